From an optimization exercise on the open Yosys and OpenROAD flow, aimed at small area; shortcuts taken in it are not production practice.
In this exercise RTL edits were held to simulation tests only and were not proved equivalent to the original.
Order is by start time. A run may have started before the one above it ended, and the first run may already hold edits.
The series may have gaps, and a smaller design here may also do less where the tests do not look.
Power is estimated from default activity; no workload was simulated.

<file path="design/flow/run.sh">
#!/bin/bash
# synth_recipe.tcl (not shown) runs the flow's synth.tcl, then flattens the netlist and writes it again
# the make line also repeats each setting of config.mk as NAME=value (left out here)
make -C /OpenROAD-flow-scripts/flow DESIGN_CONFIG=/design/flow/config.mk WORK_HOME=/design/flow/orfs CLKGATE_MAP_FILE= SYNTH_SCRIPT=/design/flow/synth_recipe.tcl finish
</file>
<file path="design/flow/config.mk">
export PLATFORM = sky130hd
export DESIGN_NAME = SD_TOP
export DESIGN_NICKNAME = SD_TOP
export VERILOG_FILES = /design/flow/design.v
export SDC_FILE = /design/flow/constraint.sdc
export NUM_CORES = 4
export LEC_CHECK = 0
export CAP_MARGIN = 20
export CORE_MARGIN = 2
export CORE_UTILIZATION = 40
export PLACE_DENSITY = 0.6
export SLEW_MARGIN = 20
</file>
<file path="design/flow/constraint.sdc">
create_clock -name core_clock -period 10.0 [get_ports {clk}]
set_input_delay 2.0000 -clock core_clock [delete_from_list [all_inputs] [get_ports {clk}]]
set_output_delay 2.0000 -clock core_clock [all_outputs]
set_load 0.01 [all_outputs]
</file>
<file path="design/flow/design.v">
module SD_TOP(
    input      rst_n,
    input      clk,
    input      SD_MISO,
    output     SD_CK,
    output     SD_MOSI,
    output     SD_CSn
);
reg  SD_CLK;
always@(posedge clk or negedge rst_n)begin
    if(!rst_n)begin
        SD_CLK <= 1'b0;
    end
    else begin
        SD_CLK <= ~SD_CLK;
    end
end
wire SD_CLK_rise  = ~SD_CLK;
reg  SD_CLK1;
always@(posedge clk or negedge rst_n)begin
    if(!rst_n)begin
        SD_CLK1 <= 1'b0;
    end
    else if(SD_CLK_rise)begin
        SD_CLK1 <= ~SD_CLK1;
    end
end
wire SD_CLK1_rise = SD_CLK_rise & ~SD_CLK1;
reg  SD_CLK2;
always@(posedge clk or negedge rst_n)begin
    if(!rst_n)begin
        SD_CLK2 <= 1'b0;
    end
    else if(SD_CLK1_rise)begin
        SD_CLK2 <= ~SD_CLK2;
    end
end
wire SD_CLK2_rise = SD_CLK1_rise & ~SD_CLK2;
reg  SD_CLK3;
always@(posedge clk or negedge rst_n)begin
    if(!rst_n)begin
        SD_CLK3 <= 1'b0;
    end
    else if(SD_CLK2_rise)begin
        SD_CLK3 <= ~SD_CLK3;
    end
end
wire ck_rise = SD_CLK2_rise & ~SD_CLK3;
wire ck_fall = SD_CLK2_rise &  SD_CLK3;
wire SD_MOSI_init,SD_MOSI_read,SD_MOSI_write;
wire SD_CSn_init,SD_CSn_read,SD_CSn_write;
wire init_o,read_ok,write_ok;
sd_initial sd_initial(
     .rst_n     (rst_n        )
    ,.clk       (clk          )
    ,.ck_rise   (ck_rise      )
    ,.ck_fall   (ck_fall      )
    ,.SD_MISO   (SD_MISO      )
    ,.SD_CSn    (SD_CSn_init  )
    ,.SD_MOSI   (SD_MOSI_init )
    ,.init_ok   (init_o       )
);
sd_read sd_read(
     .rst_n      (rst_n         )
    ,.SD_MISO    (SD_MISO       )
    ,.clk        (clk           )
    ,.ck_rise    (ck_rise       )
    ,.ck_fall    (ck_fall       )
    ,.SD_MOSI    (SD_MOSI_read  )
    ,.SD_CSn     (SD_CSn_read   )
    ,.init_o     (init_o        )
    ,.read_seq   (1'b1          ) 
    ,.ok         (read_ok     )
);
sd_write sd_write(
     .rst_n      (rst_n         )
    ,.SD_MISO    (SD_MISO       )
    ,.clk        (clk           )
    ,.ck_rise    (ck_rise       )
    ,.ck_fall    (ck_fall       )
    ,.SD_MOSI    (SD_MOSI_write )
    ,.SD_CSn     (SD_CSn_write  )
    ,.init_o     (init_o        )
    ,.write_seq  (read_ok       ) 
    ,.ok         (write_ok      )
);
assign SD_MOSI = SD_MOSI_init&SD_MOSI_read&SD_MOSI_write;
assign SD_CSn  = SD_CSn_init &SD_CSn_read &SD_CSn_write;
assign SD_CK   = SD_CLK3;
endmodule
module sd_initial(
    input           rst_n,
    input           clk,
    input           ck_rise, 
    input           ck_fall, 
    input           SD_MISO,
    output          SD_MOSI,
    output          SD_CSn,
    output          init_ok
);
parameter idle        =4'b0000;  
parameter send_cmd0   =4'b0001;  
parameter wait_01     =4'b0010;  
parameter waitb       =4'b0011;  
parameter send_cmd8   =4'b0100;  
parameter waita       =4'b0101;  
parameter send_cmd55  =4'b0110;  
parameter send_acmd41 =4'b0111;  
parameter init_done   =4'b1000;  
parameter init_fail   =4'b1001;  
parameter dummy       =4'b1010;  
reg      en; 
reg[5:0] rx_cnt; 
reg      rx_valid;
reg[47:0]rx;
reg[5:0] state,next_state;
reg      init_o,next_init_o;
reg      SD_DATAIN,next_SD_DATAIN;
reg      SD_CS,next_SD_CS;
reg[5:0] tx_cnt,next_tx_cnt;
reg[47:0]data,next_data;
reg[9:0] cnt,next_cnt;
wire     SD_DATAOUT;
always@(posedge clk or negedge rst_n)begin
    if(!rst_n)begin
        en       <= 1'b0;
        rx_valid <= 1'b0;
        rx_cnt   <= 0;
        rx       <= 48'hff_ff_ff_ff_ff_ff;
    end
    else if(ck_rise)begin
        if(!SD_DATAIN)begin
            rx <= 48'hff_ff_ff_ff_ff_ff;
            en <= 1'b0;
        end
        else if(!SD_DATAOUT&!en)begin
            rx[47:0] <= {rx[46:0],SD_DATAOUT};
            rx_valid <= 1'b0;
            en       <= 1'b1;
            rx_cnt   <= 47;
        end
        else if(en)begin
            rx_cnt   <= rx_cnt - |rx_cnt;
            if(|rx_cnt)begin
                rx[47:0] <= {rx[46:0],SD_DATAOUT};
            end
            else begin
                rx_valid <= 1'b1;
                en       <= 1'b0;
            end
        end
        else begin
            rx_valid <= 1'b0;
        end
    end
end
always@(posedge clk or negedge rst_n)begin
    if(!rst_n)begin
        state     <= idle;
        init_o    <= 1'b0;
        SD_DATAIN <= 1'b1;
        SD_CS     <= 1'b1;
        tx_cnt    <= 0;
        data      <= 0;
        cnt       <= 0;
    end
    else if(ck_fall)begin
        state     <= next_state;
        init_o    <= next_init_o;
        SD_DATAIN <= next_SD_DATAIN;
        SD_CS     <= next_SD_CS;
        tx_cnt    <= next_tx_cnt;
        data      <= next_data;
        cnt       <= next_cnt;
    end
end
always@(*)begin
    next_state     = state;
    next_tx_cnt    = tx_cnt - |tx_cnt;
    next_init_o    = init_o;
    next_SD_DATAIN = SD_DATAIN;
    next_SD_CS     = SD_CS;
    next_data      = data;
    next_cnt       = cnt  - |cnt;
    case(state)
        idle:begin
            next_cnt       = 1023;
            next_SD_CS     = 1'b1;
            next_SD_DATAIN = 1'b1;
            next_init_o    = 1'b0;
            next_state     = dummy;
        end
        dummy:begin
            if(|cnt)begin
                next_state = dummy;
            end
            else begin
                next_SD_CS  = 1'b1;
                next_state  = send_cmd0;
                next_data   = {8'h40,8'h00,8'h00,8'h00,8'h00,8'h95};
                next_tx_cnt = 48;
                next_cnt    = 0;
            end
        end
        send_cmd0:begin 
            if(|tx_cnt)begin
                next_SD_CS     = 1'b0;
                next_SD_DATAIN = data[tx_cnt-1];
            end
            else begin
                next_SD_CS     = 1'b0;
                next_SD_DATAIN = 1'b1;
                next_state     = wait_01;
            end
        end
        wait_01:begin 
            if(rx_valid)begin
                next_SD_CS     = 1'b1;
                next_SD_DATAIN = 1'b1;
                if(rx[47:40]==8'h01)begin
                    next_state = waitb;
                    next_cnt   = 1023;
                end
                else begin
                    next_state = idle;
                end
            end
            else begin
                next_SD_CS     = 1'b0;
                next_SD_DATAIN = 1'b1;
            end
        end
        waitb:begin 
            next_SD_CS     = 1'b1;
            next_SD_DATAIN = 1'b1;
            if(|cnt)begin
                next_state = waitb;
            end
            else begin
                next_state  = send_cmd8;
                next_data   = {8'h48,8'h00,8'h00,8'h01,8'haa,8'h87};
                next_tx_cnt = 48;
            end
        end
        send_cmd8:begin 
            next_SD_CS     = 1'b0;
            if(|tx_cnt)begin
                next_SD_DATAIN = data[tx_cnt-1];
                next_state     = send_cmd8;
            end
            else begin
                next_state     = waita;
                next_SD_DATAIN = 1'b1;
            end
        end
        waita:begin 
            if(rx_valid)begin
                if(rx[19:16]==4'b0001)begin
                    next_state  = send_cmd55;
                    next_data   = {8'h77,8'h00,8'h00,8'h00,8'h00,8'hff};
                    next_tx_cnt = 48;
                end
                else begin
                    next_state = init_fail;
                end
                next_SD_CS = 1'b1;
            end
            else begin
                next_SD_CS     = 1'b0;
                next_SD_DATAIN = 1'b1;
                next_state     = waita;
            end
        end
        send_cmd55:begin
            if(|tx_cnt)begin
                next_SD_CS = 1'b0;
                next_SD_DATAIN = data[tx_cnt-1];
                next_state     = send_cmd55;
                next_cnt       = tx_cnt==1 ? 127 : cnt;
            end
            else if(|cnt)begin
               next_SD_DATAIN  = 1'b1;
               if(rx_valid&rx[47:40]==8'h01)begin 
                   next_state  = send_acmd41;
                   next_data   = {8'h69,8'h40,8'h00,8'h00,8'h00,8'hff};
                   next_tx_cnt = 48;
                   next_cnt    = 0;
                   next_SD_CS = 1'b1;
               end
               else begin
                   next_state = send_cmd55;
                   next_SD_CS = 1'b0;
               end
            end
            else begin
                next_SD_CS = 1'b1;
                next_state = init_fail;
            end
        end
        send_acmd41:begin
            if(|tx_cnt)begin
                next_SD_CS = 1'b0;
                next_SD_DATAIN = data[tx_cnt-1];
                next_state     = send_acmd41;
                next_cnt       = tx_cnt==1 ? 127 : cnt;
            end
            else if(|cnt)begin
                next_SD_CS = 1'b0;
                next_SD_DATAIN = 1'b1;
                if(rx_valid&rx[47:40]==8'h00)begin
                    next_state = init_done;
                end
                else begin
                    next_state = send_acmd41;
                end
            end
            else begin
                next_SD_CS = 1'b1;
                next_state = init_fail;
            end
        end
        init_done:begin
            next_init_o    = 1'b1;
            next_SD_CS     = 1'b1;
            next_SD_DATAIN = 1'b1;
        end
        init_fail:begin
            next_init_o    = 1'b0;
            next_SD_CS     = 1'b1;
            next_SD_DATAIN = 1'b1;
            next_state     = waitb; 
        end
        default:begin
            next_state     = idle; 
            next_init_o    = 1'b0;
            next_SD_CS     = 1'b1;
            next_SD_DATAIN = 1'b1;
        end
    endcase
end
assign SD_DATAOUT = SD_MISO;
assign SD_MOSI    = SD_DATAIN;
assign SD_CSn     = SD_CS;
assign init_ok    = init_o;
endmodule
module sd_read(
    input      rst_n,
    input           clk,
    input           ck_rise, 
    input           ck_fall, 
    input      SD_MISO,
    output     SD_MOSI,
    output     SD_CSn,
    input      init_o,
    input      read_seq,
    output     ok
);
reg[7:0] rx;
reg[3:0] rx_cnt;
reg      rx_valid;
reg      en;
reg SD_DATAIN,next_SD_DATAIN;
assign SD_MOSI    = SD_DATAIN;
wire   SD_DATAOUT = SD_MISO;
always@(posedge clk or negedge rst_n)begin
    if(!rst_n)begin
        rx <= 0;
    end
    else if(ck_rise)begin
        rx <= {rx[6:0],SD_DATAOUT};
    end
end
always@(posedge clk or negedge rst_n)begin
    if(!rst_n)begin
        en       <= 1'b1;
        rx_cnt   <= 0;
        rx_valid <= 1'b0;
    end
    else if(ck_rise)begin
    if(!SD_DATAIN)begin
        rx_valid <= 1'b0;
    end
    else if(!SD_DATAOUT&!en)begin
        en <= 1'b1;
    end
    else if(en)begin
        rx_cnt <= rx_cnt - |rx_cnt;
        if(~|rx_cnt)begin
            rx_valid <= 1'b1;
        end
    end
    else begin
        en       <= 1'b0;
        rx_valid <= 1'b0;
    end
    end
end
reg[47:0] data,next_data;
reg[5:0]  state,next_state;
reg[12:0]  cnt,next_cnt;
parameter idle          = 6'h00;
parameter read_cmd      = 6'h01;
parameter read_cmd_resp = 6'h02;
parameter dummy         = 6'h03;
parameter read_start    = 6'h04;
parameter read          = 6'h05;
parameter read_done     = 6'h06;
reg[5:0] tx_cnt,next_tx_cnt;
reg      SD_CS,next_SD_CS;
reg      read_ok,next_read_ok;
reg[11:0] s_cnt,next_s_cnt;
always@(posedge clk or negedge rst_n)begin
    if(!rst_n)begin
        state     <= idle;
        data      <= 0;
        tx_cnt    <= 0;
        cnt       <= 0;
        SD_CS     <= 0;
        SD_DATAIN <= 1'b0;
        read_ok   <= 1'b0;
        s_cnt     <= 0;
    end
    else if(ck_fall)begin
        state      <= next_state;
        tx_cnt     <= next_tx_cnt;
        data       <= next_data;
        cnt        <= next_cnt;
        SD_CS      <= next_SD_CS;
        SD_DATAIN  <= next_SD_DATAIN;
        read_ok    <= next_read_ok;
        s_cnt      <= next_s_cnt;
    end
end
always@(*)begin
    next_state     = state;
    next_data      = data;
    next_tx_cnt    = tx_cnt - |tx_cnt;
    next_cnt       = cnt - |cnt;
    next_SD_CS     = SD_CS;
    next_SD_DATAIN = SD_DATAIN;
    next_read_ok   = read_ok;
    next_s_cnt     = s_cnt -((|s_cnt)&(tx_cnt==1));
    case(state)
        idle:begin
            next_SD_CS     = 1'b1;
            next_SD_DATAIN = 1'b1;
            if(!init_o)begin
                next_state = state;
            end
            else if(read_seq)begin
                next_state  = read_cmd;
                next_data   = {8'h51,8'h0,8'h0,8'h0,8'h0,8'hff};
                next_cnt    = 48;
            end
        end
        read_cmd:begin
            if(|cnt)begin
                next_tx_cnt = 48;
            end
            else begin
                next_SD_CS     = 1'b0;
                if(|tx_cnt)begin
                    next_state     = read_cmd;
                    next_SD_DATAIN = data[tx_cnt-1];
                end
                else begin
                    next_SD_DATAIN = 1'b1;
                    next_state     = read_cmd_resp;
                    next_cnt       = 128;
                end
            end
        end
        read_cmd_resp:begin
            if(|cnt)begin
                if(rx==8'h0)begin
                    next_state = dummy;
                    next_cnt   = 2048;
                    next_SD_CS = 1'b0;
                end
                else begin
                    next_state = read_cmd_resp;
                    next_SD_CS = 1'b0;
                end
            end
            else begin 
                next_state = idle;
                next_SD_CS = 1'b1;
            end
        end
        dummy:begin
            if(|cnt)begin
                if(rx==8'hfe)begin
                    next_state  = read;
                    next_s_cnt  = 512+1;
                    next_tx_cnt = 8;
                    next_cnt    = 0;
                end
                else begin
                    next_state = dummy;
                end
            end
            else begin
                next_state = idle;
            end
        end
        read:begin 
            if(|tx_cnt|(|s_cnt))begin
                if(tx_cnt==1)begin
                    next_tx_cnt = s_cnt==1 ? 0 :8;
                end
                next_SD_CS = 1'b0;
                next_state = read;
            end
            else begin
                next_SD_CS     = 1'b0;
                next_state     = read_done;
            end
        end
        read_done:begin
            next_SD_CS = 1'b1;
            next_read_ok = 1'b1;
        end
     endcase
end
assign ok         = read_ok;
assign SD_CSn     = SD_CS;
endmodule
module sd_write(
    input      rst_n,
    input           clk,
    input           ck_rise, 
    input           ck_fall, 
    input      SD_MISO,
    output     SD_MOSI,
    output     SD_CSn,
    input      init_o,
    input      write_seq,
    output     ok
);
parameter idle        = 0;
parameter write_cmd   = 1;
parameter wait_8clk   = 2;
parameter write_data  = 3;
parameter write_dummy = 4;
parameter write_done  = 5;
reg[5:0]          state,next_state;
reg[48:0]         data,next_data;
reg[12:0]         tx_cnt,next_tx_cnt;
reg[10:0]         cnt,next_cnt;
reg[9:0]          s_cnt,next_s_cnt;
reg               SD_CS,next_SD_CS;
reg[47:0]         rx;
reg[7:0]          rx_cnt;
reg               rx_valid;
reg               en;
reg SD_DATAIN,next_SD_DATAIN;
assign SD_MOSI    = SD_DATAIN;
wire   SD_DATAOUT = SD_MISO;
reg write_ok,next_write_ok;
always@(posedge clk or negedge rst_n)begin
    if(!rst_n)begin
        state     <= 0;
        SD_CS     <= 1'b0;
        SD_DATAIN <= 1'b1;
        tx_cnt    <= 0;
        cnt       <= 0;
        s_cnt     <= 0;
        data      <= 0;
        write_ok  <= 0;
    end
    else if(ck_fall)begin
        state     <= next_state;
        SD_CS     <= next_SD_CS;
        SD_DATAIN <= next_SD_DATAIN;
        tx_cnt    <= next_tx_cnt;
        cnt       <= next_cnt;
        data      <= next_data;
        write_ok  <= next_write_ok;
        s_cnt     <= next_s_cnt;
    end
end
reg KKK;
always@(*)begin
    next_state     = state;
    next_SD_CS     = SD_CS;
    next_SD_DATAIN = SD_DATAIN;
    next_tx_cnt    = tx_cnt-|tx_cnt;
    next_cnt       = cnt-|cnt;
    next_data      = data;
    next_write_ok  = write_ok;
    next_s_cnt     = s_cnt - ((|s_cnt)&(tx_cnt==1));
    case(state)
        idle:begin
            next_SD_CS     = 1'b1;
            next_SD_DATAIN = 1'b1;
            if(!init_o)begin
                next_state = idle;
            end
            else if(write_seq)begin
                next_data   = {8'h58,8'h0,8'h0,8'h0,8'h0,8'hff};
                next_tx_cnt = 48;
                next_state  = write_cmd;
            end
        end
        write_cmd:begin
            if(|tx_cnt)begin
                next_SD_CS     = 1'b0;
                next_SD_DATAIN = data[tx_cnt-1];
                next_state     = write_cmd;
                next_cnt       = 2047;
            end
            else if(|cnt)begin
                if(rx[47:40]==8'h0)begin
                    next_state     = write_data;
                    next_tx_cnt    = 8;
                    next_s_cnt     = 1+512+2; 
                    next_data      = 8'hfe;
                    next_SD_DATAIN = 1'b1;
                    next_SD_CS     = 1'b1;
                end
            end
            else begin
                next_state = idle;
            end
        end
        write_data:begin
            if((|tx_cnt)|(|s_cnt))begin
                if(tx_cnt==1)begin
                    next_data   = s_cnt==3|s_cnt==2 ? 8'hff : s_cnt;
                    next_tx_cnt = s_cnt==1 ? 0 : 8;
                end
                next_SD_CS     = 1'b0;
                next_SD_DATAIN = data[tx_cnt-1];
            end
            else begin
                next_state     = write_dummy;
                next_cnt       = 8;
                next_SD_CS     = 1'b0;
                next_SD_DATAIN = 1'b1;
            end
        end
        write_dummy:begin
            if(rx[47:40]==8'he5)begin 
                next_state = write_done;
                next_SD_CS = 1'b0;
            end
        end
        write_done:begin
            if(rx[47:40]==8'hff)begin
                next_write_ok = 1'b1;
                next_SD_CS    = 1'b1;
            end
        end
    endcase
end
assign ok = write_ok;
always@(posedge clk or negedge rst_n)begin
    if(!rst_n)begin
        rx <= 0;
    end
    else if(ck_rise)begin
    if(!SD_DATAIN)begin
        rx <= 48'hff_ff_ff_ff_ff_ff;
    end
    else begin
        rx <= {rx[46:0],SD_DATAOUT};
    end
    end
end
always@(posedge clk or negedge rst_n)begin
    if(!rst_n)begin
        en       <= 1'b1;
        rx_cnt   <= 0;
        rx_valid <= 1'b0;
    end
    else if(ck_rise)begin
    if(!SD_DATAIN)begin
        rx_valid <= 1'b0;
        rx_cnt   <= 48;
    end
    else if(!SD_DATAOUT&!en)begin
        en <= 1'b1;
    end
    else if(en)begin
        rx_cnt <= rx_cnt - |rx_cnt;
        if(~|rx_cnt)begin
            rx_valid <= 1'b1;
        end
    end
    else begin
        en       <= 1'b0;
        rx_valid <= 1'b0;
    end
    end
end
assign SD_CSn = SD_CS;
endmodule
</file>
==> run notes, run 1 <==
main flop type after synthesis dfrtp_1; GRT Util Overall about 17%; number of global-route vias before repair between 9000 and 10000; I/O pin total 6; Initial Util 40.3%; commonest non-fill, non-tap cell in the layout dfrtp_1; WS Path Type reg -> out; max-slew violation count 0; Congestion Overflow GR 0; Post-Syn Area roughly 0.013 mm²; relative slew slack about a third; synth unique cells 89; final antenna-violating net count 0; Final GP Congestion between 0.8 and 0.9; Clock Skew 17.9 ps; detailed-placement wirelength estimate about 18000 µm; RSZ-0062 raised after global routing no; most frequent cells in the layout dfrtp_1 (184), nor2_1 (179), nand2_1 (168), o21ai_0 (151), a21oi_1 (72); Synth Warn # 4; FILL cells between 3000 and 4000; clk buf depth 3; worst hold path type reg -> reg; DRT iter0 DRCs between 600 and 700; cts hold-fix bufs 0; Post-Syn Nets between 1500 and 2000; sequential power share between 40% and 50%; Clk pwr share 49.2%; Layout Utilization about 44%; Post-synth EDFFs 0; Critical Path AT around 2400 ps; worst hold slack 475 ps; largest net degree at the start of global routing approximately 130; Critical Path Source sd_write.SD_DATAIN; Max Cap Viol 0; fin cells 1900; nets roughly 1500; Leak Pwr 6.02 nW; Antenna Cells 0; core area 0.0323 mm²; post-synthesis register bit count 235; die area 0.0340 mm²; placed cells 1849; WP data required about 8000 ps; share of cells above drive strength 1 between 10% and 20%; outcome complete, no violations; CTS clock-pin slew for the worst setup and hold paths 60 ps; TritonCTS clock tree yes; crit share post-route roughly 44%; row cnt 66; setup TNS 0 ps; Vias/cell ~5.5; sequential fraction of the synthesis area 45.7%; Net Sw Power ~0.00045 W; drt drc 0; Setup WS post-layout around 5600 ps; Chip Width 184 µm; sw frac 21.3%; post-CTS resize count 0; worst hold path startpoint sd_initial.rx[31]; Area Growth Syn to Fin 9.91%; Die Height about 180 µm; Crit Path Max Fanout 50; worst vdd ir 0.150 mV; Worst-Margin Slew 979 ps; Gate power share roughly 2.6%; Critical Path Source Type flop; Post-Synthesis Cells around 1500; H-tree depth 1; FMAX around 230 MHz; Post-CTS Setup Inserts 0; Placement Setup Slack approximately 5700 ps; first-pass GRT wire length between 40000 and 50000 µm; Tmin final ~4400 ps; Hold Fails Final Rpt 0; first-pass detailed-route iteration total 5; Int Pwr between 0.0015 and 0.002 W; Root Driver clkbuf_16; antenna violations before repair 0; Avg Inst Size Synth roughly 9 µm²; IO Port Bufs 5; vias approximately 10000; Async S/R FF share, synth 100%; clock tree sinks roughly 240; reg2reg start sd_read.cnt[7]; clock latency on the worst-skew pair around 540 ps; Post-Route WL roughly 28000 µm; Critical Path Sink Type output port; Avg WL per Cell ~15 µm; power density cells about 150 mW/mm²; endpoints failing setup 0; CTS Buf Count 28
## critical path, stage by stage, from the launching register on
cell and delay, ps:
dfstp_2 1020, and3_1 300, clkdlybuf4s50_1 540
## layer usage
layer  global-route usage [%]  share of wire, %  vias to the layer above  wire length (µm)
li1                         -                 -                     5171                 -
met1                     23.2                48                     5012             13300
met2                     27.5                46                      179             12800
met3                     2.39               3.9                       41              1080
met4                     3.81               1.7                        0               466
met5                        0                 0                        -                 0
## registers in the layout (all words and copies together), names as in the netlist, 3 cells and up
| name | cells |
|---|---|
| sd_initial.cnt | 10 |
| sd_initial.data | 8 |
| sd_initial.rx | 48 |
| sd_initial.rx_cnt | 6 |
| sd_initial.state | 4 |
| sd_initial.tx_cnt | 6 |
| sd_read.cnt | 13 |
| sd_read.rx | 8 |
| sd_read.s_cnt | 12 |
| sd_read.state | 3 |
| sd_read.tx_cnt | 6 |
| sd_write.cnt | 11 |
| sd_write.data | 11 |
| sd_write.rx | 48 |
| sd_write.s_cnt | 10 |
| sd_write.state | 3 |
| sd_write.tx_cnt | 13 |
## logic make-up (layout without fill, tap and decap cells)
family          after synthesis  in the layout  share of synthesized area (%)
simple gates                613            613                           23.4
xor+xnor                     45             45                           3.03
fa+ha+maj                    25             25                           2.41
compound gates              385            385                           18.3
buf+inv                     161            132                           4.89
mux                          23             23                           2.24
flops                       235            235                           45.7
## metrics by stage
step / area, µm² / total power (W)
floorplan: 13000 / 0.00105
global placement: 13300 / 0.00108
detailed placement: 13300 / 0.00108
CTS: 14300 / 0.00214
global route: 14300 / 0.00218
finish: 14300 / 0.00210
## final cells by class
cell class / instances / area, µm² / share of cell area (%)
clock buffers: 45 / 900 / 6.29
clock inverters: 6 / 58.8 / 0.411
inverters: 65 / 249 / 1.74
multi-input cells: 1091 / 6450 / 45.1
flip-flops and latches: 235 / 5940 / 41.6
well taps: 442 / 553 / 3.87
repair buffers: 16 / 138 / 0.963
## worst paths after layout
check | end | slack [ps] | depth (start not counted)
max in group asynchronous | sd_read.s_cnt[3] | 6460 | 3
hold reg to reg | sd_initial.rx[31] | 480 | 2
min in group asynchronous | sd_initial.data[43] | 1590 | 1
setup reg to reg | sd_read.cnt[10] | 6770 | 11
hold / removal | sd_initial.rx[31] | 480 | 2
setup / recovery | SD_MOSI | 5590 | 2
## cells in the mapped netlist, types with 16 or more instances
| library cell | number | area share [%] |
|---|---|---|
| dfrtp_1 | 184 | 35 |
| nor2_1 | 180 | 5.2 |
| nand2_1 | 168 | 4.8 |
| o21ai_0 | 152 | 5.8 |
| clkbuf_1 | 75 | 2.2 |
| a21oi_1 | 72 | 2.8 |
| inv_1 | 62 | 1.8 |
| nor3_1 | 57 | 2.2 |
| dfstp_2 | 51 | 10 |
| a31oi_1 | 43 | 2.1 |
| nand3_1 | 30 | 1.2 |
| nor3b_1 | 28 | 1.6 |
| xnor2_1 | 28 | 1.9 |
| ha_1 | 25 | 2.4 |
| nor2b_1 | 23 | 1.1 |
| nor4_1 | 20 | 0.96 |
| xor2_1 | 17 | 1.1 |
| o31ai_1 | 16 | 0.92 |
## power groups by stage
stage / Clock (W) / Combinational [W] / Sequential, W
after global routing: 0.00110 / 0.0000664 / 0.00102
after detailed placement: 0 / 0.0000569 / 0.00103
final: 0.00103 / 0.0000538 / 0.00101
after CTS: 0.00107 / 0.0000566 / 0.00101
after floorplan: 0 / 0.0000299 / 0.00102
after global placement: 0 / 0.0000545 / 0.00103
==> run 2, diff against run 1 <==
==> design/flow/design.v (replaced) <==
module SD_TOP(
    input      rst_n,
    input      clk,
    input      SD_MISO,
    output     SD_CK,
    output     SD_MOSI,
    output     SD_CSn
);
reg [3:0] dv;
always@(posedge clk or negedge rst_n)begin
    if(!rst_n) dv <= 4'd0;
    else       dv <= dv - 1'b1;
end
wire rise = (dv == 4'd0);
wire fall = (dv == 4'd8);
assign SD_CK = dv[3];
localparam C0    = 5'd0,   
           W01   = 5'd1,   
           C8    = 5'd2,   
           WA    = 5'd3,   
           C55   = 5'd4,   
           C55W  = 5'd5,   
           A41   = 5'd6,   
           A41W  = 5'd7,   
           C17   = 5'd8,   
           RRESP = 5'd9,   
           RDUM  = 5'd10,  
           RREAD = 5'd11,  
           C24   = 5'd16,  
           WCW   = 5'd17,  
           WCP   = 5'd18,  
           WDATA = 5'd24,  
           WDATF = 5'd25,  
           WDUM  = 5'd26,  
           WFIRE = 5'd27;  
localparam [47:0] CMD0   = {8'h40,8'h00,8'h00,8'h00,8'h00,8'h95};
localparam [47:0] CMD8   = {8'h48,8'h00,8'h00,8'h01,8'haa,8'h87};
localparam [47:0] CMD55  = {8'h77,8'h00,8'h00,8'h00,8'h00,8'hff};
localparam [47:0] ACMD41 = {8'h69,8'h40,8'h00,8'h00,8'h00,8'hff};
localparam [47:0] CMD17  = {8'h51,8'h00,8'h00,8'h00,8'h00,8'hff};
localparam [47:0] CMD24  = {8'h58,8'h00,8'h00,8'h00,8'h00,8'hff};
reg [4:0]  st;
reg [12:0] mc;    
reg [5:0]  rc;    
reg        en,rv;
reg [3:0]  t;     
reg        mosi,cs;
reg [48:0] cv;
always@(*)begin
    case(st)
        C0     : cv = {CMD0  ,1'b1};
        C8     : cv = {CMD8  ,1'b1};
        C55    : cv = {CMD55 ,1'b1};
        A41    : cv = {ACMD41,1'b1};
        C17    : cv = {CMD17 ,1'b1};
        default: cv = {CMD24 ,1'b1};
    endcase
end
wire pre    = (mc > 13'd48);
wire cbit   = pre ? 1'b1 : cv[mc[5:0]];
wire mz     = (mc == 13'd0);
wire m1     = (mc == 13'd1);
wire [12:0] mcd = mc - 1'b1;
wire [7:0] wbyte = (mc[12] & mc[5])   ? 8'hfe :
                   (mc[12:4] == 9'd1) ? 8'hff : mc[10:3];
wire wbit = wbyte[mc[2:0]];
wire p00 = (t == 4'b0111);
wire pfe = (t == 4'b1111);
wire b = SD_MISO;
always@(posedge clk or negedge rst_n)begin
    if(!rst_n)begin
        st   <= C0;
        mc   <= 13'd1073;
        rc   <= 6'd0;
        en   <= 1'b0;
        rv   <= 1'b0;
        t    <= 4'd0;
        mosi <= 1'b0;
        cs   <= 1'b0;
    end
    else if(fall)begin
        case(st)
            C0,C8,C55,A41,C17,C24:begin
                cs   <= pre;
                mosi <= cbit;
                mc   <= mcd;
                if(!pre)begin
                    if(mz)begin
                        mc <= (st == C17) ? 13'd128 : 13'd0;
                        st <= (st == C0) ? W01 : (st == C8) ? WA : RRESP;
                    end
                    else if(m1 & (st == C55 | st == A41))begin
                        mc <= 13'd127;
                        st <= (st == C55) ? C55W : A41W;
                    end
                    else if(m1 & (st == C24))begin
                        mc <= 13'd2047;
                        st <= WCW;
                    end
                end
            end
            W01:begin
                mosi <= 1'b1;
                cs   <= rv;
                if(rv)begin
                    st <= t[1] ? C8 : C0;
                    mc <= t[1] ? 13'd1072 : 13'd1073;
                end
            end
            WA:begin
                if(rv)begin
                    cs <= 1'b1;
                    st <= t[2] ? C55 : C8;
                    mc <= t[2] ? 13'd48 : 13'd50;
                end
                else begin
                    cs   <= 1'b0;
                    mosi <= 1'b1;
                end
            end
            C55W:begin
                if(!mz)begin
                    mosi <= 1'b1;
                    mc   <= mcd;
                    cs   <= rv & t[1];
                    if(rv & t[1])begin
                        st <= A41;
                        mc <= 13'd48;
                    end
                end
                else begin
                    cs <= 1'b1;
                    st <= C8;
                    mc <= 13'd50;
                end
            end
            A41W:begin
                if(!mz)begin
                    cs   <= 1'b0;
                    mosi <= 1'b1;
                    mc   <= mcd;
                    if(rv & t[0])begin
                        st <= C17;
                        mc <= 13'd98;
                    end
                end
                else begin
                    cs <= 1'b1;
                    st <= C8;
                    mc <= 13'd50;
                end
            end
            RRESP:begin
                if(!mz)begin
                    cs <= 1'b0;
                    mc <= mcd;
                    if(p00)begin
                        st <= RDUM;
                        mc <= 13'd2048;
                    end
                end
                else begin
                    cs <= 1'b1;
                    st <= C17;
                    mc <= 13'd97;
                end
            end
            RDUM:begin
                if(!mz)begin
                    mc <= mcd;
                    if(pfe)begin
                        st <= RREAD;
                        mc <= 13'd4104;
                    end
                end
                else begin
                    st <= C17;
                    mc <= 13'd97;
                end
            end
            RREAD:begin
                if(!mz) mc <= mcd;
                else begin
                    st <= C24;
                    mc <= 13'd50;
                end
            end
            WCW:begin
                if(!mz) mc <= mcd;
                else begin
                    st <= C24;
                    mc <= 13'd49;
                end
            end
            WCP:begin
                if(!mz) mc <= mcd;
                else begin
                    st   <= WDATA;
                    mc   <= 13'd4135;
                    cs   <= 1'b1;
                    mosi <= 1'b1;
                end
            end
            WDATA,WDATF:begin
                cs <= 1'b0;
                if(mc[12:4] == 9'd0)begin
                    mosi <= 1'b1;
                    st   <= (st == WDATA) ? WDUM : WFIRE;
                end
                else begin
                    mosi <= wbit;
                    mc   <= mcd;
                end
                if(st == WDATF) rc <= rc - (|rc);
            end
            WFIRE:begin
                rc <= rc - (|rc);
                if(rc == 6'd0) cs <= 1'b1;
            end
            default:;
        endcase
    end
    else if(rise)begin
        case(st[4:3])
            2'b00:begin 
                if(!mosi)begin
                    en <= 1'b0;
                    t  <= 4'd0;
                end
                else if(!b & !en)begin
                    rv   <= 1'b0;
                    en   <= 1'b1;
                    rc   <= 6'd47;
                    t[0] <= 1'b1;
                end
                else if(en)begin
                    if(rc != 6'd0)begin
                        rc <= rc - 1'b1;
                        if(rc >= 6'd42)      t[0] <= t[0] & ~b;
                        else if(rc == 6'd41) begin
                            t[1] <= t[0] &  b;
                            t[0] <= t[0] & ~b;
                        end
                        else if(rc == 6'd20) t[2] <= ~b;
                        else if(rc == 6'd19 | rc == 6'd18) t[2] <= t[2] & ~b;
                        else if(rc == 6'd17) t[2] <= t[2] & b;
                    end
                    else begin
                        rv <= 1'b1;
                        en <= 1'b0;
                    end
                end
                else rv <= 1'b0;
            end
            2'b01:begin 
                if(t[3])begin
                    if(t[2:0] == 3'd7) t <= b ? 4'b1000 : 4'b0001;
                    else if(b)         t <= {1'b1, (t[2:0] == 3'd6) ? 3'd6 : t[2:0] + 1'b1};
                    else               t <= (t[2:0] == 3'd6) ? 4'b1111 : 4'b0000;
                end
                else begin
                    if(b) t <= 4'b1000;
                    else  t <= {1'b0, (t[2:0] == 3'd7) ? 3'd7 : t[2:0] + 1'b1};
                end
            end
            2'b10:begin 
                if(!mosi | b) t <= 4'd0;
                else          t <= {1'b0, (t[2:0] == 3'd7) ? 3'd7 : t[2:0] + 1'b1};
                if(st == WCW & mosi & !b & (t[2:0] == 3'd7) & (mc >= 13'd41))begin
                    st <= WCP;
                    mc <= 13'd40;
                end
            end
            default:begin 
                if(st == WDATA | st == WDUM)begin
                    if(!mosi) t <= 4'd3;
                    else if(t[3])begin
                        if(!b) t <= 4'd8;
                        else if(t[2:0] == 3'd7)begin
                            st <= (st == WDATA) ? WDATF : WFIRE;
                            rc <= 6'd40;
                        end
                        else t <= t + 1'b1;
                    end
                    else begin
                        case(t[2:0])
                            3'd0: t <= b ? 4'd1 : 4'd0;
                            3'd1: t <= b ? 4'd2 : 4'd0;
                            3'd2: t <= b ? 4'd3 : 4'd0;
                            3'd3: t <= b ? 4'd3 : 4'd4;
                            3'd4: t <= b ? 4'd1 : 4'd5;
                            3'd5: t <= b ? 4'd6 : 4'd0;
                            3'd6: t <= b ? 4'd2 : 4'd7;
                            3'd7: t <= b ? 4'd9 : 4'd0;
                        endcase
                    end
                end
            end
        endcase
    end
end
assign SD_MOSI = mosi;
assign SD_CSn  = cs;
endmodule
==> run 2 against run 1 <==
Still clean. Sequential power fell by 85%. Clock skew fell by 9.6 ps. Final cell count fell by 61%. Count of clock-buffer cells in the layout fell by 40. Via count fell by 52%. Worst setup slack got worse by 140 ps. Final area fell by 66%. Die area fell by 62%. Global-route usage rose by 7.9 points. Critical path depth rose by 4. Combinational power fell by 54%. Largest power group unchanged.
==> run notes, run 2 <==
synth unique cells 93 (+4.5%); Largest regs mc x13, rc x6, st x5; antenna violations before repair 0 (unchanged); Root Driver clkbuf_16; FMAX 220 MHz (-3.1%); first-pass GRT wire length 25500 µm (-47%); register with the most flip-flops mc; Hold Path Stages 1 (-1); largest net degree at the start of global routing 47 (-63%); Chip Width 114 µm (-38%); crit share post-route 45.5% (+1.4 points); Async S/R FF share, synth 100% (unchanged); CTS Buf Count 5 (-82%); worst vdd ir 0.0519 mV (-66%); setup TNS 0 ps (unchanged); Gate power share 6.7% (+4.1 points); Critical Path AT 4730 ps (+2320 ps); max-slew violation count 0 (unchanged); Post-Syn Nets 656 (-57%); post-CTS resize count 0 (unchanged); cts hold-fix bufs 0 (unchanged); detailed-placement wirelength estimate 11100 µm (-37%); Post-Syn Area 0.00480 mm² (-63%); first-pass detailed-route iteration total 5 (unchanged); Area Growth Syn to Fin 2.32%; WS Path Type in -> reg; Avg WL per Cell 21.2 µm (+46%); row cnt 40 (-39%); Hold EP dv[0]; drt drc 0 (unchanged); Crit Path Max Fanout 25 (-50%); core area 0.0119 mm² (-63%); main flop type after synthesis dfrtp_1; area of the multi-input gates 0.00347 mm² (-46%); Int Pwr 0.000273 W (-83%); post-synthesis register bit count 36 (-85%); WP data required 10180 ps (+2180 ps); Die Height 114 µm (-38%); sequential fraction of the synthesis area 18.9% (-27 points); Post-synth EDFFs 0 (unchanged); number of flip-flops in the largest register 13; Post-Synthesis Cells 631 (-58%); fin cells 742 (-61%); Placement Setup Slack 5190 ps (-499 ps); vias 5003 (-52%); Post-Route WL 15700 µm (-43%); most instantiated library cell after synthesis nand2_1; IO Port Bufs 5 (unchanged); Critical Path Sink Type flop; Synth top area share 16.7% (-19 points); overall power 0.000365 W (-83%); Final GP Congestion 0.961 (+17%); Max Cap Viol 0 (unchanged); GRT Util Overall 24.6% (+7.9 points); Tmin final 4550 ps (+141 ps); relative slew slack 30.3% (-4.4 points); Net Sw Power 0.0000913 W (-80%); Initial Util 40.5% (+0.17 points); clock latency on the worst-skew pair 290 ps (-250 ps); die area 0.0129 mm² (-62%); reg2reg end mc[6]; outcome complete, no violations; worst hold path startpoint dv[0]; share of cells above drive strength 1 8.07% (-2.4 points); Hold Fails Final Rpt 0 (unchanged); top post-synthesis cells by area dfrtp_1 (17%), ha_1 (5.7%), a21oi_1 (5.4%), o21ai_0 (5.0%), nand2_1 (4.7%); commonest non-fill, non-tap cell in the layout nand2_1; reg2reg start mc[0]; leading area contributor after synthesis dfrtp_1; Setup WS post-layout 5450 ps (-141 ps); Synth Warn # 1 (-3); clk buf depth 2 (-1); power density cells 74.3 mW/mm² (-49%); endpoints failing setup 0 (unchanged); Critical Path Source Type primary input; H-tree depth 2 (+1); Worst-Margin Slew 1040 ps (+63.0 ps); Reg2Reg Depth 8 (-3); sw frac 25.1% (+3.8 points); register-to-register setup slack 6450 ps (-320 ps); Post-CTS Setup Inserts 0 (unchanged); Leak Pwr 1.93 nW (-68%); placed cells 734 (-60%); TritonCTS clock tree yes; Clock Skew 8.27 ps (-9.64 ps); final antenna-violating net count 0 (unchanged); Antenna Cells 0 (unchanged); Congestion Overflow GR 0 (unchanged); Sequential Area 906 µm² (-85%); sequential power share 41.7% (-6.6 points); most frequent cells in the layout nand2_1 (60), a21oi_1 (52), o21ai_0 (48), nor2_1 (39), dfrtp_1 (32); RSZ-0062 raised after global routing no; CTS clock-pin slew for the worst setup and hold paths 60 ps (about the same); DRT iter0 DRCs 528 (-24%); clock tree sinks 36 (-85%); worst hold path type reg -> reg; Post-synth top cells nand2_1 (60), a21oi_1 (52), o21ai_0 (48); Vias/cell 6.74 (+23%); FILL cells 1193 (-61%); I/O pin total 6 (unchanged); nets 619 (-58%); number of global-route vias before repair 4767 (-52%); Avg Inst Size Synth 7.60 µm² (-13%); Clk pwr share 51.5% (+2.3 points); worst hold slack 438 ps (-37.3 ps)
-- run 2: cell types whose count changed after synthesis, sizes merged, moves of 19 or more --
cell    change
inv        -42
nand2     -108
dfstp      -47
xnor2      -23
nor3b      -20
nor3       -29
a31oi      -36
nor2      -142
o21ai      -98
nand3      -22
clkbuf     -36
a21oi      -19
dfrtp     -152
-- run 2: final cells by class --
type,instances,area share [%]
clock buffers,5,2.55
clock inverters,3,0.866
inverters,22,1.68
multi-input cells,517,70.7
flip-flops and latches,36,18.5
well taps,147,3.75
repair buffers,12,1.99
-- run 2: worst max path at each step --
| stage | from | endpoint | slack, ps | cells after the start |
|---|---|---|---|---|
| detailed placement | SD_MISO | rc[3] | 5190 | 6 |
| finish | SD_MISO | rc[3] | 5450 | 6 |
| CTS | SD_MISO | rc[3] | 5490 | 6 |
| global route | SD_MISO | rc[3] | 5240 | 6 |
| floorplan | SD_MISO | rc[3] | 6600 | 5 |
| global placement | SD_MISO | rc[3] | 5290 | 6 |
-- run 2: power by group through the flow --
stage / sequential (W) / combinational (W) / clock (W)
5_1_grt: 0.000152 / 0.0000282 / 0.000197
4_1_cts: 0.000152 / 0.0000247 / 0.000190
2_1_floorplan: 0.000151 / 0.0000184 / 0
3_5_place_dp: 0.000155 / 0.0000244 / 0
6_report: 0.000152 / 0.0000246 / 0.000188
3_3_place_gp: 0.000155 / 0.0000238 / 0
-- run 2: critical path, cell delays in order --
cell and delay (ps):
clkdlybuf4s50_1 810, o21ai_0 670, o221a_1 270, o21ai_1 210, or4_1 570, a21o_1 200
-- run 2: cell families after synthesis --
| logic type | Yosys count | synth area share, % |
|---|---|---|
| xor+xnor | 13 | 2.37 |
| fa+ha+maj | 22 | 5.74 |
| simple gates | 234 | 26.4 |
| compound gates | 237 | 34.6 |
| mux | 11 | 3.29 |
| buf+inv | 78 | 8.76 |
| flops | 36 | 18.9 |
-- run 2: layer usage --
metal | vias to the layer above | part of all wire [%] | global-route usage (%)
met5 | - | 0 | 0
met4 | 0 | 3.3 | 9.51
met3 | 42 | 6.6 | 3.45
met2 | 243 | 46 | 39.8
met1 | 2411 | 44 | 33.2
li1 | 2307 | - | -
-- run 2: through the flow --
stage / area, µm² / utilization (%)
after floorplan: 4800 / -
after global placement: 4740 / 40.0
after detailed placement: 4740 / 40.0
after CTS: 4910 / 41.4
after global routing: 4910 / 41.4
final: 4910 / 41.4
==> run 3, diff against run 2 <==
--- a/design/flow/design.v
+++ b/design/flow/design.v
@@ -8,2 +8,37 @@
 );
+function [12:0] dec13(input [12:0] x);
+    integer i; reg bw;
+    begin
+        bw = 1'b1;
+        for(i = 0; i < 13; i = i + 1)begin
+            dec13[i] = x[i] ^ bw;
+            bw       = bw & ~x[i];
+        end
+    end
+endfunction
+function [5:0] dec6(input [5:0] x);
+    integer i; reg bw;
+    begin
+        bw = 1'b1;
+        for(i = 0; i < 6; i = i + 1)begin
+            dec6[i] = x[i] ^ bw;
+            bw      = bw & ~x[i];
+        end
+    end
+endfunction
+function [3:0] dec4(input [3:0] x);
+    integer i; reg bw;
+    begin
+        bw = 1'b1;
+        for(i = 0; i < 4; i = i + 1)begin
+            dec4[i] = x[i] ^ bw;
+            bw      = bw & ~x[i];
+        end
+    end
+endfunction
+function [2:0] inc3(input [2:0] x);
+    begin
+        inc3 = {x[2] ^ (x[1] & x[0]), x[1] ^ x[0], ~x[0]};
+    end
+endfunction
 reg [3:0] dv;
@@ -11,3 +46,3 @@
     if(!rst_n) dv <= 4'd0;
-    else       dv <= dv - 1'b1;
+    else       dv <= dec4(dv);
 end
@@ -58,7 +93,8 @@
 end
-wire pre    = (mc > 13'd48);
+wire hi    = |mc[12:6];
+wire pre    = hi | (mc[5] & mc[4] & (|mc[3:0]));
 wire cbit   = pre ? 1'b1 : cv[mc[5:0]];
-wire mz     = (mc == 13'd0);
+wire mz     = ~hi & (mc[5:0] == 6'd0);
 wire m1     = (mc == 13'd1);
-wire [12:0] mcd = mc - 1'b1;
+wire [12:0] mcd = dec13(mc);
 wire [7:0] wbyte = (mc[12] & mc[5])   ? 8'hfe :
@@ -213,6 +249,6 @@
                 end
-                if(st == WDATF) rc <= rc - (|rc);
+                if(st == WDATF) rc <= (|rc) ? dec6(rc) : rc;
             end
             WFIRE:begin
-                rc <= rc - (|rc);
+                rc <= (|rc) ? dec6(rc) : rc;
                 if(rc == 6'd0) cs <= 1'b1;
@@ -237,3 +273,3 @@
                     if(rc != 6'd0)begin
-                        rc <= rc - 1'b1;
+                        rc <= dec6(rc);
                         if(rc >= 6'd42)      t[0] <= t[0] & ~b;
@@ -257,3 +293,3 @@
                     if(t[2:0] == 3'd7) t <= b ? 4'b1000 : 4'b0001;
-                    else if(b)         t <= {1'b1, (t[2:0] == 3'd6) ? 3'd6 : t[2:0] + 1'b1};
+                    else if(b)         t <= {1'b1, (t[2:0] == 3'd6) ? 3'd6 : inc3(t[2:0])};
                     else               t <= (t[2:0] == 3'd6) ? 4'b1111 : 4'b0000;
@@ -262,3 +298,3 @@
                     if(b) t <= 4'b1000;
-                    else  t <= {1'b0, (t[2:0] == 3'd7) ? 3'd7 : t[2:0] + 1'b1};
+                    else  t <= {1'b0, (t[2:0] == 3'd7) ? 3'd7 : inc3(t[2:0])};
                 end
@@ -267,4 +303,4 @@
                 if(!mosi | b) t <= 4'd0;
-                else          t <= {1'b0, (t[2:0] == 3'd7) ? 3'd7 : t[2:0] + 1'b1};
-                if(st == WCW & mosi & !b & (t[2:0] == 3'd7) & (mc >= 13'd41))begin
+                else          t <= {1'b0, (t[2:0] == 3'd7) ? 3'd7 : inc3(t[2:0])};
+                if(st == WCW & mosi & !b & (t[2:0] == 3'd7) & (hi | (mc[5] & (mc[4] | (mc[3] & (|mc[2:0]))))))begin
                     st <= WCP;
@@ -274,2 +310,6 @@
             default:begin 
+                if(st == WDATF & !mosi)begin
+                    st <= WDATA;
+                    t  <= 4'd3;
+                end
                 if(st == WDATA | st == WDUM)begin
@@ -282,3 +322,3 @@
                         end
-                        else t <= t + 1'b1;
+                        else t <= {t[3], inc3(t[2:0])};
                     end
==> design/flow/flow/run.sh (new file) <==
#!/bin/bash
# Standard ORFS layout, except that synthesis maps the logic with an
# area-oriented ABC script (flow/abc_area.script) and leaves adders to ABC
# instead of mapping them to half/full-adder cells first. The synthesis
# script itself (synth_recipe.tcl) and every register are unchanged.
set -euo pipefail
W=$PWD
rm -rf "$W/scripts_area"
cp -r "$FLOW_HOME/scripts" "$W/scripts_area"
cp "$W/flow/abc_area.script" "$W/scripts_area/abc_area.script"
bash standard.sh synth SCRIPTS_DIR="$W/scripts_area" ADDER_MAP_FILE= > "$W/synth.log" 2>&1
bash standard.sh > "$W/layout.log" 2>&1
==> design/flow/flow/abc_area.script (new file) <==
strash
&get -n
&fraig -x
&put
scorr
dc2
strash; &get -n; &dch -f; &nf -R 1000; &put
strash; &get -n; &dch -f; &nf -R 1000; &put
strash; &get -n; &dch -f; &nf -R 1000; &put
strash; &get -n; &dch -f; &nf -R 1000; &put
topo
dnsize
==> design/flow/standard.sh (new file) <==
#!/bin/bash
# synth_recipe.tcl (not shown) runs the flow's synth.tcl, then flattens the netlist and writes it again
# the make line also repeats each setting of config.mk as NAME=value (left out here)
make -C /OpenROAD-flow-scripts/flow DESIGN_CONFIG=/design/flow/config.mk WORK_HOME=/design/flow/orfs CLKGATE_MAP_FILE= SYNTH_SCRIPT=/design/flow/synth_recipe.tcl "${@:-finish}"
--- a/design/flow/config.mk
+++ b/design/flow/config.mk
@@ -7,2 +7,3 @@
 export LEC_CHECK = 0
+export ABC_AREA = 1
 export CAP_MARGIN = 20
removed: design/flow/run.sh
==> run 3 against run 2 <==
Sequential power rose by 9.9%. Sequential share of layout area grew 8.6 points. Utilization is 2.6 points higher. Sequential cell count stayed put. Synthesized area decreased by 36%. Count of clock-buffer cells in the layout rose by 2. Critical path depth up 4. Fmax increased by 7.3%. Synthesized cell count shrank 30%. Combinational power grew 25%. Register-to-register slack worse by 160 ps.
==> run notes, run 3 <==
Area Growth Syn to Fin 8.65%; Post-Syn Area 0.00308 mm² (-36%); Clock Skew 14.6 ps (+6.32 ps); most frequent cells in the layout nor2_1 (73), nand2_1 (62), o21ai_0 (47), a21oi_1 (44), dfrtp_1 (32); Avg Inst Size Synth 6.96 µm² (-8.5%); relative slew slack 32.9% (+2.6 points); register-to-register setup slack 6290 ps (-160 ps); Post-Route WL 10800 µm (-32%); outcome complete, no violations; first-pass detailed-route iteration total 5 (unchanged); IO Port Bufs 5 (unchanged); Critical Path Source Type primary input; Async S/R FF share, synth 100% (unchanged); Post-synth top cells nor2_1 (73), nand2_1 (62), o21ai_0 (47); cts hold-fix bufs 0 (unchanged); Hold Fails Final Rpt 0 (unchanged); H-tree depth 2 (unchanged); post-synthesis register bit count 36 (unchanged); endpoints failing setup 0 (unchanged); drt drc 0 (unchanged); Critical Path AT 4450 ps (-280 ps); CTS Buf Count 5 (unchanged); CP Capture Point st[1]; reg2reg start mc[1]; main flop type after synthesis dfrtp_1; most instantiated library cell after synthesis nor2_1; Worst-Margin Slew 1000 ps (-39.7 ps); reg2reg end st[2]; max-slew violation count 0 (unchanged); global-route track usage on met2 43.0% (+3.2 points); leading area contributor after synthesis dfrtp_1; crit share post-route 42.4% (-3.1 points); detailed-placement wirelength estimate 8010 µm (-28%); post-CTS resize count 0 (unchanged); vias 3681 (-26%); largest net degree at the start of global routing 37 (-21%); Initial Util 40.5% (+0.056 points); Root Driver clkbuf_8; Synth top area share 26.0% (+9.3 points); Post-synth EDFFs 0 (unchanged); Reg2Reg Depth 10 (+2); Vias/cell 6.60 (-2.2%); row cnt 32 (-20%); CTS clock-pin slew for the worst setup and hold paths 70 ps (about the same); Tmin final 4240 ps (-311 ps); Most Used Layer, Global Route met2; Post-Synthesis Cells 443 (-30%); commonest non-fill, non-tap cell in the layout nor2_1; TritonCTS clock tree yes; GRT Util Overall 26.3% (+1.7 points); number of global-route vias before repair 3429 (-28%); first-pass GRT wire length 17600 µm (-31%); WS Path Type in -> reg; Antenna Cells 0 (unchanged); top post-synthesis cells by area dfrtp_1 (26%), nor2_1 (8.9%), o21ai_0 (7.6%), nand2_1 (7.6%), a21oi_1 (7.1%); setup TNS 0 ps (unchanged); Crit Path Max Fanout 17 (-32%); Post-CTS Setup Inserts 0 (unchanged); DRT iter0 DRCs 358 (-32%); FMAX 236 MHz (+7.3%); worst hold path type reg -> reg; Avg WL per Cell 19.3 µm (-9.2%); die area 0.00842 mm² (-35%); worst hold slack 512 ps (+74.2 ps); clock tree sinks 36 (unchanged); Congestion Overflow GR 0 (unchanged); Max Cap Viol 0 (unchanged); M1 GR Usage 35.2% (+1.9 points); clk buf depth 2 (unchanged); Synth Warn # 1 (unchanged); worst vdd ir 0.0563 mV (+8.6%); FILL cells 821 (-31%); Chip Width 91.8 µm (-19%); sequential fraction of the synthesis area 29.4% (+11 points); power density cells 93.0 mW/mm² (+25%); I/O pin total 6 (unchanged); Critical Path Sink Type flop; Leak Pwr 1.25 nW (-35%); synth unique cells 47 (-49%); clock latency on the worst-skew pair 300 ps (about the same); core area 0.00761 mm² (-36%); Die Height 91.8 µm (-19%); Largest regs mc x13, rc x6, st x5; share of cells above drive strength 1 2.63% (-5.4 points); nets 458 (-26%); register with the most flip-flops mc; RSZ-0062 raised after global routing no; WP data required 10210 ps (+30 ps); antenna violations before repair 0 (unchanged); Final GP Congestion 0.924 (-3.9%); Post-Syn Nets 446 (-32%); final antenna-violating net count 0 (unchanged); number of flip-flops in the largest register 13 (unchanged); GRT met3 Usage 3.78% (+0.33 points); Critical Path Source SD_MISO
[run 3: changes by cell type in the layout (fill, tap and decap cells not counted), sizes merged, moves of 9 or more]
cell | before | now
nor2 | 39 | 73
ha | 22 | 0
inv | 22 | 0
nand3 | 8 | 25
nand2b | 15 | 4
nor2b | 17 | 6
o31ai | 13 | 2
a21oi | 53 | 44
a31oi | 7 | 16
o21ai | 56 | 47
[run 3: worst min path at each step]
stage           start  endpoint  depth (start not counted)
6_report       mc[10]    mc[10]                          2
2_1_floorplan   dv[0]     dv[0]                          1
4_1_cts         dv[0]     dv[0]                          1
3_3_place_gp    dv[0]     dv[0]                          1
3_5_place_dp    dv[0]     dv[0]                          1
5_1_grt         dv[0]     dv[0]                          1
[run 3: kinds of logic after synthesis]
group,Yosys count,share of synthesized area [%]
AND/OR/NAND/NOR,226,33.5
flip-flops,36,29.4
AO/OA/AOI/OAI,167,34.1
XOR/XNOR,8,2.27
buffers and inverters,6,0.731
[run 3: where the power goes]
group	switching [W]	internal [W]	total, W
Combinational	0.0000178	0.0000130	0.0000308
Sequential	0.0000153	0.000152	0.000167
Clock	0.0000571	0.0000561	0.000113
Total	0.0000903	0.000221	0.000311
[run 3: layout make-up]
cell class / instances / area (µm²) / area share [%]
multi-input combinational: 401 / 2150 / 64.3
sequential: 36 / 906 / 27.1
tap: 102 / 128 / 3.81
clock buffer: 7 / 86.3 / 2.58
timing repair buffer: 5 / 45.0 / 1.35
inverter: 6 / 22.5 / 0.673
clock inverter: 1 / 7.51 / 0.224
[run 3: layer usage]
metal / wire length, µm / vias to the layer above / share of wire, %
met3: 756 / 33 / 7.0
met4: 355 / 0 / 3.3
met1: 4570 / 1732 / 43
met2: 5070 / 198 / 47
met5: 0 / - / 0
li1: - / 1718 / -
[run 3: worst max-delay path, cell delays in order]
cell and delay [ps]:
clkdlybuf4s50_1 700, nand2b_1 320, a2111o_1 350, o21ai_0 250, o22ai_1 110, nor2_1 140, o21ai_0 170, a21oi_1 190
nor2_1 60, a31oi_1 160
[run 3: stage by stage]
| stage | worst slack [ps] | power (W) | area, µm² | util (%) | std cells |
|---|---|---|---|---|---|
| final | 5760 | 0.000311 | 3350 | 44.0 | 558 |
| after global routing | 5540 | 0.000326 | 3350 | 44.0 | 558 |
| after CTS | 5820 | 0.000313 | 3350 | 44.0 | 558 |
| after detailed placement | 5530 | 0.000201 | 3250 | 42.8 | 550 |
| after global placement | 5610 | 0.000199 | 3250 | 42.8 | 550 |
| after floorplan | 6610 | 0.000188 | 3080 | - | 443 |
==> run 4, diff against run 3 <==
==> design/flow/flow/abc_area.script (replaced) <==
strash
dc2
&get -n; &deepsyn -T 150; &put
strash; &get -n; &dch -f; &nf -R 1000; &put
strash; &get -n; &dch -f; &nf -R 1000; &put
topo
dnsize
==> run 4 against run 3 <==
Worst setup slack worse by 340 ps. Final area fell by 17%. Fmax fell by 7.5%. Count of clock-buffer cells in the layout is 2 lower. Power down 6.3%. Still clean. Utilization grew 2.2 points. Clock power is 16% higher. Register-to-register slack worse by 420 ps. Synthesized cell count fell by 24%. Sequential cell count is the same.
==> run notes, run 4 <==
XOR/XNOR Fraction of Synth Area 3.46% (+1.2 points); Post-Syn Nets 339 (-24%); Critical Path AT 4760 ps (+310 ps); Post-synth top cells nand2_1 (51), nor2_1 (39), o21ai_0 (36); mux share of post-synthesis cell area 0.395% (+0.40 points); share of cells above drive strength 1 3.72% (+1.1 points); H-tree depth 2 (unchanged); Avg WL per Cell 16.8 µm (-13%); clock tree sinks 36 (unchanged); Critical Path Sink Type flop; nets 351 (-23%); worst vdd ir 0.0767 mV (+36%); Sequential Area 906 µm² (unchanged); most instantiated library cell after synthesis nand2_1; area of the multi-input gates 0.00159 mm² (-26%); Clk pwr share 44.8% (+8.4 points); Post-Synthesis Cells 336 (-24%); register with the most flip-flops mc; Congestion Overflow GR 0 (unchanged); Layout Utilization 46.2% (+2.2 points); Synth Warn # 1 (unchanged); post-synthesis register bit count 36 (unchanged); post-synthesis compound-gate area fraction 28.6% (-5.5 points); max-slew violation count 0 (unchanged); IO Port Bufs 5 (unchanged); Async S/R FF share, synth 100% (unchanged); largest net degree at the start of global routing 37 (unchanged); main flop type after synthesis dfrtp_1; Leak Pwr 1.01 nW (-19%); outcome complete, no violations; RSZ-0062 raised after global routing no; Largest regs mc x13, rc x6, st x5; leading area contributor after synthesis dfrtp_1; Die Height 83.6 µm (-8.9%); commonest non-fill, non-tap cell in the layout nand2_1; I/O pin total 6 (unchanged); most frequent cells in the layout nand2_1 (51), nor2_1 (39), o21ai_0 (36), dfrtp_1 (32), a21oi_1 (28); TritonCTS clock tree yes; Synth Area in Simple Gates 30.1% (-3.4 points); sw frac 22.9% (-6.1 points); core area 0.00603 mm² (-21%); setup TNS 0 ps (unchanged); Net Sw Power 0.0000668 W (-26%); Tmin final 4580 ps (+342 ps); sequential fraction of the synthesis area 35.8% (+6.4 points); GRT Util Overall 21.1% (-5.1 points); Root Driver clkbuf_8; Max Cap Viol 0 (unchanged); top post-synthesis cells by area dfrtp_1 (32%), nand2_1 (7.6%), o21ai_0 (7.1%), nor2_1 (5.8%), a21oi_1 (5.5%); first-pass detailed-route iteration total 5 (unchanged); post-CTS resize count 0 (unchanged); relative slew slack 45.2% (+12 points); Final GP Congestion 0.915 (-0.99%); Avg Inst Size Synth 7.54 µm² (+8.4%); largest family of logic cells by synthesized area simple AND/OR/NAND/NOR gates; Initial Util 42.0% (+1.5 points); worst hold path type reg -> reg; Post-CTS Setup Inserts 0 (unchanged); clock latency on the worst-skew pair 300 ps (about the same); CTS clock-pin slew for the worst setup and hold paths 70 ps (about the same); detailed-placement wirelength estimate 5110 µm (-36%); die area 0.00699 mm² (-17%); cts hold-fix bufs 0 (unchanged); WP data required 10180 ps (-30 ps); Post-synth EDFFs 0 (unchanged); final antenna-violating net count 0 (unchanged); Post-Route WL 7140 µm (-34%); vias 2669 (-27%); number of global-route vias before repair 2386 (-30%); Int Pwr 0.000225 W (+1.7%); Chip Width 83.6 µm (-8.9%); Vias/cell 6.29 (-4.6%); endpoints failing setup 0 (unchanged); power density cells 105 mW/mm² (+13%); Worst-Margin Slew 822 ps (-180 ps); FILL cells 614 (-25%); number of flip-flops in the largest register 13 (unchanged); placed cells 416 (-24%); DRT iter0 DRCs 421 (+18%); overall power 0.000292 W (-6.3%); FMAX 218 MHz (-7.5%); WS Path Type in -> reg; fin cells 424 (-24%); Hold Fails Final Rpt 0 (unchanged); Post-Syn Area 0.00253 mm² (-18%); Crit Path Max Fanout 11 (-6); Post-Synth Adder-Cell Area 0% (unchanged); Clock Skew 8.76 ps (-5.82 ps); Antenna Cells 0 (unchanged); drt drc 0 (unchanged); crit share post-route 45.8% (+3.4 points); antenna violations before repair 0 (unchanged); Synth top area share 31.6% (+5.6 points); Critical Path Source Type primary input; synth unique cells 49 (+4.3%); Area Growth Syn to Fin 9.88%; CTS Buf Count 5 (unchanged); Gate power share 3.5% (-6.4 points); row cnt 28 (-13%); sequential power share 51.7% (-2.1 points); clk buf depth 2 (unchanged); first-pass GRT wire length 12100 µm (-31%)
==> run 4: cell types whose count changed after synthesis, sizes merged, moves of 6 or more <==
cell / change
a22o: -6
nand2: -11
nand3: -12
o21ai: -11
a21oi: -16
nand4: -6
a31oi: -7
nor2: -34
nand2b: +6
==> run 4: final timing paths <==
| path | startpoint | endpoint | slack [ps] | cells past startpoint |
|---|---|---|---|---|
| worst max-delay path | SD_MISO | st[0] | 5420 | 12 |
| worst min-delay path | dv[1] | dv[1] | 480 | 1 |
| worst max register to register | st[3] | mc[12] | 5870 | 18 |
| worst min register to register | dv[1] | dv[1] | 480 | 1 |
| max in group asynchronous | rst_n | st[0] | 7680 | 1 |
| min in group asynchronous | rst_n | mc[2] | 1790 | 1 |
==> run 4: stage by stage <==
step | hold slack (ps) | area (µm²) | setup slack, ps
final | 484 | 2780 | 5420
after global routing | 526 | 2780 | 5150
after CTS | 488 | 2780 | 5460
after detailed placement | 477 | 2670 | 5170
after global placement | 479 | 2670 | 5170
after floorplan | 456 | 2530 | 6150
==> run 4: cells by family (layout without fill, tap and decap cells) <==
family                    Yosys count  count (layout)
AOI/OAI and AO/OA                 116             116
muxes                               1               1
xor gates and xnor gates           10              10
buffers and inverters              11              24
and+or+nand+nor                   162             162
DFF                                36              36
==> run 4: area by class of cell <==
type	count	share of cell area [%]
clock buffer	5	2.47
tap	75	3.37
clock inverter	3	1.53
multi-input combinational	289	57.0
sequential	36	32.5
inverter	11	1.48
timing repair buffer	5	1.62
==> run 4: layer usage <==
layer / wire, µm / global-route usage (%) / part of all wire, % / vias to the layer above
li1: - / - / - / 1281
met1: 3350 / 30.9 / 47 / 1221
met2: 3020 / 31.1 / 42 / 147
met3: 609 / 5.04 / 8.5 / 20
met4: 160 / 5.87 / 2.2 / 0
met5: 0 / 0 / 0 / -
==> run 4: power groups by stage <==
stage | Sequential (W) | Clock [W] | Combinational [W]
floorplan | 0.000153 | 0 | 0.00000539
global placement | 0.000153 | 0 | 0.0000104
detailed placement | 0.000153 | 0 | 0.0000105
CTS | 0.000151 | 0.000135 | 0.0000105
global route | 0.000151 | 0.000142 | 0.0000121
finish | 0.000151 | 0.000131 | 0.0000102
==> run 4: worst max-delay path, stage by stage <==
cell and delay, ps:
clkdlybuf4s50_1 610, nand3b_1 310, nor4_1 260, o21ai_0 160
nand2b_1 360, a211o_1 300, a31oi_1 230, nor2_1 60
o21ai_0 80, nand2_1 90, o32ai_1 220, nand2b_1 80
==> run 5, diff against run 4 <==
==> design/flow/flow/run.sh (replaced) <==
#!/bin/bash
# Standard ORFS layout, except:
# - synthesis maps the logic with an area-oriented ABC script
#   (flow/abc_area.script) and leaves adders to ABC instead of mapping them
#   to half/full-adder cells first; the synthesis script itself
#   (synth_recipe.tcl) and every register are unchanged;
# - the port buffers are buf_1 cells;
# - clock tree synthesis uses clkbuf_4 cells and no dummy loads.
set -euo pipefail
W=$PWD
rm -rf "$W/scripts_area"
cp -r "$FLOW_HOME/scripts" "$W/scripts_area"
cp "$W/flow/abc_area.script" "$W/scripts_area/abc_area.script"
bash standard.sh synth SCRIPTS_DIR="$W/scripts_area" ADDER_MAP_FILE= > "$W/synth.log" 2>&1
bash standard.sh finish \
    "BUFFER_PORTS_ARGS=-buffer_cell sky130_fd_sc_hd__buf_1" \
    "CTS_ARGS=-sink_clustering_enable -repair_clock_nets -dont_use_dummy_load -buf_list sky130_fd_sc_hd__clkbuf_4 -root_buf sky130_fd_sc_hd__clkbuf_4" \
    > "$W/layout.log" 2>&1
==> run 5 against run 4 <==
Critical path depth stayed put. Synthesized area stayed put. Power is 19% lower. First-iteration DRC count is 14% lower. Hold slack better by 13 ps. Final cell count is 0.71% lower. Non-clock buffer count stayed put. Still clean. Combinational power hardly changed. Sequential cell count stayed put. Sequential share of layout area is 1.2 points higher. Synthesized cell count stayed put. Via count is 1.4% higher.
==> run notes, run 5 <==
I/O pin total 6 (unchanged); Max Cap Viol 0 (unchanged); cts hold-fix bufs 0 (unchanged); sw frac 26.2% (+3.3 points); RSZ-0062 raised after global routing no; die area 0.00699 mm² (unchanged); post-route cell area 0.00269 mm² (-3.6%); GRT Util Overall 22.1% (+1.0 points); CP max stage cell nand2b_1; FMAX 240 MHz (+9.7%); CP cell instances buf_1, nand3b_1, nor4_1, o21ai_0, nand2b_1, a211o_1, a31oi_1, nor2_1, o21ai_0, nand2_1, o32ai_1, nand2b_1; Async S/R FF share, synth 100% (unchanged); Sequential Area 906 µm² (unchanged); reg2reg start st[3]; drt drc 0 (unchanged); Critical Path Source Type primary input; Post-Route WL 7420 µm (+3.9%); Synth Area in Simple Gates 30.1% (unchanged); setup TNS 0 ps (unchanged); row cnt 28 (unchanged); TritonCTS clock tree yes; detailed-placement wirelength estimate 5300 µm (+3.6%); Post-Syn Nets 339 (unchanged); DRT iter0 DRCs 361 (-14%); Hold Fails Final Rpt 0 (unchanged); largest family of logic cells by synthesized area simple AND/OR/NAND/NOR gates; Critical Path Source SD_MISO; WS Path Type in -> reg; first-pass GRT wire length 12600 µm (+4.2%); XOR/XNOR Fraction of Synth Area 3.46% (unchanged); max-slew violation count 0 (unchanged); crit share post-route 41.7% (-4.1 points); Critical Path Sink Type flop; commonest non-fill, non-tap cell in the layout nand2_1; Clock Skew 10.6 ps (+1.87 ps); Clk pwr share 32.0% (-13 points); Area Growth Syn to Fin 5.98%; Post-Synth Adder-Cell Area 0% (unchanged); Avg Inst Size Synth 7.54 µm² (unchanged); WP data required 10230 ps (+50 ps); Chip Width 83.6 µm (unchanged); first-pass detailed-route iteration total 7 (+2); Initial Util 42.0% (unchanged); clock latency on the worst-skew pair 350 ps (+50 ps); CP max stage delay 360 ps (-250 ps); FILL cells 641 (+4.4%); leading area contributor after synthesis dfrtp_1; Largest regs mc x13, rc x6, st x5; IO Port Bufs 5 (unchanged); Tmin final 4170 ps (-406 ps); sequential fraction of the synthesis area 35.8% (unchanged); number of global-route vias before repair 2501 (+4.8%); Reg2Reg Depth 17 (-1); share of cells above drive strength 1 2.89% (-0.83 points); Worst-Margin Slew 914 ps (+91.8 ps); core area 0.00603 mm² (unchanged); Congestion Overflow GR 0 (unchanged); worst hold path type reg -> reg; CTS Buf Count 5 (unchanged); area of the multi-input gates 0.00159 mm² (unchanged); Net Sw Power 0.0000620 W (-7.2%); Levels on crit path 12 (unchanged); outcome complete, no violations; post-CTS resize count 0 (unchanged); most frequent cells in the layout nand2_1 (51), nor2_1 (39), o21ai_0 (36), dfrtp_1 (32), a21oi_1 (28); Post-synth top cells nand2_1 (51), nor2_1 (39), o21ai_0 (36); Post-CTS Setup Inserts 0 (unchanged); Critical Path AT 4410 ps (-350 ps); sequential power share 63.8% (+12 points); clk buf depth 2 (unchanged); Post-DP Area 0.00265 mm² (-0.94%); final antenna-violating net count 0 (unchanged); Gate power share 4.2% (+0.7 points); Synth Warn # 1 (unchanged); family with the most delay on the worst path simple AND/OR/NAND/NOR gates; worst vdd ir 0.0542 mV (-29%); antenna violations before repair 0 (unchanged); Int Pwr 0.000175 W (-22%); Post-synth EDFFs 0 (unchanged); post-synthesis register bit count 36 (unchanged); CP bufs+invs 1 (unchanged); most instantiated library cell after synthesis nand2_1; nets 351 (unchanged); Post-Syn Area 0.00253 mm² (unchanged); synth unique cells 49 (unchanged); H-tree depth 2 (unchanged); number of flip-flops in the largest register 13 (unchanged); Leak Pwr 0.963 nW (-4.3%); power density cells 88.1 mW/mm² (-16%); top post-synthesis cells by area dfrtp_1 (32%), nand2_1 (7.6%), o21ai_0 (7.1%), nor2_1 (5.8%), a21oi_1 (5.5%); relative slew slack 39.1% (-6.1 points); CP Capture Point st[0]; CTS clock-pin slew for the worst setup and hold paths 110 ps (+40 ps); vias 2707 (+1.4%); Final GP Congestion 0.925 (+1.1%); Antenna Cells 0 (unchanged); register with the most flip-flops mc; register-to-register setup slack 5850 ps (-20 ps); main flop type after synthesis dfrtp_1; Root Driver clkbuf_4; clock tree sinks 36 (unchanged); Crit Path Max Fanout 11 (unchanged); post-synthesis compound-gate area fraction 28.6% (unchanged); Die Height 83.6 µm (unchanged); endpoints failing setup 0 (unchanged); Vias/cell 6.43 (+2.1%); largest net degree at the start of global routing 37 (unchanged); Avg WL per Cell 17.6 µm (+4.7%); Synth top area share 31.6% (unchanged); reg2reg end mc[12]; mux share of post-synthesis cell area 0.395% (unchanged); Post-Synthesis Cells 336 (unchanged)
## run 5: final cells by class
type,count,area share [%]
well taps,75,3.49
repair buffers,5,0.746
flip-flops and latches,36,33.7
clock buffers,5,1.40
multi-input cells,289,59.1
inverters,11,1.54
## run 5: logic make-up (layout without fill, tap and decap cells)
group           count (synthesis)  after routing
simple gates                  162            162
xor+xnor                       10             10
flops                          36             36
buf+inv                        11             21
compound gates                116            116
mux                             1              1
## run 5: how the worst min path moves through the flow
stage	start	end	depth (start not counted)
after CTS	dv[1]	dv[1]	1
final	dv[1]	dv[1]	1
after global routing	dv[1]	dv[1]	1
after floorplan	dv[1]	dv[1]	1
after global placement	dv[1]	dv[1]	1
after detailed placement	dv[1]	dv[1]	1
## run 5: per-stage QoR
stage / cells / total power [W] / setup WS, ps / util (%) / hold slack [ps]
after floorplan: 336 / 0.000158 / 6150 / - / 456
after detailed placement: 416 / 0.000164 / 5510 / 43.9 / 483
after global routing: 421 / 0.000247 / 5480 / 44.6 / 535
after CTS: 421 / 0.000238 / 5880 / 44.6 / 500
after global placement: 416 / 0.000164 / 5590 / 43.9 / 480
final: 421 / 0.000237 / 5830 / 44.6 / 497
## run 5: routing by layer
metal | track usage (%) | share of wire (%)
met5 | 0 | 0
met1 | 33.6 | 49
met2 | 30.8 | 42
met3 | 4.06 | 6.9
met4 | 8.80 | 2.0
## run 5: power groups by stage
stage	clock, W	combinational [W]	sequential (W)
6_report	0.0000757	0.0000100	0.000151
3_3_place_gp	0	0.0000101	0.000153
4_1_cts	0.0000773	0.0000103	0.000151
3_5_place_dp	0	0.0000103	0.000154
5_1_grt	0.0000833	0.0000121	0.000151
2_1_floorplan	0	0.00000539	0.000153
==> run 6, diff against run 5 <==
--- a/design/flow/flow/run.sh
+++ b/design/flow/flow/run.sh
@@ -16,3 +16,3 @@
     "BUFFER_PORTS_ARGS=-buffer_cell sky130_fd_sc_hd__buf_1" \
-    "CTS_ARGS=-sink_clustering_enable -repair_clock_nets -dont_use_dummy_load -buf_list sky130_fd_sc_hd__clkbuf_4 -root_buf sky130_fd_sc_hd__clkbuf_4" \
+    "CTS_ARGS=-sink_clustering_enable -repair_clock_nets -dont_use_dummy_load -sink_clustering_size 10 -buf_list sky130_fd_sc_hd__clkbuf_4 -root_buf sky130_fd_sc_hd__clkbuf_4" \
     > "$W/layout.log" 2>&1
==> run 6 against run 5 <==
Combinational power barely moved. Sequential power about the same. Final area unchanged. First-iteration DRC count unchanged. Fmax did not move. Synthesized area unchanged. Clock skew unchanged. Critical path type unchanged.
==> run notes, run 6 <==
detailed-placement wirelength estimate 5300 µm (unchanged); Post-Syn Area 0.00253 mm² (unchanged); WL met1 3610 µm (unchanged); first-pass GRT wire length 12600 µm (unchanged); Post-Synth Adder-Cell Area 0% (unchanged); vias 2707 (unchanged); met3 WL 509 µm (unchanged); Post-synth top cells nand2_1 (51), nor2_1 (39), o21ai_0 (36); Post-CTS Setup Inserts 0 (unchanged); placed cells 416 (unchanged); Reg2Reg Depth 17 (unchanged); number of global-route vias before repair 2501 (unchanged); register-to-register setup slack 5850 ps (about the same); endpoints failing setup 0 (unchanged); worst hold path startpoint dv[1]; Avg WL per Cell 17.6 µm (unchanged); cts hold-fix bufs 0 (unchanged); DRT iter0 DRCs 361 (unchanged); synth unique cells 49 (unchanged); row cnt 28 (unchanged); power density cells 88.1 mW/mm² (unchanged); Initial Util 42.0% (unchanged); main flop type after synthesis dfrtp_1; clock tree sinks 36 (unchanged); register with the most flip-flops mc; worst hold path type reg -> reg; reg2reg start st[3]; Post-Synthesis Cells 336 (unchanged); number of flip-flops in the largest register 13 (unchanged); CTS Buf Count 5 (unchanged); Crit Path Max Fanout 11 (unchanged); reg2reg end mc[12]; Net Sw Power 0.0000620 W (unchanged); post-synthesis compound-gate area fraction 28.6% (unchanged); WP data required 10230 ps (about the same); setup TNS 0 ps (unchanged); sw frac 26.2% (unchanged); WS Path Type in -> reg; Critical Path AT 4410 ps (about the same); commonest non-fill, non-tap cell in the layout nand2_1; Int Pwr 0.000175 W (unchanged); Critical Path Source Type primary input; first-pass detailed-route iteration total 7 (unchanged); Synth Warn # 1 (unchanged); post-synthesis register bit count 36 (unchanged); Gate power share 4.2% (about the same); outcome complete, no violations; CTS clock-pin slew for the worst setup and hold paths 110 ps (about the same); I/O pin total 6 (unchanged); Hold Fails Final Rpt 0 (unchanged); mux share of post-synthesis cell area 0.395% (unchanged); Post-synth EDFFs 0 (unchanged); Leak Pwr 0.963 nW (unchanged); max-slew violation count 0 (unchanged); die area 0.00699 mm² (unchanged); CP max stage delay 360 ps (about the same); Max Cap Viol 0 (unchanged); top post-synthesis cells by area dfrtp_1 (32%), nand2_1 (7.6%), o21ai_0 (7.1%), nor2_1 (5.8%), a21oi_1 (5.5%); leading area contributor after synthesis dfrtp_1; FMAX 240 MHz (unchanged); Antenna Cells 0 (unchanged); Clock Skew 10.6 ps (unchanged); TritonCTS clock tree yes; worst vdd ir 0.0542 mV (unchanged); Clk pwr share 32.0% (about the same); Top Metal Used met4; Final GP Congestion 0.925 (unchanged); Vias/cell 6.43 (unchanged); Post-Route WL 7420 µm (unchanged); antenna violations before repair 0 (unchanged); Post-Syn Nets 339 (unchanged); post-CTS resize count 0 (unchanged); Async S/R FF share, synth 100% (unchanged); most instantiated library cell after synthesis nand2_1; XOR/XNOR Fraction of Synth Area 3.46% (unchanged); Area Growth Syn to Fin 5.98% (unchanged); Synth Area in Simple Gates 30.1% (unchanged); CP max stage cell nand2b_1; Die Height 83.6 µm (unchanged); Avg Inst Size Synth 7.54 µm² (unchanged); clk buf depth 2 (unchanged); FILL cells 641 (unchanged); RSZ-0062 raised after global routing no; H-tree depth 2 (unchanged); most frequent cells in the layout nand2_1 (51), nor2_1 (39), o21ai_0 (36), dfrtp_1 (32), a21oi_1 (28); sequential fraction of the synthesis area 35.8% (unchanged); sequential power share 63.8% (about the same); CP cell instances buf_1, nand3b_1, nor4_1, o21ai_0, nand2b_1, a211o_1, a31oi_1, nor2_1, o21ai_0, nand2_1, o32ai_1, nand2b_1; crit share post-route 41.7% (unchanged); core area 0.00603 mm² (unchanged); Critical Path Sink Type flop; Hold EP dv[1]; Synth top area share 31.6% (unchanged); post-route cell area 0.00269 mm² (unchanged); relative slew slack 39.1% (unchanged); Chip Width 83.6 µm (unchanged); largest net degree at the start of global routing 37 (unchanged); Largest regs mc x13, rc x6, st x5; Root Driver clkbuf_4; Post-DP Area 0.00265 mm² (unchanged); drt drc 0 (unchanged); clock latency on the worst-skew pair 350 ps (about the same); nets 351 (unchanged); final antenna-violating net count 0 (unchanged); Congestion Overflow GR 0 (unchanged); share of cells above drive strength 1 2.89% (unchanged); GRT Util Overall 22.1% (unchanged); Hold Path Stages 1 (unchanged); Worst-Margin Slew 914 ps (unchanged); worst hold slack 497 ps (unchanged); Setup WS post-layout 5830 ps (unchanged); Tmin final 4170 ps (unchanged); met2 wire length 3150 µm (unchanged); IO Port Bufs 5 (unchanged); largest family of logic cells by synthesized area simple AND/OR/NAND/NOR gates; fin cells 421 (unchanged); Placement Setup Slack 5510 ps (unchanged)
[run 6: cell counts after synthesis]
No cell type changed its count.
[run 6: cell type report]
type / count / area, µm² / share of cell area, %
clock buffer: 5 / 37.5 / 1.40
inverter: 11 / 41.3 / 1.54
multi-input combinational: 289 / 1590 / 59.1
sequential: 36 / 906 / 33.7
tap: 75 / 93.8 / 3.49
timing repair buffer: 5 / 20.0 / 0.746
[run 6: power groups by stage]
stage	Sequential [W]	Combinational [W]	Clock [W]
2_1_floorplan	0.000153	0.00000539	0
3_3_place_gp	0.000153	0.0000101	0
3_5_place_dp	0.000154	0.0000103	0
4_1_cts	0.000151	0.0000103	0.0000773
5_1_grt	0.000151	0.0000121	0.0000833
6_report	0.000151	0.0000100	0.0000757
[run 6: kinds of logic after synthesis]
family	Yosys count
AO/OA/AOI/OAI	116
XOR/XNOR	10
buffers and inverters	11
flip-flops	36
multiplexers	1
AND/OR/NAND/NOR	162
[run 6: worst max-delay path by stage]
stage	startpoint	end	slack [ps]	cells after the start
final	SD_MISO	st[0]	5830	12
after global routing	st[3]	mc[12]	5480	18
after CTS	SD_MISO	st[0]	5880	12
after detailed placement	SD_MISO	st[0]	5510	12
after global placement	SD_MISO	st[0]	5590	12
after floorplan	SD_MISO	st[0]	6150	11
[run 6: through the flow]
step / util [%] / total power, W
floorplan: - / 0.000158
global placement: 43.9 / 0.000164
detailed placement: 43.9 / 0.000164
CTS: 44.6 / 0.000238
global route: 44.6 / 0.000247
finish: 44.6 / 0.000237
[run 6: per-layer routing]
layer  up-vias  GRT usage (%)
met5         -              0
met4         0           8.80
met3        12           4.06
met2       135           30.8
met1      1293           33.6
li1       1267              -
[run 6: worst max-delay path: cells and delay by family]
family          cells  cell delay, ps
buf+inv             1             230
compound gates      5            1030
simple gates        6            1140
==> run 7, diff against run 6 <==
--- a/design/flow/flow/run.sh
+++ b/design/flow/flow/run.sh
@@ -16,3 +16,3 @@
     "BUFFER_PORTS_ARGS=-buffer_cell sky130_fd_sc_hd__buf_1" \
-    "CTS_ARGS=-sink_clustering_enable -repair_clock_nets -dont_use_dummy_load -sink_clustering_size 10 -buf_list sky130_fd_sc_hd__clkbuf_4 -root_buf sky130_fd_sc_hd__clkbuf_4" \
+    "CTS_ARGS=-sink_clustering_enable -repair_clock_nets -dont_use_dummy_load -buf_list {sky130_fd_sc_hd__clkbuf_4 sky130_fd_sc_hd__clkbuf_8} -root_buf sky130_fd_sc_hd__clkbuf_4" \
     > "$W/layout.log" 2>&1
==> run 7 against run 6 <==
Still clean on timing, DRC and antenna. Sequential power barely moved. Count of clock-buffer cells in the layout did not move. Synthesized area did not move. Global-route usage did not move. Critical endpoint unchanged.
==> run notes, run 7 <==
outcome complete, no violations; Post-Route WL 7420 µm (unchanged); setup TNS 0 ps (unchanged); number of global-route vias before repair 2501 (unchanged); sequential fraction of the synthesis area 35.8% (unchanged); clk buf depth 2 (unchanged); max-slew violation count 0 (unchanged); number of flip-flops in the largest register 13 (unchanged); nets 351 (unchanged); FILL cells 641 (unchanged); WP data required 10230 ps (about the same); RSZ-0062 raised after global routing no; most frequent cells in the layout nand2_1 (51), nor2_1 (39), o21ai_0 (36), dfrtp_1 (32), a21oi_1 (28); Max Cap Viol 0 (unchanged); CTS clock-pin slew for the worst setup and hold paths 110 ps (about the same); clock tree sinks 36 (unchanged); Clock Skew 10.6 ps (unchanged); die area 0.00699 mm² (unchanged); DRT iter0 DRCs 361 (unchanged); leading area contributor after synthesis dfrtp_1; Post-CTS Setup Inserts 0 (unchanged); Post-Syn Nets 339 (unchanged); Hold Path Stages 1 (unchanged); Vias/cell 6.43 (unchanged); top post-synthesis cells by area dfrtp_1 (32%), nand2_1 (7.6%), o21ai_0 (7.1%), nor2_1 (5.8%), a21oi_1 (5.5%); Leak Pwr 0.963 nW (unchanged); Die Height 83.6 µm (unchanged); share of cells above drive strength 1 2.89% (unchanged); Initial Util 42.0% (unchanged); Post-Syn Area 0.00253 mm² (unchanged); FMAX 240 MHz (unchanged); first-pass detailed-route iteration total 7 (unchanged); Post-synth EDFFs 0 (unchanged); Worst-Margin Slew 914 ps (unchanged); Setup WS post-layout 5830 ps (unchanged); overall power 0.000237 W (unchanged); Chip Width 83.6 µm (unchanged); register-to-register setup slack 5850 ps (about the same); Critical Path Sink Type flop; most instantiated library cell after synthesis nand2_1; Tmin final 4170 ps (unchanged); Avg WL per Cell 17.6 µm (unchanged); CP max stage delay 360 ps (about the same); commonest non-fill, non-tap cell in the layout nand2_1; antenna violations before repair 0 (unchanged); Sequential Area 906 µm² (unchanged); Avg Inst Size Synth 7.54 µm² (unchanged); post-CTS resize count 0 (unchanged); Congestion Overflow GR 0 (unchanged); worst hold path type reg -> reg; Post-synth top cells nand2_1 (51), nor2_1 (39), o21ai_0 (36); drt drc 0 (unchanged); WS Path Type in -> reg; post-synthesis register bit count 36 (unchanged); Synth top area share 31.6% (unchanged); synth unique cells 49 (unchanged); Largest regs mc x13, rc x6, st x5; TritonCTS clock tree yes; main flop type after synthesis dfrtp_1; core area 0.00603 mm² (unchanged); Area Growth Syn to Fin 5.98% (unchanged); Root Driver clkbuf_4; Crit Path Max Fanout 11 (unchanged); relative slew slack 39.1% (unchanged); reg2reg end mc[12]; Antenna Cells 0 (unchanged); IO Port Bufs 5 (unchanged); worst hold path startpoint dv[1]; final antenna-violating net count 0 (unchanged); worst vdd ir 0.0542 mV (unchanged); power density cells 88.1 mW/mm² (unchanged); family with the most delay on the worst path simple AND/OR/NAND/NOR gates; CP bufs+invs 1 (unchanged); crit share post-route 41.7% (unchanged); register with the most flip-flops mc; Final GP Congestion 0.925 (unchanged); CTS Buf Count 5 (unchanged); cts hold-fix bufs 0 (unchanged); Post-Synthesis Cells 336 (unchanged); GRT Util Overall 22.1% (unchanged); Async S/R FF share, synth 100% (unchanged); endpoints failing setup 0 (unchanged); reg2reg start st[3]; first-pass GRT wire length 12600 µm (unchanged); row cnt 28 (unchanged); Critical Path Source SD_MISO; Critical Path Source Type primary input; area of the multi-input gates 0.00159 mm² (unchanged); CP max stage cell nand2b_1; clock latency on the worst-skew pair 350 ps (about the same); Reg2Reg Depth 17 (unchanged); I/O pin total 6 (unchanged); largest net degree at the start of global routing 37 (unchanged); CP cell instances buf_1, nand3b_1, nor4_1, o21ai_0, nand2b_1, a211o_1, a31oi_1, nor2_1, o21ai_0, nand2_1, o32ai_1, nand2b_1; Synth Warn # 1 (unchanged); H-tree depth 2 (unchanged); Placement Setup Slack 5510 ps (unchanged); vias 2707 (unchanged); Hold EP dv[1]; Critical Path AT 4410 ps (about the same); detailed-placement wirelength estimate 5300 µm (unchanged); Hold Fails Final Rpt 0 (unchanged)
[run 7: cell counts after synthesis]
Identical to the previous run, type by type.
[run 7: cells by family after synthesis]
logic type	Yosys count	share of synthesized area [%]
simple gates	162	30.1
compound gates	116	28.6
flops	36	35.8
buf+inv	11	1.63
xor+xnor	10	3.46
mux	1	0.395
[run 7: report_power, final]
group / internal [W] / switching [W]
clock: 0.0000236 / 0.0000521
combinational: 0.00000335 / 0.00000665
sequential: 0.000148 / 0.00000318
[run 7: worst max path at each step]
| stage | endpoint | slack, ps | depth (start not counted) |
|---|---|---|---|
| 2_1_floorplan | st[0] | 6150 | 11 |
| 3_3_place_gp | st[0] | 5590 | 12 |
| 3_5_place_dp | st[0] | 5510 | 12 |
| 4_1_cts | st[0] | 5880 | 12 |
| 5_1_grt | mc[12] | 5480 | 18 |
| 6_report | st[0] | 5830 | 12 |
[run 7: through the flow]
stage          hold slack [ps]  utilization [%]  area (µm²)  cells
2_1_floorplan              456                -        2530    336
3_3_place_gp               480             43.9        2650    416
3_5_place_dp               483             43.9        2650    416
4_1_cts                    500             44.6        2690    421
5_1_grt                    535             44.6        2690    421
6_report                   497             44.6        2690    421
[run 7: cell type report]
class	instances	area share [%]
inverter	11	1.54
timing repair buffer	5	0.746
sequential	36	33.7
tap	75	3.49
clock buffer	5	1.40
multi-input combinational	289	59.1
[run 7: metal layers]
metal	global-route usage (%)	up-vias	wire length, µm
met4	8.80	0	148
met2	30.8	135	3150
met3	4.06	12	509
met1	33.6	1293	3610
li1	-	1267	-
met5	0	-	0
[run 7: worst register-to-register path, stage by stage, from the launching register on]
cell	delay, ps
dfrtp_1	670
or2_0	510
nor2_1	200
nand2_1	110
a21oi_1	80
nor2b_1	200
nand3_1	180
a21oi_1	360
nand2_1	220
nor2_1	520
nand2_1	130
nand2_1	160
a31oi_1	150
nor2_1	100
o21ai_0	90
nand2_1	100
mux2i_1	90
xnor2_1	150
==> run 8, diff against run 7 <==
--- a/design/flow/flow/run.sh
+++ b/design/flow/flow/run.sh
@@ -16,3 +16,3 @@
     "BUFFER_PORTS_ARGS=-buffer_cell sky130_fd_sc_hd__buf_1" \
-    "CTS_ARGS=-sink_clustering_enable -repair_clock_nets -dont_use_dummy_load -buf_list {sky130_fd_sc_hd__clkbuf_4 sky130_fd_sc_hd__clkbuf_8} -root_buf sky130_fd_sc_hd__clkbuf_4" \
+    "CTS_ARGS=-sink_clustering_enable -repair_clock_nets -dont_use_dummy_load -buf_list sky130_fd_sc_hd__clkbuf_8 -root_buf sky130_fd_sc_hd__clkbuf_4" \
     > "$W/layout.log" 2>&1
==> run 8 against run 7 <==
Utilization is the same. Synthesized area is the same. Die area is the same. Clock power is essentially flat. Power is the same. Final cell count is the same. Sequential power is essentially flat.
==> run notes, run 8 <==
clk buf depth 2 (unchanged); largest net degree at the start of global routing 37 (unchanged); top post-synthesis cells by area dfrtp_1 (32%), nand2_1 (7.6%), o21ai_0 (7.1%), nor2_1 (5.8%), a21oi_1 (5.5%); endpoints failing setup 0 (unchanged); main flop type after synthesis dfrtp_1; Async S/R FF share, synth 100% (unchanged); leading area contributor after synthesis dfrtp_1; Crit Path Max Fanout 11 (unchanged); Congestion Overflow GR 0 (unchanged); share of cells above drive strength 1 2.89% (unchanged); synth unique cells 49 (unchanged); fin cells 421 (unchanged); DRT iter0 DRCs 361 (unchanged); setup TNS 0 ps (unchanged); Post-synth top cells nand2_1 (51), nor2_1 (39), o21ai_0 (36); CP max stage cell nand2b_1; Critical Path Source Type primary input; placed cells 416 (unchanged); Largest regs mc x13, rc x6, st x5; Avg WL per Cell 17.6 µm (unchanged); RSZ-0062 raised after global routing no; Final GP Congestion 0.925 (unchanged); antenna violations before repair 0 (unchanged); vias 2707 (unchanged); Antenna Cells 0 (unchanged); number of flip-flops in the largest register 13 (unchanged); Post-Route WL 7420 µm (unchanged); worst vdd ir 0.0542 mV (unchanged); max-slew violation count 0 (unchanged); Synth top area share 31.6% (unchanged); Critical Path Source SD_MISO; Synth Warn # 1 (unchanged); first-pass detailed-route iteration total 7 (unchanged); Max Cap Viol 0 (unchanged); Worst-Margin Slew 914 ps (unchanged); Root Driver clkbuf_4; worst hold path type reg -> reg; relative slew slack 39.1% (unchanged); Critical Path AT 4410 ps (about the same); Top Metal Used met4; WP data required 10230 ps (about the same); commonest non-fill, non-tap cell in the layout nand2_1; worst hold path startpoint dv[1]; Chip Width 83.6 µm (unchanged); Layout Utilization 44.6% (unchanged); WL met1 3610 µm (unchanged); Critical Path Sink Type flop; drt drc 0 (unchanged); clock tree sinks 36 (unchanged); WS Path Type in -> reg; Post-Synthesis Cells 336 (unchanged); overall power 0.000237 W (unchanged); post-synthesis register bit count 36 (unchanged); Avg Inst Size Synth 7.54 µm² (unchanged); most frequent cells in the layout nand2_1 (51), nor2_1 (39), o21ai_0 (36), dfrtp_1 (32), a21oi_1 (28); CP max stage delay 360 ps (about the same); Area Growth Syn to Fin 5.98% (unchanged); core area 0.00603 mm² (unchanged); power density cells 88.1 mW/mm² (unchanged); I/O pin total 6 (unchanged); TritonCTS clock tree yes; crit share post-route 41.7% (unchanged); Hold Fails Final Rpt 0 (unchanged); Initial Util 42.0% (unchanged); row cnt 28 (unchanged); CTS Buf Count 5 (unchanged); family with the most delay on the worst path simple AND/OR/NAND/NOR gates; register with the most flip-flops mc; IO Port Bufs 5 (unchanged); Tmin final 4170 ps (unchanged); outcome complete, no violations; Post-CTS Setup Inserts 0 (unchanged); sequential fraction of the synthesis area 35.8% (unchanged); cts hold-fix bufs 0 (unchanged); CTS clock-pin slew for the worst setup and hold paths 110 ps (about the same); detailed-placement wirelength estimate 5300 µm (unchanged); CP bufs+invs 1 (unchanged); GRT Util Overall 22.1% (unchanged); most instantiated library cell after synthesis nand2_1; met2 wire length 3150 µm (unchanged); Leak Pwr 0.963 nW (unchanged); reg2reg start st[3]; number of global-route vias before repair 2501 (unchanged); post-CTS resize count 0 (unchanged); Clock Skew 10.6 ps (unchanged); CP cell instances buf_1, nand3b_1, nor4_1, o21ai_0, nand2b_1, a211o_1, a31oi_1, nor2_1, o21ai_0, nand2_1, o32ai_1, nand2b_1; Vias/cell 6.43 (unchanged); final antenna-violating net count 0 (unchanged); clock latency on the worst-skew pair 350 ps (about the same); FMAX 240 MHz (unchanged); Post-Syn Nets 339 (unchanged); Post-Syn Area 0.00253 mm² (unchanged); nets 351 (unchanged); met3 WL 509 µm (unchanged); first-pass GRT wire length 12600 µm (unchanged); H-tree depth 2 (unchanged); Die Height 83.6 µm (unchanged); Post-synth EDFFs 0 (unchanged); die area 0.00699 mm² (unchanged)
run 8: power breakdown:
| part | internal (W) | leakage [nW] | switching [W] |
|---|---|---|---|
| combinational | 0.00000335 | 0.543 | 0.00000665 |
| clock | 0.0000236 | 0.0230 | 0.0000521 |
| sequential | 0.000148 | 0.397 | 0.00000318 |
| total | 0.000175 | 0.963 | 0.0000620 |
run 8: logic make-up (layout without fill, tap and decap cells):
| logic type | Yosys count | in the layout | share of synthesized area [%] |
|---|---|---|---|
| buffers and inverters | 11 | 21 | 1.63 |
| AO/OA/AOI/OAI | 116 | 116 | 28.6 |
| flip-flops | 36 | 36 | 35.8 |
| XOR/XNOR | 10 | 10 | 3.46 |
| AND/OR/NAND/NOR | 162 | 162 | 30.1 |
| multiplexers | 1 | 1 | 0.395 |
run 8: worst paths after layout:
path	to	slack (ps)	cells after the start
setup / recovery	st[0]	5830	12
hold / removal	dv[1]	500	1
setup reg to reg	mc[12]	5850	17
hold reg to reg	dv[1]	500	1
max in group asynchronous	rc[0]	7660	1
min in group asynchronous	st[1]	1760	1
run 8: area by class of cell:
class,count,area (µm²)
multi-input combinational,289,1590
sequential,36,906
timing repair buffer,5,20.0
fill,641,3340
tap,75,93.8
clock buffer,5,37.5
inverter,11,41.3
run 8: per-stage QoR:
| step | hold WS (ps) | setup slack [ps] | cell area, µm² |
|---|---|---|---|
| 2_1_floorplan | 456 | 6150 | 2530 |
| 3_3_place_gp | 480 | 5590 | 2650 |
| 3_5_place_dp | 483 | 5510 | 2650 |
| 4_1_cts | 500 | 5880 | 2690 |
| 5_1_grt | 535 | 5480 | 2690 |
| 6_report | 497 | 5830 | 2690 |
run 8: metal layers:
metal / vias to the layer above / GRT usage [%]
li1: 1267 / -
met3: 12 / 4.06
met4: 0 / 8.80
met1: 1293 / 33.6
met2: 135 / 30.8
met5: - / 0
==> run 9, diff against run 8 <==
--- a/design/flow/flow/run.sh
+++ b/design/flow/flow/run.sh
@@ -16,3 +16,3 @@
     "BUFFER_PORTS_ARGS=-buffer_cell sky130_fd_sc_hd__buf_1" \
-    "CTS_ARGS=-sink_clustering_enable -repair_clock_nets -dont_use_dummy_load -buf_list sky130_fd_sc_hd__clkbuf_8 -root_buf sky130_fd_sc_hd__clkbuf_4" \
+    "CTS_ARGS=-sink_clustering_enable -repair_clock_nets -dont_use_dummy_load -buf_list sky130_fd_sc_hd__clkbuf_4 -root_buf sky130_fd_sc_hd__clkbuf_4" \
     > "$W/layout.log" 2>&1
--- a/design/flow/config.mk
+++ b/design/flow/config.mk
@@ -10,4 +10,4 @@
 export CORE_MARGIN = 2
-export CORE_UTILIZATION = 40
-export PLACE_DENSITY = 0.6
+export CORE_UTILIZATION = 65
+export PLACE_DENSITY = 0.75
 export SLEW_MARGIN = 20
==> run 9 against run 8 <==
Clock skew decreased by 5.0 ps. Via count decreased by 2.2%. Register-to-register slack improved by 70 ps. First-iteration DRC count increased by 21%.
==> run notes, run 9 <==
first-pass detailed-route iteration total 5 (-2); CTS Buf Count 5 (unchanged); final antenna-violating net count 0 (unchanged); TritonCTS clock tree yes; Hold Fails Final Rpt 0 (unchanged); Area Growth Syn to Fin 4.64%; FMAX 241 MHz (+0.47%); Critical Path AT 4380 ps (-30 ps); crit share post-route 41.5% (-0.20 points); Synth Warn # 1 (unchanged); Tmin final 4150 ps (-19.5 ps); power density cells 87.0 mW/mm² (-1.3%); register with the most flip-flops mc; most frequent cells in the layout nand2_1 (51), nor2_1 (39), o21ai_0 (36), dfrtp_1 (32), a21oi_1 (28); Initial Util 68.2% (+26 points); Vias/cell 6.72 (+4.5%); clock latency on the worst-skew pair 340 ps (about the same); reg2reg end mc[12]; Post-Route WL 6900 µm (-7.0%); Post-Syn Area 0.00253 mm² (unchanged); Leak Pwr 0.963 nW (unchanged); Critical Path Source Type primary input; number of global-route vias before repair 2395 (-4.2%); top post-synthesis cells by area dfrtp_1 (32%), nand2_1 (7.6%), o21ai_0 (7.1%), nor2_1 (5.8%), a21oi_1 (5.5%); Post-synth EDFFs 0 (unchanged); DRT iter0 DRCs 436 (+21%); nets 351 (unchanged); post-synthesis register bit count 36 (unchanged); outcome complete, no violations; core area 0.00372 mm² (-38%); die area 0.00441 mm² (-37%); cts hold-fix bufs 0 (unchanged); GRT Util Overall 35.2% (+13 points); most instantiated library cell after synthesis nand2_1; setup TNS 0 ps (unchanged); Worst-Margin Slew 885 ps (-29.5 ps); Avg WL per Cell 17.5 µm (-0.65%); post-CTS resize count 0 (unchanged); reg2reg start st[3]; detailed-placement wirelength estimate 5050 µm (-4.6%); endpoints failing setup 0 (unchanged); Max Cap Viol 0 (unchanged); CTS clock-pin slew for the worst setup and hold paths 100 ps (about the same); Post-Syn Nets 339 (unchanged); commonest non-fill, non-tap cell in the layout nand2_1; max-slew violation count 0 (unchanged); number of flip-flops in the largest register 13 (unchanged); I/O pin total 6 (unchanged); Post-CTS Setup Inserts 0 (unchanged); Congestion Overflow GR 0 (unchanged); IO Port Bufs 5 (unchanged); Layout Utilization 71.3% (+27 points); main flop type after synthesis dfrtp_1; Reg2Reg Depth 18 (+1); worst hold path type reg -> reg; H-tree depth 2 (unchanged); drt drc 0 (unchanged); Final GP Congestion 1.02 (+10%); Synth top area share 31.6% (unchanged); Hold Path Stages 1 (unchanged); Critical Path Sink Type flop; placed cells 389 (-6.5%); first-pass GRT wire length 11800 µm (-6.1%); Chip Width 66.4 µm (-21%); CP max stage cell nand2b_1; antenna violations before repair 0 (unchanged); Async S/R FF share, synth 100% (unchanged); CP max stage delay 340 ps (-20 ps); RSZ-0062 raised after global routing no; sequential fraction of the synthesis area 35.8% (unchanged); vias 2648 (-2.2%); worst hold path startpoint dv[1]; WS Path Type in -> reg; Largest regs mc x13, rc x6, st x5; synth unique cells 49 (unchanged); largest net degree at the start of global routing 37 (unchanged); Die Height 66.4 µm (-21%); Antenna Cells 0 (unchanged); Hold EP dv[1]; register-to-register setup slack 5920 ps (+70 ps); Post-Synthesis Cells 336 (unchanged); clock tree sinks 36 (unchanged); fin cells 394 (-6.4%); WP data required 10220 ps (about the same); row cnt 22 (-21%); relative slew slack 41.0% (+2.0 points); Crit Path Max Fanout 11 (unchanged); Clock Skew 5.67 ps (-4.96 ps); share of cells above drive strength 1 2.89% (unchanged); Root Driver clkbuf_4; clk buf depth 2 (unchanged); leading area contributor after synthesis dfrtp_1; Avg Inst Size Synth 7.54 µm² (unchanged); worst hold slack 498 ps (+0.110 ps); CP cell instances buf_1, nand3b_1, nor4_1, o21ai_0, nand2b_1, a211o_1, a31oi_1, nor2_1, o21ai_0, nand2_1, o32ai_1, nand2b_1; worst vdd ir 0.107 mV (+98%); Post-synth top cells nand2_1 (51), nor2_1 (39), o21ai_0 (36)
-- run 9: cell counts in the layout (fill, tap and decap cells not counted) --
Identical to the previous run, type by type.
-- run 9: routing by layer --
| layer | routed length, µm | track usage [%] |
|---|---|---|
| met1 | 3220 | 54.9 |
| met2 | 2850 | 50.0 |
| met5 | 0 | 0 |
| met3 | 716 | 7.16 |
| met4 | 110 | 7.40 |
-- run 9: cells by family (layout without fill, tap and decap cells) --
group / after synthesis / after routing / share of synthesized area [%]
buffers and inverters: 11 / 21 / 1.63
AOI/OAI and AO/OA: 116 / 116 / 28.6
DFF: 36 / 36 / 35.8
muxes: 1 / 1 / 0.395
and+or+nand+nor: 162 / 162 / 30.1
xor gates and xnor gates: 10 / 10 / 3.46
-- run 9: area by class of cell --
type,count,area [µm²]
inverters,11,41.3
multi-input cells,289,1590
repair buffers,5,20.0
well taps,48,60.1
flip-flops and latches,36,906
fillers,340,1060
clock buffers,5,37.5
-- run 9: worst max path at each step --
stage,from,end,slack [ps],cells after the start
final,SD_MISO,st[0],5850,12
after global routing,SD_MISO,st[0],5590,12
after CTS,SD_MISO,st[0],5890,12
after detailed placement,SD_MISO,st[0],5550,12
after global placement,SD_MISO,st[0],5670,12
after floorplan,SD_MISO,st[0],6150,11
-- run 9: metrics by stage --
step	cell area (µm²)	worst slack, ps	power, W
5_1_grt	2650	5590	0.000239
2_1_floorplan	2530	6150	0.000158
3_5_place_dp	2610	5550	0.000164
4_1_cts	2650	5890	0.000232
6_report	2650	5850	0.000231
3_3_place_gp	2610	5670	0.000163
-- run 9: power breakdown --
part	total [W]	internal, W	switching (W)
sequential	0.000151	0.000148	0.00000342
clock	0.0000698	0.0000235	0.0000463
combinational	0.00000976	0.00000335	0.00000641
total	0.000231	0.000174	0.0000561
-- run 9: worst max-delay path, delay by kind of cell --
| kind | cells | cell delay, ps |
|---|---|---|
| and+or+nand+nor | 6 | 1130 |
| buffers and inverters | 1 | 230 |
| AOI/OAI and AO/OA | 5 | 1010 |
==> run 10, diff against run 9 <==
--- a/design/flow/design.v
+++ b/design/flow/design.v
@@ -79,3 +79,3 @@
 reg [5:0]  rc;    
-reg        en,rv;
+reg        rv;
 reg [3:0]  t;     
@@ -110,3 +110,2 @@
         rc   <= 6'd0;
-        en   <= 1'b0;
         rv   <= 1'b0;
@@ -262,16 +261,15 @@
                 if(!mosi)begin
-                    en <= 1'b0;
+                    rc <= 6'd0;
                     t  <= 4'd0;
                 end
-                else if(!b & !en)begin
+                else if(!b & (rc == 6'd0))begin
                     rv   <= 1'b0;
-                    en   <= 1'b1;
-                    rc   <= 6'd47;
+                    rc   <= 6'd48;
                     t[0] <= 1'b1;
                 end
-                else if(en)begin
-                    if(rc != 6'd0)begin
+                else if(rc != 6'd0)begin
+                    if(rc != 6'd1)begin
                         rc <= dec6(rc);
-                        if(rc >= 6'd42)      t[0] <= t[0] & ~b;
-                        else if(rc == 6'd41) begin
+                        if(rc >= 6'd43)      t[0] <= t[0] & ~b;
+                        else if(rc == 6'd42) begin
                             t[1] <= t[0] &  b;
@@ -279,5 +277,5 @@
                         end
-                        else if(rc == 6'd20) t[2] <= ~b;
-                        else if(rc == 6'd19 | rc == 6'd18) t[2] <= t[2] & ~b;
-                        else if(rc == 6'd17) t[2] <= t[2] & b;
+                        else if(rc == 6'd21) t[2] <= ~b;
+                        else if(rc == 6'd20 | rc == 6'd19) t[2] <= t[2] & ~b;
+                        else if(rc == 6'd18) t[2] <= t[2] & b;
                     end
@@ -285,3 +283,3 @@
                         rv <= 1'b1;
-                        en <= 1'b0;
+                        rc <= 6'd0;
                     end
==> run 10 against run 9 <==
Worst setup slack better by 230 ps. Combinational power rose to 2.6 times the previous value. Clock skew up 8.2 ps. Non-clock buffer count up 1. Largest power group unchanged.
==> run notes, run 10 <==
worst hold path startpoint cs; sequential fraction of the synthesis area 34.8% (-0.92 points); Post-Synthesis Cells 337 (+0.30%); Critical Path Sink Type flop; cts hold-fix bufs 0 (unchanged); most instantiated library cell after synthesis nand2_1; Critical Path Source Type flop; Synth top area share 30.7% (-0.93 points); leading area contributor after synthesis dfrtp_1; Tmin final 3920 ps (-232 ps); register-to-register setup slack 6080 ps (+160 ps); relative slew slack 40.8% (-0.26 points); first-pass GRT wire length 12200 µm (+2.7%); Initial Util 68.6% (+0.37 points); Root Driver clkbuf_4; endpoints failing setup 0 (unchanged); Critical Path Source st[3]; Area Growth Syn to Fin 4.95%; drt drc 0 (unchanged); Async S/R FF share, synth 100% (unchanged); Critical Path AT 4140 ps (-240 ps); register with the most flip-flops mc; Antenna Cells 0 (unchanged); max-slew violation count 0 (unchanged); post-CTS resize count 0 (unchanged); Vias/cell 7.09 (+5.5%); sw frac 27.1% (+2.7 points); Hold Fails Final Rpt 0 (unchanged); clk buf depth 2 (unchanged); DRT iter0 DRCs 548 (+26%); Worst-Margin Slew 889 ps (+3.84 ps); synth unique cells 46 (-6.1%); Die Height 66.4 µm (about the same); I/O pin total 6 (unchanged); Most Used Layer, Global Route met1; most frequent cells in the layout nand2_1 (48), a21oi_1 (44), o21ai_0 (37), nor2_1 (34), dfrtp_1 (31); share of cells above drive strength 1 3.16% (+0.27 points); Crit Path Max Fanout 18 (+7); global-route track usage on met2 51.7% (+1.7 points); Congestion Overflow GR 0 (unchanged); die area 0.00440 mm² (-0.20%); core area 0.00369 mm² (-0.74%); main flop type after synthesis dfrtp_1; WP data required 10210 ps (about the same); GRT met3 Usage 8.18% (+1.0 points); Post-CTS Setup Inserts 0 (unchanged); first-pass detailed-route iteration total 5 (unchanged); reg2reg end mc[12]; CTS clock-pin slew for the worst setup and hold paths 100 ps (about the same); setup TNS 0 ps (unchanged); Largest regs mc x13, rc x6, st x5; post-synthesis register bit count 35 (-2.8%); GRT Util Overall 36.4% (+1.2 points); Post-synth EDFFs 0 (unchanged); sequential power share 63.4% (-2.1 points); RSZ-0062 raised after global routing no; top post-synthesis cells by area dfrtp_1 (31%), a21oi_1 (8.7%), o21ai_0 (7.5%), nand2_1 (7.1%), nor2_1 (5.0%); Reg2Reg Depth 13 (-5); commonest non-fill, non-tap cell in the layout nand2_1; number of global-route vias before repair 2468 (+3.0%); worst hold path type reg -> reg; FMAX 255 MHz (+5.9%); largest net degree at the start of global routing 36 (-2.7%); Post-Syn Area 0.00253 mm² (-0.20%); Post-Syn Nets 340 (+0.29%); detailed-placement wirelength estimate 5340 µm (+5.8%); clock latency on the worst-skew pair 330 ps (about the same); vias 2808 (+6.0%); reg2reg start st[3]; final antenna-violating net count 0 (unchanged); M1 GR Usage 54.6% (-0.30 points); worst vdd ir 0.0814 mV (-24%); Clock Skew 13.9 ps (+8.20 ps); Avg WL per Cell 18.6 µm (+6.0%); IO Port Bufs 5 (unchanged); antenna violations before repair 0 (unchanged); Gate power share 10.4% (+6.2 points); Leak Pwr 0.968 nW (+0.51%); Synth Warn # 1 (unchanged); Final GP Congestion 1.02 (about the same); crit share post-route 39.2% (-2.3 points); Max Cap Viol 0 (unchanged); number of flip-flops in the largest register 13 (unchanged); Chip Width 66.4 µm (about the same); Setup WS post-layout 6080 ps (+232 ps); clock tree sinks 35 (-2.8%); Int Pwr 0.000181 W (+3.5%); power density cells 93.3 mW/mm² (+7.2%); CTS Buf Count 5 (unchanged); Net Sw Power 0.0000670 W (+19%); WS Path Type reg -> reg; nets 353 (+0.57%); row cnt 22 (unchanged); H-tree depth 2 (unchanged); Post-Route WL 7350 µm (+6.5%); Avg Inst Size Synth 7.50 µm² (-0.49%); CP Capture Point mc[12]; Post-synth top cells nand2_1 (48), a21oi_1 (44), o21ai_0 (38); Clk pwr share 26.3% (-4.0 points); outcome complete, no violations; TritonCTS clock tree yes; Placement Setup Slack 6060 ps (+510 ps)
[run 10: cell types whose count changed in the layout (fill, tap and decap cells not counted), sizes merged, moves of 4 or more]
cell and delta:
a21o +4, a21oi +16, and2 +4, and3 +5, clkinv -4, nor2 -5
o211ai +4, o31ai +4, xnor2 -5
[run 10: worst min-delay path by stage]
stage | to | cells past startpoint
2_1_floorplan | dv[0] | 1
3_5_place_dp | cs | 1
4_1_cts | cs | 1
5_1_grt | cs | 1
6_report | cs | 1
3_3_place_gp | cs | 1
[run 10: logic make-up (layout without fill, tap and decap cells)]
group,after synthesis,in the layout,share of synthesized area (%)
compound gates,136,136,32.9
xor+xnor,4,4,1.39
buf+inv,7,18,1.04
flops,35,35,34.8
mux,4,4,1.68
simple gates,151,151,28.2
[run 10: final cells by class]
type,instances,area (µm²)
clock buffer,5,37.5
sequential,35,881
fill,303,1030
tap,48,60.1
inverter,7,26.3
multi-input combinational,295,1620
timing repair buffer,6,27.5
[run 10: power by group through the flow]
stage	clock network [W]	registers (W)	logic [W]
after floorplan	0	0.000156	0.0000179
after global placement	0	0.000159	0.0000250
after detailed placement	0	0.000159	0.0000253
after CTS	0.0000671	0.000156	0.0000255
after global routing	0.0000717	0.000158	0.0000295
final	0.0000650	0.000157	0.0000257
[run 10: per-stage QoR]
step                hold slack (ps)  utilization (%)  area [µm²]  power [W]  instances
global placement                478             70.9        2620   0.000184        391
global route                    533             71.9        2650   0.000259        396
CTS                             514             71.9        2650   0.000249        396
detailed placement              480             70.9        2620   0.000184        391
floorplan                       479                -        2530   0.000174        337
finish                          509             71.9        2650   0.000248        396
[run 10: worst max-delay path, stage by stage, from the launching register on]
cell and delay, ps:
dfrtp_1 700, or2_0 300, nor2_1 190, o21ai_0 230
o21ai_0 170, a41o_1 260, o21ai_0 240, nor2_1 140
nor2_1 220, nand2_1 170, o21ai_0 670, o211ai_1 260
a21oi_1 200, a31oi_1 60
[run 10: layer usage]
layer | vias to the layer above | part of all wire (%)
li1 | 1293 | -
met1 | 1270 | 43
met2 | 219 | 43
met3 | 26 | 13
met4 | 0 | 1.9
met5 | - | 0
==> run 11, diff against run 10 <==
--- a/design/flow/design.v
+++ b/design/flow/design.v
@@ -96,2 +96,3 @@
 wire cbit   = pre ? 1'b1 : cv[mc[5:0]];
+wire wide   = hi | (mc[5] & (mc[4] | (mc[3] & (|mc[2:0])))); 
 wire mz     = ~hi & (mc[5:0] == 6'd0);
@@ -223,3 +224,7 @@
             WCW:begin
-                if(!mz) mc <= mcd;
+                if(t[3] & wide)begin 
+                    st <= WCP;
+                    mc <= 13'd39;
+                end
+                else if(!mz) mc <= mcd;
                 else begin
@@ -234,2 +239,3 @@
                     mc   <= 13'd4135;
+                    rv   <= 1'b0;
                     cs   <= 1'b1;
@@ -242,3 +248,3 @@
                     mosi <= 1'b1;
-                    st   <= (st == WDATA) ? WDUM : WFIRE;
+                    st   <= (st == WDATF | rv) ? WFIRE : WDUM;
                 end
@@ -247,4 +253,12 @@
                     mc   <= mcd;
+                    st   <= ((st == WDATF | rv) & wbit) ? WDATF : WDATA;
                 end
                 if(st == WDATF) rc <= (|rc) ? dec6(rc) : rc;
+                else            rc <= 6'd39;
+            end
+            WDUM:begin
+                if(rv)begin
+                    st <= WFIRE;
+                    rc <= 6'd39;
+                end
             end
@@ -302,20 +316,13 @@
                 else          t <= {1'b0, (t[2:0] == 3'd7) ? 3'd7 : inc3(t[2:0])};
-                if(st == WCW & mosi & !b & (t[2:0] == 3'd7) & (hi | (mc[5] & (mc[4] | (mc[3] & (|mc[2:0]))))))begin
-                    st <= WCP;
-                    mc <= 13'd40;
-                end
+                if(st == WCW & mosi & !b & (t[2:0] == 3'd7)) t[3] <= 1'b1;
             end
             default:begin 
-                if(st == WDATF & !mosi)begin
-                    st <= WDATA;
-                    t  <= 4'd3;
-                end
                 if(st == WDATA | st == WDUM)begin
-                    if(!mosi) t <= 4'd3;
+                    if(!mosi)begin
+                        t  <= 4'd3;
+                        rv <= 1'b0;
+                    end
                     else if(t[3])begin
                         if(!b) t <= 4'd8;
-                        else if(t[2:0] == 3'd7)begin
-                            st <= (st == WDATA) ? WDATF : WFIRE;
-                            rc <= 6'd40;
-                        end
+                        else if(t[2:0] == 3'd7) rv <= 1'b1; 
                         else t <= {t[3], inc3(t[2:0])};
==> design/flow/flow/run.sh (replaced) <==
#!/bin/bash
# Standard ORFS layout, except:
# - synthesis maps the logic with an area-oriented ABC script
#   (flow/abc_area.script, built around ABC's &deepsyn) and leaves adders to
#   ABC instead of mapping them to half/full-adder cells first. The
#   synthesis script itself (synth_recipe.tcl) and every register are
#   unchanged. &deepsyn is a randomised search, so synthesis runs once per
#   seed, in parallel, and the layout continues from the smallest netlist;
# - the port buffers are buf_1 cells;
set -euo pipefail
W=$PWD
SEEDS="1 2 3 4"
for k in $SEEDS; do
    rm -rf "$W/scripts_$k" "$W/orfs_$k"
    cp -r "$FLOW_HOME/scripts" "$W/scripts_$k"
    sed "s/SEED/$k/" "$W/flow/abc_area.script" > "$W/scripts_$k/abc_area.script"
    ( bash standard.sh synth SCRIPTS_DIR="$W/scripts_$k" ADDER_MAP_FILE= \
          WORK_HOME="$W/orfs_$k" > "$W/synth_$k.log" 2>&1 || true ) &
done
wait
best=""
bestarea=""
for k in $SEEDS; do
    f="$W/orfs_$k/reports/$FLOW_PLATFORM/SD_TOP/base/synth_stat.txt"
    [[ -f "$W/orfs_$k/results/$FLOW_PLATFORM/SD_TOP/base/1_synth.odb" && -f "$f" ]] || continue
    a=$(grep "Chip area" "$f" | awk '{print $NF}')
    echo "seed $k: synthesised area $a" >> "$W/synth_choice.log"
    if [[ -z "$best" ]] || awk -v a="$a" -v b="$bestarea" 'BEGIN{exit !(a < b)}'; then
        best=$k
        bestarea=$a
    fi
done
echo "using seed $best" >> "$W/synth_choice.log"
rm -rf "$W/orfs"
cp -a "$W/orfs_$best" "$W/orfs"
bash standard.sh finish \
    "BUFFER_PORTS_ARGS=-buffer_cell sky130_fd_sc_hd__buf_1" \
    > "$W/layout.log" 2>&1
==> design/flow/flow/abc_area.script (replaced) <==
strash
dc2
&get -n; &deepsyn -T 300 -S SEED; &put
strash; &get -n; &dch -f; &nf -R 1000; &put
strash; &get -n; &dch -f; &nf -R 1000; &put
topo
dnsize
==> run 11 against run 10 <==
Clock skew fell by 9.4 ps. Sequential cell count did not move. Critical path depth fell by 3. Fmax rose by 5.2%. Critical endpoint is now mc[2].
==> run notes, run 11 <==
Post-CTS Setup Inserts 0 (unchanged); worst hold path type reg -> reg; clock latency on the worst-skew pair 290 ps (-40 ps); clk buf depth 2 (unchanged); Initial Util 67.8% (-0.78 points); cts hold-fix bufs 0 (unchanged); Root Driver clkbuf_8; Async S/R FF share, synth 100% (unchanged); Post-DP Area 0.00256 mm² (-2.1%); I/O pin total 6 (unchanged); Synth Warn # 1 (unchanged); final antenna-violating net count 0 (unchanged); Critical Path Source st[3]; Post-synth top cells nand2_1 (43), nor2_1 (38), dfrtp_1 (31); worst vdd ir 0.0774 mV (-4.8%); row cnt 22 (unchanged); Critical Path Source Type flop; Area Growth Syn to Fin 7.92%; DRT iter0 DRCs 329 (-40%); CP cell instances or2_0, a21oi_1, o21ai_0, a31oi_1, nor2b_1, nand2_1, a31o_1, o21ai_0, a21boi_0, o22ai_1; worst hold path startpoint cs; Post-Syn Nets 322 (-5.3%); detailed-placement wirelength estimate 4970 µm (-7.0%); vias 2697 (-4.0%); number of global-route vias before repair 2496 (+1.1%); top post-synthesis cells by area dfrtp_1 (31%), nand2_1 (6.5%), nor2_1 (5.7%), a21oi_1 (5.0%), o21ai_0 (4.8%); Post-Route WL 6960 µm (-5.3%); GRT Util Overall 34.7% (-1.7 points); Critical Path AT 3880 ps (-260 ps); nets 334 (-5.4%); Avg WL per Cell 18.3 µm (-1.3%); Crit Path Max Fanout 23 (+5); Levels on crit path 10 (-3); sequential fraction of the synthesis area 35.5% (+0.67 points); outcome complete, no violations; Post-Syn Area 0.00248 mm² (-1.9%); commonest non-fill, non-tap cell in the layout nand2_1; first-pass GRT wire length 11600 µm (-4.3%); Max Cap Viol 0 (unchanged); fin cells 380 (-4.0%); largest net degree at the start of global routing 36 (unchanged); post-synthesis register bit count 35 (unchanged); Largest regs mc x13, rc x6, st x5; most frequent cells in the layout nand2_1 (43), nor2_1 (38), dfrtp_1 (31), a21oi_1 (25), o21ai_0 (24); sequential power share 48.8% (-15 points); CP max stage cell nor2b_1; H-tree depth 2 (unchanged); register-to-register setup slack 6280 ps (+200 ps); CP max stage delay 700 ps (about the same); power density cells 120 mW/mm² (+29%); FILL cells 304 (+0.33%); Chip Width 65.8 µm (-0.89%); Layout Utilization 73.1% (+1.2 points); drt drc 0 (unchanged); share of cells above drive strength 1 3.92% (+0.75 points); Final GP Congestion 0.998 (-2.2%); WP data required 10160 ps (-50 ps); max-slew violation count 0 (unchanged); TritonCTS clock tree yes; Tmin final 3720 ps (-196 ps); register with the most flip-flops mc; most instantiated library cell after synthesis nand2_1; crit share post-route 37.2% (-2.0 points); Clock Skew 4.52 ps (-9.35 ps); WS Path Type reg -> reg; Clk pwr share 41.8% (+15 points); Avg Inst Size Synth 7.78 µm² (+3.7%); Post-Synthesis Cells 319 (-5.3%); CTS Buf Count 5 (unchanged); IO Port Bufs 5 (unchanged); synth unique cells 45 (-2.2%); antenna violations before repair 0 (unchanged); Worst-Margin Slew 875 ps (-13.2 ps); family with the most delay on the worst path compound AO/OA/AOI/OAI gates; Reg2Reg Depth 10 (-3); core area 0.00366 mm² (-0.75%); post-route cell area 0.00268 mm² (+0.90%); relative slew slack 41.6% (+0.88 points); main flop type after synthesis dfrtp_1; Antenna Cells 0 (unchanged); reg2reg start st[3]; cell repeated most along the worst path o21ai_0; Die Height 65.8 µm (-0.89%); CP bufs+invs 0 (unchanged); post-CTS resize count 0 (unchanged); first-pass detailed-route iteration total 5 (unchanged); clock tree sinks 35 (unchanged); Congestion Overflow GR 0 (unchanged); die area 0.00433 mm² (-1.8%); FMAX 268 MHz (+5.2%); leading area contributor after synthesis dfrtp_1; CTS clock-pin slew for the worst setup and hold paths 80 ps (-20 ps); Post-synth EDFFs 0 (unchanged); Synth top area share 31.3% (+0.59 points); Critical Path Sink Type flop; RSZ-0062 raised after global routing no; Hold Path Stages 2 (+1); sw frac 27.0% (-0.085 points); Leak Pwr 1.04 nW (+7.7%); Net Sw Power 0.0000868 W (+30%); Gate power share 9.4% (-1.0 points); Vias/cell 7.10 (about the same); Hold Fails Final Rpt 0 (unchanged); number of flip-flops in the largest register 13 (unchanged); endpoints failing setup 0 (unchanged); Int Pwr 0.000235 W (+30%); setup TNS 0 ps (unchanged); placed cells 372 (-4.9%)
==> run 11: worst reg2reg max path, cell delays in order (launching register included) <==
cell and delay, ps:
dfrtp_1 650, or2_0 460, a21oi_1 250, o21ai_0 150, a31oi_1 230, nor2b_1 700, nand2_1 230, a31o_1 310
o21ai_0 290, a21boi_0 240, o22ai_1 90
==> run 11: final timing paths <==
check | endpoint
worst max-delay path | mc[2]
worst min-delay path | cs
worst max register to register | mc[2]
worst min register to register | cs
max in group asynchronous | t[0]
min in group asynchronous | mc[3]
==> run 11: cell type report <==
cell class	count	area, µm²	share of cell area (%)
repair buffers	5	20.0	0.748
inverters	6	22.5	0.841
well taps	48	60.1	2.24
flip-flops and latches	35	881	32.9
clock buffers	5	68.8	2.57
multi-input cells	278	1580	58.9
clock inverters	3	47.5	1.78
==> run 11: kinds of logic (layout without fill, tap and decap cells) <==
family	Yosys count	count (layout)	synth area share [%]
AO/OA/AOI/OAI	121	121	31.9
multiplexers	2	2	0.807
AND/OR/NAND/NOR	144	144	27.0
XOR/XNOR	11	11	3.88
buffers and inverters	6	19	0.908
flip-flops	35	35	35.5
==> run 11: power groups by stage <==
stage	Clock (W)	Sequential [W]	Combinational (W)
5_1_grt	0.000139	0.000158	0.0000342
6_report	0.000135	0.000157	0.0000302
2_1_floorplan	0	0.000157	0.0000212
3_5_place_dp	0	0.000160	0.0000298
4_1_cts	0.000136	0.000157	0.0000300
3_3_place_gp	0	0.000159	0.0000289
==> run 11: metrics by stage <==
stage | total power (W) | hold WS (ps) | setup WS (ps)
6_report | 0.000322 | 497 | 6280
5_1_grt | 0.000331 | 525 | 5940
4_1_cts | 0.000323 | 499 | 6420
3_5_place_dp | 0.000189 | 481 | 6190
3_3_place_gp | 0.000188 | 469 | 6260
2_1_floorplan | 0.000178 | 479 | 6780
==> run 11: routing by layer <==
layer	vias to the layer above	GRT usage (%)	part of all wire (%)	routed length, µm
li1	1237	-	-	-
met1	1231	43.7	40	2760
met2	193	57.2	47	3260
met3	36	5.62	9.5	659
met4	0	18.0	4.1	288
met5	-	0	0	0
==> run 12, diff against run 11 <==
--- a/design/flow/flow/run.sh
+++ b/design/flow/flow/run.sh
@@ -9,2 +9,3 @@
 # - the port buffers are buf_1 cells;
+# - clock tree synthesis uses small clusters of clkbuf_4 cells and no dummy loads.
 set -euo pipefail
@@ -37,2 +38,3 @@
     "BUFFER_PORTS_ARGS=-buffer_cell sky130_fd_sc_hd__buf_1" \
+    "CTS_ARGS=-sink_clustering_enable -repair_clock_nets -dont_use_dummy_load -sink_clustering_size 5 -sink_clustering_max_diameter 40 -buf_list sky130_fd_sc_hd__clkbuf_4 -root_buf sky130_fd_sc_hd__clkbuf_4" \
     > "$W/layout.log" 2>&1
==> run 12 against run 11 <==
Still clean on timing, DRC and antenna. Synthesized cell count stayed put. Die area is the same. Power is 20% lower. Synthesized area is the same. Combinational power about the same. Critical path type unchanged. Critical endpoint is now rv. Largest power group unchanged. Highest routed layer unchanged.
==> run notes, run 12 <==
Post-CTS Setup Inserts 0 (unchanged); I/O pin total 6 (unchanged); Antenna Cells 0 (unchanged); worst hold slack 507 ps (+10.2 ps); TritonCTS clock tree yes; vias 2692 (-0.19%); sequential fraction of the synthesis area 35.5% (unchanged); Chip Width 65.8 µm (unchanged); power density cells 99.4 mW/mm² (-17%); Post-synth top cells nand2_1 (43), nor2_1 (38), dfrtp_1 (31); post-CTS resize count 0 (unchanged); Worst-Margin Slew 872 ps (-3.66 ps); clock latency on the worst-skew pair 360 ps (+70 ps); largest family of logic cells by synthesized area compound AO/OA/AOI/OAI gates; Avg Inst Size Synth 7.78 µm² (unchanged); most frequent cells in the layout nand2_1 (43), nor2_1 (38), dfrtp_1 (31), a21oi_1 (25), o21ai_0 (24); max-slew violation count 0 (unchanged); post-route cell area 0.00260 mm² (-2.9%); first-pass detailed-route iteration total 6 (+1); FILL cells 314 (+3.3%); cell repeated most along the worst path nand2_1; antenna violations before repair 0 (unchanged); number of flip-flops in the largest register 13 (unchanged); Avg WL per Cell 18.5 µm (+1.1%); endpoints failing setup 0 (unchanged); WS Path Type reg -> reg; Post-Route WL 6990 µm (+0.33%); Synth Warn # 1 (unchanged); post-synthesis register bit count 35 (unchanged); final antenna-violating net count 0 (unchanged); FMAX 271 MHz (+0.83%); XOR/XNOR Fraction of Synth Area 3.88% (unchanged); CP cell instances or3_1, or3_1, nor2_1, nand2_1, a22oi_1, o21ai_0, a21oi_1, nor2_1, nand2_1, and2_0, nand3_1, nand3b_1, nand2_1; Critical Path Source Type flop; relative slew slack 41.9% (+0.24 points); Synth top area share 31.3% (unchanged); Post-Syn Area 0.00248 mm² (unchanged); Post-synth EDFFs 0 (unchanged); GRT Util Overall 34.8% (+0.15 points); CP max stage delay 650 ps (-50 ps); Critical Path AT 3920 ps (+40 ps); DRT iter0 DRCs 395 (+20%); leading area contributor after synthesis dfrtp_1; H-tree depth 2 (unchanged); WP data required 10220 ps (+60 ps); Clock Skew 33.6 ps (+29.1 ps); Post-Syn Nets 322 (unchanged); Root Driver clkbuf_4; Congestion Overflow GR 0 (unchanged); worst vdd ir 0.0715 mV (-7.7%); Post-DP Area 0.00256 mm² (unchanged); top post-synthesis cells by area dfrtp_1 (31%), nand2_1 (6.5%), nor2_1 (5.7%), a21oi_1 (5.0%), o21ai_0 (4.8%); Initial Util 67.8% (unchanged); Tmin final 3690 ps (-30.8 ps); drt drc 0 (unchanged); share of cells above drive strength 1 3.04% (-0.88 points); Post-Synth Adder-Cell Area 0% (unchanged); most instantiated library cell after synthesis nand2_1; number of global-route vias before repair 2478 (-0.72%); Leak Pwr 1.01 nW (-3.4%); worst hold path type reg -> reg; register with the most flip-flops mc; clk buf depth 2 (unchanged); CTS clock-pin slew for the worst setup and hold paths 120 ps (+40 ps); mux share of post-synthesis cell area 0.807% (unchanged); Layout Utilization 71.0% (-2.2 points); detailed-placement wirelength estimate 4970 µm (unchanged); Final GP Congestion 0.998 (unchanged); outcome complete, no violations; core area 0.00366 mm² (unchanged); commonest non-fill, non-tap cell in the layout nand2_1; Critical Path Sink Type flop; Hold Fails Final Rpt 0 (unchanged); family with the most delay on the worst path simple AND/OR/NAND/NOR gates; synth unique cells 45 (unchanged); die area 0.00433 mm² (unchanged); nets 334 (unchanged); RSZ-0062 raised after global routing no; first-pass GRT wire length 11600 µm (about the same); CP max stage cell and2_0; largest net degree at the start of global routing 36 (unchanged); Setup WS post-layout 6310 ps (+30.8 ps); Vias/cell 7.14 (+0.61%); Synth Area in Simple Gates 27.0% (unchanged); IO Port Bufs 5 (unchanged); Largest regs mc x13, rc x6, st x5; CTS Buf Count 5 (unchanged); cts hold-fix bufs 0 (unchanged); Max Cap Viol 0 (unchanged); CP bufs+invs 0 (unchanged); Crit Path Max Fanout 13 (-43%); row cnt 22 (unchanged); Die Height 65.8 µm (unchanged); crit share post-route 36.9% (-0.31 points); Post-Synthesis Cells 319 (unchanged); clock tree sinks 35 (unchanged); main flop type after synthesis dfrtp_1; setup TNS 0 ps (unchanged); Placement Setup Slack 6190 ps (unchanged); Async S/R FF share, synth 100% (unchanged); Area Growth Syn to Fin 4.74%; post-synthesis compound-gate area fraction 31.9% (unchanged)
run 12: worst paths after layout:
kind,startpoint,end,slack (ps),cells after the start
hold reg to reg,cs,cs,510,2
hold / removal,cs,cs,510,2
max in group asynchronous,rst_n,t[0],7690,1
setup reg to reg,mc[1],rv,6310,13
min in group asynchronous,rst_n,dv[3],1730,1
setup / recovery,mc[1],rv,6310,13
run 12: area by class of cell:
cell class	instances	area (µm²)	area share, %
Tap cell	48	60.1	2.31
Timing Repair Buffer	5	20.0	0.770
Sequential cell	35	881	33.9
Inverter	6	22.5	0.867
Multi-Input combinational cell	278	1580	60.7
Clock buffer	5	37.5	1.44
run 12: power breakdown:
| part | internal (W) | switching [W] |
|---|---|---|
| combinational | 0.0000122 | 0.0000181 |
| sequential | 0.000147 | 0.00000978 |
| clock | 0.0000235 | 0.0000473 |
run 12: cell families (layout without fill, tap and decap cells):
| kind of cell | after synthesis | count (layout) |
|---|---|---|
| flops | 35 | 35 |
| compound gates | 121 | 121 |
| xor+xnor | 11 | 11 |
| mux | 2 | 2 |
| simple gates | 144 | 144 |
| buf+inv | 6 | 16 |
run 12: tightest hold or removal path, cell delays in order (launching register included):
cell	delay, ps
dfrtp_1	370
nand2_1	50
o21ai_0	70
run 12: metal layers:
metal  GRT usage [%]  part of all wire [%]
met5               0                     0
met4            18.5                   4.2
met3            7.33                   7.6
met2            56.6                    48
met1            43.4                    41
run 12: through the flow:
| stage | total power [W] | std cells |
|---|---|---|
| floorplan | 0.000178 | 319 |
| global placement | 0.000188 | 372 |
| detailed placement | 0.000189 | 372 |
| CTS | 0.000257 | 377 |
| global route | 0.000267 | 377 |
| finish | 0.000258 | 377 |
==> run 13, diff against run 12 <==
--- a/design/flow/design.v
+++ b/design/flow/design.v
@@ -77,3 +77,5 @@
 reg [4:0]  st;
-reg [12:0] mc;    
+localparam [12:0] MK = 13'd1073;
+reg [12:0] mcx;
+wire [12:0] mc = mcx ^ MK;
 reg [5:0]  rc;    
@@ -109,3 +111,3 @@
         st   <= C0;
-        mc   <= 13'd1073;
+        mcx  <= 13'd0;
         rc   <= 6'd0;
@@ -121,6 +123,6 @@
                 mosi <= cbit;
-                mc   <= mcd;
+                mcx   <= (mcd) ^ MK;
                 if(!pre)begin
                     if(mz)begin
-                        mc <= (st == C17) ? 13'd128 : 13'd0;
+                        mcx <= ((st == C17) ? 13'd128 : 13'd0) ^ MK;
                         st <= (st == C0) ? W01 : (st == C8) ? WA : RRESP;
@@ -128,3 +130,3 @@
                     else if(m1 & (st == C55 | st == A41))begin
-                        mc <= 13'd127;
+                        mcx <= (13'd127) ^ MK;
                         st <= (st == C55) ? C55W : A41W;
@@ -132,3 +134,3 @@
                     else if(m1 & (st == C24))begin
-                        mc <= 13'd2047;
+                        mcx <= (13'd2047) ^ MK;
                         st <= WCW;
@@ -142,3 +144,3 @@
                     st <= t[1] ? C8 : C0;
-                    mc <= t[1] ? 13'd1072 : 13'd1073;
+                    mcx <= (t[1] ? 13'd1072 : 13'd1073) ^ MK;
                 end
@@ -149,3 +151,3 @@
                     st <= t[2] ? C55 : C8;
-                    mc <= t[2] ? 13'd48 : 13'd50;
+                    mcx <= (t[2] ? 13'd48 : 13'd50) ^ MK;
                 end
@@ -159,3 +161,3 @@
                     mosi <= 1'b1;
-                    mc   <= mcd;
+                    mcx   <= (mcd) ^ MK;
                     cs   <= rv & t[1];
@@ -163,3 +165,3 @@
                         st <= A41;
-                        mc <= 13'd48;
+                        mcx <= (13'd48) ^ MK;
                     end
@@ -169,3 +171,3 @@
                     st <= C8;
-                    mc <= 13'd50;
+                    mcx <= (13'd50) ^ MK;
                 end
@@ -176,6 +178,6 @@
                     mosi <= 1'b1;
-                    mc   <= mcd;
+                    mcx   <= (mcd) ^ MK;
                     if(rv & t[0])begin
                         st <= C17;
-                        mc <= 13'd98;
+                        mcx <= (13'd98) ^ MK;
                     end
@@ -185,3 +187,3 @@
                     st <= C8;
-                    mc <= 13'd50;
+                    mcx <= (13'd50) ^ MK;
                 end
@@ -191,6 +193,6 @@
                     cs <= 1'b0;
-                    mc <= mcd;
+                    mcx <= (mcd) ^ MK;
                     if(p00)begin
                         st <= RDUM;
-                        mc <= 13'd2048;
+                        mcx <= (13'd2048) ^ MK;
                     end
@@ -200,3 +202,3 @@
                     st <= C17;
-                    mc <= 13'd97;
+                    mcx <= (13'd97) ^ MK;
                 end
@@ -205,6 +207,6 @@
                 if(!mz)begin
-                    mc <= mcd;
+                    mcx <= (mcd) ^ MK;
                     if(pfe)begin
                         st <= RREAD;
-                        mc <= 13'd4104;
+                        mcx <= (13'd4104) ^ MK;
                     end
@@ -213,3 +215,3 @@
                     st <= C17;
-                    mc <= 13'd97;
+                    mcx <= (13'd97) ^ MK;
                 end
@@ -217,6 +219,6 @@
             RREAD:begin
-                if(!mz) mc <= mcd;
+                if(!mz) mcx <= (mcd) ^ MK;
                 else begin
                     st <= C24;
-                    mc <= 13'd50;
+                    mcx <= (13'd50) ^ MK;
                 end
@@ -226,8 +228,8 @@
                     st <= WCP;
-                    mc <= 13'd39;
+                    mcx <= (13'd39) ^ MK;
                 end
-                else if(!mz) mc <= mcd;
+                else if(!mz) mcx <= (mcd) ^ MK;
                 else begin
                     st <= C24;
-                    mc <= 13'd49;
+                    mcx <= (13'd49) ^ MK;
                 end
@@ -235,6 +237,6 @@
             WCP:begin
-                if(!mz) mc <= mcd;
+                if(!mz) mcx <= (mcd) ^ MK;
                 else begin
                     st   <= WDATA;
-                    mc   <= 13'd4135;
+                    mcx   <= (13'd4135) ^ MK;
                     rv   <= 1'b0;
@@ -252,3 +254,3 @@
                     mosi <= wbit;
-                    mc   <= mcd;
+                    mcx   <= (mcd) ^ MK;
                     st   <= ((st == WDATF | rv) & wbit) ? WDATF : WDATA;
--- a/design/flow/flow/run.sh
+++ b/design/flow/flow/run.sh
@@ -9,3 +9,3 @@
 # - the port buffers are buf_1 cells;
-# - clock tree synthesis uses small clusters of clkbuf_4 cells and no dummy loads.
+# - clock tree synthesis uses a clkbuf_4 root, clkbuf_8 branches and no dummy loads.
 set -euo pipefail
@@ -38,3 +38,3 @@
     "BUFFER_PORTS_ARGS=-buffer_cell sky130_fd_sc_hd__buf_1" \
-    "CTS_ARGS=-sink_clustering_enable -repair_clock_nets -dont_use_dummy_load -sink_clustering_size 5 -sink_clustering_max_diameter 40 -buf_list sky130_fd_sc_hd__clkbuf_4 -root_buf sky130_fd_sc_hd__clkbuf_4" \
+    "CTS_ARGS=-sink_clustering_enable -repair_clock_nets -dont_use_dummy_load -root_buf sky130_fd_sc_hd__clkbuf_4 -tree_buf sky130_fd_sc_hd__clkbuf_8 -buf_list sky130_fd_sc_hd__clkbuf_8" \
     > "$W/layout.log" 2>&1
==> run 13 against run 12 <==
Combinational power fell by 42%. Synthesized area down 0.96%. Sequential cell count stayed put. Fmax shrank 0.83%. Power shrank 6.0%. Global-route usage up 0.41 points. Sequential power about the same. Via count decreased by 0.71%. Non-clock buffer count grew 1. Synthesized cell count is 1.9% higher. Largest power group unchanged. Critical path depth is 3 higher. Final cell count rose by 1.9%.
==> run notes, run 13 <==
Antenna Cells 0 (unchanged); RSZ-0062 raised after global routing no; H-tree depth 2 (unchanged); leading area contributor after synthesis dfrtp_1; Post-CTS Setup Inserts 0 (unchanged); Hold Path Stages 1 (-1); Root Driver clkbuf_4; Critical Path Source Type flop; CP max stage delay 740 ps (+90 ps); vias 2673 (-0.71%); FMAX 268 MHz (-0.83%); Hold Fails Final Rpt 0 (unchanged); Post-Route WL 6860 µm (-1.8%); Clock Skew 18.0 ps (-15.6 ps); WP data required 10200 ps (-20 ps); IO Port Bufs 5 (unchanged); DRT iter0 DRCs 563 (+43%); worst vdd ir 0.0900 mV (+26%); TritonCTS clock tree yes; post-synthesis register bit count 35 (unchanged); clk buf depth 2 (unchanged); relative slew slack 41.3% (-0.59 points); Initial Util 67.1% (-0.65 points); Crit Path Max Fanout 19 (+6); Congestion Overflow GR 0 (unchanged); most frequent cells in the layout o21ai_0 (43), nor2_1 (42), nand2_1 (39), dfrtp_1 (35), a21oi_1 (32); post-CTS resize count 0 (unchanged); CTS clock-pin slew for the worst setup and hold paths 110 ps (about the same); share of cells above drive strength 1 2.08% (-0.96 points); register-to-register setup slack 6280 ps (-30 ps); register with the most flip-flops mcx; most instantiated library cell after synthesis o21ai_0; post-route cell area 0.00258 mm² (-0.63%); Post-Synthesis Cells 325 (+1.9%); power density cells 94.1 mW/mm² (-5.4%); Final GP Congestion 1.03 (+3.0%); Chip Width 65.5 µm (-0.45%); Largest regs mcx x13, rc x6, st x5; number of flip-flops in the largest register 13 (unchanged); WS Path Type reg -> reg; Vias/cell 6.96 (-2.5%); Avg Inst Size Synth 7.56 µm² (-2.8%); Synth Warn # 1 (unchanged); sequential fraction of the synthesis area 35.6% (+0.14 points); Synth top area share 35.6% (+4.4 points); cts hold-fix bufs 0 (unchanged); Async S/R FF share, synth 100% (unchanged); CP bufs+invs 1 (+1); max-slew violation count 0 (unchanged); Post-Syn Area 0.00246 mm² (-0.96%); first-pass GRT wire length 11700 µm (+0.41%); Die Height 65.5 µm (-0.45%); Worst-Margin Slew 881 ps (+8.80 ps); Tmin final 3720 ps (+30.8 ps); overall power 0.000243 W (-6.0%); Max Cap Viol 0 (unchanged); crit share post-route 37.2% (+0.31 points); reg2reg end st[4]; main flop type after synthesis dfrtp_1; CP max stage cell dfrtp_1; Post-Syn Nets 328 (+1.9%); synth unique cells 45 (unchanged); setup TNS 0 ps (unchanged); core area 0.00366 mm² (unchanged); worst hold path type reg -> reg; Area Growth Syn to Fin 5.09%; detailed-placement wirelength estimate 4950 µm (-0.38%); number of global-route vias before repair 2360 (-4.8%); Reg2Reg Depth 16 (+3); reg2reg start st[2]; Post-synth EDFFs 0 (unchanged); Hold EP dv[1]; worst hold path startpoint dv[1]; Post-DP Area 0.00254 mm² (-0.64%); Avg WL per Cell 17.9 µm (-3.6%); family with the most delay on the worst path compound AO/OA/AOI/OAI gates; endpoints failing setup 0 (unchanged); final antenna-violating net count 0 (unchanged); clock tree sinks 35 (unchanged); Critical Path Sink Type flop; I/O pin total 6 (unchanged); largest net degree at the start of global routing 36 (unchanged); Leak Pwr 0.931 nW (-7.5%); die area 0.00429 mm² (-0.89%); nets 341 (+2.1%); GRT Util Overall 35.2% (+0.41 points); first-pass detailed-route iteration total 6 (unchanged); clock latency on the worst-skew pair 340 ps (-20 ps); drt drc 0 (unchanged); row cnt 22 (unchanged); top post-synthesis cells by area dfrtp_1 (36%), o21ai_0 (8.8%), a21oi_1 (6.5%), nor2_1 (6.4%), nand2_1 (6.0%); commonest non-fill, non-tap cell in the layout o21ai_0; outcome complete, no violations; CTS Buf Count 5 (unchanged); antenna violations before repair 0 (unchanged); Post-synth top cells o21ai_0 (43), nor2_1 (42), nand2_1 (39); Critical Path AT 3920 ps (about the same); CP cell instances nor2_1, nand2_1, a21oi_1, nor2_1, o21ai_0, o31a_1, a31oi_1, buf_4, nand2_1, a21oi_1, and2_0, o21ai_0, o21ai_0, nor2_1, a21oi_1, a31oi_1
run 13: layout make-up:
type                    instances  area [µm²]
inverters                      13        48.8
clock buffers                   5        37.5
well taps                      48        60.1
multi-input cells             277        1530
repair buffers                  6        27.5
flip-flops and latches         35         876
fillers                       299        1080
run 13: layer usage:
| layer | track usage, % | share of wire [%] |
|---|---|---|
| met5 | 0 | 0 |
| met4 | 9.11 | 1.9 |
| met3 | 9.42 | 12 |
| met2 | 47.2 | 41 |
| met1 | 55.8 | 45 |
run 13: through the flow:
stage	instances	setup WS [ps]	hold slack, ps	utilization, %
6_report	384	6280	539	70.5
5_1_grt	384	5940	557	70.5
4_1_cts	384	6430	540	70.5
3_5_place_dp	379	6160	513	69.5
3_3_place_gp	379	6250	507	69.5
2_1_floorplan	325	6650	479	-
run 13: worst max path at each step:
stage	from	to	slack [ps]	cells past startpoint
3_3_place_gp	SD_MISO	t[1]	6250	9
4_1_cts	st[2]	st[4]	6430	16
2_1_floorplan	SD_MISO	t[1]	6650	8
3_5_place_dp	SD_MISO	t[1]	6160	9
6_report	st[2]	st[4]	6280	16
5_1_grt	mcx[6]	st[4]	5940	14
run 13: logic make-up after synthesis:
logic type                Yosys count  synth area share (%)
AOI/OAI and AO/OA                 126                  31.4
xor gates and xnor gates           14                  4.99
buffers and inverters              13                  1.99
DFF                                35                  35.6
muxes                               2                 0.866
and+or+nand+nor                   135                  25.1
run 13: report_power, final:
part           leakage, nW  internal, W  total (W)  switching, W
combinational        0.493   0.00000738  0.0000175     0.0000101
sequential           0.414     0.000146   0.000156    0.00000984
clock               0.0230    0.0000235  0.0000697     0.0000462
total                0.931     0.000177   0.000243     0.0000661
==> run 14, diff against run 13 <==
--- a/design/flow/design.v
+++ b/design/flow/design.v
@@ -61,11 +61,11 @@
            RRESP = 5'd9,   
-           RDUM  = 5'd10,  
-           RREAD = 5'd11,  
+           RDUM  = 5'd11,  
+           RREAD = 5'd13,  
            C24   = 5'd16,  
            WCW   = 5'd17,  
-           WCP   = 5'd18,  
-           WDATA = 5'd24,  
-           WDATF = 5'd25,  
-           WDUM  = 5'd26,  
-           WFIRE = 5'd27;  
+           WCP   = 5'd19,  
+           WDATA = 5'd25,  
+           WDATF = 5'd27,  
+           WDUM  = 5'd29,  
+           WFIRE = 5'd31;  
 localparam [47:0] CMD0   = {8'h40,8'h00,8'h00,8'h00,8'h00,8'h95};
--- a/design/flow/flow/run.sh
+++ b/design/flow/flow/run.sh
@@ -9,14 +9,16 @@
 # - the port buffers are buf_1 cells;
-# - clock tree synthesis uses a clkbuf_4 root, clkbuf_8 branches and no dummy loads.
+# - clock tree synthesis uses clkbuf_4 buffers and no dummy loads.
 set -euo pipefail
 W=$PWD
-SEEDS="1 2 3 4"
-for k in $SEEDS; do
-    rm -rf "$W/scripts_$k" "$W/orfs_$k"
-    cp -r "$FLOW_HOME/scripts" "$W/scripts_$k"
-    sed "s/SEED/$k/" "$W/flow/abc_area.script" > "$W/scripts_$k/abc_area.script"
-    ( bash standard.sh synth SCRIPTS_DIR="$W/scripts_$k" ADDER_MAP_FILE= \
-          WORK_HOME="$W/orfs_$k" > "$W/synth_$k.log" 2>&1 || true ) &
+SEEDS="1 2 3 4 5 6 7 8"
+for wave in "1 2 3 4" "5 6 7 8"; do
+    for k in $wave; do
+        rm -rf "$W/scripts_$k" "$W/orfs_$k"
+        cp -r "$FLOW_HOME/scripts" "$W/scripts_$k"
+        sed "s/SEED/$k/" "$W/flow/abc_area.script" > "$W/scripts_$k/abc_area.script"
+        ( bash standard.sh synth SCRIPTS_DIR="$W/scripts_$k" ADDER_MAP_FILE= \
+              WORK_HOME="$W/orfs_$k" > "$W/synth_$k.log" 2>&1 || true ) &
+    done
+    wait
 done
-wait
 best=""
==> run 14 against run 13 <==
Critical path depth fell by 5. Synthesized area fell by 0.46%. Worst setup slack improved by 400 ps. Largest power group unchanged.
==> run notes, run 14 <==
final antenna-violating net count 0 (unchanged); register with the most flip-flops mcx; nets 341 (unchanged); CTS clock-pin slew for the worst setup and hold paths 120 ps (about the same); Post-synth EDFFs 0 (unchanged); clk buf depth 2 (unchanged); relative slew slack 42.2% (+0.88 points); post-synthesis register bit count 35 (unchanged); clock latency on the worst-skew pair 350 ps (about the same); Area Growth Syn to Fin 4.81%; main flop type after synthesis dfrtp_1; power density cells 85.4 mW/mm² (-9.2%); clock tree sinks 35 (unchanged); WS Path Type reg -> reg; share of cells above drive strength 1 1.79% (-0.30 points); GRT met3 Usage 7.71% (-1.7 points); Chip Width 65.3 µm (-0.21%); antenna violations before repair 0 (unchanged); Largest regs mcx x13, rc x6, st x5; Tmin final 3330 ps (-396 ps); synth unique cells 42 (-6.7%); die area 0.00427 mm² (-0.43%); Die Height 65.3 µm (-0.21%); vias 2666 (-0.26%); register-to-register setup slack 6670 ps (+400 ps); drt drc 0 (unchanged); Final GP Congestion 1.01 (-2.2%); Avg WL per Cell 18.4 µm (+2.9%); post-route cell area 0.00256 mm² (-0.73%); CTS Buf Count 5 (unchanged); Post-CTS Setup Inserts 0 (unchanged); Max Cap Viol 0 (unchanged); max-slew violation count 0 (unchanged); Root Driver clkbuf_4; Crit Path Max Fanout 17 (-2); Post-Syn Area 0.00245 mm² (-0.46%); Initial Util 67.3% (+0.20 points); row cnt 22 (unchanged); CP max stage cell dfrtp_1; number of flip-flops in the largest register 13 (unchanged); most instantiated library cell after synthesis nor2_1; FMAX 300 MHz (+12%); worst hold path startpoint dv[0]; number of global-route vias before repair 2587 (+9.6%); worst hold path type reg -> reg; Post-synth top cells nor2_1 (44), nand2_1 (41), a21oi_1 (36); Most Used Layer, Global Route met2; cell repeated most along the worst path a21oi_1; most frequent cells in the layout nor2_1 (44), nand2_1 (41), a21oi_1 (36), dfrtp_1 (35), o21ai_0 (30); crit share post-route 33.3% (-4.0 points); WP data required 10260 ps (+60 ps); H-tree depth 2 (unchanged); post-CTS resize count 0 (unchanged); largest net degree at the start of global routing 36 (unchanged); sequential fraction of the synthesis area 35.8% (+0.16 points); outcome complete, no violations; Critical Path AT 3590 ps (-330 ps); Antenna Cells 0 (unchanged); Synth Warn # 1 (unchanged); endpoints failing setup 0 (unchanged); TritonCTS clock tree yes; reg2reg end st[1]; I/O pin total 6 (unchanged); Leak Pwr 0.923 nW (-0.86%); Synth top area share 35.8% (+0.16 points); M1 GR Usage 50.1% (-5.7 points); Avg Inst Size Synth 7.50 µm² (-0.76%); CP cell instances nor2b_1, a21oi_1, nor3_1, o31ai_1, a21oi_1, o21a_1, nor2_1, a21oi_1, a21boi_0, nor2_1, a41oi_1; Vias/cell 6.94 (-0.26%); Post-Syn Nets 329 (+0.30%); first-pass detailed-route iteration total 6 (unchanged); Worst-Margin Slew 867 ps (-13.1 ps); Post-DP Area 0.00253 mm² (-0.74%); family with the most delay on the worst path compound AO/OA/AOI/OAI gates; CP max stage delay 650 ps (-90 ps); Hold Path Stages 1 (unchanged); setup TNS 0 ps (unchanged); RSZ-0062 raised after global routing no; commonest non-fill, non-tap cell in the layout nor2_1; GRT Util Overall 37.8% (+2.5 points); worst vdd ir 0.0827 mV (-8.2%); CP bufs+invs 0 (-1); Post-Synthesis Cells 326 (+0.31%); Hold Fails Final Rpt 0 (unchanged); Congestion Overflow GR 0 (unchanged); Hold EP dv[1]; FILL cells 334 (+12%); Critical Path Source Type flop; Critical Path Sink Type flop; detailed-placement wirelength estimate 5040 µm (+1.7%); reg2reg start st[0]; Clock Skew 29.0 ps (+11.0 ps); leading area contributor after synthesis dfrtp_1; core area 0.00363 mm² (-0.75%); Reg2Reg Depth 11 (-5); Post-Route WL 7060 µm (+2.9%); global-route track usage on met2 59.6% (+12 points); Async S/R FF share, synth 100% (unchanged); cts hold-fix bufs 0 (unchanged); first-pass GRT wire length 12400 µm (+6.3%); IO Port Bufs 5 (unchanged); top post-synthesis cells by area dfrtp_1 (36%), a21oi_1 (7.4%), nor2_1 (6.8%), nand2_1 (6.3%), o21ai_0 (6.1%); DRT iter0 DRCs 371 (-34%)
run 14: worst register-to-register path, stage by stage, from the launching register on:
cell and delay, ps:
dfrtp_1 650, nor2b_1 420, a21oi_1 80, nor3_1 410, o31ai_1 150, a21oi_1 280
o21a_1 540, nor2_1 90, a21oi_1 200, a21boi_0 200, nor2_1 60, a41oi_1 180
run 14: worst max path at each step:
stage / start / endpoint / slack [ps] / cells past startpoint
2_1_floorplan: SD_MISO / rv / 7180 / 6
3_3_place_gp: SD_MISO / t[0] / 6760 / 7
3_5_place_dp: SD_MISO / rv / 6610 / 7
4_1_cts: mcx[6] / st[1] / 6800 / 12
5_1_grt: st[4] / st[0] / 6410 / 9
6_report: st[0] / st[1] / 6670 / 11
run 14: layout make-up:
| class | count | area (µm²) | share of cell area (%) |
|---|---|---|---|
| Sequential cell | 35 | 876 | 34.2 |
| Multi-Input combinational cell | 280 | 1530 | 59.6 |
| Tap cell | 48 | 60.1 | 2.34 |
| Inverter | 11 | 41.3 | 1.61 |
| Timing Repair Buffer | 5 | 20.0 | 0.781 |
| Clock buffer | 5 | 37.5 | 1.46 |
run 14: power by group:
group          switching, W  internal [W]
logic            0.00000544    0.00000225
registers        0.00000142      0.000142
clock network     0.0000443     0.0000235
run 14: cell families (layout without fill, tap and decap cells):
family	after synthesis	after routing	share of synthesized area, %
AND/OR/NAND/NOR	150	150	28.6
AO/OA/AOI/OAI	120	120	30.3
flip-flops	35	35	35.8
buffers and inverters	11	21	1.69
XOR/XNOR	10	10	3.58
run 14: layer usage:
layer / up-vias / share of wire (%)
li1: 1236 / -
met5: - / 0
met2: 164 / 47
met1: 1236 / 41
met4: 0 / 3.8
met3: 30 / 7.8
run 14: stage by stage:
step / setup WS (ps) / hold WS (ps) / cells / power, W / utilization, %
2_1_floorplan: 7180 / 479 / 326 / 0.000149 / -
3_3_place_gp: 6760 / 493 / 379 / 0.000154 / 69.5
3_5_place_dp: 6610 / 509 / 379 / 0.000154 / 69.5
4_1_cts: 6800 / 508 / 384 / 0.000221 / 70.6
5_1_grt: 6410 / 551 / 384 / 0.000228 / 70.6
6_report: 6670 / 514 / 384 / 0.000219 / 70.6
==> run 15, diff against run 14 <==
--- a/design/flow/design.v
+++ b/design/flow/design.v
@@ -61,11 +61,11 @@
            RRESP = 5'd9,   
-           RDUM  = 5'd11,  
-           RREAD = 5'd13,  
+           RDUM  = 5'd10,  
+           RREAD = 5'd11,  
            C24   = 5'd16,  
            WCW   = 5'd17,  
-           WCP   = 5'd19,  
-           WDATA = 5'd25,  
-           WDATF = 5'd27,  
-           WDUM  = 5'd29,  
-           WFIRE = 5'd31;  
+           WCP   = 5'd18,  
+           WDATA = 5'd24,  
+           WDATF = 5'd25,  
+           WDUM  = 5'd26,  
+           WFIRE = 5'd27;  
 localparam [47:0] CMD0   = {8'h40,8'h00,8'h00,8'h00,8'h00,8'h95};
==> run 15 against run 14 <==
Count of clock-buffer cells in the layout unchanged. Clock power increased by 3%. Final cell count unchanged. Global-route usage decreased by 2.5 points. Fmax decreased by 11%. Sequential power increased by 9%. Hold slack improved by 25 ps. Die area increased by 0.43%. Register-to-register slack got worse by 400 ps. Critical path type unchanged. Largest cell class unchanged. Highest routed layer unchanged.
==> run notes, run 15 <==
Post-Syn Area 0.00246 mm² (+0.46%); endpoints failing setup 0 (unchanged); post-synthesis register bit count 35 (unchanged); Synth top area share 35.6% (-0.16 points); Max Cap Viol 0 (unchanged); outcome complete, no violations; worst hold slack 539 ps (+25.3 ps); detailed-placement wirelength estimate 4950 µm (-1.7%); Avg Inst Size Synth 7.56 µm² (+0.77%); antenna violations before repair 0 (unchanged); Vias/cell 6.96 (+0.26%); WP data required 10200 ps (-60 ps); worst vdd ir 0.0900 mV (+8.9%); Die Height 65.5 µm (+0.21%); nets 341 (unchanged); CP max stage cell dfrtp_1; synth unique cells 45 (+7.1%); crit share post-route 37.2% (+4.0 points); clock tree sinks 35 (unchanged); Initial Util 67.1% (-0.20 points); Synth Warn # 1 (unchanged); WS Path Type reg -> reg; first-pass detailed-route iteration total 6 (unchanged); DRT iter0 DRCs 563 (+52%); worst hold path type reg -> reg; clock latency on the worst-skew pair 340 ps (about the same); Chip Width 65.5 µm (+0.21%); leading area contributor after synthesis dfrtp_1; max-slew violation count 0 (unchanged); Post-Route WL 6860 µm (-2.8%); cts hold-fix bufs 0 (unchanged); drt drc 0 (unchanged); TritonCTS clock tree yes; FMAX 268 MHz (-11%); Post-synth EDFFs 0 (unchanged); row cnt 22 (unchanged); Avg WL per Cell 17.9 µm (-2.8%); clk buf depth 2 (unchanged); Post-CTS Setup Inserts 0 (unchanged); Critical Path Sink Type flop; H-tree depth 2 (unchanged); Clock Skew 18.0 ps (-11.0 ps); CP bufs+invs 1 (+1); Congestion Overflow GR 0 (unchanged); Crit Path Max Fanout 19 (+2); final antenna-violating net count 0 (unchanged); Tmin final 3720 ps (+396 ps); Post-Synthesis Cells 325 (-0.31%); Hold Fails Final Rpt 0 (unchanged); number of global-route vias before repair 2360 (-8.8%); commonest non-fill, non-tap cell in the layout o21ai_0; relative slew slack 41.3% (-0.88 points); CTS clock-pin slew for the worst setup and hold paths 110 ps (about the same); top post-synthesis cells by area dfrtp_1 (36%), o21ai_0 (8.8%), a21oi_1 (6.5%), nor2_1 (6.4%), nand2_1 (6.0%); Leak Pwr 0.931 nW (+0.87%); Async S/R FF share, synth 100% (unchanged); core area 0.00366 mm² (+0.76%); family with the most delay on the worst path compound AO/OA/AOI/OAI gates; most instantiated library cell after synthesis o21ai_0; Post-Syn Nets 328 (-0.30%); register with the most flip-flops mcx; main flop type after synthesis dfrtp_1; I/O pin total 6 (unchanged); largest net degree at the start of global routing 36 (unchanged); power density cells 94.1 mW/mm² (+10%); CP max stage delay 740 ps (+90 ps); CTS Buf Count 5 (unchanged); RSZ-0062 raised after global routing no; setup TNS 0 ps (unchanged); vias 2673 (+0.26%); Antenna Cells 0 (unchanged); Root Driver clkbuf_4; Critical Path AT 3920 ps (+330 ps); Final GP Congestion 1.03 (+2.2%); Largest regs mcx x13, rc x6, st x5; Critical Path Source Type flop; Post-synth top cells o21ai_0 (43), nor2_1 (42), nand2_1 (39); Worst-Margin Slew 881 ps (+13.1 ps); CP cell instances nor2_1, nand2_1, a21oi_1, nor2_1, o21ai_0, o31a_1, a31oi_1, buf_4, nand2_1, a21oi_1, and2_0, o21ai_0, o21ai_0, nor2_1, a21oi_1, a31oi_1; share of cells above drive strength 1 2.08% (+0.30 points); die area 0.00429 mm² (+0.43%); Area Growth Syn to Fin 5.09%; sequential fraction of the synthesis area 35.6% (-0.16 points); GRT Util Overall 35.2% (-2.5 points); number of flip-flops in the largest register 13 (unchanged); most frequent cells in the layout o21ai_0 (43), nor2_1 (42), nand2_1 (39), dfrtp_1 (35), a21oi_1 (32); IO Port Bufs 5 (unchanged); first-pass GRT wire length 11700 µm (-6.0%); post-CTS resize count 0 (unchanged)
## run 15: cell count changes after synthesis, moves of 4 or more
cell      delta
nor3_1       -6
o31ai_1      -4
a21boi_0     -4
o211ai_1     -4
o21ai_0     +13
a31oi_1      +5
a21oi_1      -4
xnor2_1      +6
a22oi_1      +4
## run 15: area by class of cell
| cell class | instances | area (µm²) |
|---|---|---|
| Fill cell | 299 | 1080 |
| Clock buffer | 5 | 37.5 |
| Multi-Input combinational cell | 277 | 1530 |
| Tap cell | 48 | 60.1 |
| Inverter | 13 | 48.8 |
| Sequential cell | 35 | 876 |
| Timing Repair Buffer | 6 | 27.5 |
## run 15: power by group
| part | total, W | switching, W | internal [W] | leakage (nW) |
|---|---|---|---|---|
| registers | 0.000156 | 0.00000984 | 0.000146 | 0.414 |
| logic | 0.0000175 | 0.0000101 | 0.00000738 | 0.493 |
| clock network | 0.0000697 | 0.0000462 | 0.0000235 | 0.0230 |
| total | 0.000243 | 0.0000661 | 0.000177 | 0.931 |
## run 15: stage by stage
stage / instances / utilization [%] / power (W) / worst slack, ps / instance area, µm²
global route: 384 / 70.5 / 0.000254 / 5940 / 2580
CTS: 384 / 70.5 / 0.000243 / 6430 / 2580
finish: 384 / 70.5 / 0.000243 / 6280 / 2580
detailed placement: 379 / 69.5 / 0.000176 / 6160 / 2540
floorplan: 325 / - / 0.000167 / 6650 / 2460
global placement: 379 / 69.5 / 0.000175 / 6250 / 2540
## run 15: worst register-to-register path: stages (launching register included)
cell	delay (ps)
dfrtp_1	740
nor2_1	180
nand2_1	150
a21oi_1	90
nor2_1	290
o21ai_0	140
o31a_1	160
a31oi_1	150
buf_4	210
nand2_1	70
a21oi_1	400
and2_0	300
o21ai_0	150
o21ai_0	190
nor2_1	100
a21oi_1	170
a31oi_1	110
## run 15: logic make-up after synthesis
logic type             synth area share, %
AO/OA/AOI/OAI                         31.4
buffers and inverters                 1.99
flip-flops                            35.6
AND/OR/NAND/NOR                       25.1
multiplexers                         0.866
XOR/XNOR                              4.99
## run 15: worst paths after layout
path | startpoint | end | slack, ps | cells after the start
hold / removal | dv[1] | dv[1] | 540 | 1
min in group asynchronous | rst_n | mcx[0] | 1750 | 1
setup reg to reg | st[2] | st[4] | 6280 | 16
hold reg to reg | dv[1] | dv[1] | 540 | 1
max in group asynchronous | rst_n | cs | 7680 | 1
setup / recovery | st[2] | st[4] | 6280 | 16
## run 15: routing by layer
layer	routed length, µm	vias to the layer above	global-route usage, %	share of wire [%]
li1	-	1243	-	-
met1	3070	1212	55.8	45
met2	2840	192	47.2	41
met3	822	26	9.42	12
met4	128	0	9.11	1.9
met5	0	-	0	0
==> run 16, diff against run 15 <==
--- a/design/flow/design.v
+++ b/design/flow/design.v
@@ -61,11 +61,11 @@
            RRESP = 5'd9,   
-           RDUM  = 5'd10,  
-           RREAD = 5'd11,  
+           RDUM  = 5'd11,  
+           RREAD = 5'd13,  
            C24   = 5'd16,  
            WCW   = 5'd17,  
-           WCP   = 5'd18,  
-           WDATA = 5'd24,  
-           WDATF = 5'd25,  
-           WDUM  = 5'd26,  
-           WFIRE = 5'd27;  
+           WCP   = 5'd19,  
+           WDATA = 5'd25,  
+           WDATF = 5'd27,  
+           WDUM  = 5'd29,  
+           WFIRE = 5'd31;  
 localparam [47:0] CMD0   = {8'h40,8'h00,8'h00,8'h00,8'h00,8'h95};
--- a/design/flow/flow/run.sh
+++ b/design/flow/flow/run.sh
@@ -3,3 +3,3 @@
 # - synthesis maps the logic with an area-oriented ABC script
-#   (flow/abc_area.script, built around ABC's &deepsyn) and leaves adders to
+#   (flow/abc_area.script, built around two passes of ABC's &deepsyn) and leaves adders to
 #   ABC instead of mapping them to half/full-adder cells first. The
==> design/flow/flow/abc_area.script (replaced) <==
strash
dc2
&get -n; &deepsyn -T 240 -S SEED; &put
strash; &get -n; &dch -f; &nf -R 1000; &put
strash; &get -n; &dch -f; &nf -R 1000; &put
&get -n; &deepsyn -T 120 -S 1SEED; &put
strash; &get -n; &dch -f; &nf -R 1000; &put
topo
dnsize
==> run 16 against run 15 <==
Clock power is 3.9% lower. Fmax is 0.49% higher. Global-route usage is 0.76 points lower. Die area is 0.76% lower. Final cell count is 3.4% lower. Routed wire length is 2.6% lower. Hold slack worse by 27 ps. Sequential power is 3% higher. Synthesized cell count is 3.7% lower. First-iteration DRC count is 15% lower. Final area is 1.1% lower. Critical path type unchanged. Largest power group unchanged.
==> run notes, run 16 <==
outcome complete, no violations; clock tree sinks 35 (unchanged); Antenna Cells 0 (unchanged); CP bufs+invs 0 (-1); Post-synth EDFFs 0 (unchanged); Hold EP cs; Root Driver clkbuf_4; worst hold path startpoint cs; CP max stage delay 500 ps (-240 ps); Congestion Overflow GR 0 (unchanged); Critical Path Sink Type flop; Int Pwr 0.000181 W (+2.2%); Clk pwr share 26.9% (-1.8 points); clk buf depth 2 (unchanged); TritonCTS clock tree yes; worst hold path type reg -> reg; Post-CTS Setup Inserts 0 (unchanged); Synth top area share 35.9% (+0.29 points); post-CTS resize count 0 (unchanged); register with the most flip-flops mcx; IO Port Bufs 5 (unchanged); Critical Path AT 3910 ps (about the same); Layout Utilization 70.3% (-0.22 points); Async S/R FF share, synth 100% (unchanged); FMAX 270 MHz (+0.49%); first-pass GRT wire length 11400 µm (-2.3%); commonest non-fill, non-tap cell in the layout o21ai_0; DRT iter0 DRCs 478 (-15%); first-pass detailed-route iteration total 6 (unchanged); Die Height 65.2 µm (-0.38%); vias 2697 (+0.90%); die area 0.00426 mm² (-0.76%); Critical Path Source Type flop; cts hold-fix bufs 0 (unchanged); clock latency on the worst-skew pair 340 ps (about the same); Post-Synthesis Cells 313 (-3.7%); Post-Syn Nets 316 (-3.7%); Crit Path Max Fanout 9 (-10); core area 0.00363 mm² (-0.75%); Reg2Reg Depth 12 (-4); detailed-placement wirelength estimate 4860 µm (-1.9%); post-synthesis register bit count 35 (unchanged); RSZ-0062 raised after global routing no; reg2reg start mcx[6]; Post-Syn Area 0.00244 mm² (-0.81%); Vias/cell 7.27 (+4.4%); sw frac 27.5% (+0.29 points); GRT Util Overall 34.5% (-0.76 points); Synth Warn # 1 (unchanged); power density cells 97.5 mW/mm² (+3.7%); Avg Inst Size Synth 7.79 µm² (+3.0%); Sequential Area 876 µm² (unchanged); max-slew violation count 0 (unchanged); area of the multi-input gates 0.00151 mm² (-1.3%); top post-synthesis cells by area dfrtp_1 (36%), o21ai_0 (7.6%), a21oi_1 (6.0%), nand2_1 (5.4%), nor2_1 (5.2%); CP cell instances nor4_1, nand2_1, nor2_1, nand2_1, nor2_1, a311oi_1, a21oi_1, nand2_1, a21oi_1, nand2_1, a311oi_1, a21oi_1; cell repeated most along the worst path nand2_1; Chip Width 65.2 µm (-0.38%); most frequent cells in the layout o21ai_0 (37), nand2_1 (35), dfrtp_1 (35), nor2_1 (34), a21oi_1 (29); Gate power share 9.0% (+1.8 points); nets 328 (-3.8%); Critical Path Source mcx[6]; Final GP Congestion 1.01 (-1.7%); Largest regs mcx x13, rc x6, st x5; crit share post-route 37.1% (-0.18 points); CP max stage cell nor2_1; number of global-route vias before repair 2331 (-1.2%); most instantiated library cell after synthesis o21ai_0; reg2reg end mcx[6]; Initial Util 67.1% (about the same); H-tree depth 2 (unchanged); FILL cells 305 (+2.0%); CTS clock-pin slew for the worst setup and hold paths 110 ps (about the same); Net Sw Power 0.0000686 W (+3.7%); Worst-Margin Slew 977 ps (+96.6 ps); Avg WL per Cell 18.0 µm (+0.80%); Area Growth Syn to Fin 4.83%; Tmin final 3710 ps (-18.2 ps); WS Path Type reg -> reg; Clock Skew 29.8 ps (+11.8 ps); I/O pin total 6 (unchanged); worst vdd ir 0.0884 mV (-1.8%); endpoints failing setup 0 (unchanged); share of cells above drive strength 1 2.17% (+0.084 points); row cnt 22 (unchanged); Post-synth top cells o21ai_0 (37), dfrtp_1 (35), nand2_1 (35); largest net degree at the start of global routing 36 (unchanged); setup TNS 0 ps (unchanged); CTS Buf Count 5 (unchanged); relative slew slack 34.2% (-7.1 points); WP data required 10200 ps (about the same); leading area contributor after synthesis dfrtp_1; register-to-register setup slack 6290 ps (+20 ps); Post-Route WL 6680 µm (-2.6%); antenna violations before repair 0 (unchanged); Leak Pwr 0.868 nW (-6.7%); family with the most delay on the worst path simple AND/OR/NAND/NOR gates; sequential fraction of the synthesis area 35.9% (+0.29 points); sequential power share 64.1% (about the same); final antenna-violating net count 0 (unchanged); Hold Path Stages 1 (unchanged); main flop type after synthesis dfrtp_1; number of flip-flops in the largest register 13 (unchanged); Hold Fails Final Rpt 0 (unchanged); Max Cap Viol 0 (unchanged); drt drc 0 (unchanged); synth unique cells 46 (+2.2%)
## run 16: changes by cell type in the layout (fill, tap and decap cells not counted), moves of 4 or more
cell,before,now
a22oi_1,5,1
nand2_1,39,35
nor2_1,42,34
nor3_1,10,15
o21a_1,1,5
o21ai_0,43,37
xnor2_1,10,6
## run 16: area by class of cell
type	instances	area share, %
Sequential cell	35	34.3
Inverter	13	1.91
Timing Repair Buffer	5	0.784
Clock buffer	5	1.47
Tap cell	48	2.35
Multi-Input combinational cell	265	59.2
## run 16: per-layer routing
layer / vias up / routed length (µm) / global-route usage [%]
met3: 21 / 779 / 5.65
met2: 219 / 2860 / 48.9
li1: 1213 / - / -
met1: 1244 / 2930 / 54.3
met4: 0 / 109 / 9.64
met5: - / 0 / 0
## run 16: worst max path at each step
stage	slack, ps	cells after the start	to
floorplan	6820	8	rc[5]
global placement	6430	9	rc[5]
detailed placement	6360	9	rc[5]
CTS	6510	12	mcx[6]
global route	6070	12	mcx[6]
finish	6290	12	mcx[6]
## run 16: stage by stage
step	instances	worst slack [ps]	total power [W]	hold WS (ps)	area, µm²
after floorplan	313	6820	0.000174	479	2440
after global placement	366	6430	0.000184	482	2520
after detailed placement	366	6360	0.000184	493	2520
after CTS	371	6510	0.000250	520	2550
after global routing	371	6070	0.000259	551	2550
final	371	6290	0.000249	512	2550
## run 16: power by group through the flow
stage / sequential, W / combinational [W] / clock (W)
detailed placement: 0.000162 / 0.0000223 / 0
global route: 0.000161 / 0.0000261 / 0.0000723
floorplan: 0.000158 / 0.0000162 / 0
finish: 0.000160 / 0.0000224 / 0.0000670
CTS: 0.000159 / 0.0000224 / 0.0000683
global placement: 0.000162 / 0.0000221 / 0
## run 16: worst register-to-register path, cell delays in order (launching register included)
cell      delay (ps)
dfrtp_1          450
nor4_1           300
nand2_1          140
nor2_1           310
nand2_1          140
nor2_1           500
a311oi_1         110
a21oi_1          230
nand2_1          180
a21oi_1          380
nand2_1          350
a311oi_1         420
a21oi_1           80
## run 16: logic make-up (layout without fill, tap and decap cells)
kind of cell / after synthesis / after routing / share of synthesized area [%]
AO/OA/AOI/OAI: 122 / 122 / 31.5
multiplexers: 3 / 3 / 1.85
AND/OR/NAND/NOR: 129 / 129 / 24.7
flip-flops: 35 / 35 / 35.9
buffers and inverters: 13 / 23 / 2.00
XOR/XNOR: 11 / 11 / 3.95
==> run 17, diff against run 16 <==
--- a/design/flow/design.v
+++ b/design/flow/design.v
@@ -80,4 +80,4 @@
 wire [12:0] mc = mcx ^ MK;
-reg [5:0]  rc;    
-reg        rv;
+reg [5:0]  rc;
+wire       rv = (rc == 6'd63);
 reg [3:0]  t;     
@@ -113,3 +113,2 @@
         rc   <= 6'd0;
-        rv   <= 1'b0;
         t    <= 4'd0;
@@ -241,3 +240,3 @@
                     mcx   <= (13'd4135) ^ MK;
-                    rv   <= 1'b0;
+                    rc   <= 6'd39;
                     cs   <= 1'b1;
@@ -277,7 +276,6 @@
                 if(!mosi)begin
-                    rc <= 6'd0;
+                    rc <= rv ? 6'd63 : 6'd0;
                     t  <= 4'd0;
                 end
-                else if(!b & (rc == 6'd0))begin
-                    rv   <= 1'b0;
+                else if(!b & ((rc == 6'd0) | rv))begin
                     rc   <= 6'd48;
@@ -285,3 +283,3 @@
                 end
-                else if(rc != 6'd0)begin
+                else if((rc != 6'd0) & ~rv)begin
                     if(rc != 6'd1)begin
@@ -297,8 +295,5 @@
                     end
-                    else begin
-                        rv <= 1'b1;
-                        rc <= 6'd0;
-                    end
+                    else rc <= 6'd63;
                 end
-                else rv <= 1'b0;
+                else rc <= 6'd0;
             end
@@ -322,9 +317,6 @@
                 if(st == WDATA | st == WDUM)begin
-                    if(!mosi)begin
-                        t  <= 4'd3;
-                        rv <= 1'b0;
-                    end
+                    if(!mosi) t <= 4'd3;
                     else if(t[3])begin
                         if(!b) t <= 4'd8;
-                        else if(t[2:0] == 3'd7) rv <= 1'b1; 
+                        else if(t[2:0] == 3'd7) rc <= 6'd63; 
                         else t <= {t[3], inc3(t[2:0])};
--- a/design/flow/flow/run.sh
+++ b/design/flow/flow/run.sh
@@ -3,3 +3,3 @@
 # - synthesis maps the logic with an area-oriented ABC script
-#   (flow/abc_area.script, built around two passes of ABC's &deepsyn) and leaves adders to
+#   (flow/abc_area.script, built around ABC's &deepsyn) and leaves adders to
 #   ABC instead of mapping them to half/full-adder cells first. The
==> design/flow/flow/abc_area.script (replaced) <==
strash
dc2
&get -n; &deepsyn -T 300 -S SEED; &put
strash; &get -n; &dch -f; &nf -R 1000; &put
strash; &get -n; &dch -f; &nf -R 1000; &put
topo
dnsize
==> run 17 against run 16 <==
Still clean on timing, DRC and antenna. Worst setup slack got worse by 610 ps. Routed wire length decreased by 4.1%. Register-to-register slack got worse by 220 ps. Die area shrank 0.20%. Sequential share of layout area down 0.91 points. Global-route usage shrank 0.95 points. Critical path type is now in -> reg. Highest routed layer unchanged.
==> run notes, run 17 <==
outcome complete, no violations; Post-synth top cells a21oi_1 (40), nand2_1 (38), nor2_1 (37); Critical Path AT 4570 ps (+660 ps); setup TNS 0 ps (unchanged); Hold Path Stages 1 (unchanged); commonest non-fill, non-tap cell in the layout a21oi_1; GRT Util Overall 33.5% (-0.95 points); post-CTS resize count 0 (unchanged); power density cells 88.4 mW/mm² (-9.4%); Tmin final 4310 ps (+606 ps); RSZ-0062 raised after global routing no; mux share of post-synthesis cell area 1.75% (-0.099 points); antenna violations before repair 0 (unchanged); Post-DP Area 0.00251 mm² (-0.20%); first-pass detailed-route iteration total 6 (unchanged); WS Path Type in -> reg; Placement Setup Slack 5400 ps (-954 ps); Avg Inst Size Synth 7.51 µm² (-3.6%); most instantiated library cell after synthesis a21oi_1; row cnt 22 (unchanged); Critical Path Source SD_MISO; cts hold-fix bufs 0 (unchanged); Post-synth EDFFs 0 (unchanged); XOR/XNOR Fraction of Synth Area 2.52% (-1.4 points); Synth top area share 35.0% (-0.95 points); main flop type after synthesis dfrtp_1; largest family of logic cells by synthesized area compound AO/OA/AOI/OAI gates; register with the most flip-flops mcx; WP data required 10260 ps (+60 ps); worst hold path type reg -> reg; worst hold path startpoint dv[1]; CP cell instances buf_1, nor2_1, o21ai_0, a31oi_1, o21a_1, nand3_1, a21oi_1, nor2_1, or2_0, nand3b_1, or3_1, nor2_1, o21ai_0, o21ai_0; post-synthesis compound-gate area fraction 31.8% (+0.27 points); most frequent cells in the layout a21oi_1 (40), nand2_1 (38), nor2_1 (37), o21ai_0 (35), dfrtp_1 (34); clock latency on the worst-skew pair 340 ps (about the same); Congestion Overflow GR 0 (unchanged); Final GP Congestion 0.972 (-3.8%); endpoints failing setup 0 (unchanged); max-slew violation count 0 (unchanged); number of global-route vias before repair 2309 (-0.94%); Post-Syn Area 0.00243 mm² (-0.21%); Post-Syn Nets 327 (+3.5%); top post-synthesis cells by area dfrtp_1 (35%), a21oi_1 (8.2%), o21ai_0 (7.2%), nand2_1 (5.9%), nor2_1 (5.7%); Critical Path Source Type primary input; final antenna-violating net count 0 (unchanged); Synth Warn # 1 (unchanged); I/O pin total 6 (unchanged); Post-Synthesis Cells 324 (+3.5%); Post-Route WL 6410 µm (-4.1%); TritonCTS clock tree yes; Post-Synth Adder-Cell Area 0% (unchanged); Chip Width 65.2 µm (about the same); Reg2Reg Depth 11 (-1); CTS clock-pin slew for the worst setup and hold paths 100 ps (about the same); Worst-Margin Slew 815 ps (-162 ps); Die Height 65.2 µm (about the same); synth unique cells 46 (unchanged); nets 339 (+3.4%); Layout Utilization 70.2% (-0.14 points); Antenna Cells 0 (unchanged); die area 0.00425 mm² (-0.20%); Max Cap Viol 0 (unchanged); detailed-placement wirelength estimate 4610 µm (-5.1%); Leak Pwr 0.989 nW (+14%); DRT iter0 DRCs 520 (+8.8%); Synth Area in Simple Gates 27.1% (+2.4 points); number of flip-flops in the largest register 13 (unchanged); drt drc 0 (unchanged); placed cells 377 (+3.0%); Avg WL per Cell 16.8 µm (-6.9%); FMAX 232 MHz (-14%); Critical Path Sink Type flop; Post-CTS Setup Inserts 0 (unchanged); Largest regs mcx x13, rc x6, st x5; leading area contributor after synthesis dfrtp_1; clk buf depth 2 (unchanged); vias 2576 (-4.5%); CP max stage cell or3_1; worst vdd ir 0.110 mV (+24%); Async S/R FF share, synth 100% (unchanged); core area 0.00363 mm² (unchanged); Clock Skew 9.44 ps (-20.4 ps); clock tree sinks 34 (-2.9%); Vias/cell 6.74 (-7.2%); Area Growth Syn to Fin 4.84% (about the same); IO Port Bufs 5 (unchanged); CTS Buf Count 5 (unchanged); crit share post-route 43.1% (+6.1 points); Root Driver clkbuf_4; first-pass GRT wire length 11200 µm (-1.6%); reg2reg start mcx[1]; sequential fraction of the synthesis area 35.0% (-0.95 points); Initial Util 66.9% (-0.14 points); Hold Fails Final Rpt 0 (unchanged); post-synthesis register bit count 34 (-2.9%); CP max stage delay 400 ps (-100 ps); Crit Path Max Fanout 12 (+3); H-tree depth 2 (unchanged); largest net degree at the start of global routing 35 (-2.8%); post-route cell area 0.00255 mm² (-0.20%); share of cells above drive strength 1 1.80% (-0.37 points); Setup WS post-layout 5690 ps (-606 ps); fin cells 382 (+3.0%); relative slew slack 45.6% (+11 points)
==> run 17: cell types whose count changed after synthesis, moves of 3 or more <==
| cell | delta |
|---|---|
| nand3_1 | +3 |
| o311ai_0 | +3 |
| nor2_1 | +3 |
| nand2_1 | +3 |
| a31oi_1 | -3 |
| nand4_1 | +5 |
| nor3_1 | -4 |
| o22ai_1 | +4 |
| a21oi_1 | +11 |
| nand2b_1 | +3 |
| xnor2_1 | -4 |
==> run 17: area by class of cell <==
| type | instances | area [µm²] |
|---|---|---|
| multi-input cells | 278 | 1540 |
| fillers | 312 | 1080 |
| flip-flops and latches | 34 | 851 |
| well taps | 48 | 60.1 |
| inverters | 12 | 45.0 |
| clock buffers | 5 | 37.5 |
| repair buffers | 5 | 20.0 |
==> run 17: path summary, 6_finish.rpt <==
check	endpoint	slack, ps
worst min register to register	dv[1]	500
worst min-delay path	dv[1]	500
max in group asynchronous	rc[0]	7750
worst max-delay path	rc[4]	5690
worst max register to register	mcx[10]	6070
min in group asynchronous	mcx[9]	1730
==> run 17: metrics by stage <==
stage          power (W)  hold slack (ps)
2_1_floorplan   0.000154              464
3_3_place_gp    0.000159              482
3_5_place_dp    0.000159              483
4_1_cts         0.000227              502
5_1_grt         0.000232              534
6_report        0.000225              502
==> run 17: routing by layer <==
layer	vias to the layer above	part of all wire (%)	track usage [%]
met5	-	0	0
met4	0	1.3	9.11
met3	12	10	8.05
met2	163	42	46.7
met1	1160	46	51.8
li1	1241	-	-
==> run 17: power by group <==
group,internal [W],leakage (nW),total [W],switching [W]
Sequential,0.000140,0.402,0.000146,0.00000561
Clock,0.0000235,0.0230,0.0000683,0.0000448
Combinational,0.00000406,0.565,0.0000113,0.00000728
Total,0.000168,0.989,0.000225,0.0000577
==> run 17: critical path: cells and delay by family <==
kind / cells / cell delay [ps]
compound gates: 6 / 1030
buf+inv: 1 / 230
simple gates: 7 / 1310
==> run 17: kinds of logic after synthesis <==
logic type / Yosys count
AO/OA/AOI/OAI: 127
XOR/XNOR: 7
buffers and inverters: 12
flip-flops: 34
multiplexers: 4
AND/OR/NAND/NOR: 140
==> run 18, diff against run 17 <==
--- a/design/flow/flow/run.sh
+++ b/design/flow/flow/run.sh
@@ -3,3 +3,3 @@
 # - synthesis maps the logic with an area-oriented ABC script
-#   (flow/abc_area.script, built around ABC's &deepsyn) and leaves adders to
+#   (flow/abc_area.script, built around two passes of ABC's &deepsyn) and leaves adders to
 #   ABC instead of mapping them to half/full-adder cells first. The
==> design/flow/flow/abc_area.script (replaced) <==
strash
dc2
&get -n; &deepsyn -T 240 -S SEED; &put
strash; &get -n; &dch -f; &nf -R 1000; &put
strash; &get -n; &dch -f; &nf -R 1000; &put
&get -n; &deepsyn -T 120 -S 1SEED; &put
strash; &get -n; &dch -f; &nf -R 1000; &put
topo
dnsize
==> run 18 against run 17 <==
Clock power increased by 1%. Die area increased by 1.3%. Largest cell class unchanged. Worst setup slack gained 75 ps. Fmax up 1.8%. Count of clock-buffer cells in the layout did not move. Sequential share of layout area shrank 0.52 points. Still clean. Synthesized area rose by 1.3%. Critical path depth shrank 1. Combinational power is essentially flat.
==> run notes, run 18 <==
vias 2719 (+5.6%); Leak Pwr 0.979 nW (-1.0%); Avg Inst Size Synth 7.45 µm² (-0.81%); number of flip-flops in the largest register 13 (unchanged); IO Port Bufs 5 (unchanged); main flop type after synthesis dfrtp_1; Crit Path Max Fanout 12 (unchanged); Layout Utilization 70.7% (+0.57 points); Post-CTS Setup Inserts 0 (unchanged); WP data required 10250 ps (about the same); worst vdd ir 0.0707 mV (-36%); cell repeated most along the worst path a21oi_1; post-CTS resize count 0 (unchanged); share of cells above drive strength 1 2.05% (+0.25 points); outcome complete, no violations; CTS Buf Count 5 (unchanged); nets 347 (+2.4%); leading area contributor after synthesis dfrtp_1; Area Growth Syn to Fin 5.08%; cts hold-fix bufs 0 (unchanged); Worst-Margin Slew 981 ps (+165 ps); Final GP Congestion 0.953 (-2.0%); Post-Syn Area 0.00246 mm² (+1.3%); crit share post-route 42.4% (-0.75 points); Reg2Reg Depth 11 (unchanged); first-pass GRT wire length 11800 µm (+4.8%); I/O pin total 6 (unchanged); H-tree depth 2 (unchanged); Critical Path Sink Type flop; largest net degree at the start of global routing 35 (unchanged); clock tree sinks 34 (unchanged); WS Path Type in -> reg; endpoints failing setup 0 (unchanged); core area 0.00366 mm² (+0.76%); synth unique cells 46 (unchanged); reg2reg start mcx[6]; Async S/R FF share, synth 100% (unchanged); Top Metal Used met4; Post-Syn Nets 334 (+2.1%); register with the most flip-flops mcx; power density cells 87.2 mW/mm² (-1.3%); Placement Setup Slack 5450 ps (+43.6 ps); CP bufs+invs 1 (unchanged); Congestion Overflow GR 0 (unchanged); max-slew violation count 0 (unchanged); GRT Util Overall 35.7% (+2.2 points); Critical Path AT 4490 ps (-80 ps); Vias/cell 6.97 (+3.4%); Initial Util 67.3% (+0.39 points); post-synthesis register bit count 34 (unchanged); reg2reg end rc[4]; worst hold path type reg -> reg; drt drc 0 (unchanged); Synth top area share 34.5% (-0.46 points); top post-synthesis cells by area dfrtp_1 (35%), a21oi_1 (7.1%), nor2_1 (7.0%), o21ai_0 (6.7%), nand2_1 (6.5%); Max Cap Viol 0 (unchanged); commonest non-fill, non-tap cell in the layout nor2_1; met3 WL 445 µm (-34%); sequential fraction of the synthesis area 34.5% (-0.46 points); clock latency on the worst-skew pair 360 ps (+20 ps); Antenna Cells 0 (unchanged); Setup WS post-layout 5760 ps (+75.1 ps); DRT iter0 DRCs 258 (-50%); Critical Path Source Type primary input; Tmin final 4240 ps (-75.1 ps); worst hold path startpoint dv[0]; Post-Synthesis Cells 331 (+2.2%); placed cells 385 (+2.1%); Chip Width 65.6 µm (+0.63%); fin cells 390 (+2.1%); Post-Route WL 7010 µm (+9.4%); die area 0.00430 mm² (+1.3%); RSZ-0062 raised after global routing no; Hold EP dv[0]; CP cell instances buf_1, nor2_1, a21oi_1, a21oi_1, o31ai_1, nor2_1, nand3_1, a21oi_1, o221ai_1, a21o_1, nor4_1, o21ai_0, o21ai_0; Avg WL per Cell 18.0 µm (+7.2%); number of global-route vias before repair 2509 (+8.7%); Post-synth EDFFs 0 (unchanged); detailed-placement wirelength estimate 4970 µm (+7.8%); family with the most delay on the worst path compound AO/OA/AOI/OAI gates; Largest regs mcx x13, rc x6, st x5; Hold Fails Final Rpt 0 (unchanged); WL met1 2930 µm (-0.31%); Synth Warn # 1 (unchanged); final antenna-violating net count 0 (unchanged); FILL cells 327 (+4.8%); FMAX 236 MHz (+1.8%); Hold Path Stages 1 (unchanged); CP max stage cell nor4_1; row cnt 22 (unchanged); register-to-register setup slack 5900 ps (-170 ps); most frequent cells in the layout nor2_1 (46), nand2_1 (43), a21oi_1 (35), dfrtp_1 (34), o21ai_0 (33); setup TNS 0 ps (unchanged); Die Height 65.6 µm (+0.63%); clk buf depth 2 (unchanged); Root Driver clkbuf_4; first-pass detailed-route iteration total 5 (-1); relative slew slack 34.1% (-12 points); met2 wire length 3360 µm (+24%); Post-synth top cells nor2_1 (46), nand2_1 (43), a21oi_1 (35); CP max stage delay 300 ps (-100 ps); TritonCTS clock tree yes; Clock Skew 34.6 ps (+25.1 ps); CTS clock-pin slew for the worst setup and hold paths 80 ps (-20 ps); most instantiated library cell after synthesis nor2_1; antenna violations before repair 0 (unchanged)
run 18: changes by cell type in the layout (fill, tap and decap cells not counted), sizes merged, moves of 3 or more:
cell | before | now
o22ai | 7 | 3
nor2 | 37 | 46
nor4b | 0 | 3
a21oi | 40 | 35
nand2 | 38 | 43
nor4 | 4 | 8
run 18: report_power, final:
group / leakage (nW) / internal (W) / switching [W]
Combinational: 0.554 / 0.00000403 / 0.00000710
Sequential: 0.402 / 0.000140 / 0.00000583
Clock: 0.0230 / 0.0000235 / 0.0000455
Total: 0.979 / 0.000167 / 0.0000584
run 18: worst max path at each step:
stage	start	end	slack [ps]	cells after the start
2_1_floorplan	SD_MISO	rc[4]	6100	11
3_3_place_gp	SD_MISO	rc[4]	5590	12
3_5_place_dp	SD_MISO	rc[4]	5450	13
4_1_cts	SD_MISO	rc[4]	5790	13
5_1_grt	SD_MISO	rc[4]	5440	13
6_report	SD_MISO	rc[4]	5760	13
run 18: per-layer routing:
layer,global-route usage [%],vias to the layer above
li1,-,1272
met1,44.2,1291
met2,58.8,124
met3,5.48,32
met4,21.4,0
met5,0,-
run 18: layout make-up:
| cell class | instances | area, µm² | share of cell area, % |
|---|---|---|---|
| clock buffer | 5 | 37.5 | 1.45 |
| timing repair buffer | 6 | 27.5 | 1.06 |
| tap | 48 | 60.1 | 2.32 |
| inverter | 10 | 37.5 | 1.45 |
| multi-input combinational | 287 | 1580 | 60.9 |
| sequential | 34 | 851 | 32.9 |
run 18: kinds of logic (layout without fill, tap and decap cells):
family                 count (synthesis)  after routing  synth area share, %
AO/OA/AOI/OAI                        119            119                 30.0
XOR/XNOR                               9              9                 3.20
buffers and inverters                 10             21                 1.52
flip-flops                            34             34                 34.5
multiplexers                           1              1                0.406
AND/OR/NAND/NOR                      158            158                 30.4
run 18: per-stage QoR:
step	hold WS, ps	total power [W]	cell area (µm²)
6_report	501	0.000226	2590
3_5_place_dp	485	0.000159	2550
4_1_cts	505	0.000226	2590
5_1_grt	535	0.000232	2590
2_1_floorplan	464	0.000153	2460
3_3_place_gp	475	0.000159	2550
run 18: worst register-to-register path, delay by kind of cell, from the launching register on:
kind             cells  cell delay, ps
AND/OR/NAND/NOR      7            2650
AO/OA/AOI/OAI        4             870
flip-flops           1             470

what the ideal ports hide:
The results above use ideal ports. As a check the final layouts listed here were re-extracted and re-timed, cells and wires unchanged. Step 1 (the two cells are an assumption about what drives the block):
set clk [get_ports {clk}]
set_driving_cell -lib_cell sky130_fd_sc_hd__clkbuf_16 $clk
set_driving_cell -lib_cell sky130_fd_sc_hd__buf_2 [delete_from_list [all_inputs] $clk]
Step 2 adds t to the input delays and takes it off the output delays; t is the mean of the earliest and latest rising clock arrival at the registers after step 1. Input paths then give back, and output paths get back, about the clock's delay inside the block. Slacks: no drivers / after step 1 / after step 2; pairs: no drivers / after step 1.
| run | t, ns | setup slack, ns | hold WS [ns] | slew at the worst register clock pin (ns) | worst slew at a driven data input, ns |
|---|---|---|---|---|---|
| run 1 | 0.581 | 5.594 / 5.545 / 5.884 | 0.475 / 0.475 / 0.475 | 0.06 / 0.06 | 0.05 |
| run 2 | 0.322 | 5.452 / 5.464 / 5.142 | 0.438 / 0.438 / 0.438 | 0.07 / 0.07 | 0.03 |
| run 3 | 0.329 | 5.763 / 5.777 / 5.448 | 0.512 / 0.512 / 0.512 | 0.08 / 0.08 | 0.03 |
| run 4 | 0.321 | 5.421 / 5.428 / 5.107 | 0.484 / 0.484 / 0.484 | 0.08 / 0.08 | 0.03 |
| run 5 | 0.370 | 5.828 / 5.838 / 5.467 | 0.497 / 0.497 / 0.497 | 0.12 / 0.12 | 0.03 |
| run 6 | 0.370 | 5.828 / 5.838 / 5.467 | 0.497 / 0.497 / 0.497 | 0.12 / 0.12 | 0.03 |
| run 7 | 0.370 | 5.828 / 5.838 / 5.467 | 0.497 / 0.497 / 0.497 | 0.12 / 0.12 | 0.03 |
| run 8 | 0.370 | 5.828 / 5.838 / 5.467 | 0.497 / 0.497 / 0.497 | 0.12 / 0.12 | 0.03 |
| run 9 | 0.357 | 5.847 / 5.850 / 5.493 | 0.498 / 0.498 / 0.498 | 0.11 / 0.11 | 0.03 |
| run 10 | 0.348 | 6.080 / 6.080 / 5.962 | 0.509 / 0.509 / 0.509 | 0.10 / 0.10 | 0.03 |
| run 11 | 0.318 | 6.275 / 6.275 / 6.154 | 0.497 / 0.497 / 0.497 | 0.08 / 0.08 | 0.03 |
| run 12 | 0.369 | 6.306 / 6.306 / 6.141 | 0.507 / 0.507 / 0.507 | 0.12 / 0.12 | 0.03 |
| run 13 | 0.362 | 6.275 / 6.275 / 6.071 | 0.539 / 0.539 / 0.539 | 0.11 / 0.11 | 0.03 |
| run 14 | 0.367 | 6.671 / 6.671 / 6.531 | 0.514 / 0.514 / 0.514 | 0.12 / 0.12 | 0.03 |
| run 15 | 0.362 | 6.275 / 6.275 / 6.071 | 0.539 / 0.539 / 0.539 | 0.11 / 0.11 | 0.03 |
| run 16 | 0.350 | 6.293 / 6.293 / 6.293 | 0.512 / 0.512 / 0.512 | 0.11 / 0.11 | 0.04 |
| run 17 | 0.356 | 5.687 / 5.690 / 5.333 | 0.502 / 0.502 / 0.502 | 0.11 / 0.11 | 0.03 |
| run 18 | 0.371 | 5.762 / 5.770 / 5.398 | 0.501 / 0.501 / 0.501 | 0.13 / 0.13 | 0.03 |
After both steps setup and hold are still met in every run listed. The setup slack of run 18, which loses most, moves by +0.008 ns with the drivers and by -0.364 ns with both steps. The worst setup slack also covers recovery checks on asynchronous resets.
